What follows belongs to an exercise in optimizing a design on an open flow for small area and a short achievable clock period; a production flow would make more cautious choices.
At most, simulation tests tie the RTL to the original design; equivalence was not proved.
The runs stand in the order in which they began. Some may have run side by side, so a run need not build on the results above it, and the first need not be the original design.
The series may have gaps, and a smaller design here may also do less where the tests do not look.
For run 1, only the layout was checked, not whether the RTL still works.
Power is estimated from default activity; no workload was simulated.

## design/flow/config.mk

```make
export PLATFORM = sky130hd
export DESIGN_NAME = PipeLineCPU
export DESIGN_NICKNAME = PipeLineCPU
export VERILOG_FILES = /design/flow/design.v
export SDC_FILE = /design/flow/constraint.sdc
export NUM_CORES = 4
export LEC_CHECK = 0
export CAP_MARGIN = 20
export CORE_MARGIN = 2
export CORE_UTILIZATION = 40
export GPL_ROUTABILITY_DRIVEN = 1
export PLACE_DENSITY = 0.5
export SLEW_MARGIN = 20
```

## design/flow/constraint.sdc

```tcl
create_clock -name core_clock -period 10.0 [get_ports {clk}]
set_input_delay 2.0000 -clock core_clock [delete_from_list [all_inputs] [get_ports {clk}]]
set_output_delay 2.0000 -clock core_clock [all_outputs]
set_load 0.01 [all_outputs]
```

## design/flow/design.v

```verilog
module IF(
    input	wire 		clk,
	input	wire		rst,
	input 	wire		Branch,
	input 	wire[31:0] 	Addr,
	input	wire 	    stall,
	output	reg [31:0] 	PC_out 
);
    always @ (posedge clk or posedge rst) begin
	if (rst)
		PC_out <= 32'h3000;
	else if (stall) begin
			PC_out <= PC_out;  
        end
	else if(Branch) PC_out <= Addr;
	else begin
		PC_out <= PC_out + 4'h4;
	end
    end
endmodule
module IF_ID(
    input   wire        clk,
	input   wire        rst,
	input   wire        LoadStall, 
    input   wire        BranchStall, 
	input   wire[31:0]	ifPC,
	input   wire[31:0]  ifInst,
	output  reg[31:0]   idPC,
	output  reg[31:0]   idInst
    );
always @ (posedge clk or posedge rst) begin
if (rst)
    idPC <= 32'h3000;
else if(LoadStall)
    idPC <= idPC;
else if (BranchStall)
    idPC <= 32'h3000;
else
    idPC <= ifPC;
end
always @ (posedge clk or posedge rst) begin
    if (rst)
        idInst <= 32'b0;
    else if (LoadStall)
        idInst <= idInst;
    else if (BranchStall)
        idInst <= 32'b0;
    else
        idInst <= ifInst;
end
endmodule
module Control(
    input  [6:0] Instruction,
    output reg jal,
    output reg branch,
    output reg [1:0] RegSrc,
    output reg [1:0] ALUop,
    output reg MemWrite,
    output reg ALUSrc,
    output reg RegWrite,
    output reg imm,
    output reg Load,
    output float 
);
always@ (*)
    begin
    case(Instruction)
    7'b1101111: 
    begin
        jal = 1;
        branch = 0;
        RegSrc = 2'h2; 
        ALUop = 2'b00;
        MemWrite = 0;
        ALUSrc = 1'h0;
        RegWrite = 1;
        Load = 0;
        imm = 1;
    end
    7'b1100011: 
    begin
        jal = 0;
        branch = 1;
        RegSrc = 2'h0; 
        ALUop = 2'b01;
        MemWrite = 0;
        ALUSrc = 1'h0;
        RegWrite = 0;
        Load = 0;
        imm = 0;
    end
    7'b0000011: 
    begin
        jal = 0;
        branch = 0;
        RegSrc = 2'h1; 
        ALUop = 2'b00;
        MemWrite = 0;
        ALUSrc = 1'h1;
        RegWrite = 1;
        Load = 1;
        imm = 1;
    end
    7'b0100011,7'b0100111: 
    begin
        jal = 0;
        branch = 0;
        RegSrc = 2'h0;
        ALUop = 2'b00;
        MemWrite = 1;
        ALUSrc = 1'h1;
        RegWrite = 0;    
        Load = 0;
        imm = 1;
    end
    7'b0010011: 
    begin
        jal = 0;
        branch = 0;
        RegSrc = 2'h0;
        ALUop = 2'b00;
        MemWrite = 0;
        ALUSrc = 1'h1; 
        RegWrite = 1;
        Load = 0;
        imm = 1;     
    end
    7'b0110011: 
    begin
        jal = 0;
        branch = 0;
        RegSrc = 2'h0;
        ALUop = 2'b10;
        MemWrite = 0;
        ALUSrc = 1'h0; 
        RegWrite = 1; 
        Load = 0;         
        imm = 0;
    end
    default:begin
            jal = 0;
            branch = 0;
            RegSrc = 2'h0;
            ALUop = 2'b00;
            MemWrite = 0;
            ALUSrc = 1'h0;
            RegWrite = 0;
            Load = 0;
            imm = 0;
            end
    endcase
    end
assign float = (Instruction == 7'b0100111 || Instruction == 7'b1010011);
endmodule
module HDU #(parameter SCALE=5)(
    input             exLoad, 
    input [SCALE-1:0] exRegDes,
    input [SCALE-1:0] RegSrc1, 
    input [SCALE-1:0] RegSrc2,
    input             Branch,
    input             idfloat,
    input             exfloat, 
    output LoadStall,
    output BranchStall 
); 
assign BranchStall = Branch;
assign LoadStall = ((exLoad | (idfloat & exfloat)) & 
((exRegDes == RegSrc1)||(exRegDes == RegSrc2)) & (exRegDes != 0));
endmodule
module BrhUnit(
    input wire branch, 
    input wire [4:0] Rs1,
    input wire [4:0] Rs2,
    input wire [4:0] id_ex_Rd,
    input wire [4:0] ex_mem_Rd,
    input wire [6:0] ex_mem_InsType,
    input wire [31:0] MEMResult,
    output wire LoadStall,
    output reg fw1,
    output reg fw2, 
    output reg [31:0] FWdata1,
    output reg [31:0] FWdata2
);
reg LS1,LS2;
assign LoadStall = LS1 | LS2;
always@(*)
begin
    if(branch)begin
        if((id_ex_Rd!=0)&(id_ex_Rd == Rs1))begin
            LS1 = 1; 
            fw1 = 0;
            FWdata1 = 32'b0; 
        end
        else if((ex_mem_Rd!=0)&(ex_mem_Rd == Rs1))begin
            if(ex_mem_InsType == 7'b0110011||ex_mem_InsType == 7'b0010011)begin
                LS1 = 0;
                fw1 = 1;
                FWdata1 = MEMResult;
            end
            else if(ex_mem_InsType == 7'b0000011)begin
                LS1 = 1;
                fw1 = 0; 
                FWdata1 = 32'b0;
            end
            else begin
                LS1 = 0;
                fw1 = 0;
                FWdata1 = 32'b0;
            end
        end
        else begin
            LS1 = 0;
            fw1 = 0;
            FWdata1 = 32'b0;
        end
    end
    else begin
        LS1 = 0;
        fw1 = 0;
        FWdata1 = 32'b0;
    end
end
always@(*)
begin
    if(branch)begin
        if((id_ex_Rd!=0)&(id_ex_Rd == Rs2))begin
            LS2 = 1; 
            fw2 = 0;
            FWdata2 = 32'b0; 
        end
        else if((ex_mem_Rd!=0)&(ex_mem_Rd == Rs2))begin
            if(ex_mem_InsType == 7'b0110011||ex_mem_InsType == 7'b0010011)begin
                LS2 = 0;
                fw2 = 1;
                FWdata2 = MEMResult;
            end
            else if(ex_mem_InsType == 7'b0000011)begin
                LS2 = 1;
                fw2 = 0; 
                FWdata2 = 32'b0;
            end
            else begin
                LS2 = 0;
                fw2 = 0;
                FWdata2 = 32'b0;
            end
        end
        else begin
            LS2 = 0;
            fw2 = 0;
            FWdata2 = 32'b0;
        end
    end
    else begin
        LS2 = 0;
        fw2 = 0;
        FWdata2 = 32'b0;
    end
end
endmodule
module Regfile #(parameter SCALE=3,WIDTH=32)
(
    input clk,
    input [SCALE-1:0] ra0,
    output reg [WIDTH-1:0] rd0,
    input [SCALE-1:0] ra1,
    output reg [WIDTH-1:0] rd1,
    input [SCALE-1:0] ra2,
    output reg  [WIDTH-1:0] rd2,
    input [SCALE-1:0] wa,
    input we,
    input [WIDTH-1:0] wd
);
    reg [WIDTH-1:0] regfile [0:2**SCALE - 1];
    always@(*)
    begin
        if(!ra0) rd0 = 0;
        else
        begin
            if(ra0==wa)
            rd0 = wd;
            else 
            rd0 = regfile[ra0];
        end
    end
    always@(*)
    begin
        if(!ra1) rd1 = 0;
        else
        begin
            if(ra1==wa)
            rd1 = wd;
            else 
            rd1 = regfile[ra1];
        end
    end
    always@(*)
    begin
        if(!ra2) rd2 = 0;
        else
        begin
            if(ra2==wa)
            rd2 = wd;
            else 
            rd2 = regfile[ra2];
        end
    end
always @(posedge clk)
    begin
        if(we)
        begin
            regfile[wa] <= wd;
        end
    end
endmodule
module IGU(
    input [31:0] Instruction,
    output reg [31:0] out
);
always@(*)
    begin
     case(Instruction[6:0])
          7'b1101111:begin 
                out = {{12{Instruction[31]}}, Instruction[19:12], Instruction[20], Instruction[30:21], 1'b0};
                end
          7'b1100011:begin 
                out = {{19{Instruction[31]}},
                Instruction[31],Instruction[7],Instruction[30:25],Instruction[11:8],1'b0};
                end
          7'b0010011:begin 
                out = {{20{Instruction[31]}},
                Instruction[31:20]};          
                end
            7'b0000011:begin 
                out = {{20{Instruction[31]}},
                Instruction[31:20]}; 
                end
          7'b0100011,7'b0100111:begin 
                out = {{20{Instruction[31]}},
                Instruction[31:25],Instruction[11:7]};    
                end
          default:begin
                out = 32'b0;
                end                                                                           
     endcase
    end
endmodule
module ID(
    input   wire        clk,
    input   wire        rst,
    input   wire[31:0]  pc_i,
    input   wire[31:0]  inst_i,  
    input   wire[4:0]   exRegDes, 
    input   wire[4:0]   memRegDes,
    input   wire[6:0]   memInsType,
    input   wire[31:0]  MEMResult,
    input   wire        wbRegWrite, 
    input   wire[4:0]   wbRegDes, 
    input   wire[32-1:0] wbRegData, 
    input wire exLoad,
    input exfloat,
    output  wire[1:0]   ALUop, 
    output  wire[2:0]   funct3,
    output  wire        funct7, 
    output  wire[31:0]  IMM,
    output  wire[31:0]  Operand1,
    output  wire[31:0]  Operand2, 
    output  wire[6:0]   InsType, 
    output  wire        Branch,        
    output  wire[31:0]  BranchAddr,    
    output  wire[31:0]  LinkAddr,  
    output  wire        MEMWrite, 
    output  wire        RegWrite, 
    output  wire[4:0]   RegDes, 
    output  wire[4:0]   RegSrc1,
    output  wire[4:0]   RegSrc2, 
    output  wire        LoadStall, 
    output  wire        BranchStall, 
    output  wire        imm,
    output  wire[1:0]   WBSrc, 
    output wire Load,
    output wire float_o,
    input [4:0]   m_rf_addr,
    output dbg_fw1,
    output dbg_fw2,
    output equal,
    output jal,
    output brh,
    output brhStall,
    output [32-1:0]    rf_data 
);
parameter SCALE = 5;
wire HazardStall;
wire [31:0] cmp1;
wire [31:0] cmp2;
wire [31:0] brhFW1;
wire [31:0] brhFW2;
wire fw1,fw2; 
wire [31:0] op1;
wire [31:0] op2; 
wire idfloat;
assign cmp1 = (fw1==1'b1)?brhFW1:op1;
assign cmp2 = (fw2==1'b1)?brhFW2:op2; 
assign dbg_fw1 = fw1;
assign dbg_fw2 = fw2;
assign equal = (cmp1 == cmp2);
assign Branch = jal | (brh & equal);
assign LoadStall = HazardStall | brhStall;
assign Operand1 = op1;
assign Operand2 = op2;
assign funct7 = inst_i[30];
assign funct3 = inst_i[14:12];
assign RegDes = inst_i[11:7];
assign InsType = inst_i[6:0];
Control CU(
    .Instruction(inst_i[6:0]),
    .jal(jal),
    .branch(brh),
    .ALUop(ALUop),
    .RegWrite(RegWrite),
    .Load(Load),
    .MemWrite(MEMWrite),
    .float(idfloat),
    .imm(imm),
    .RegSrc(WBSrc)
);
assign RegSrc1 = inst_i[19:15];
assign RegSrc2 = inst_i[24:20];
assign float_o = idfloat;
HDU #(.SCALE(SCALE)) Hazard(
    .exLoad(exLoad),
    .exRegDes(exRegDes),
    .RegSrc1(inst_i[19:15]),
    .RegSrc2(inst_i[24:20]),
    .idfloat(idfloat),
    .exfloat(exfloat),
    .Branch(Branch),
    .LoadStall(HazardStall),
    .BranchStall(BranchStall)
);
BrhUnit BRU(
    .branch(brh),
    .Rs1(RegSrc1),
    .Rs2(RegSrc2),
    .id_ex_Rd(exRegDes),
    .ex_mem_Rd(memRegDes),
    .ex_mem_InsType(memInsType),
    .MEMResult(MEMResult),
    .LoadStall(brhStall),
    .FWdata1(brhFW1),
    .FWdata2(brhFW2),
    .fw1(fw1),
    .fw2(fw2)
);
Regfile #(.SCALE(SCALE),.WIDTH(32)) Register(
    .clk(clk),
    .wa(wbRegDes),
    .we(wbRegWrite),
    .wd(wbRegData),
    .ra0(inst_i[19:15]),
    .rd0(op1),
    .ra1(inst_i[24:20]),
    .rd1(op2),
    .ra2(m_rf_addr),
    .rd2(rf_data)
);
IGU ImmUnit(
    .Instruction(inst_i),
    .out(IMM)
);
assign BranchAddr = pc_i + IMM;
assign LinkAddr = BranchAddr; 
endmodule
module ID_EX(
    input clk,
    input rst,
    input   wire        LoadStall, 
    input   wire[1:0]   idWBSrc,
    input   wire[1:0]   idALUop, 
    input   wire[2:0]   idfunct3,
    input   wire        idfunct7, 
    input   wire[31:0]  idIMM,
    input   wire        imm,
    input   wire[31:0]  idOperand1,
    input   wire[31:0]  idOperand2, 
    input   wire[6:0]   idInsType,
    input wire idLoad,
    input idfloat,
    output reg exfloat,
    input  wire [4:0]   idRegSrc1,
    input  wire [4:0]   idRegSrc2,
    input   wire        idMEMWrite,
    input   wire        idRegWrite,
    input   wire[4:0]   idRegDes,
    input   wire[31:0]  idLinkAddr,
    output  reg  [1:0]   exWBSrc,
    output  reg [4:0]   exRegSrc1,
    output  reg [4:0]   exRegSrc2,
    output  reg         exMEMWrite,
    output  reg [1:0]   exALUop,
    output  reg [2:0]   exfunct3,
    output  reg         exfunct7,
	output  reg [31:0]  exOperand1,
	output  reg [31:0]  exOperand2,
    output  reg [31:0]  exMEMWdata,
    output  reg [4:0]   exRegDes,
	output  reg         exRegWrite,
    output reg exLoad,
    output reg eximm,
    output  reg [31:0]  exLinkAddr,
    output  reg [6:0]   exInsType
);
always@(posedge clk)
begin
    if(rst|LoadStall)begin
        exMEMWrite <= 1'b0;
        exALUop <= 2'b0;
        exfunct3 <= 3'b0;
        exfunct7 <= 1'b0;
        exOperand1 <= 32'b0;
        exOperand2 <= 32'b0;
        exRegDes <= 5'b0;
        exRegWrite <= 1'b0; 
        exLinkAddr <= 32'b0;
        exRegSrc1 <= 5'b0;
        exRegSrc2 <= 5'b0;
        exInsType <= 7'b0;
        exWBSrc <= 0;
        exMEMWdata <= 0;
        eximm <= 0;
        exLoad <= 0;
        exfloat <= 0;
    end
    else begin
        exMEMWrite  <=  idMEMWrite;
        exALUop     <=  idALUop;
        exfunct3    <=  idfunct3;
        exfunct7    <=  idfunct7;
        exOperand1  <=  idOperand1;
        exOperand2  <=  (imm == 0)? idOperand2:idIMM;
        exRegDes    <=  idRegDes;
        exRegWrite  <=  idRegWrite; 
        exLinkAddr  <=  idLinkAddr;
        exRegSrc1   <=  idRegSrc1;
        exRegSrc2   <=  idRegSrc2;
        exInsType <= idInsType;
        exWBSrc <= idWBSrc;
        exLoad <= idLoad;
        eximm <= imm;
        exfloat <= idfloat;
        exMEMWdata <= idOperand2;
    end
end
endmodule
module ALUcontrol(
    input [1:0] ALUop,
    input funct7,
    input [2:0] funct3,
    output reg [2:0] Operation
);
always@(*)
begin
    case(ALUop)
    2'b00:
    begin
        Operation = 0; 
    end
    2'b01:
    begin
        Operation = 1; 
    end
    2'b10:
    begin
        if(funct7==1) Operation = 1;
        else Operation = 0;
    end
    default:
    begin
        Operation = 0;
    end
    endcase
end
endmodule
module ALU #(parameter WIDTH=32)
(
    input [WIDTH-1:0] a, b,	 
    input [2:0] f,			 
    output [WIDTH-1:0] y, 	 
    output z 
);
reg [WIDTH-1:0] tempY;
always@(*)
begin
    case(f)
    3'b000:tempY=a+b;
    3'b001:tempY=a-b;
    3'b010:tempY=a&b;
    3'b011:tempY=a|b;
    3'b100:tempY=a^b;
    default:tempY=0;
    endcase
end
assign z=~|tempY;
assign y=tempY;
endmodule
module EX(
	input	wire[1:0]   ALUop_i,
    input   wire[31:0]  Operand1_i,
    input   wire[31:0]  Operand2_i,
    input   wire        funct7,
    input   wire[2:0]   funct3,
    input   wire[6:0]   InsType_i,
    input save_float,
    input [31:0] float,
    input imm_i,
    output imm_o,
    input   wire        MEMWrite_i,
    input   wire[4:0]   RegDes_i,
	input 	wire		RegWrite_i,
	input	wire[31:0]  LinkAddr_i,
    input   wire[1:0]   ALUMUX1,
    input   wire[1:0]   ALUMUX2,
    input   wire[1:0]   memFW, 
    input   wire[31:0]  MEMFWdata,
    input   wire[31:0]  WBFWdata, 
    input wire [1:0] WBSrc_i,
    input wire [31:0]   MEMWdata_i,
    output wire [31:0] dbg_fwop1,
    output wire [31:0] dbg_fwop2, 
    output wire [1:0]   WBSrc_o,
    output  wire[6:0]   InsType_o,
    output  wire        MEMWrite_o,
	output	wire 		RegWrite_o,
	output	wire [4:0]	RegDes_o,
    output  wire[31:0]  LinkAddr_o,
    output  wire[31:0]  Result, 
    output  [31:0] MEMWdata_o
);
wire [2:0] ALUoperation;
wire zero;
reg [31:0] tempMEMWdata_o;
reg [31:0] ALUoperand1;
reg [31:0] ALUoperand2;
assign LinkAddr_o = LinkAddr_i;
assign RegWrite_o = RegWrite_i;
assign RegDes_o = RegDes_i;
assign MEMWrite_o = MEMWrite_i;
assign InsType_o = InsType_i;
assign WBSrc_o = WBSrc_i;
assign imm_o = imm_i;
always@(*)
begin
    if(ALUMUX1==2'b01) ALUoperand1 = WBFWdata;
    else if(ALUMUX1 == 2'b10) ALUoperand1 = MEMFWdata;
    else ALUoperand1 = Operand1_i;
end
always@(*)
begin
    if(ALUMUX2==2'b01) ALUoperand2 = WBFWdata;
    else if(ALUMUX2 == 2'b10) ALUoperand2 = MEMFWdata;
    else ALUoperand2 = Operand2_i;
end
always@(*)
begin
    if(memFW==2'b01) tempMEMWdata_o <= WBFWdata;
    else if(memFW == 2'b10) tempMEMWdata_o <= MEMFWdata;
    else tempMEMWdata_o <= MEMWdata_i;
end
assign MEMWdata_o = (save_float==0)?tempMEMWdata_o:float;
ALUcontrol ACU(
    .ALUop(ALUop_i),
    .funct7(funct7),
    .funct3(funct3),
    .Operation(ALUoperation)
);
ALU #(.WIDTH(32)) ALU(
    .a(ALUoperand1),
    .b(ALUoperand2),
    .f(ALUoperation),
    .y(Result),
    .z(zero)
);
assign dbg_fwop1 = ALUoperand1;
assign dbg_fwop2 = ALUoperand2;
endmodule
module Forward(
    input wire [4:0] Rs1,
    input wire [4:0] Rs2,
    input wire [4:0] MEMRd,
    input wire [4:0] WBRd,
    input wire       imm,
    input wire       memWrite, 
    input wire       MEMRegWrite,
    input wire       WBRegWrite, 
    output reg [1:0] memFW,
    output reg [1:0] ALUMUX1,
    output reg [1:0] ALUMUX2
);
always@(*)
begin
    if(MEMRegWrite & (MEMRd!=0) & (Rs1==MEMRd))
    begin
        ALUMUX1 = 2'b10;
    end
    else if(WBRegWrite & (WBRd!=0) & (Rs1 == WBRd))begin
        ALUMUX1 = 2'b01;
    end
    else 
    begin
        ALUMUX1 = 2'b00;
    end
end
always@(*)
begin
    if(MEMRegWrite & (MEMRd!=0) & (Rs2==MEMRd) & ~imm)
    begin
        ALUMUX2 = 2'b10;
    end
    else if(WBRegWrite & (WBRd!=0) & (Rs2 == WBRd) & ~imm)begin
        ALUMUX2 = 2'b01;
    end
    else 
    begin
        ALUMUX2 = 2'b00;
    end
end
always@(*)
begin
    if(MEMRegWrite & (MEMRd!=0) & (Rs2==MEMRd) & memWrite)
    begin
        memFW = 2'b10;
    end
    else if(WBRegWrite & (WBRd!=0) & (Rs2 == WBRd) & memWrite)begin
        memFW = 2'b01;
    end
    else 
    begin
        memFW = 2'b00;
    end
end
endmodule
module EX_MEM(
    input   clk,
    input   rst,
    input   wire[1:0]  exWBSrc,
    input   wire[6:0]   exInsType,
    input   wire        exMEMWrite,
	input   wire 		exRegWrite,
	input	wire[4:0]	exRegDes,
    input   wire[31:0]  exLinkAddr,
    input   wire[31:0]  exResult, 
    input   wire[31:0]  exMEMWdata,
    output  reg[6:0]   memInsType,
    output  reg        memMEMWrite,
	output	reg 		memRegWrite,
	output	reg [4:0]	memRegDes,
    output  reg[31:0]  memLinkAddr,
    output  reg[31:0]  memResult,
    output  reg[1:0]      memWBSrc,
    output  reg[31:0]   memMEMWdata
);
always@(posedge clk)begin
    if(rst)begin
    memInsType <= 0;
    memMEMWrite <= 0;
    memRegWrite <= 0;
    memRegDes <= 0;
    memLinkAddr <= 0;
    memResult <= 0;
    memWBSrc <= 0;
    memMEMWdata <= 0;
    end
    else begin
    memInsType <= exInsType;
    memMEMWrite <= exMEMWrite;
    memRegWrite <= exRegWrite;
    memRegDes <= exRegDes;
    memLinkAddr <= exLinkAddr;
    memResult <= exResult;
    memWBSrc <= exWBSrc;
    memMEMWdata <= exMEMWdata;
    end
end
endmodule
module MEM(
    input clk,
    input   wire[6:0]    InsType,
    input   wire         MEMWrite,
	input	wire 		 RegWrite_i,
	input   wire[4:0]	 RegDes_i,
    input   wire[31:0]   LinkAddr_i,
    input   wire[31:0]   Result_i, 
    input   wire[1:0]    WBSrc_i,
    input   wire[31:0]   MEMWdata,
    output wire RegWrite_o,
    output wire [4:0] RegDes_o,
    output wire [31:0] LinkAddr_o,
    output wire [31:0] Result_o, 
    output wire [31:0] MEMdata, 
    output wire [1:0]  WBSrc_o,
    output [7:0] dmem_addr,
    output [31:0] dmem_wdata,
    output dmem_we,
    input [31:0] dmem_rdata
);
assign RegWrite_o = RegWrite_i;
assign RegDes_o = RegDes_i;
assign LinkAddr_o = LinkAddr_i;
assign Result_o = Result_i;
assign WBSrc_o = WBSrc_i;
assign dmem_addr = Result_i[9:2];
assign dmem_wdata = MEMWdata;
assign dmem_we = MEMWrite & (~Result_i[10]);
assign MEMdata = dmem_rdata;
endmodule
module MEM_WB(
    input clk,
    input rst,
    input wire memRegWrite,
    input wire [4:0] memRegDes,
    input wire [31:0] LinkAddr,
    input wire [31:0] memResult, 
    input wire [31:0] MEMdata, 
    input wire [1:0]  WBSrc,
    input wire [31:0] io_din, 
    output reg wbRegWrite,
    output reg [4:0] wbRegDes,
    output reg [31:0] wbResult 
);
reg [31:0] tmpResult;
always@(*)
begin
    if(rst) tmpResult <= 0;
    else if(memResult[10])
    begin
        tmpResult <= io_din;
    end
    else
    begin
        tmpResult <= MEMdata;
    end
end
always@(posedge clk)
begin
    if(WBSrc == 2'h0) wbResult <= memResult;
    else if(WBSrc == 2'h1) wbResult <= tmpResult;
    else if(WBSrc == 2'h2) wbResult <= LinkAddr;
    else wbResult <= 32'b0;
end
always@(posedge clk)
begin
    if(rst)begin
        wbRegWrite <= 0;
        wbRegDes <= 0;
    end
    else begin
    wbRegWrite <= memRegWrite;
    wbRegDes <= memRegDes;
    end
end
endmodule
module SWAP(
    input [31:0] inst_i, 
    input [31:0] Float1,
    input [31:0] Float2, 
    output save, 
    output regWrite, 
    output [4:0] FALUop, 
    output [4:0] fRs1,
    output [4:0] fRs2, 
    output [4:0] fRd, 
    output [7:0] expDiff, 
    output [31:0] save_Float, 
    output sign, 
    output swap, 
    output hidemax,
    output hidemin, 
    output [31:0] FloatMAX,
    output [31:0] FloatMIN
);
wire MUX;
assign MUX = (Float1[30:23] >= Float2[30:23]); 
assign FloatMAX = (MUX==1)?Float1:Float2;
assign FloatMIN = (MUX==1)?Float2:Float1;
assign save_Float = Float2;
assign hidemax = |FloatMAX[30:23];
assign hidemin = |FloatMIN[30:23];
assign expDiff = FloatMAX[30:23] - FloatMIN[30:23];
assign fRs1 = inst_i[19:15];
assign fRs2 = inst_i[24:20];
assign fRd = ~(~inst_i[11:7]);
assign FALUop = inst_i[31:27];
assign save = (inst_i[6:0] == 7'b0100111);
assign regWrite = (inst_i[6:0] == 7'b1010011);
assign sign = Float1[31] ^ Float2[31];
assign swap = (Float1[30:23]<Float2[30:23]);
endmodule 
module Fregfile #(parameter SCALE=5,WIDTH=32)
(
    input clk,rst,
    input [SCALE-1:0] ra0,
    output reg [WIDTH-1:0] rd0,
    input [SCALE-1:0] ra1,
    output reg [WIDTH-1:0] rd1,
    input [SCALE-1:0] ra2,
    output reg  [WIDTH-1:0] rd2,
    input [SCALE-1:0] wa,
    input we,
    input [WIDTH-1:0] wd
);
    reg [WIDTH-1:0] regfile [0:2**SCALE - 1];
    always@(*)
    begin
        if(ra0==wa)
            rd0 = wd;
        else 
            rd0 = regfile[ra0];
    end
    always@(*)
    begin
        if(ra1==wa)
            rd1 = wd;
        else 
            rd1 = regfile[ra1];
    end
    always@(*)
    begin
        if(ra2==wa)
            rd2 = wd;
        else 
            rd2 = regfile[ra2];
    end
always @(posedge clk or posedge rst)
    begin
        if(rst)begin
            regfile[0] <= 32'h3F000000; 
            regfile[1] <= 32'h3E999999; 
            regfile[2] <= 32'h3E8F5C28; 
            regfile[3] <= 32'h3F68F5C2; 
        end
        else if(we)
        begin
            regfile[wa] <= wd;
        end
    end
endmodule
module PRE_EX(
    input clk,
    input rst,
    input PREsave,
    input PREfregWrite,
    input [4:0]     PREFALUop,
    input [4:0]     PREfRs1,
    input [4:0]     PREfRs2, 
    input [4:0]     PREfRd, 
    input [7:0]     PREexpDiff, 
    input           PREsign, 
    input           PREswap,
    input           PREhidemax,
    input           PREhidemin, 
    input [31:0]    PREFloatMAX,
    input [31:0]    PREFloatMIN,
    input [31:0]    PREsave_Float, 
    output reg          EXsave,
    output reg [31:0]   EXsave_Float,
    output reg          EXfregWrite,
    output reg [4:0]    EXFALUop,
    output reg [4:0]    EXfRs1,
    output reg [4:0]    EXfRs2,
    output reg [4:0]    EXfRd,
    output reg [7:0]    EXexpDiff,
    output reg          EXsign,
    output reg          EXhidemax,
    output reg          EXhidemin,
    output reg [31:0]   EXFloatMAX,
    output reg [31:0]   EXFloatMIN
);
reg [1:0] tempswap;
always@(posedge clk or posedge rst)begin
    if(rst)
    begin
        EXsave <= 1'b0;
        EXFALUop <= 5'b0;
        EXfRs1 <= 5'b0;
        EXfRs2 <= 5'b0;
        EXfRd <= 5'b0;
        EXexpDiff <= 8'b0;
        EXsign <= 1'b0;
        EXhidemax <= 1'b0;
        EXhidemin <= 1'b0;
        EXFloatMAX <= 32'b0;
        EXFloatMIN <= 32'b0;
        EXfregWrite <= 1'b0;
        EXsave_Float <= 32'b0;
    end
    else
    begin
        EXsave <= PREsave;
        EXsave_Float <= PREsave_Float;
        EXfregWrite <= PREfregWrite;
        EXFALUop <= PREFALUop;
        EXfRs1 <= PREfRs1;
        EXfRs2 <= PREfRs2;
        EXfRd <= PREfRd;
        EXexpDiff <= PREexpDiff;
        EXsign <= PREsign;
        EXhidemax <= PREhidemax;
        EXhidemin <= PREhidemin;
        EXFloatMAX <= PREFloatMAX;
        EXFloatMIN <= PREFloatMIN;
    end
end
endmodule
module Shift(
    input [31:0] FloatMAX,
    input [31:0] FloatMIN,
    input hidemax,
    input hidemin,
    input [7:0] expDiff,
    input [4:0] FALUop,
    output [23:0] FracMAX,
    output [23:0] FracMIN
);
wire [23:0] tempFrac;
assign tempFrac = {hidemin,FloatMIN[22:0]};
assign FracMAX = {hidemax,FloatMAX[22:0]};
assign FracMIN = (FALUop==5'b00010)?tempFrac:(tempFrac >> expDiff);
endmodule
module FALU(
    input [23:0] FracMAX,
    input [23:0] FracMIN, 
    input [4:0] FALUop,
    input signMAX,
    input signMIN, 
    input swap, 
    input [7:0] expMAX,
    input [7:0] expMIN,
    output [25:0] dbg_cplMAX,
    output [25:0] dbg_cplMIN,
    output [25:0] dbg_temp,
    output [7:0] expSUM,
    output reg [47:0] fracResult
);
reg [25:0] temp; 
reg [47:0] tempMUL;
wire [25:0] cplMAX,cplMIN; 
assign cplMAX = (signMAX==0)?{2'b0,FracMAX}:({1'b1,~{1'b0,FracMAX}+24'b1});
assign cplMIN = (signMIN==0)?{2'b0,FracMIN}:({1'b1,~{1'b0,FracMIN}+24'b1});
assign dbg_temp = temp;
assign dbg_cplMAX = cplMAX;
assign dbg_cplMIN = cplMIN;
always@(*)
begin
    case(FALUop)
    5'b00000:begin temp = cplMAX + cplMIN; tempMUL = 48'b0; end
    5'b00001:begin temp = (swap == 1'b0)?(cplMAX + (~cplMIN + 26'b1)):(cplMIN + (~cplMAX+26'b1)); tempMUL = 48'b0; end
    5'b00010:begin tempMUL = FracMAX * FracMIN; temp = 26'b0; end
    default:begin
        temp = 26'b0;
        tempMUL = 48'b0;
    end
    endcase
end
always@(*)
begin
    case(FALUop)
    5'b00000,5'b00001:begin
        fracResult = (temp[25]==0)?{22'b0,temp}:{1'b1,22'b0,~temp[24:0]+1'b1};
    end
    5'b00010:begin fracResult = tempMUL;end
    default:begin
        fracResult = 48'b0;
    end
    endcase
end
wire [7:0] realexpMIN;
assign realexpMIN = expMIN - 8'd127; 
assign expSUM = realexpMIN + expMAX; 
endmodule
module EX_NORMAL(
    input clk,
    input rst,
    input [47:0]    exfracALU,
    input           exswap,
    input           exsign,
    input [4:0]     exFALUop,
    input [7:0]     exexpSUM,
    input [7:0]     exexpMAX,
    input exfregWrite,
    input [4:0]     exfRd, 
    input           exsignMAX,
    output reg           norsignMAX,
    output reg           norfregWrite,
    output reg [4:0]     norfRd,
    output reg [47:0]    norfracALU,
    output reg           norswap,
    output reg           norsign,
    output reg [4:0]     norFALUop,
    output reg [7:0]     norexpSUM,
    output reg [7:0]     norexpMAX
);
always@(posedge clk or posedge rst)
begin
    if(rst)
    begin
        norsignMAX <= 1'b0;
        norfracALU <= 48'b0;
        norswap <= 1'b0;
        norsign <= 1'b0;
        norFALUop <= 5'b0;
        norexpSUM <= 8'b0;
        norexpMAX <= 8'b0;
        norfRd <= 5'b0;
        norfregWrite <= 1'b0;
    end
    else 
    begin
        norsignMAX <= exsignMAX;
        norfRd <= exfRd;
        norfregWrite <= exfregWrite;
        norfracALU  <= exfracALU;
        norswap     <= exswap;
        norsign     <= exsign;
        norFALUop   <= exFALUop;
        norexpSUM   <= exexpSUM;
        norexpMAX   <= exexpMAX;
    end
end
endmodule
module Normal(
    input [47:0] fracALU,
    input swap,
    input sign,
    input signMAX,
    input [4:0] FALUop,
    input [7:0] expMAX, 
    input [7:0] expSUM, 
    output [31:0] float 
);
reg signResult;
wire [7:0] expResult; 
wire [22:0] fracResult;
reg [7:0] expRevise;
reg [7:0] shift; 
wire [47:0] tempfrac;
always@(*)
begin
    if(FALUop == 5'b00010) signResult = sign; 
    else if(FALUop == 5'b00000 || FALUop== 5'b00001) begin
         signResult = fracALU[47]; 
    end
    else begin
        signResult = 0;
    end
end
always@(*)begin
    shift = 0; expRevise = 0;
    if(FALUop==5'b00010) begin
        if(fracALU[47] == 1'b1) begin shift = 0; expRevise = 8'b11111111;end 
        else if(fracALU[46] == 1'b1) begin shift = 8'b1;expRevise = 0;end
    end
    else if(FALUop == 5'b00000|| FALUop == 5'b00001) begin
        if( fracALU[24:23] == 2'b10 || fracALU[24:23] == 2'b11) begin shift = 8'b11111111;expRevise = 8'b11111111; end 
        else if( fracALU[24:23] == 2'b00 & fracALU[22] ) begin shift =  5'd1;expRevise = 8'd1; end
        else if( fracALU[24:23] == 2'b00 & fracALU[21] ) begin shift =  5'd2;expRevise = 8'd2; end
        else if( fracALU[24:23] == 2'b00 & fracALU[20] ) begin shift =  5'd3;expRevise = 8'd3; end
        else if( fracALU[24:23] == 2'b00 & fracALU[19] ) begin shift =  5'd4;expRevise = 8'd4; end
        else if( fracALU[24:23] == 2'b00 & fracALU[18] ) begin shift =  5'd5;expRevise = 8'd5; end
        else if( fracALU[24:23] == 2'b00 & fracALU[17] ) begin shift =  5'd6;expRevise = 8'd6; end
        else if( fracALU[24:23] == 2'b00 & fracALU[16] ) begin shift =  5'd7;expRevise = 8'd7; end
        else if( fracALU[24:23] == 2'b00 & fracALU[15] ) begin shift =  5'd8;expRevise = 8'd8; end
        else if( fracALU[24:23] == 2'b00 & fracALU[14] ) begin shift =  5'd9;expRevise = 8'd9; end 
        else if( fracALU[24:23] == 2'b00 & fracALU[13] ) begin shift =  5'd10;expRevise = 8'd10; end
        else if( fracALU[24:23] == 2'b00 & fracALU[12] ) begin shift =  5'd11;expRevise = 8'd11; end
        else if( fracALU[24:23] == 2'b00 & fracALU[11] ) begin shift =  5'd12;expRevise = 8'd12; end
        else if( fracALU[24:23] == 2'b00 & fracALU[10] ) begin shift =  5'd13;expRevise = 8'd13; end
        else if( fracALU[24:23] == 2'b00 & fracALU[9] ) begin shift =  5'd14;expRevise = 8'd14; end
        else if( fracALU[24:23] == 2'b00 & fracALU[8] ) begin shift =  5'd15;expRevise = 8'd15; end
        else if( fracALU[24:23] == 2'b00 & fracALU[7] ) begin shift =  5'd16;expRevise = 8'd16; end
        else if( fracALU[24:23] == 2'b00 & fracALU[6] ) begin shift =  5'd17;expRevise = 8'd17; end
        else if( fracALU[24:23] == 2'b00 & fracALU[5] ) begin shift =  5'd18;expRevise = 8'd18; end
        else if( fracALU[24:23] == 2'b00 & fracALU[4] ) begin shift =  5'd19;expRevise = 8'd19; end
        else if( fracALU[24:23] == 2'b00 & fracALU[3] ) begin shift =  5'd20;expRevise = 8'd20; end
        else if( fracALU[24:23] == 2'b00 & fracALU[2] ) begin shift =  5'd21;expRevise = 8'd21; end
        else if( fracALU[24:23] == 2'b00 & fracALU[1] ) begin shift =  5'd22;expRevise = 8'd22; end
        else if( fracALU[24:23] == 2'b00 & fracALU[0] ) begin shift =  5'd23;expRevise = 8'd23; end
        else begin
            shift = 0;expRevise = 0;
        end
    end
end
assign tempfrac = (shift==8'b11111111)?(fracALU >> 1):(fracALU << shift);
assign expResult = (FALUop == 5'b00010)?(expSUM - expRevise):(expMAX - expRevise);
assign fracResult = (FALUop == 5'b00010)?tempfrac[46:24]:tempfrac[22:0]; 
assign float = {signResult,expResult,fracResult}; 
endmodule
module FPU(
    input clk,
    input rst,
    input [31:0] inst_i,
    output [25:0] dbg_cplMAX,
    output [25:0] dbg_cplMIN,
    output [25:0] dbg_temp,
    output [4:0] dbg_FALUop,
    output [23:0]dbg_FracMAX,
    output [23:0]dbg_FracMIN,
    output dbg_hidemax,
    output dbg_hidemin,
    output dbg_PREswap,
    output [4:0] dbg_EXfRs1,
    output [4:0] dbg_PRERd,
    output [4:0] dbg_Rd,
    output dbg_swap,
    output dbg_save,
    output [47:0] dbg_fracResult,
    output [4:0] dbg_Rs1,
    output [4:0] dbg_Rs2,
    output [31:0] dbg_float,
    output fmemWrite, 
    output [31:0] memfloat
);
wire save;
wire regWrite;
wire [4:0] FALUop;
wire [4:0] fRs1;
wire [4:0] fRs2;
wire [4:0] fRd;
wire [7:0] expDiff;
wire sign;
wire swap;
wire hidemax;
wire hidemin;
wire [31:0] FloatMAX;
wire [31:0] FloatMIN;
wire [31:0] Float1;
wire [31:0] Float2;
wire [4:0] norfRd;
wire norfregWrite; 
wire [31:0] float;
wire [31:0] save_Float;
SWAP SWAP_u (
.inst_i(inst_i),
.Float1(Float1),
.Float2(Float2),
.save(save),
.regWrite(regWrite),
.FALUop(FALUop),
.fRs1(fRs1),
.fRs2(fRs2),
.fRd(fRd),
.expDiff(expDiff),
.save_Float(save_Float),
.sign(sign),
.swap(swap),
.hidemax(hidemax),
.hidemin(hidemin),
.FloatMAX(FloatMAX),
.FloatMIN(FloatMIN)
);
assign dbg_save = norfRd;
assign dbg_Rs1 = inst_i[19:15];
assign dbg_Rs2 = inst_i[24:20];
Fregfile #(.SCALE(5),.WIDTH(32))registers(
    .clk(clk),
    .rst(rst),
    .ra0(inst_i[19:15]),
    .rd0(Float1),
    .ra1(inst_i[24:20]),
    .rd1(Float2),
    .wa(norfRd),
    .we(norfregWrite),
    .wd(float)
);
wire [31:0] EXsave_Float;
wire EXfregWrite;
wire [4:0] EXFALUop;
wire [4:0] EXfRs1;
wire [4:0] EXfRs2;
reg [4:0] EXfRd;
wire [7:0] EXexpDiff;
wire [7:0] EXexpMAX;
wire EXsign;
reg EXswap;
wire EXhidemax;
wire EXhidemin;
wire [31:0] EXFloatMAX;
wire [31:0] EXFloatMIN;
PRE_EX PRE_EX_u (
.clk(clk),
.rst(rst),
.PREsave(save),
.PREfregWrite(regWrite),
.PREFALUop(FALUop),
.PREfRs1(fRs1),
.PREfRs2(fRs2),
.PREfRd(fRd),
.PREexpDiff(expDiff),
.PREsign(sign),
.PREswap(swap),
.PREhidemax(hidemax),
.PREhidemin(hidemin),
.PREFloatMAX(FloatMAX),
.PREFloatMIN(FloatMIN),
.PREsave_Float(save_Float),
.EXsave(fmemWrite),
.EXsave_Float(EXsave_Float),
.EXfregWrite(EXfregWrite),
.EXFALUop(EXFALUop),
.EXfRs1(EXfRs1),
.EXfRs2(EXfRs2),
.EXexpDiff(EXexpDiff),
.EXsign(EXsign),
.EXhidemax(EXhidemax),
.EXhidemin(EXhidemin),
.EXFloatMAX(EXFloatMAX),
.EXFloatMIN(EXFloatMIN)
);
always@(posedge clk)
begin
    EXswap <= swap;
    EXfRd <= fRd;
end
assign memfloat = EXsave_Float;
wire [23:0] FracMAX;
wire [23:0] FracMIN;
Shift Shift_u (
.FloatMAX(EXFloatMAX),
.FloatMIN(EXFloatMIN),
.FALUop(EXFALUop),
.hidemax(EXhidemax),
.hidemin(EXhidemin),
.expDiff(EXexpDiff),
.FracMAX(FracMAX),
.FracMIN(FracMIN)
);
wire [7:0] expSUM;
wire [47:0] fracResult;
FALU FALU_u (
.FracMAX(FracMAX),
.FracMIN(FracMIN),
.FALUop(EXFALUop),
.swap(EXswap),
.dbg_cplMAX(dbg_cplMAX),
.dbg_cplMIN(dbg_cplMIN),
.dbg_temp(dbg_temp),
.signMAX(EXFloatMAX[31]),
.signMIN(EXFloatMIN[31]),
.expMAX(EXFloatMAX[30:23]),
.expMIN(EXFloatMIN[30:23]),
.expSUM(expSUM),
.fracResult(fracResult)
);
wire [47:0] norfracALU;
wire norswap;
wire norsign;
wire [4:0] norFALUop;
wire [7:0] norexpSUM;
wire [7:0] norexpMAX;
wire norsignMAX;
EX_NORMAL EX_NORMAL_u (
.clk(clk),
.rst(rst),
.exfracALU(fracResult),
.exswap(EXswap),
.exsign(EXsign),
.exFALUop(EXFALUop),
.exexpSUM(expSUM),
.exexpMAX(EXFloatMAX[30:23]),
.exfregWrite(EXfregWrite),
.exfRd(EXfRd),
.exsignMAX(EXFloatMAX[31]),
.norsignMAX(norsignMAX),
.norfregWrite(norfregWrite),
.norfRd(norfRd),
.norfracALU(norfracALU),
.norswap(norswap),
.norsign(norsign),
.norFALUop(norFALUop),
.norexpSUM(norexpSUM),
.norexpMAX(norexpMAX)
);
Normal Normal_u (
.fracALU(norfracALU),
.swap(norswap),
.sign(norsign),
.signMAX(norsignMAX),
.FALUop(norFALUop),
.expMAX(norexpMAX),
.expSUM(norexpSUM),
.float(float)
);
assign dbg_float = float;
assign dbg_swap = EXswap;
assign dbg_Rd = EXfRd;
assign dbg_PRERd = fRd;
assign dbg_EXfRs1 = EXfRs1;
assign dbg_PREswap = swap;
assign dbg_fracResult = fracResult;
assign dbg_hidemax = FracMAX[23];
assign dbg_hidemin = FracMIN[23];
assign dbg_FracMAX = FracMAX;
assign dbg_FracMIN = FracMIN;
assign dbg_FALUop = EXFALUop;
endmodule
module PipeLineCPU(
    input clk,
    input rst,
    output wire [31:0] pc,
    input  wire [31:0] inst,
    output wire [7:0]  dmem_addr,
    output wire [31:0] dmem_wdata,
    output wire        dmem_we,
    input  wire [31:0] dmem_rdata,
    output wire [7:0]  io_addr,
    output wire [31:0] io_dout,
    output wire        io_we,
    input  wire [31:0] io_din
);
wire Branch;
wire [31:0] BranchAddr;
wire LoadStall;
wire BranchStall;
wire [31:0] idpc;
wire [31:0] idinst;
wire[4:0]   exRegDes; 
wire[4:0]   memRegDes;
wire[6:0]   memInsType;
wire        wbRegWrite; 
wire[4:0]   wbRegDes; 
wire[1:0]   ALUop; 
wire[2:0]   funct3;
wire        funct7; 
wire[31:0]  IMM;
wire[31:0]  Operand1;
wire[31:0]  Operand2; 
wire[6:0]   InsType; 
wire[31:0]  LinkAddr;  
wire        MEMWrite; 
wire        RegWrite; 
wire[4:0]   RegDes; 
wire[4:0]   RegSrc1;
wire[4:0]   RegSrc2; 
wire        imm;
wire[1:0]   WBSrc; 
wire [4:0] RegDes_o;
wire [31:0] memResult;
wire [31:0] wbResult;
wire [31:0] Result;
wire memRegWrite_o;
wire [4:0] memRegDes_o;
wire [31:0] memLinkAddr_o;
wire [31:0] memResult_o;
wire [31:0] memMEMdata;
wire [1:0] memWBSrc_o;
wire [1:0]   exWBSrc;
wire [4:0]   exRegSrc1;
wire [4:0]   exRegSrc2;
wire         exMEMWrite;
wire [1:0]   exALUop;
wire [2:0]   exfunct3;
wire         exfunct7;
wire [31:0]  exOperand1;
wire [31:0]  exOperand2;
wire [31:0]  exMEMWdata;
wire         exRegWrite;
wire [31:0]  exLinkAddr;
wire [6:0]   exInsType;
wire memRegWrite;
wire [1:0] ALUMUX1;
wire [1:0] ALUMUX2;
wire [1:0] memFW;
wire [1:0] WBSrc_o;
wire [6:0] InsType_o;
wire MEMWrite_o;
wire [31:0] LinkAddr_o;
wire [31:0] MEMWdata_o;
wire        RegWrite_o;
wire memMEMWrite;
wire [31:0] memLinkAddr;
wire [1:0] memWBSrc;
wire [31:0] memMEMWdata;
wire save_float;
wire [31:0] float;
assign io_dout = memMEMWdata;
assign io_addr = memResult[7:0];
assign io_we = memResult[10] & memMEMWrite;
IF IF(
    .clk(clk),
    .rst(rst),
    .Addr(BranchAddr),
    .Branch(Branch),
    .stall(LoadStall),
    .PC_out(pc)
);
IF_ID FD(
    .clk(clk),
    .rst(rst),
    .LoadStall(LoadStall),
    .BranchStall(BranchStall),
    .ifPC(pc),
    .ifInst(inst),
    .idPC(idpc),
    .idInst(idinst)
);
FPU FPU(
    .clk(clk),
    .rst(rst),
    .inst_i(idinst),
    .fmemWrite(save_float),
    .memfloat(float)
);
wire idLoad;
wire exLoad;
wire idfloat;
wire exfloat;
ID ID(
    .clk(clk),
    .rst(rst),
    .pc_i(idpc),
    .inst_i(idinst),
    .exLoad(exLoad),
    .exRegDes(exRegDes),
    .memRegDes(memRegDes),
    .memInsType(memInsType),
    .MEMResult(memResult),
    .wbRegDes(wbRegDes),
    .wbRegData(wbResult),
    .wbRegWrite(wbRegWrite),
    .ALUop(ALUop),
    .funct3(funct3),
    .funct7(funct7),
    .IMM(IMM),
    .Operand1(Operand1),
    .Operand2(Operand2),
    .InsType(InsType),
    .LinkAddr(LinkAddr),
    .MEMWrite(MEMWrite),
    .RegWrite(RegWrite),
    .RegDes(RegDes),
    .RegSrc1(RegSrc1),
    .RegSrc2(RegSrc2),
    .exfloat(exfloat),
    .float_o(idfloat),
    .Branch(Branch),
    .BranchAddr(BranchAddr),
    .LoadStall(LoadStall),
    .Load(idLoad),
    .BranchStall(BranchStall),
    .imm(imm),
    .WBSrc(WBSrc),
    .m_rf_addr(5'b0),
    .dbg_fw1(),
    .dbg_fw2(),
    .jal(),
    .brh(),
    .brhStall(),
    .equal(),
    .rf_data()
);
wire eximm;
wire imm_o;
ID_EX IE(
    .clk(clk),
    .rst(rst),
    .LoadStall(LoadStall),
    .idWBSrc(WBSrc),
    .idALUop(ALUop),
    .idfunct3(funct3),
    .idfunct7(funct7),
    .idIMM(IMM),
    .imm(imm),
    .idOperand1(Operand1),
    .idOperand2(Operand2),
    .idInsType(InsType),
    .idRegSrc1(RegSrc1),
    .idRegSrc2(RegSrc2),
    .idMEMWrite(MEMWrite),
    .idRegWrite(RegWrite),
    .idRegDes(RegDes),
    .idLinkAddr(LinkAddr),
    .idLoad(idLoad),
    .idfloat(idfloat),
    .exLoad(exLoad),
    .eximm(eximm),
    .exfloat(exfloat),
    .exWBSrc(exWBSrc),
    .exRegSrc1(exRegSrc1),
    .exRegSrc2(exRegSrc2),
    .exMEMWrite(exMEMWrite),
    .exALUop(exALUop),
    .exfunct3(exfunct3),
    .exfunct7(exfunct7),
    .exOperand1(exOperand1),
    .exOperand2(exOperand2),
    .exMEMWdata(exMEMWdata),
    .exRegDes(exRegDes),
    .exRegWrite(exRegWrite),
    .exLinkAddr(exLinkAddr),
    .exInsType(exInsType)
);
EX EX_u (
.ALUop_i(exALUop),
.Operand1_i(exOperand1),
.Operand2_i(exOperand2),
.funct7(exfunct7),
.funct3(exfunct3),
.InsType_i(exInsType),
.MEMWrite_i(exMEMWrite),
.RegDes_i(exRegDes),
.RegWrite_i(exRegWrite),
.RegDes_o(RegDes_o),
.LinkAddr_i(exLinkAddr),
.imm_i(eximm),
.imm_o(imm_o),
.ALUMUX1(ALUMUX1),
.ALUMUX2(ALUMUX2),
.memFW(memFW),
.MEMFWdata(memResult),
.WBFWdata(wbResult),
.save_float(save_float),
.float(float),
.WBSrc_i(exWBSrc),
.MEMWdata_i(exMEMWdata),
.WBSrc_o(WBSrc_o),
.InsType_o(InsType_o),
.MEMWrite_o(MEMWrite_o),
.RegWrite_o(RegWrite_o),
.LinkAddr_o(LinkAddr_o),
.Result(Result),
.dbg_fwop1(),
.dbg_fwop2(),
.MEMWdata_o(MEMWdata_o)
);
Forward Forward_u (
.Rs1(exRegSrc1),
.Rs2(exRegSrc2),
.MEMRd(memRegDes),
.imm(imm_o),
.WBRd(wbRegDes),
.memWrite(MEMWrite_o),
.MEMRegWrite(memRegWrite),
.WBRegWrite(wbRegWrite),
.ALUMUX1(ALUMUX1),
.ALUMUX2(ALUMUX2),
.memFW(memFW)
);
EX_MEM EX_MEM_u (
.clk(clk),
.rst(rst),
.exWBSrc(WBSrc_o),
.exInsType(InsType_o),
.exMEMWrite(MEMWrite_o),
.exRegWrite(RegWrite_o),
.exRegDes(RegDes_o),
.exLinkAddr(LinkAddr_o),
.exResult(Result),
.exMEMWdata(MEMWdata_o),
.memInsType(memInsType),
.memMEMWrite(memMEMWrite),
.memLinkAddr(memLinkAddr),
.memResult(memResult),
.memWBSrc(memWBSrc),
.memRegDes(memRegDes),
.memRegWrite(memRegWrite),
.memMEMWdata(memMEMWdata)
);
MEM MEM_u (
.clk(clk),
.InsType(memInsType),
.MEMWrite(memMEMWrite),
.RegDes_i(memRegDes),
.LinkAddr_i(memLinkAddr),
.RegWrite_i(memRegWrite),
.Result_i(memResult),
.WBSrc_i(memWBSrc),
.MEMWdata(memMEMWdata),
.RegWrite_o(memRegWrite_o),
.RegDes_o(memRegDes_o),
.LinkAddr_o(memLinkAddr_o),
.Result_o(memResult_o),
.MEMdata(memMEMdata),
.WBSrc_o(memWBSrc_o),
.dmem_addr(dmem_addr),
.dmem_wdata(dmem_wdata),
.dmem_we(dmem_we),
.dmem_rdata(dmem_rdata)
);
MEM_WB MEM_WB_u (
.clk(clk),
.rst(rst),
.memRegWrite(memRegWrite_o),
.memRegDes(memRegDes_o),
.LinkAddr(memLinkAddr_o),
.memResult(memResult_o),
.MEMdata(memMEMdata),
.WBSrc(memWBSrc_o),
.io_din(io_din),
.wbRegWrite(wbRegWrite),
.wbRegDes(wbRegDes),
.wbResult(wbResult)
);
endmodule
```

## design/flow/run.sh

```bash
#!/bin/bash
# synth_recipe.tcl (not shown) runs the flow's synth.tcl, then flattens the netlist and writes it again
# the make line also repeats each setting of config.mk as NAME=value (left out here)
make -C /OpenROAD-flow-scripts/flow DESIGN_CONFIG=/design/flow/config.mk WORK_HOME=/design/flow/orfs CLKGATE_MAP_FILE= SYNTH_SCRIPT=/design/flow/synth_recipe.tcl finish
```

==> summary.txt, run 1 <==
Outcome
  – Status: timing/DRC/antenna clean

Setup path
  – Worst path max stage delay: 0.58 ns
  – Worst Reg2Reg Path Length in Cells: 31
  – Req. time, crit path: 10.80 ns
  – CP Launch Type: register
  – Crit. End Element: register
  – FF-to-FF setup slack: 0.45 ns
  – Worst setup path endpoint: FPU.EX_NORMAL_u.norfracALU[47]$_DFF_PP0_
  – WP data arrival: 10.35 ns
  – Cell mode on critical path: fa_1
  – Crit Path Class: register to register
  – Worst-path fanout max: 26
  – Slowest CP cell: fa_1
  – Reg2reg start: FPU.PRE_EX_u.EXexpDiff[7]$_DFF_PP0_
  – Worst reg2reg endpoint: FPU.EX_NORMAL_u.norfracALU[47]$_DFF_PP0_
  – Crit. Startpoint: FPU.PRE_EX_u.EXexpDiff[7]$_DFF_PP0_

Route
  – Via count: 117,521
  – Remaining DRCs: 0
  – Wirelength, routed: 678,000 um
  – Vias per cell: 6.56
  – WL/cell: 37.9 um
  – DR pass1 iterations: 9
  – Initial DRC count: 18,117
  – Post-detailed-route count of antenna-violating nets: 0

Placement
  – Placer Congestion: 0.958
  – Hpwl dp: 428,000 um
  – IO Port Bufs: 211

Logic synthesis
  – Syn Inst Count: 12,570
  – Post-Syn Area: 150,000 um^2
  – FF+latch count, synth: 2,649
  – Async set-reset flop share out of synthesis: 15.6%
  – Syn. warnings: 20
  – Seq/Total Area, Yosys: 49.4%
  – Dominant synthesized flop cell: edfxtp_1
  – Unique masters post-synth: 111
  – Syn Area/Cell: 12.0 um^2
  – Syn_nets: 13,504
  – EDFF count, synth: 1,920

Timing
  – Fin crit share: 95.5%
  – Worst Max-Slew Pin Slew: 1.28 ns
  – Slew headroom: 13.9%
  – Clk_skew: 0.0820 ns
  – Final setup TNS: 0 ns
  – Final setup vio count: 0
  – Achievable frequency: 105 MHz
  – Final Hold Fails: 0
  – Hold WS: 0.328 ns
  – RSZ-0062 raised after global routing: false
  – Slew Limit Fails: 0
  – Period minus WS final: 9.55 ns

Global route
  – Met2 usage: 53.0%
  – Largest net degree at the start of global routing: 143
  – First-pass GRT wire length: 933,000 um
  – Busiest layer in global routing: met2
  – Grt ovf: 0
  – Grt met3 use: 7.78%
  – GRT met1 Usage: 45.7%
  – Initial antenna violation count: 39
  – Total GRT Usage: 34.8%
  – Number of global-route vias before repair: 116,041

Floorplan
  – IO Pins: 212
  – Row Count: 225
  – Initial core utilization: 40.1%
  – Die height: 617 um
  – Core area: 375,000 um^2
  – Die Span X: 617 um
  – Die area: 381,000 um^2

CTS
  – Sink Count: 2,649
  – CTS Buf Count: 310
  – Post-CTS Setup Inserts: 0
  – CTS root buf: clkbuf_16
  – Worst-path clk slew: 0.06 ns
  – H-tree Lvls: 5
  – CTS tree: done
  – Clock Latency Late Sink: 0.99 ns
  – CTS Buffer Depth: 4

Power
  – Internal: 0.0251 W
  – Net Sw Power: 0.0164 W
  – Sw frac: 39.5%
  – Worst IR Drop VDD: 190 uV
  – Lkg Pwr: 62.7 nW
  – Pwr Density: 244 nW/um^2
  – Reg power frac: 33.5%
  – Gate power share: 37.9%
  – Clock Power Share: 28.6%

Finish
  – Flip-flop and latch area: 74,400 um^2
  – Layout area overhead: 12.8%
  – Fill cells: 34,026
  – Multi-input gate area: 70,000 um^2
  – Biggest regs: FPU.registers.regfile (1024), ID.Register.regfile (1024), FPU.EX_NORMAL_u.norfracALU (48)
  – Final core utilization: 45.3%
  – Layout cell share with drive strength beyond 1: 15.4%
  – Nets@finish: 13,556

Worst hold path
  – HP Class: register to register

Job
  – Max_cap viols: 0
==> layer usage <==
layer	wire, um	share of wire [%]
met5	204	0.030
met4	49600	7.3
met3	73000	11
met2	296000	44
met1	259000	38
==> cells by family after synthesis <==
group / after synthesis / share of synthesized area (%)
AND/OR/NAND/NOR: 3292 / 10.3
adder cells (fa/ha/maj): 836 / 9.39
flip-flops: 2649 / 49.4
buffers and inverters: 1663 / 4.87
XOR/XNOR: 299 / 1.74
AO/OA/AOI/OAI: 2812 / 12.8
multiplexers: 1019 / 11.5
==> worst min-delay path by stage <==
stage,startpoint,end,slack [ns],depth (start not counted)
detailed placement,FPU.EXfRd[3]$_DFF_P_,FPU.EX_NORMAL_u.norfRd[3]$_DFF_PP0_,0.32,0
global route,FPU.EXfRd[3]$_DFF_P_,FPU.EX_NORMAL_u.norfRd[3]$_DFF_PP0_,0.33,0
finish,FPU.EXfRd[3]$_DFF_P_,FPU.EX_NORMAL_u.norfRd[3]$_DFF_PP0_,0.33,0
global placement,FPU.EXfRd[1]$_DFF_P_,FPU.EX_NORMAL_u.norfRd[1]$_DFF_PP0_,0.32,0
CTS,FPU.EXfRd[3]$_DFF_P_,FPU.EX_NORMAL_u.norfRd[3]$_DFF_PP0_,0.33,0
floorplan,FPU.EXfRd[0]$_DFF_P_,FPU.EX_NORMAL_u.norfRd[0]$_DFF_PP0_,0.32,0
==> critical path, delay by kind of cell, from the launching register on <==
kind                     cells  cell delay, ns
AO/OA/AOI/OAI               13            3.15
XOR/XNOR                     1            0.17
adder cells (fa/ha/maj)      8            3.91
buffers and inverters        4            0.37
flip-flops                   1            0.39
AND/OR/NAND/NOR              5            1.37
==> cell usage after synthesis, drive strengths merged, types with 28 or more instances <==
| cell | n | area share [%] |
|---|---|---|
| dfstp | 61 | 1.1 |
| or3 | 62 | 0.26 |
| o22ai | 81 | 0.34 |
| nor4 | 88 | 0.39 |
| o211ai | 72 | 0.37 |
| mux2 | 139 | 1.0 |
| clkbuf | 565 | 1.4 |
| ha | 347 | 2.9 |
| dfrtp | 353 | 5.9 |
| nand3 | 126 | 0.42 |
| dfxtp | 315 | 4.2 |
| nand4 | 135 | 0.56 |
| nand2b | 58 | 0.24 |
| nor2 | 635 | 1.6 |
| a211oi | 106 | 0.54 |
| and3 | 130 | 0.54 |
| fa | 489 | 6.5 |
| o31ai | 59 | 0.30 |
| a221oi | 43 | 0.25 |
| mux2i | 322 | 2.1 |
| nor3 | 197 | 0.66 |
| o21ai | 503 | 1.7 |
| xor2 | 118 | 0.69 |
| a2111oi | 34 | 0.20 |
| a22oi | 961 | 4.8 |
| xnor2 | 181 | 1.1 |
| and2 | 180 | 0.75 |
| a21oi | 447 | 1.5 |
| a21o | 84 | 0.42 |
| a31oi | 47 | 0.20 |
| inv | 726 | 1.8 |
| o21a | 41 | 0.20 |
| o21bai | 29 | 0.14 |
| or2 | 28 | 0.12 |
| buf | 368 | 1.6 |
| nand2 | 1374 | 3.4 |
| mux4 | 558 | 8.4 |
| a22o | 43 | 0.25 |
| edfxtp | 1920 | 38 |
| nand3b | 34 | 0.17 |
| nor2b | 160 | 0.67 |
==> layout make-up <==
| type | instances | area share, % |
|---|---|---|
| inverter | 730 | 1.62 |
| tap | 4994 | 3.68 |
| multi-input combinational | 8258 | 41.2 |
| timing repair buffer | 673 | 3.43 |
| sequential | 2649 | 43.8 |
| clock inverter | 163 | 1.14 |
| antenna | 23 | 0.0339 |
| clock buffer | 413 | 5.01 |
==> placed cells by master, fill, tap and decap left out, types with 210 or more instances in the layout <==
| cell | count |
|---|---|
| dfxtp_1 | 311 |
| edfxtp_1 | 1920 |
| nor2_1 | 529 |
| fa_1 | 489 |
| clkdlybuf4s50_1 | 210 |
| mux4_2 | 558 |
| dfrtp_1 | 337 |
| mux2i_1 | 320 |
| nand2_1 | 1365 |
| clkbuf_16 | 314 |
| a22oi_1 | 960 |
| o21ai_0 | 467 |
| a21oi_1 | 442 |
| buf_4 | 443 |
| ha_1 | 347 |
| inv_1 | 719 |
==> what timing repair did <==
action | CTS | global route
hold buffers | 0 | 0
endpoints found under the setup margin | 0 | 4
resized for setup | 0 | 6
==> power by group through the flow <==
| stage | clock network [W] | logic [W] | registers, W |
|---|---|---|---|
| 2_1_floorplan | 0 | 0.00959 | 0.0137 |
| 3_3_place_gp | 0 | 0.0153 | 0.0141 |
| 3_5_place_dp | 0 | 0.0154 | 0.0141 |
| 4_1_cts | 0.0119 | 0.0154 | 0.0139 |
| 5_1_grt | 0.0123 | 0.0170 | 0.0139 |
| 6_report | 0.0119 | 0.0157 | 0.0139 |
==> through the flow <==
step                      instances  worst slack, ns  area, um^2  power (W)
after floorplan               12570            0.369      150000     0.0233
after global placement        17296            0.376      159000     0.0294
after detailed placement      17300            0.438      159000     0.0295
after CTS                     17876            0.428      170000     0.0413
after global routing          17890           0.0175      170000     0.0433
final                         17903            0.449      170000     0.0415
==> run 2: changes to the inputs <==
==> design/flow/design.v (replaced) <==
module ksdual #(parameter W = 32) (
    input  [W-1:0] a,
    input  [W-1:0] b,
    output [W-1:0] s0,
    output [W-1:0] s1,
    output         c0,
    output         c1
);
localparam L = (W <= 2) ? 1 : (W <= 4) ? 2 : (W <= 8) ? 3 : (W <= 16) ? 4 : (W <= 32) ? 5 : 6;
wire [W-1:0] g [0:L];
wire [W-1:0] p [0:L];
assign g[0] = a & b;
assign p[0] = a ^ b;
genvar i, j;
generate
    for (j = 0; j < L; j = j + 1) begin : lvl
        for (i = 0; i < W; i = i + 1) begin : bit_
            if (i >= (1 << j)) begin : comb
                assign g[j+1][i] = g[j][i] | (p[j][i] & g[j][i - (1 << j)]);
                assign p[j+1][i] = p[j][i] & p[j][i - (1 << j)];
            end else begin : pass
                assign g[j+1][i] = g[j][i];
                assign p[j+1][i] = p[j][i];
            end
        end
    end
endgenerate
wire [W:0] cin0 = {g[L], 1'b0};
wire [W:0] cin1 = {g[L] | p[L], 1'b1};
assign s0 = p[0] ^ cin0[W-1:0];
assign s1 = p[0] ^ cin1[W-1:0];
assign c0 = cin0[W];
assign c1 = cin1[W];
endmodule
module ksadd #(parameter W = 32) (
    input  [W-1:0] a,
    input  [W-1:0] b,
    input          ci,
    output [W-1:0] s,
    output         co
);
wire [W:0] s0, s1;
wire c0, c1;
ksdual #(.W(W+1)) u (.a({a, ci}), .b({b, ci}), .s0(s0), .s1(s1), .c0(c0), .c1(c1));
assign s = s0[W:1];
assign co = c0;
endmodule
module fbooth(
    input  [23:0] b,
    output [12:0] one,
    output [12:0] two,
    output [12:0] neg
);
wire [25:0] bx = {2'b00, b};
assign one[0] = bx[0] ^ 1'b0;
assign two[0] = (bx[1] & ~bx[0] & ~1'b0) | (~bx[1] & bx[0] & 1'b0);
assign neg[0] = bx[1];
assign one[1] = bx[2] ^ bx[1];
assign two[1] = (bx[3] & ~bx[2] & ~bx[1]) | (~bx[3] & bx[2] & bx[1]);
assign neg[1] = bx[3];
assign one[2] = bx[4] ^ bx[3];
assign two[2] = (bx[5] & ~bx[4] & ~bx[3]) | (~bx[5] & bx[4] & bx[3]);
assign neg[2] = bx[5];
assign one[3] = bx[6] ^ bx[5];
assign two[3] = (bx[7] & ~bx[6] & ~bx[5]) | (~bx[7] & bx[6] & bx[5]);
assign neg[3] = bx[7];
assign one[4] = bx[8] ^ bx[7];
assign two[4] = (bx[9] & ~bx[8] & ~bx[7]) | (~bx[9] & bx[8] & bx[7]);
assign neg[4] = bx[9];
assign one[5] = bx[10] ^ bx[9];
assign two[5] = (bx[11] & ~bx[10] & ~bx[9]) | (~bx[11] & bx[10] & bx[9]);
assign neg[5] = bx[11];
assign one[6] = bx[12] ^ bx[11];
assign two[6] = (bx[13] & ~bx[12] & ~bx[11]) | (~bx[13] & bx[12] & bx[11]);
assign neg[6] = bx[13];
assign one[7] = bx[14] ^ bx[13];
assign two[7] = (bx[15] & ~bx[14] & ~bx[13]) | (~bx[15] & bx[14] & bx[13]);
assign neg[7] = bx[15];
assign one[8] = bx[16] ^ bx[15];
assign two[8] = (bx[17] & ~bx[16] & ~bx[15]) | (~bx[17] & bx[16] & bx[15]);
assign neg[8] = bx[17];
assign one[9] = bx[18] ^ bx[17];
assign two[9] = (bx[19] & ~bx[18] & ~bx[17]) | (~bx[19] & bx[18] & bx[17]);
assign neg[9] = bx[19];
assign one[10] = bx[20] ^ bx[19];
assign two[10] = (bx[21] & ~bx[20] & ~bx[19]) | (~bx[21] & bx[20] & bx[19]);
assign neg[10] = bx[21];
assign one[11] = bx[22] ^ bx[21];
assign two[11] = (bx[23] & ~bx[22] & ~bx[21]) | (~bx[23] & bx[22] & bx[21]);
assign neg[11] = bx[23];
assign one[12] = bx[24] ^ bx[23];
assign two[12] = (bx[25] & ~bx[24] & ~bx[23]) | (~bx[25] & bx[24] & bx[23]);
assign neg[12] = bx[25];
endmodule
module fmul_csa(
    input  [23:0] a,
    input  [12:0] one,
    input  [12:0] two,
    input  [12:0] neg,
    output [47:0] s,
    output [47:0] c
);
wire [24:0] a1 = {1'b0, a};
wire [24:0] a2 = {a, 1'b0};
wire g0_one = one[0];
wire g0_two = two[0];
wire g0_neg = neg[0];
wire [24:0] pp0 = ({25{g0_one}} & a1 | {25{g0_two}} & a2) ^ {25{g0_neg}};
wire g1_one = one[1];
wire g1_two = two[1];
wire g1_neg = neg[1];
wire [24:0] pp1 = ({25{g1_one}} & a1 | {25{g1_two}} & a2) ^ {25{g1_neg}};
wire g2_one = one[2];
wire g2_two = two[2];
wire g2_neg = neg[2];
wire [24:0] pp2 = ({25{g2_one}} & a1 | {25{g2_two}} & a2) ^ {25{g2_neg}};
wire g3_one = one[3];
wire g3_two = two[3];
wire g3_neg = neg[3];
wire [24:0] pp3 = ({25{g3_one}} & a1 | {25{g3_two}} & a2) ^ {25{g3_neg}};
wire g4_one = one[4];
wire g4_two = two[4];
wire g4_neg = neg[4];
wire [24:0] pp4 = ({25{g4_one}} & a1 | {25{g4_two}} & a2) ^ {25{g4_neg}};
wire g5_one = one[5];
wire g5_two = two[5];
wire g5_neg = neg[5];
wire [24:0] pp5 = ({25{g5_one}} & a1 | {25{g5_two}} & a2) ^ {25{g5_neg}};
wire g6_one = one[6];
wire g6_two = two[6];
wire g6_neg = neg[6];
wire [24:0] pp6 = ({25{g6_one}} & a1 | {25{g6_two}} & a2) ^ {25{g6_neg}};
wire g7_one = one[7];
wire g7_two = two[7];
wire g7_neg = neg[7];
wire [24:0] pp7 = ({25{g7_one}} & a1 | {25{g7_two}} & a2) ^ {25{g7_neg}};
wire g8_one = one[8];
wire g8_two = two[8];
wire g8_neg = neg[8];
wire [24:0] pp8 = ({25{g8_one}} & a1 | {25{g8_two}} & a2) ^ {25{g8_neg}};
wire g9_one = one[9];
wire g9_two = two[9];
wire g9_neg = neg[9];
wire [24:0] pp9 = ({25{g9_one}} & a1 | {25{g9_two}} & a2) ^ {25{g9_neg}};
wire g10_one = one[10];
wire g10_two = two[10];
wire g10_neg = neg[10];
wire [24:0] pp10 = ({25{g10_one}} & a1 | {25{g10_two}} & a2) ^ {25{g10_neg}};
wire g11_one = one[11];
wire g11_two = two[11];
wire g11_neg = neg[11];
wire [24:0] pp11 = ({25{g11_one}} & a1 | {25{g11_two}} & a2) ^ {25{g11_neg}};
wire g12_one = one[12];
wire g12_two = two[12];
wire g12_neg = neg[12];
wire [24:0] pp12 = ({25{g12_one}} & a1 | {25{g12_two}} & a2) ^ {25{g12_neg}};
wire t1 = pp0[24] ^ pp1[22];
wire t2 = pp0[24] & pp1[22];
wire t3 = g0_neg ^ pp1[23];
wire t4 = g0_neg & pp1[23];
wire t5 = ~g0_neg ^ pp1[24] ^ pp2[22];
wire t6 = (~g0_neg & pp1[24]) | (~g0_neg & pp2[22]) | (pp1[24] & pp2[22]);
wire t7 = g1_neg ^ pp2[23];
wire t8 = g1_neg & pp2[23];
wire t9 = pp0[16] ^ pp1[14];
wire t10 = pp0[16] & pp1[14];
wire t11 = pp0[17] ^ pp1[15];
wire t12 = pp0[17] & pp1[15];
wire t13 = pp0[18] ^ pp1[16] ^ pp2[14];
wire t14 = (pp0[18] & pp1[16]) | (pp0[18] & pp2[14]) | (pp1[16] & pp2[14]);
wire t15 = pp3[12] ^ pp4[10];
wire t16 = pp3[12] & pp4[10];
wire t17 = pp0[19] ^ pp1[17] ^ pp2[15];
wire t18 = (pp0[19] & pp1[17]) | (pp0[19] & pp2[15]) | (pp1[17] & pp2[15]);
wire t19 = pp3[13] ^ pp4[11];
wire t20 = pp3[13] & pp4[11];
wire t21 = pp0[20] ^ pp1[18] ^ pp2[16];
wire t22 = (pp0[20] & pp1[18]) | (pp0[20] & pp2[16]) | (pp1[18] & pp2[16]);
wire t23 = pp3[14] ^ pp4[12] ^ pp5[10];
wire t24 = (pp3[14] & pp4[12]) | (pp3[14] & pp5[10]) | (pp4[12] & pp5[10]);
wire t25 = pp6[8] ^ pp7[6];
wire t26 = pp6[8] & pp7[6];
wire t27 = pp0[21] ^ pp1[19] ^ pp2[17];
wire t28 = (pp0[21] & pp1[19]) | (pp0[21] & pp2[17]) | (pp1[19] & pp2[17]);
wire t29 = pp3[15] ^ pp4[13] ^ pp5[11];
wire t30 = (pp3[15] & pp4[13]) | (pp3[15] & pp5[11]) | (pp4[13] & pp5[11]);
wire t31 = pp6[9] ^ pp7[7];
wire t32 = pp6[9] & pp7[7];
wire t33 = pp0[22] ^ pp1[20] ^ pp2[18];
wire t34 = (pp0[22] & pp1[20]) | (pp0[22] & pp2[18]) | (pp1[20] & pp2[18]);
wire t35 = pp3[16] ^ pp4[14] ^ pp5[12];
wire t36 = (pp3[16] & pp4[14]) | (pp3[16] & pp5[12]) | (pp4[14] & pp5[12]);
wire t37 = pp6[10] ^ pp7[8] ^ pp8[6];
wire t38 = (pp6[10] & pp7[8]) | (pp6[10] & pp8[6]) | (pp7[8] & pp8[6]);
wire t39 = pp9[4] ^ pp10[2];
wire t40 = pp9[4] & pp10[2];
wire t41 = pp0[23] ^ pp1[21] ^ pp2[19];
wire t42 = (pp0[23] & pp1[21]) | (pp0[23] & pp2[19]) | (pp1[21] & pp2[19]);
wire t43 = pp3[17] ^ pp4[15] ^ pp5[13];
wire t44 = (pp3[17] & pp4[15]) | (pp3[17] & pp5[13]) | (pp4[15] & pp5[13]);
wire t45 = pp6[11] ^ pp7[9] ^ pp8[7];
wire t46 = (pp6[11] & pp7[9]) | (pp6[11] & pp8[7]) | (pp7[9] & pp8[7]);
wire t47 = pp9[5] ^ pp10[3];
wire t48 = pp9[5] & pp10[3];
wire t49 = pp2[20] ^ pp3[18] ^ pp4[16];
wire t50 = (pp2[20] & pp3[18]) | (pp2[20] & pp4[16]) | (pp3[18] & pp4[16]);
wire t51 = pp5[14] ^ pp6[12] ^ pp7[10];
wire t52 = (pp5[14] & pp6[12]) | (pp5[14] & pp7[10]) | (pp6[12] & pp7[10]);
wire t53 = pp8[8] ^ pp9[6] ^ pp10[4];
wire t54 = (pp8[8] & pp9[6]) | (pp8[8] & pp10[4]) | (pp9[6] & pp10[4]);
wire t55 = pp11[2] ^ pp12[0] ^ g12_neg;
wire t56 = (pp11[2] & pp12[0]) | (pp11[2] & g12_neg) | (pp12[0] & g12_neg);
wire t57 = pp2[21] ^ pp3[19] ^ pp4[17];
wire t58 = (pp2[21] & pp3[19]) | (pp2[21] & pp4[17]) | (pp3[19] & pp4[17]);
wire t59 = pp5[15] ^ pp6[13] ^ pp7[11];
wire t60 = (pp5[15] & pp6[13]) | (pp5[15] & pp7[11]) | (pp6[13] & pp7[11]);
wire t61 = pp8[9] ^ pp9[7] ^ pp10[5];
wire t62 = (pp8[9] & pp9[7]) | (pp8[9] & pp10[5]) | (pp9[7] & pp10[5]);
wire t63 = pp11[3] ^ pp12[1] ^ t3;
wire t64 = (pp11[3] & pp12[1]) | (pp11[3] & t3) | (pp12[1] & t3);
wire t65 = pp3[20] ^ pp4[18] ^ pp5[16];
wire t66 = (pp3[20] & pp4[18]) | (pp3[20] & pp5[16]) | (pp4[18] & pp5[16]);
wire t67 = pp6[14] ^ pp7[12] ^ pp8[10];
wire t68 = (pp6[14] & pp7[12]) | (pp6[14] & pp8[10]) | (pp7[12] & pp8[10]);
wire t69 = pp9[8] ^ pp10[6] ^ pp11[4];
wire t70 = (pp9[8] & pp10[6]) | (pp9[8] & pp11[4]) | (pp10[6] & pp11[4]);
wire t71 = pp12[2] ^ 1'b1 ^ t5;
wire t72 = (pp12[2] & 1'b1) | (pp12[2] & t5) | (1'b1 & t5);
wire t73 = pp3[21] ^ pp4[19] ^ pp5[17];
wire t74 = (pp3[21] & pp4[19]) | (pp3[21] & pp5[17]) | (pp4[19] & pp5[17]);
wire t75 = pp6[15] ^ pp7[13] ^ pp8[11];
wire t76 = (pp6[15] & pp7[13]) | (pp6[15] & pp8[11]) | (pp7[13] & pp8[11]);
wire t77 = pp9[9] ^ pp10[7] ^ pp11[5];
wire t78 = (pp9[9] & pp10[7]) | (pp9[9] & pp11[5]) | (pp10[7] & pp11[5]);
wire t79 = pp12[3] ^ 1'b1 ^ t7;
wire t80 = (pp12[3] & 1'b1) | (pp12[3] & t7) | (1'b1 & t7);
wire t81 = ~g1_neg ^ pp2[24] ^ pp3[22];
wire t82 = (~g1_neg & pp2[24]) | (~g1_neg & pp3[22]) | (pp2[24] & pp3[22]);
wire t83 = pp4[20] ^ pp5[18] ^ pp6[16];
wire t84 = (pp4[20] & pp5[18]) | (pp4[20] & pp6[16]) | (pp5[18] & pp6[16]);
wire t85 = pp7[14] ^ pp8[12] ^ pp9[10];
wire t86 = (pp7[14] & pp8[12]) | (pp7[14] & pp9[10]) | (pp8[12] & pp9[10]);
wire t87 = pp10[8] ^ pp11[6] ^ pp12[4];
wire t88 = (pp10[8] & pp11[6]) | (pp10[8] & pp12[4]) | (pp11[6] & pp12[4]);
wire t89 = g2_neg ^ pp3[23] ^ pp4[21];
wire t90 = (g2_neg & pp3[23]) | (g2_neg & pp4[21]) | (pp3[23] & pp4[21]);
wire t91 = pp5[19] ^ pp6[17] ^ pp7[15];
wire t92 = (pp5[19] & pp6[17]) | (pp5[19] & pp7[15]) | (pp6[17] & pp7[15]);
wire t93 = pp8[13] ^ pp9[11] ^ pp10[9];
wire t94 = (pp8[13] & pp9[11]) | (pp8[13] & pp10[9]) | (pp9[11] & pp10[9]);
wire t95 = pp11[7] ^ pp12[5];
wire t96 = pp11[7] & pp12[5];
wire t97 = ~g2_neg ^ pp3[24] ^ pp4[22];
wire t98 = (~g2_neg & pp3[24]) | (~g2_neg & pp4[22]) | (pp3[24] & pp4[22]);
wire t99 = pp5[20] ^ pp6[18] ^ pp7[16];
wire t100 = (pp5[20] & pp6[18]) | (pp5[20] & pp7[16]) | (pp6[18] & pp7[16]);
wire t101 = pp8[14] ^ pp9[12] ^ pp10[10];
wire t102 = (pp8[14] & pp9[12]) | (pp8[14] & pp10[10]) | (pp9[12] & pp10[10]);
wire t103 = g3_neg ^ pp4[23] ^ pp5[21];
wire t104 = (g3_neg & pp4[23]) | (g3_neg & pp5[21]) | (pp4[23] & pp5[21]);
wire t105 = pp6[19] ^ pp7[17] ^ pp8[15];
wire t106 = (pp6[19] & pp7[17]) | (pp6[19] & pp8[15]) | (pp7[17] & pp8[15]);
wire t107 = pp9[13] ^ pp10[11];
wire t108 = pp9[13] & pp10[11];
wire t109 = ~g3_neg ^ pp4[24] ^ pp5[22];
wire t110 = (~g3_neg & pp4[24]) | (~g3_neg & pp5[22]) | (pp4[24] & pp5[22]);
wire t111 = pp6[20] ^ pp7[18] ^ pp8[16];
wire t112 = (pp6[20] & pp7[18]) | (pp6[20] & pp8[16]) | (pp7[18] & pp8[16]);
wire t113 = g4_neg ^ pp5[23] ^ pp6[21];
wire t114 = (g4_neg & pp5[23]) | (g4_neg & pp6[21]) | (pp5[23] & pp6[21]);
wire t115 = pp7[19] ^ pp8[17];
wire t116 = pp7[19] & pp8[17];
wire t117 = ~g4_neg ^ pp5[24] ^ pp6[22];
wire t118 = (~g4_neg & pp5[24]) | (~g4_neg & pp6[22]) | (pp5[24] & pp6[22]);
wire t119 = g5_neg ^ pp6[23];
wire t120 = g5_neg & pp6[23];
wire t121 = pp0[10] ^ pp1[8];
wire t122 = pp0[10] & pp1[8];
wire t123 = pp0[11] ^ pp1[9];
wire t124 = pp0[11] & pp1[9];
wire t125 = pp0[12] ^ pp1[10] ^ pp2[8];
wire t126 = (pp0[12] & pp1[10]) | (pp0[12] & pp2[8]) | (pp1[10] & pp2[8]);
wire t127 = pp3[6] ^ pp4[4];
wire t128 = pp3[6] & pp4[4];
wire t129 = pp0[13] ^ pp1[11] ^ pp2[9];
wire t130 = (pp0[13] & pp1[11]) | (pp0[13] & pp2[9]) | (pp1[11] & pp2[9]);
wire t131 = pp3[7] ^ pp4[5];
wire t132 = pp3[7] & pp4[5];
wire t133 = pp0[14] ^ pp1[12] ^ pp2[10];
wire t134 = (pp0[14] & pp1[12]) | (pp0[14] & pp2[10]) | (pp1[12] & pp2[10]);
wire t135 = pp3[8] ^ pp4[6] ^ pp5[4];
wire t136 = (pp3[8] & pp4[6]) | (pp3[8] & pp5[4]) | (pp4[6] & pp5[4]);
wire t137 = pp6[2] ^ pp7[0];
wire t138 = pp6[2] & pp7[0];
wire t139 = pp0[15] ^ pp1[13] ^ pp2[11];
wire t140 = (pp0[15] & pp1[13]) | (pp0[15] & pp2[11]) | (pp1[13] & pp2[11]);
wire t141 = pp3[9] ^ pp4[7] ^ pp5[5];
wire t142 = (pp3[9] & pp4[7]) | (pp3[9] & pp5[5]) | (pp4[7] & pp5[5]);
wire t143 = pp6[3] ^ pp7[1];
wire t144 = pp6[3] & pp7[1];
wire t145 = pp2[12] ^ pp3[10] ^ pp4[8];
wire t146 = (pp2[12] & pp3[10]) | (pp2[12] & pp4[8]) | (pp3[10] & pp4[8]);
wire t147 = pp5[6] ^ pp6[4] ^ pp7[2];
wire t148 = (pp5[6] & pp6[4]) | (pp5[6] & pp7[2]) | (pp6[4] & pp7[2]);
wire t149 = pp8[0] ^ g8_neg ^ t9;
wire t150 = (pp8[0] & g8_neg) | (pp8[0] & t9) | (g8_neg & t9);
wire t151 = pp2[13] ^ pp3[11] ^ pp4[9];
wire t152 = (pp2[13] & pp3[11]) | (pp2[13] & pp4[9]) | (pp3[11] & pp4[9]);
wire t153 = pp5[7] ^ pp6[5] ^ pp7[3];
wire t154 = (pp5[7] & pp6[5]) | (pp5[7] & pp7[3]) | (pp6[5] & pp7[3]);
wire t155 = pp8[1] ^ t11 ^ t10;
wire t156 = (pp8[1] & t11) | (pp8[1] & t10) | (t11 & t10);
wire t157 = pp5[8] ^ pp6[6] ^ pp7[4];
wire t158 = (pp5[8] & pp6[6]) | (pp5[8] & pp7[4]) | (pp6[6] & pp7[4]);
wire t159 = pp8[2] ^ pp9[0] ^ g9_neg;
wire t160 = (pp8[2] & pp9[0]) | (pp8[2] & g9_neg) | (pp9[0] & g9_neg);
wire t161 = t13 ^ t15 ^ t12;
wire t162 = (t13 & t15) | (t13 & t12) | (t15 & t12);
wire t163 = pp5[9] ^ pp6[7] ^ pp7[5];
wire t164 = (pp5[9] & pp6[7]) | (pp5[9] & pp7[5]) | (pp6[7] & pp7[5]);
wire t165 = pp8[3] ^ pp9[1] ^ t17;
wire t166 = (pp8[3] & pp9[1]) | (pp8[3] & t17) | (pp9[1] & t17);
wire t167 = t19 ^ t14 ^ t16;
wire t168 = (t19 & t14) | (t19 & t16) | (t14 & t16);
wire t169 = pp8[4] ^ pp9[2] ^ pp10[0];
wire t170 = (pp8[4] & pp9[2]) | (pp8[4] & pp10[0]) | (pp9[2] & pp10[0]);
wire t171 = g10_neg ^ t21 ^ t23;
wire t172 = (g10_neg & t21) | (g10_neg & t23) | (t21 & t23);
wire t173 = t25 ^ t18 ^ t20;
wire t174 = (t25 & t18) | (t25 & t20) | (t18 & t20);
wire t175 = pp8[5] ^ pp9[3] ^ pp10[1];
wire t176 = (pp8[5] & pp9[3]) | (pp8[5] & pp10[1]) | (pp9[3] & pp10[1]);
wire t177 = t27 ^ t29 ^ t31;
wire t178 = (t27 & t29) | (t27 & t31) | (t29 & t31);
wire t179 = t22 ^ t24 ^ t26;
wire t180 = (t22 & t24) | (t22 & t26) | (t24 & t26);
wire t181 = pp11[0] ^ g11_neg ^ t33;
wire t182 = (pp11[0] & g11_neg) | (pp11[0] & t33) | (g11_neg & t33);
wire t183 = t35 ^ t37 ^ t39;
wire t184 = (t35 & t37) | (t35 & t39) | (t37 & t39);
wire t185 = t28 ^ t30 ^ t32;
wire t186 = (t28 & t30) | (t28 & t32) | (t30 & t32);
wire t187 = pp11[1] ^ t41 ^ t43;
wire t188 = (pp11[1] & t41) | (pp11[1] & t43) | (t41 & t43);
wire t189 = t45 ^ t47 ^ t34;
wire t190 = (t45 & t47) | (t45 & t34) | (t47 & t34);
wire t191 = t36 ^ t38 ^ t40;
wire t192 = (t36 & t38) | (t36 & t40) | (t38 & t40);
wire t193 = t1 ^ t49 ^ t51;
wire t194 = (t1 & t49) | (t1 & t51) | (t49 & t51);
wire t195 = t53 ^ t55 ^ t42;
wire t196 = (t53 & t55) | (t53 & t42) | (t55 & t42);
wire t197 = t44 ^ t46 ^ t48;
wire t198 = (t44 & t46) | (t44 & t48) | (t46 & t48);
wire t199 = t2 ^ t57 ^ t59;
wire t200 = (t2 & t57) | (t2 & t59) | (t57 & t59);
wire t201 = t61 ^ t63 ^ t50;
wire t202 = (t61 & t63) | (t61 & t50) | (t63 & t50);
wire t203 = t52 ^ t54 ^ t56;
wire t204 = (t52 & t54) | (t52 & t56) | (t54 & t56);
wire t205 = t4 ^ t65 ^ t67;
wire t206 = (t4 & t65) | (t4 & t67) | (t65 & t67);
wire t207 = t69 ^ t71 ^ t58;
wire t208 = (t69 & t71) | (t69 & t58) | (t71 & t58);
wire t209 = t60 ^ t62 ^ t64;
wire t210 = (t60 & t62) | (t60 & t64) | (t62 & t64);
wire t211 = t6 ^ t73 ^ t75;
wire t212 = (t6 & t73) | (t6 & t75) | (t73 & t75);
wire t213 = t77 ^ t79 ^ t66;
wire t214 = (t77 & t79) | (t77 & t66) | (t79 & t66);
wire t215 = t68 ^ t70 ^ t72;
wire t216 = (t68 & t70) | (t68 & t72) | (t70 & t72);
wire t217 = t8 ^ t81 ^ t83;
wire t218 = (t8 & t81) | (t8 & t83) | (t81 & t83);
wire t219 = t85 ^ t87 ^ t74;
wire t220 = (t85 & t87) | (t85 & t74) | (t87 & t74);
wire t221 = t76 ^ t78 ^ t80;
wire t222 = (t76 & t78) | (t76 & t80) | (t78 & t80);
wire t223 = 1'b1 ^ t89 ^ t91;
wire t224 = (1'b1 & t89) | (1'b1 & t91) | (t89 & t91);
wire t225 = t93 ^ t95 ^ t82;
wire t226 = (t93 & t95) | (t93 & t82) | (t95 & t82);
wire t227 = t84 ^ t86 ^ t88;
wire t228 = (t84 & t86) | (t84 & t88) | (t86 & t88);
wire t229 = pp11[8] ^ pp12[6] ^ t97;
wire t230 = (pp11[8] & pp12[6]) | (pp11[8] & t97) | (pp12[6] & t97);
wire t231 = t99 ^ t101 ^ t90;
wire t232 = (t99 & t101) | (t99 & t90) | (t101 & t90);
wire t233 = t92 ^ t94 ^ t96;
wire t234 = (t92 & t94) | (t92 & t96) | (t94 & t96);
wire t235 = pp11[9] ^ pp12[7] ^ 1'b1;
wire t236 = (pp11[9] & pp12[7]) | (pp11[9] & 1'b1) | (pp12[7] & 1'b1);
wire t237 = t103 ^ t105 ^ t107;
wire t238 = (t103 & t105) | (t103 & t107) | (t105 & t107);
wire t239 = t98 ^ t100 ^ t102;
wire t240 = (t98 & t100) | (t98 & t102) | (t100 & t102);
wire t241 = pp9[14] ^ pp10[12] ^ pp11[10];
wire t242 = (pp9[14] & pp10[12]) | (pp9[14] & pp11[10]) | (pp10[12] & pp11[10]);
wire t243 = pp12[8] ^ t109 ^ t111;
wire t244 = (pp12[8] & t109) | (pp12[8] & t111) | (t109 & t111);
wire t245 = t104 ^ t106 ^ t108;
wire t246 = (t104 & t106) | (t104 & t108) | (t106 & t108);
wire t247 = pp9[15] ^ pp10[13] ^ pp11[11];
wire t248 = (pp9[15] & pp10[13]) | (pp9[15] & pp11[11]) | (pp10[13] & pp11[11]);
wire t249 = pp12[9] ^ 1'b1 ^ t113;
wire t250 = (pp12[9] & 1'b1) | (pp12[9] & t113) | (1'b1 & t113);
wire t251 = t115 ^ t110 ^ t112;
wire t252 = (t115 & t110) | (t115 & t112) | (t110 & t112);
wire t253 = pp7[20] ^ pp8[18] ^ pp9[16];
wire t254 = (pp7[20] & pp8[18]) | (pp7[20] & pp9[16]) | (pp8[18] & pp9[16]);
wire t255 = pp10[14] ^ pp11[12] ^ pp12[10];
wire t256 = (pp10[14] & pp11[12]) | (pp10[14] & pp12[10]) | (pp11[12] & pp12[10]);
wire t257 = t117 ^ t114 ^ t116;
wire t258 = (t117 & t114) | (t117 & t116) | (t114 & t116);
wire t259 = pp7[21] ^ pp8[19] ^ pp9[17];
wire t260 = (pp7[21] & pp8[19]) | (pp7[21] & pp9[17]) | (pp8[19] & pp9[17]);
wire t261 = pp10[15] ^ pp11[13] ^ pp12[11];
wire t262 = (pp10[15] & pp11[13]) | (pp10[15] & pp12[11]) | (pp11[13] & pp12[11]);
wire t263 = 1'b1 ^ t119 ^ t118;
wire t264 = (1'b1 & t119) | (1'b1 & t118) | (t119 & t118);
wire t265 = ~g5_neg ^ pp6[24] ^ pp7[22];
wire t266 = (~g5_neg & pp6[24]) | (~g5_neg & pp7[22]) | (pp6[24] & pp7[22]);
wire t267 = pp8[20] ^ pp9[18] ^ pp10[16];
wire t268 = (pp8[20] & pp9[18]) | (pp8[20] & pp10[16]) | (pp9[18] & pp10[16]);
wire t269 = pp11[14] ^ pp12[12] ^ t120;
wire t270 = (pp11[14] & pp12[12]) | (pp11[14] & t120) | (pp12[12] & t120);
wire t271 = g6_neg ^ pp7[23] ^ pp8[21];
wire t272 = (g6_neg & pp7[23]) | (g6_neg & pp8[21]) | (pp7[23] & pp8[21]);
wire t273 = pp9[19] ^ pp10[17] ^ pp11[15];
wire t274 = (pp9[19] & pp10[17]) | (pp9[19] & pp11[15]) | (pp10[17] & pp11[15]);
wire t275 = pp12[13] ^ 1'b1;
wire t276 = pp12[13] & 1'b1;
wire t277 = ~g6_neg ^ pp7[24] ^ pp8[22];
wire t278 = (~g6_neg & pp7[24]) | (~g6_neg & pp8[22]) | (pp7[24] & pp8[22]);
wire t279 = pp9[20] ^ pp10[18] ^ pp11[16];
wire t280 = (pp9[20] & pp10[18]) | (pp9[20] & pp11[16]) | (pp10[18] & pp11[16]);
wire t281 = g7_neg ^ pp8[23] ^ pp9[21];
wire t282 = (g7_neg & pp8[23]) | (g7_neg & pp9[21]) | (pp8[23] & pp9[21]);
wire t283 = pp10[19] ^ pp11[17];
wire t284 = pp10[19] & pp11[17];
wire t285 = ~g7_neg ^ pp8[24] ^ pp9[22];
wire t286 = (~g7_neg & pp8[24]) | (~g7_neg & pp9[22]) | (pp8[24] & pp9[22]);
wire t287 = g8_neg ^ pp9[23];
wire t288 = g8_neg & pp9[23];
wire t289 = pp0[6] ^ pp1[4];
wire t290 = pp0[6] & pp1[4];
wire t291 = pp0[7] ^ pp1[5];
wire t292 = pp0[7] & pp1[5];
wire t293 = pp0[8] ^ pp1[6] ^ pp2[4];
wire t294 = (pp0[8] & pp1[6]) | (pp0[8] & pp2[4]) | (pp1[6] & pp2[4]);
wire t295 = pp3[2] ^ pp4[0];
wire t296 = pp3[2] & pp4[0];
wire t297 = pp0[9] ^ pp1[7] ^ pp2[5];
wire t298 = (pp0[9] & pp1[7]) | (pp0[9] & pp2[5]) | (pp1[7] & pp2[5]);
wire t299 = pp3[3] ^ pp4[1];
wire t300 = pp3[3] & pp4[1];
wire t301 = pp2[6] ^ pp3[4] ^ pp4[2];
wire t302 = (pp2[6] & pp3[4]) | (pp2[6] & pp4[2]) | (pp3[4] & pp4[2]);
wire t303 = pp5[0] ^ g5_neg ^ t121;
wire t304 = (pp5[0] & g5_neg) | (pp5[0] & t121) | (g5_neg & t121);
wire t305 = pp2[7] ^ pp3[5] ^ pp4[3];
wire t306 = (pp2[7] & pp3[5]) | (pp2[7] & pp4[3]) | (pp3[5] & pp4[3]);
wire t307 = pp5[1] ^ t123 ^ t122;
wire t308 = (pp5[1] & t123) | (pp5[1] & t122) | (t123 & t122);
wire t309 = pp5[2] ^ pp6[0] ^ g6_neg;
wire t310 = (pp5[2] & pp6[0]) | (pp5[2] & g6_neg) | (pp6[0] & g6_neg);
wire t311 = t125 ^ t127 ^ t124;
wire t312 = (t125 & t127) | (t125 & t124) | (t127 & t124);
wire t313 = pp5[3] ^ pp6[1] ^ t129;
wire t314 = (pp5[3] & pp6[1]) | (pp5[3] & t129) | (pp6[1] & t129);
wire t315 = t131 ^ t126 ^ t128;
wire t316 = (t131 & t126) | (t131 & t128) | (t126 & t128);
wire t317 = g7_neg ^ t133 ^ t135;
wire t318 = (g7_neg & t133) | (g7_neg & t135) | (t133 & t135);
wire t319 = t137 ^ t130 ^ t132;
wire t320 = (t137 & t130) | (t137 & t132) | (t130 & t132);
wire t321 = t139 ^ t141 ^ t143;
wire t322 = (t139 & t141) | (t139 & t143) | (t141 & t143);
wire t323 = t134 ^ t136 ^ t138;
wire t324 = (t134 & t136) | (t134 & t138) | (t136 & t138);
wire t325 = t145 ^ t147 ^ t149;
wire t326 = (t145 & t147) | (t145 & t149) | (t147 & t149);
wire t327 = t140 ^ t142 ^ t144;
wire t328 = (t140 & t142) | (t140 & t144) | (t142 & t144);
wire t329 = t151 ^ t153 ^ t155;
wire t330 = (t151 & t153) | (t151 & t155) | (t153 & t155);
wire t331 = t146 ^ t148 ^ t150;
wire t332 = (t146 & t148) | (t146 & t150) | (t148 & t150);
wire t333 = t157 ^ t159 ^ t161;
wire t334 = (t157 & t159) | (t157 & t161) | (t159 & t161);
wire t335 = t152 ^ t154 ^ t156;
wire t336 = (t152 & t154) | (t152 & t156) | (t154 & t156);
wire t337 = t163 ^ t165 ^ t167;
wire t338 = (t163 & t165) | (t163 & t167) | (t165 & t167);
wire t339 = t158 ^ t160 ^ t162;
wire t340 = (t158 & t160) | (t158 & t162) | (t160 & t162);
wire t341 = t169 ^ t171 ^ t173;
wire t342 = (t169 & t171) | (t169 & t173) | (t171 & t173);
wire t343 = t164 ^ t166 ^ t168;
wire t344 = (t164 & t166) | (t164 & t168) | (t166 & t168);
wire t345 = t175 ^ t177 ^ t179;
wire t346 = (t175 & t177) | (t175 & t179) | (t177 & t179);
wire t347 = t170 ^ t172 ^ t174;
wire t348 = (t170 & t172) | (t170 & t174) | (t172 & t174);
wire t349 = t181 ^ t183 ^ t185;
wire t350 = (t181 & t183) | (t181 & t185) | (t183 & t185);
wire t351 = t176 ^ t178 ^ t180;
wire t352 = (t176 & t178) | (t176 & t180) | (t178 & t180);
wire t353 = t187 ^ t189 ^ t191;
wire t354 = (t187 & t189) | (t187 & t191) | (t189 & t191);
wire t355 = t182 ^ t184 ^ t186;
wire t356 = (t182 & t184) | (t182 & t186) | (t184 & t186);
wire t357 = t193 ^ t195 ^ t197;
wire t358 = (t193 & t195) | (t193 & t197) | (t195 & t197);
wire t359 = t188 ^ t190 ^ t192;
wire t360 = (t188 & t190) | (t188 & t192) | (t190 & t192);
wire t361 = t199 ^ t201 ^ t203;
wire t362 = (t199 & t201) | (t199 & t203) | (t201 & t203);
wire t363 = t194 ^ t196 ^ t198;
wire t364 = (t194 & t196) | (t194 & t198) | (t196 & t198);
wire t365 = t205 ^ t207 ^ t209;
wire t366 = (t205 & t207) | (t205 & t209) | (t207 & t209);
wire t367 = t200 ^ t202 ^ t204;
wire t368 = (t200 & t202) | (t200 & t204) | (t202 & t204);
wire t369 = t211 ^ t213 ^ t215;
wire t370 = (t211 & t213) | (t211 & t215) | (t213 & t215);
wire t371 = t206 ^ t208 ^ t210;
wire t372 = (t206 & t208) | (t206 & t210) | (t208 & t210);
wire t373 = t217 ^ t219 ^ t221;
wire t374 = (t217 & t219) | (t217 & t221) | (t219 & t221);
wire t375 = t212 ^ t214 ^ t216;
wire t376 = (t212 & t214) | (t212 & t216) | (t214 & t216);
wire t377 = t223 ^ t225 ^ t227;
wire t378 = (t223 & t225) | (t223 & t227) | (t225 & t227);
wire t379 = t218 ^ t220 ^ t222;
wire t380 = (t218 & t220) | (t218 & t222) | (t220 & t222);
wire t381 = t229 ^ t231 ^ t233;
wire t382 = (t229 & t231) | (t229 & t233) | (t231 & t233);
wire t383 = t224 ^ t226 ^ t228;
wire t384 = (t224 & t226) | (t224 & t228) | (t226 & t228);
wire t385 = t235 ^ t237 ^ t239;
wire t386 = (t235 & t237) | (t235 & t239) | (t237 & t239);
wire t387 = t230 ^ t232 ^ t234;
wire t388 = (t230 & t232) | (t230 & t234) | (t232 & t234);
wire t389 = t241 ^ t243 ^ t245;
wire t390 = (t241 & t243) | (t241 & t245) | (t243 & t245);
wire t391 = t236 ^ t238 ^ t240;
wire t392 = (t236 & t238) | (t236 & t240) | (t238 & t240);
wire t393 = t247 ^ t249 ^ t251;
wire t394 = (t247 & t249) | (t247 & t251) | (t249 & t251);
wire t395 = t242 ^ t244 ^ t246;
wire t396 = (t242 & t244) | (t242 & t246) | (t244 & t246);
wire t397 = t253 ^ t255 ^ t257;
wire t398 = (t253 & t255) | (t253 & t257) | (t255 & t257);
wire t399 = t248 ^ t250 ^ t252;
wire t400 = (t248 & t250) | (t248 & t252) | (t250 & t252);
wire t401 = t259 ^ t261 ^ t263;
wire t402 = (t259 & t261) | (t259 & t263) | (t261 & t263);
wire t403 = t254 ^ t256 ^ t258;
wire t404 = (t254 & t256) | (t254 & t258) | (t256 & t258);
wire t405 = t265 ^ t267 ^ t269;
wire t406 = (t265 & t267) | (t265 & t269) | (t267 & t269);
wire t407 = t260 ^ t262 ^ t264;
wire t408 = (t260 & t262) | (t260 & t264) | (t262 & t264);
wire t409 = t271 ^ t273 ^ t275;
wire t410 = (t271 & t273) | (t271 & t275) | (t273 & t275);
wire t411 = t266 ^ t268 ^ t270;
wire t412 = (t266 & t268) | (t266 & t270) | (t268 & t270);
wire t413 = pp12[14] ^ t277 ^ t279;
wire t414 = (pp12[14] & t277) | (pp12[14] & t279) | (t277 & t279);
wire t415 = t272 ^ t274 ^ t276;
wire t416 = (t272 & t274) | (t272 & t276) | (t274 & t276);
wire t417 = pp12[15] ^ 1'b1 ^ t281;
wire t418 = (pp12[15] & 1'b1) | (pp12[15] & t281) | (1'b1 & t281);
wire t419 = t283 ^ t278 ^ t280;
wire t420 = (t283 & t278) | (t283 & t280) | (t278 & t280);
wire t421 = pp10[20] ^ pp11[18] ^ pp12[16];
wire t422 = (pp10[20] & pp11[18]) | (pp10[20] & pp12[16]) | (pp11[18] & pp12[16]);
wire t423 = t285 ^ t282 ^ t284;
wire t424 = (t285 & t282) | (t285 & t284) | (t282 & t284);
wire t425 = pp10[21] ^ pp11[19] ^ pp12[17];
wire t426 = (pp10[21] & pp11[19]) | (pp10[21] & pp12[17]) | (pp11[19] & pp12[17]);
wire t427 = 1'b1 ^ t287 ^ t286;
wire t428 = (1'b1 & t287) | (1'b1 & t286) | (t287 & t286);
wire t429 = ~g8_neg ^ pp9[24] ^ pp10[22];
wire t430 = (~g8_neg & pp9[24]) | (~g8_neg & pp10[22]) | (pp9[24] & pp10[22]);
wire t431 = pp11[20] ^ pp12[18] ^ t288;
wire t432 = (pp11[20] & pp12[18]) | (pp11[20] & t288) | (pp12[18] & t288);
wire t433 = g9_neg ^ pp10[23] ^ pp11[21];
wire t434 = (g9_neg & pp10[23]) | (g9_neg & pp11[21]) | (pp10[23] & pp11[21]);
wire t435 = pp12[19] ^ 1'b1;
wire t436 = pp12[19] & 1'b1;
wire t437 = ~g9_neg ^ pp10[24] ^ pp11[22];
wire t438 = (~g9_neg & pp10[24]) | (~g9_neg & pp11[22]) | (pp10[24] & pp11[22]);
wire t439 = g10_neg ^ pp11[23];
wire t440 = g10_neg & pp11[23];
wire t441 = pp0[4] ^ pp1[2];
wire t442 = pp0[4] & pp1[2];
wire t443 = pp0[5] ^ pp1[3];
wire t444 = pp0[5] & pp1[3];
wire t445 = pp2[2] ^ pp3[0] ^ g3_neg;
wire t446 = (pp2[2] & pp3[0]) | (pp2[2] & g3_neg) | (pp3[0] & g3_neg);
wire t447 = pp2[3] ^ pp3[1] ^ t291;
wire t448 = (pp2[3] & pp3[1]) | (pp2[3] & t291) | (pp3[1] & t291);
wire t449 = g4_neg ^ t293 ^ t295;
wire t450 = (g4_neg & t293) | (g4_neg & t295) | (t293 & t295);
wire t451 = t297 ^ t299 ^ t294;
wire t452 = (t297 & t299) | (t297 & t294) | (t299 & t294);
wire t453 = t301 ^ t303 ^ t298;
wire t454 = (t301 & t303) | (t301 & t298) | (t303 & t298);
wire t455 = t305 ^ t307 ^ t302;
wire t456 = (t305 & t307) | (t305 & t302) | (t307 & t302);
wire t457 = t309 ^ t311 ^ t306;
wire t458 = (t309 & t311) | (t309 & t306) | (t311 & t306);
wire t459 = t313 ^ t315 ^ t310;
wire t460 = (t313 & t315) | (t313 & t310) | (t315 & t310);
wire t461 = t317 ^ t319 ^ t314;
wire t462 = (t317 & t319) | (t317 & t314) | (t319 & t314);
wire t463 = t321 ^ t323 ^ t318;
wire t464 = (t321 & t323) | (t321 & t318) | (t323 & t318);
wire t465 = t325 ^ t327 ^ t322;
wire t466 = (t325 & t327) | (t325 & t322) | (t327 & t322);
wire t467 = t329 ^ t331 ^ t326;
wire t468 = (t329 & t331) | (t329 & t326) | (t331 & t326);
wire t469 = t333 ^ t335 ^ t330;
wire t470 = (t333 & t335) | (t333 & t330) | (t335 & t330);
wire t471 = t337 ^ t339 ^ t334;
wire t472 = (t337 & t339) | (t337 & t334) | (t339 & t334);
wire t473 = t341 ^ t343 ^ t338;
wire t474 = (t341 & t343) | (t341 & t338) | (t343 & t338);
wire t475 = t345 ^ t347 ^ t342;
wire t476 = (t345 & t347) | (t345 & t342) | (t347 & t342);
wire t477 = t349 ^ t351 ^ t346;
wire t478 = (t349 & t351) | (t349 & t346) | (t351 & t346);
wire t479 = t353 ^ t355 ^ t350;
wire t480 = (t353 & t355) | (t353 & t350) | (t355 & t350);
wire t481 = t357 ^ t359 ^ t354;
wire t482 = (t357 & t359) | (t357 & t354) | (t359 & t354);
wire t483 = t361 ^ t363 ^ t358;
wire t484 = (t361 & t363) | (t361 & t358) | (t363 & t358);
wire t485 = t365 ^ t367 ^ t362;
wire t486 = (t365 & t367) | (t365 & t362) | (t367 & t362);
wire t487 = t369 ^ t371 ^ t366;
wire t488 = (t369 & t371) | (t369 & t366) | (t371 & t366);
wire t489 = t373 ^ t375 ^ t370;
wire t490 = (t373 & t375) | (t373 & t370) | (t375 & t370);
wire t491 = t377 ^ t379 ^ t374;
wire t492 = (t377 & t379) | (t377 & t374) | (t379 & t374);
wire t493 = t381 ^ t383 ^ t378;
wire t494 = (t381 & t383) | (t381 & t378) | (t383 & t378);
wire t495 = t385 ^ t387 ^ t382;
wire t496 = (t385 & t387) | (t385 & t382) | (t387 & t382);
wire t497 = t389 ^ t391 ^ t386;
wire t498 = (t389 & t391) | (t389 & t386) | (t391 & t386);
wire t499 = t393 ^ t395 ^ t390;
wire t500 = (t393 & t395) | (t393 & t390) | (t395 & t390);
wire t501 = t397 ^ t399 ^ t394;
wire t502 = (t397 & t399) | (t397 & t394) | (t399 & t394);
wire t503 = t401 ^ t403 ^ t398;
wire t504 = (t401 & t403) | (t401 & t398) | (t403 & t398);
wire t505 = t405 ^ t407 ^ t402;
wire t506 = (t405 & t407) | (t405 & t402) | (t407 & t402);
wire t507 = t409 ^ t411 ^ t406;
wire t508 = (t409 & t411) | (t409 & t406) | (t411 & t406);
wire t509 = t413 ^ t415 ^ t410;
wire t510 = (t413 & t415) | (t413 & t410) | (t415 & t410);
wire t511 = t417 ^ t419 ^ t414;
wire t512 = (t417 & t419) | (t417 & t414) | (t419 & t414);
wire t513 = t421 ^ t423 ^ t418;
wire t514 = (t421 & t423) | (t421 & t418) | (t423 & t418);
wire t515 = t425 ^ t427 ^ t422;
wire t516 = (t425 & t427) | (t425 & t422) | (t427 & t422);
wire t517 = t429 ^ t431 ^ t426;
wire t518 = (t429 & t431) | (t429 & t426) | (t431 & t426);
wire t519 = t433 ^ t435 ^ t430;
wire t520 = (t433 & t435) | (t433 & t430) | (t435 & t430);
wire t521 = pp12[20] ^ t437 ^ t434;
wire t522 = (pp12[20] & t437) | (pp12[20] & t434) | (t437 & t434);
wire t523 = pp12[21] ^ 1'b1 ^ t439;
wire t524 = (pp12[21] & 1'b1) | (pp12[21] & t439) | (1'b1 & t439);
wire t525 = ~g10_neg ^ pp11[24] ^ pp12[22];
wire t526 = (~g10_neg & pp11[24]) | (~g10_neg & pp12[22]) | (pp11[24] & pp12[22]);
wire t527 = g11_neg ^ pp12[23];
wire t528 = g11_neg & pp12[23];
wire t529 = pp0[2] ^ pp1[0];
wire t530 = pp0[2] & pp1[0];
wire t531 = pp0[3] ^ pp1[1];
wire t532 = pp0[3] & pp1[1];
wire t533 = pp2[0] ^ g2_neg ^ t441;
wire t534 = (pp2[0] & g2_neg) | (pp2[0] & t441) | (g2_neg & t441);
wire t535 = pp2[1] ^ t443 ^ t442;
wire t536 = (pp2[1] & t443) | (pp2[1] & t442) | (t443 & t442);
wire t537 = t289 ^ t445 ^ t444;
wire t538 = (t289 & t445) | (t289 & t444) | (t445 & t444);
wire t539 = t290 ^ t447 ^ t446;
wire t540 = (t290 & t447) | (t290 & t446) | (t447 & t446);
wire t541 = t292 ^ t449 ^ t448;
wire t542 = (t292 & t449) | (t292 & t448) | (t449 & t448);
wire t543 = t296 ^ t451 ^ t450;
wire t544 = (t296 & t451) | (t296 & t450) | (t451 & t450);
wire t545 = t300 ^ t453 ^ t452;
wire t546 = (t300 & t453) | (t300 & t452) | (t453 & t452);
wire t547 = t304 ^ t455 ^ t454;
wire t548 = (t304 & t455) | (t304 & t454) | (t455 & t454);
wire t549 = t308 ^ t457 ^ t456;
wire t550 = (t308 & t457) | (t308 & t456) | (t457 & t456);
wire t551 = t312 ^ t459 ^ t458;
wire t552 = (t312 & t459) | (t312 & t458) | (t459 & t458);
wire t553 = t316 ^ t461 ^ t460;
wire t554 = (t316 & t461) | (t316 & t460) | (t461 & t460);
wire t555 = t320 ^ t463 ^ t462;
wire t556 = (t320 & t463) | (t320 & t462) | (t463 & t462);
wire t557 = t324 ^ t465 ^ t464;
wire t558 = (t324 & t465) | (t324 & t464) | (t465 & t464);
wire t559 = t328 ^ t467 ^ t466;
wire t560 = (t328 & t467) | (t328 & t466) | (t467 & t466);
wire t561 = t332 ^ t469 ^ t468;
wire t562 = (t332 & t469) | (t332 & t468) | (t469 & t468);
wire t563 = t336 ^ t471 ^ t470;
wire t564 = (t336 & t471) | (t336 & t470) | (t471 & t470);
wire t565 = t340 ^ t473 ^ t472;
wire t566 = (t340 & t473) | (t340 & t472) | (t473 & t472);
wire t567 = t344 ^ t475 ^ t474;
wire t568 = (t344 & t475) | (t344 & t474) | (t475 & t474);
wire t569 = t348 ^ t477 ^ t476;
wire t570 = (t348 & t477) | (t348 & t476) | (t477 & t476);
wire t571 = t352 ^ t479 ^ t478;
wire t572 = (t352 & t479) | (t352 & t478) | (t479 & t478);
wire t573 = t356 ^ t481 ^ t480;
wire t574 = (t356 & t481) | (t356 & t480) | (t481 & t480);
wire t575 = t360 ^ t483 ^ t482;
wire t576 = (t360 & t483) | (t360 & t482) | (t483 & t482);
wire t577 = t364 ^ t485 ^ t484;
wire t578 = (t364 & t485) | (t364 & t484) | (t485 & t484);
wire t579 = t368 ^ t487 ^ t486;
wire t580 = (t368 & t487) | (t368 & t486) | (t487 & t486);
wire t581 = t372 ^ t489 ^ t488;
wire t582 = (t372 & t489) | (t372 & t488) | (t489 & t488);
wire t583 = t376 ^ t491 ^ t490;
wire t584 = (t376 & t491) | (t376 & t490) | (t491 & t490);
wire t585 = t380 ^ t493 ^ t492;
wire t586 = (t380 & t493) | (t380 & t492) | (t493 & t492);
wire t587 = t384 ^ t495 ^ t494;
wire t588 = (t384 & t495) | (t384 & t494) | (t495 & t494);
wire t589 = t388 ^ t497 ^ t496;
wire t590 = (t388 & t497) | (t388 & t496) | (t497 & t496);
wire t591 = t392 ^ t499 ^ t498;
wire t592 = (t392 & t499) | (t392 & t498) | (t499 & t498);
wire t593 = t396 ^ t501 ^ t500;
wire t594 = (t396 & t501) | (t396 & t500) | (t501 & t500);
wire t595 = t400 ^ t503 ^ t502;
wire t596 = (t400 & t503) | (t400 & t502) | (t503 & t502);
wire t597 = t404 ^ t505 ^ t504;
wire t598 = (t404 & t505) | (t404 & t504) | (t505 & t504);
wire t599 = t408 ^ t507 ^ t506;
wire t600 = (t408 & t507) | (t408 & t506) | (t507 & t506);
wire t601 = t412 ^ t509 ^ t508;
wire t602 = (t412 & t509) | (t412 & t508) | (t509 & t508);
wire t603 = t416 ^ t511 ^ t510;
wire t604 = (t416 & t511) | (t416 & t510) | (t511 & t510);
wire t605 = t420 ^ t513 ^ t512;
wire t606 = (t420 & t513) | (t420 & t512) | (t513 & t512);
wire t607 = t424 ^ t515 ^ t514;
wire t608 = (t424 & t515) | (t424 & t514) | (t515 & t514);
wire t609 = t428 ^ t517 ^ t516;
wire t610 = (t428 & t517) | (t428 & t516) | (t517 & t516);
wire t611 = t432 ^ t519 ^ t518;
wire t612 = (t432 & t519) | (t432 & t518) | (t519 & t518);
wire t613 = t436 ^ t521 ^ t520;
wire t614 = (t436 & t521) | (t436 & t520) | (t521 & t520);
wire t615 = t438 ^ t523 ^ t522;
wire t616 = (t438 & t523) | (t438 & t522) | (t523 & t522);
wire t617 = t440 ^ t525 ^ t524;
wire t618 = (t440 & t525) | (t440 & t524) | (t525 & t524);
wire t619 = 1'b1 ^ t527 ^ t526;
wire t620 = (1'b1 & t527) | (1'b1 & t526) | (t527 & t526);
assign s = {t619, t617, t615, t613, t611, t609, t607, t605, t603, t601, t599, t597, t595, t593, t591, t589, t587, t585, t583, t581, t579, t577, t575, t573, t571, t569, t567, t565, t563, t561, t559, t557, t555, t553, t551, t549, t547, t545, t543, t541, t539, t537, t535, t533, t531, g1_neg, pp0[1], pp0[0]};
assign c = {t618, t616, t614, t612, t610, t608, t606, t604, t602, t600, t598, t596, t594, t592, t590, t588, t586, t584, t582, t580, t578, t576, t574, t572, t570, t568, t566, t564, t562, t560, t558, t556, t554, t552, t550, t548, t546, t544, t542, t540, t538, t536, t534, t532, t530, t529, 1'b0, g0_neg};
endmodule
module FPU(
    input clk,
    input rst,
    input [31:0] inst_i,
    input [31:0] oh1,
    input [31:0] oh2,
    input fF1,
    input fF2,
    output [4:0] xRd_o,
    output fmemWrite,
    output [31:0] memfloat
);
reg [31:0] freg [0:31];
reg [31:0] xF1, xF2;
reg        xGE;             
reg [12:0] xOne, xTwo, xNeg;  
reg [7:0]  xD12, xD21;      
reg        xEqE;            
reg        xH1, xH2;        
reg        xZ1, xZ2;        
reg        xAS, xSub, xMul;
reg [4:0]  xRd;
reg        xWrite, xSave;
reg        nAS, nMul;
reg        nSign;
reg [7:0]  nExp;
reg [24:0] nMag;
reg [23:0] nS, nC;
reg        nP23, nCy;
reg [4:0]  nRd;
reg        nWrite;
wire [31:0] float;
wire [4:0] ra1 = inst_i[19:15];
wire [4:0] ra2 = inst_i[24:20];
reg [31:0] row1, row2;
integer k;
always @(*) begin
    row1 = 32'b0;
    row2 = 32'b0;
    for (k = 0; k < 32; k = k + 1) begin
        row1 = row1 | ({32{oh1[k]}} & freg[k]);
        row2 = row2 | ({32{oh2[k]}} & freg[k]);
    end
end
wire [31:0] F1 = fF1 ? float : row1;
wire [31:0] F2 = fF2 ? float : row2;
wire [7:0] e1 = F1[30:23];
wire [7:0] e2 = F2[30:23];
wire ge;
ksdual #(.W(8)) EXPCMP(.a(e1), .b(~e2), .s0(), .s1(), .c0(), .c1(ge));
wire h2 = |e2;
wire [12:0] bOne, bTwo, bNeg;
fbooth BOOTH(.b({h2, F2[22:0]}), .one(bOne), .two(bTwo), .neg(bNeg));
wire [4:0] op = inst_i[31:27];
always @(posedge clk) begin
    xF1 <= F1;
    xF2 <= F2;
    xGE <= ge;
    xD12 <= e1 - e2;
    xD21 <= e2 - e1;
    xEqE <= (e1 == e2);
    xH1 <= |e1;
    xH2 <= h2;
    xOne <= bOne;
    xTwo <= bTwo;
    xNeg <= bNeg;
    xZ1 <= ~|F1[30:0];
    xZ2 <= ~|F2[30:0];
    xAS <= (op == 5'b00000) | (op == 5'b00001);
    xSub <= (op == 5'b00001);
    xMul <= (op == 5'b00010);
    xRd <= inst_i[11:7];
end
always @(posedge clk or posedge rst) begin
    if (rst) begin
        xWrite <= 1'b0;
        xSave <= 1'b0;
    end else begin
        xWrite <= (inst_i[6:0] == 7'b1010011);
        xSave <= (inst_i[6:0] == 7'b0100111);
    end
end
assign fmemWrite = xSave;
assign xRd_o = xRd;
assign memfloat = xF2;
wire [31:0] MAX = xGE ? xF1 : xF2;
wire [31:0] MIN = xGE ? xF2 : xF1;
wire swap = ~xGE;
wire sMAX = MAX[31];
wire sMIN = MIN[31];
wire [7:0] xDiff = xGE ? xD12 : xD21;
wire [23:0] X  = {xGE ? xH1 : xH2, MAX[22:0]};
wire [23:0] Ym = {xGE ? xH2 : xH1, MIN[22:0]};
wire [23:0] Y  = Ym >> xDiff;
wire X0 = xGE ? xZ1 : xZ2;
wire Y0 = (Y == 24'd0);
wire zx = sMAX & X0;
wire q  = zx ^ (sMIN & Y0);
wire eps1 = (xSub & swap) ^ sMAX;
wire eps2 = (xSub & ~swap) ^ sMIN;
wire [24:0] sumXY;
ksadd #(.W(24)) ADDXY(.a(X), .b(Y), .ci(1'b0), .s(sumXY[23:0]), .co(sumXY[24]));
wire [23:0] dm1XY, dXY;
ksdual #(.W(24)) SUBXY(.a(X), .b(~Y), .s0(dm1XY), .s1(dXY), .c0(), .c1());
wire [23:0] dYX = ~dm1XY;
wire xltY = xEqE & (X < Ym);
wire xeqY = xEqE & (X == Ym);
wire [24:0] negX = 25'd0 - {1'b0, X};
wire [24:0] negY = 25'd0 - {1'b0, Y};
wire same = (eps1 == eps2);
wire [24:0] absV = same ? sumXY : {1'b0, xltY ? dYX : dXY};
wire vNeg = same ? (eps1 & ~(X0 & Y0)) : (eps1 ? (~xltY & ~xeqY) : xltY);
wire asSign = q ^ vNeg;
wire [24:0] asMag = q ? (zx ? negY : negX) : absV;
wire [7:0] expSUM = xF1[30:23] + xF2[30:23] + 8'd129;
wire [47:0] ms, mc;
fmul_csa MUL(
    .a({xH1, xF1[22:0]}),
    .one(xOne),
    .two(xTwo),
    .neg(xNeg),
    .s(ms),
    .c(mc)
);
wire [23:0] mlo;
wire mlc;
ksadd #(.W(24)) MULLO(.a(ms[23:0]), .b(mc[23:0]), .ci(1'b0), .s(mlo), .co(mlc));
always @(posedge clk) begin
    nMag <= asMag;
    nS <= ms[47:24];
    nC <= mc[47:24];
    nP23 <= mlo[23];
    nCy <= mlc;
end
always @(posedge clk or posedge rst) begin
    if (rst) begin
        nAS <= 1'b0;
        nMul <= 1'b0;
        nSign <= 1'b0;
        nExp <= 8'b0;
        nRd <= 5'b0;
        nWrite <= 1'b0;
    end else begin
        nAS <= xAS;
        nMul <= xMul;
        nSign <= xMul ? (xF1[31] ^ xF2[31]) : (xAS & asSign);
        nExp <= xMul ? expSUM : MAX[30:23];
        nRd <= xRd;
        nWrite <= xWrite;
    end
end
wire [47:0] P;
ksadd #(.W(24)) MULHI(.a(nS), .b(nC), .ci(nCy), .s(P[47:24]), .co());
assign P[23] = nP23;
assign P[22:0] = 23'b0;
wire [22:0] mFrac = P[47] ? P[46:24] : (P[46] ? P[45:23] : P[46:24]);
wire [7:0]  mExp  = P[47] ? nExp + 8'd1 : nExp;
reg [4:0] lz;
integer i;
always @(*) begin
    lz = 5'd0;
    for (i = 0; i < 24; i = i + 1)
        if (nMag[i]) lz = 23 - i;
end
wire [23:0] shl = nMag[23:0] << lz;
wire [22:0] aFrac = nMag[24] ? nMag[23:1] : shl[22:0];
wire [7:0]  aExp  = nMag[24] ? nExp + 8'd1 : nExp - {3'b0, lz};
wire [22:0] frac = nMul ? mFrac : (nAS ? aFrac : 23'd0);
wire [7:0]  expo = nMul ? mExp : (nAS ? aExp : nExp);
assign float = {nSign, expo, frac};
always @(posedge clk or posedge rst) begin
    if (rst) begin
        freg[0] <= 32'h3F000000;
        freg[1] <= 32'h3E999999;
        freg[2] <= 32'h3E8F5C28;
        freg[3] <= 32'h3F68F5C2;
    end else if (nWrite) begin
        freg[nRd] <= float;
    end
end
endmodule
module PipeLineCPU(
    input clk,
    input rst,
    output wire [31:0] pc,
    input  wire [31:0] inst,
    output wire [7:0]  dmem_addr,
    output wire [31:0] dmem_wdata,
    output wire        dmem_we,
    input  wire [31:0] dmem_rdata,
    output wire [7:0]  io_addr,
    output wire [31:0] io_dout,
    output wire        io_we,
    input  wire [31:0] io_din
);
reg  [31:0] pc_r;
reg  [31:0] idPC;
reg  [31:0] idInst;
reg         exMEMWrite, exRegWrite, exLoad, exfloat, exSub;
reg  [1:0]  exWBSrc;
reg  [4:0]  exRegDes;
reg         exIsAddAddi, exIsLw;
reg  [31:0] exOperand1, exOperand2, exMEMWdata;
reg         exA_mem, exA_wb, exB_mem, exB_wb, exM_mem, exM_wb;
reg         memMEMWrite, memRegWrite;
reg  [1:0]  memWBSrc;
reg  [4:0]  memRegDes;
reg         memIsAddAddi, memIsLw;
reg  [31:0] memResult, memMEMWdata;
reg         wbRegWrite;
reg  [4:0]  wbRegDes;
reg  [31:0] wbResult;
reg  [31:0] xreg [1:31];
wire [6:0] opc = idInst[6:0];
wire isJal  = (opc == 7'b1101111);
wire isBeq  = (opc == 7'b1100011);
wire isLw   = (opc == 7'b0000011);
wire isSw   = (opc == 7'b0100011) | (opc == 7'b0100111);
wire isAddi = (opc == 7'b0010011);
wire isAdd  = (opc == 7'b0110011);
wire isFsw  = (opc == 7'b0100111);
wire isFop  = (opc == 7'b1010011);
wire idfloat = isFsw | isFop;
wire idRegWrite = isJal | isLw | isAddi | isAdd;
wire idImm = isJal | isLw | isSw | isAddi;
wire [1:0] idWBSrc = isJal ? 2'd2 : (isLw ? 2'd1 : 2'd0);
wire [4:0] rs1 = idInst[19:15];
wire [4:0] rs2 = idInst[24:20];
wire [4:0] rd  = idInst[11:7];
reg [31:0] IMM;
always @(*) begin
    case (opc)
    7'b1101111:        IMM = {{12{idInst[31]}}, idInst[19:12], idInst[20], idInst[30:21], 1'b0};
    7'b1100011:        IMM = {{20{idInst[31]}}, idInst[7], idInst[30:25], idInst[11:8], 1'b0};
    7'b0010011, 7'b0000011:  IMM = {{20{idInst[31]}}, idInst[31:20]};
    7'b0100011, 7'b0100111:   IMM = {{20{idInst[31]}}, idInst[31:25], idInst[11:7]};
    default:     IMM = 32'b0;
    endcase
end
reg [31:0] oh1, oh2;         
reg        fX1, fX2;         
reg        fF1, fF2;         
reg [31:0] row1, row2;
integer k;
always @(*) begin
    row1 = 32'b0;
    row2 = 32'b0;
    for (k = 1; k < 32; k = k + 1) begin
        row1 = row1 | ({32{oh1[k]}} & xreg[k]);
        row2 = row2 | ({32{oh2[k]}} & xreg[k]);
    end
end
wire [31:0] rf1 = fX1 ? wbResult : row1;
wire [31:0] rf2 = fX2 ? wbResult : row2;
reg exM1, exM2, memM1, memM2;
wire fw1 = isBeq & ~exM1 & memM1 & memIsAddAddi;
wire fw2 = isBeq & ~exM2 & memM2 & memIsAddAddi;
wire brhStall = isBeq & (exM1 | exM2 | (~exM1 & memM1 & memIsLw) | (~exM2 & memM2 & memIsLw));
wire [31:0] cmp1 = fw1 ? memResult : rf1;
wire [31:0] cmp2 = fw2 ? memResult : rf2;
wire equal = (cmp1 == cmp2);
wire Branch = isJal | (isBeq & equal);
wire hazStall = (exLoad | (idfloat & exfloat)) & (exM1 | exM2);
wire LoadStall = hazStall | brhStall;
wire [31:0] BranchAddr;
ksadd #(.W(32)) BRADD(.a(idPC), .b(IMM), .ci(1'b0), .s(BranchAddr), .co());
assign pc = pc_r;
always @(posedge clk or posedge rst) begin
    if (rst) pc_r <= 32'h3000;
    else if (LoadStall) pc_r <= pc_r;
    else if (Branch) pc_r <= BranchAddr;
    else pc_r <= pc_r + 32'h4;
end
always @(posedge clk or posedge rst) begin
    if (rst) idInst <= 32'b0;
    else if (LoadStall) idInst <= idInst;
    else if (Branch) idInst <= 32'b0;
    else idInst <= inst;
end
always @(posedge clk) begin
    if (!LoadStall) idPC <= pc_r;
end
wire [4:0] nrs1 = inst[19:15];
wire [4:0] nrs2 = inst[24:20];
wire [4:0] fxRd;             
always @(posedge clk or posedge rst) begin
    if (rst) begin
        oh1 <= 32'd1;
        oh2 <= 32'd1;
        fX1 <= 1'b0;
        fX2 <= 1'b0;
        exM1 <= 1'b0;
        exM2 <= 1'b0;
        memM1 <= 1'b0;
        memM2 <= 1'b0;
        fF1 <= 1'b1;
        fF2 <= 1'b1;
    end else if (LoadStall) begin
        exM1 <= 1'b0;
        exM2 <= 1'b0;
        memM1 <= exM1;
        memM2 <= exM2;
        fX1 <= (rs1 != 5'd0) & (rs1 == memRegDes);
        fX2 <= (rs2 != 5'd0) & (rs2 == memRegDes);
        fF1 <= (rs1 == fxRd);
        fF2 <= (rs2 == fxRd);
    end else if (Branch) begin
        oh1 <= 32'd1;
        oh2 <= 32'd1;
        fX1 <= 1'b0;
        fX2 <= 1'b0;
        exM1 <= 1'b0;
        exM2 <= 1'b0;
        memM1 <= 1'b0;
        memM2 <= 1'b0;
        fF1 <= (fxRd == 5'd0);
        fF2 <= (fxRd == 5'd0);
    end else begin
        oh1 <= 32'd1 << nrs1;
        oh2 <= 32'd1 << nrs2;
        exM1 <= (rd != 5'd0) & (rd == nrs1);
        exM2 <= (rd != 5'd0) & (rd == nrs2);
        memM1 <= (exRegDes != 5'd0) & (exRegDes == nrs1);
        memM2 <= (exRegDes != 5'd0) & (exRegDes == nrs2);
        fX1 <= (nrs1 != 5'd0) & (nrs1 == memRegDes);
        fX2 <= (nrs2 != 5'd0) & (nrs2 == memRegDes);
        fF1 <= (nrs1 == fxRd);
        fF2 <= (nrs2 == fxRd);
    end
end
wire nA_mem = exRegWrite & exM1;
wire nA_wb  = memRegWrite & memM1;
wire nB_mem = exRegWrite & exM2;
wire nB_wb  = memRegWrite & memM2;
always @(posedge clk) begin
    if (rst | LoadStall) begin
        exMEMWrite <= 1'b0;
        exRegWrite <= 1'b0;
        exLoad <= 1'b0;
        exfloat <= 1'b0;
        exSub <= 1'b0;
        exWBSrc <= 2'b0;
        exRegDes <= 5'b0;
        exIsAddAddi <= 1'b0;
        exIsLw <= 1'b0;
        exA_mem <= 1'b0; exA_wb <= 1'b0;
        exB_mem <= 1'b0; exB_wb <= 1'b0;
        exM_mem <= 1'b0; exM_wb <= 1'b0;
    end else begin
        exMEMWrite <= isSw;
        exRegWrite <= idRegWrite;
        exLoad <= isLw;
        exfloat <= idfloat;
        exSub <= isBeq | (isAdd & idInst[30]);
        exWBSrc <= idWBSrc;
        exRegDes <= rd;
        exIsAddAddi <= isAdd | isAddi;
        exIsLw <= isLw;
        exA_mem <= nA_mem;
        exA_wb  <= ~nA_mem & nA_wb;
        exB_mem <= nB_mem & ~idImm;
        exB_wb  <= ~nB_mem & nB_wb & ~idImm;
        exM_mem <= nB_mem & isSw;
        exM_wb  <= ~nB_mem & nB_wb & isSw;
    end
end
always @(posedge clk) begin
    exOperand1 <= rf1;
    exOperand2 <= idImm ? IMM : rf2;
    exMEMWdata <= rf2;
end
wire        fsave;           
wire [31:0] fsaveData;
wire [31:0] aluA = exA_mem ? memResult : (exA_wb ? wbResult : exOperand1);
wire [31:0] aluB = exB_mem ? memResult : (exB_wb ? wbResult : exOperand2);
wire [31:0] aluY;
ksadd #(.W(32)) ALUADD(.a(aluA), .b(aluB ^ {32{exSub}}), .ci(exSub), .s(aluY), .co());
wire [31:0] stData = fsave ? fsaveData :
                     (exM_mem ? memResult : (exM_wb ? wbResult : exMEMWdata));
always @(posedge clk) begin
    if (rst) begin
        memMEMWrite <= 1'b0;
        memRegWrite <= 1'b0;
        memWBSrc <= 2'b0;
        memRegDes <= 5'b0;
        memIsAddAddi <= 1'b0;
        memIsLw <= 1'b0;
    end else begin
        memMEMWrite <= exMEMWrite;
        memRegWrite <= exRegWrite;
        memWBSrc <= exWBSrc;
        memRegDes <= exRegDes;
        memIsAddAddi <= exIsAddAddi;
        memIsLw <= exIsLw;
    end
end
always @(posedge clk) begin
    memResult <= aluY;
    memMEMWdata <= stData;
end
assign dmem_addr = memResult[9:2];
assign dmem_wdata = memMEMWdata;
assign dmem_we = memMEMWrite & ~memResult[10];
assign io_addr = memResult[7:0];
assign io_dout = memMEMWdata;
assign io_we = memResult[10] & memMEMWrite;
wire [31:0] linkAddr = {pc_r[31:2] - 30'd1, pc_r[1:0]};
wire [31:0] loadData = rst ? 32'b0 : (memResult[10] ? io_din : dmem_rdata);
always @(posedge clk) begin
    case (memWBSrc)
    2'd0: wbResult <= memResult;
    2'd1: wbResult <= loadData;
    2'd2: wbResult <= linkAddr;
    default: wbResult <= 32'b0;
    endcase
end
always @(posedge clk) begin
    if (rst) begin
        wbRegWrite <= 1'b0;
        wbRegDes <= 5'b0;
    end else begin
        wbRegWrite <= memRegWrite;
        wbRegDes <= memRegDes;
    end
end
always @(posedge clk) begin
    for (k = 1; k < 32; k = k + 1)
        if (wbRegWrite && wbRegDes == k) xreg[k] <= wbResult;
end
FPU FPU(
    .clk(clk),
    .rst(rst),
    .inst_i(idInst),
    .oh1(oh1),
    .oh2(oh2),
    .fF1(fF1),
    .fF2(fF2),
    .xRd_o(fxRd),
    .fmemWrite(fsave),
    .memfloat(fsaveData)
);
endmodule
--- a/design/flow/config.mk
+++ b/design/flow/config.mk
@@ -12,2 +12,3 @@
 export PLACE_DENSITY = 0.5
+export SETUP_SLACK_MARGIN = 5
 export SLEW_MARGIN = 20
==> summary.txt, run 2 <==
Timing
  – Final setup TNS: 0 ns
  – Final worst slack: 4.84 ns
  – Slew Limit Fails: 0
  – Clk_skew: 0.0932 ns
  – Worst Max-Slew Pin Slew: 1.35 ns
  – Slew headroom: 9.25%
  – Fin crit share: 51.6%
  – RSZ-0062 raised after global routing: true
  – Hold WS: 0.357 ns
  – Period minus WS final: 5.16 ns
  – Final setup vio count: 0
  – Achievable frequency: 194 MHz
  – Final Hold Fails: 0

Logic synthesis
  – Dominant synthesized flop cell: edfxtp_1
  – Post-Syn Area: 135,000 um^2
  – Top-area cell type share of the netlist area: 42.6%
  – Seq/Total Area, Yosys: 54.1%
  – Dominant cells by area after synthesis: edfxtp_1, dfxtp_1, a22oi_1
  – Syn. warnings: 8
  – EDFF count, synth: 1,920
  – Syn Area/Cell: 11.8 um^2
  – FF+latch count, synth: 2,622
  – Post-synth top cells: edfxtp_1, a22oi_1, nand2_1, a221oi_1, a22o_1
  – Syn Inst Count: 11,480
  – Unique masters post-synth: 109
  – Async set-reset flop share out of synthesis: 10.8%
  – Syn_nets: 12,101
  – Most frequent cell after synthesis: edfxtp_1
  – Yosys top cell by area: edfxtp_1

Floorplan
  – Initial core utilization: 40.2%
  – Row Count: 213
  – Die Span X: 586 um
  – IO Pins: 212
  – Die area: 343,000 um^2
  – Die height: 586 um
  – Core area: 337,000 um^2

Setup path
  – WP data arrival: 5.99 ns
  – Req. time, crit path: 10.83 ns
  – Worst-path fanout max: 56
  – FF-to-FF setup slack: 4.84 ns
  – CP Launch Type: register
  – Crit Path Class: register to register
  – Crit. End Element: register
  – Worst reg2reg endpoint: pc_r[31]$_DFFE_PP0P_
  – Reg2reg start: oh1[31]$_DFFE_PP0P_
  – Crit. Startpoint: oh1[31]$_DFFE_PP0P_
  – Worst Reg2Reg Path Length in Cells: 15

Finish
  – Reg with most FFs: FPU.freg
  – Layout area overhead: 18.2%
  – Design Area, Final: 160,000 um^2
  – Nets@finish: 12,397
  – Commonest non-fill, non-tap cell in the layout: edfxtp_1
  – Most frequent cells in the layout: edfxtp_1, a22oi_1, nand2_1, a22o_1, a221oi_1
  – Layout cell share with drive strength beyond 1: 16.0%
  – Fin cells: 16,602
  – Biggest regs: FPU.freg (1024), xreg (992)
  – Max reg flops: 1,024

Worst hold path
  – Min-Delay Path Depth: 0
  – Worst Hold Path EP: FPU.nWrite$_DFF_PP0_
  – HP Class: register to register
  – HP Start: FPU.xWrite$_DFF_PP0_

CTS
  – CTS tree: done
  – Sink Count: 2,622
  – CTS root buf: clkbuf_16
  – CTS Buffer Depth: 4
  – H-tree Lvls: 5
  – CTS Buf Count: 300
  – Clock Latency Late Sink: 0.98 ns
  – Worst-path clk slew: 0.06 ns

Global route
  – Largest net degree at the start of global routing: 87
  – Initial antenna violation count: 60
  – First-pass GRT wire length: 988,000 um
  – Total GRT Usage: 42.0%
  – Number of global-route vias before repair: 113,543
  – Grt ovf: 0

Route
  – Vias per cell: 7.35
  – Initial DRC count: 25,334
  – WL/cell: 45.2 um
  – DR pass1 iterations: 15
  – Via count: 121,998
  – Wirelength, routed: 751,000 um
  – Post-detailed-route count of antenna-violating nets: 0
  – Remaining DRCs: 0

Placement
  – Cell total after placement: 15,631
  – Post-DP Area: 143,000 um^2
  – Placer Congestion: 0.970
  – Hpwl dp: 422,000 um
  – Dpl ws: 3.11 ns
  – IO Port Bufs: 211

Outcome
  – Status: timing/DRC/antenna clean

Power
  – Lkg Pwr: 56.9 nW
  – Worst IR Drop VDD: 979 uV
  – Pwr Density: 333 nW/um^2

Job
  – Max_cap viols: 0
[run 2: cell types whose count changed after synthesis, moves of 139 or more]
cell and delta:
nand3_1 +156, inv_1 -252, mux4_2 -530, a221oi_1 +599, nand2_1 -700, fa_1 -224
and2_1 -139, nand4_1 +154, a22o_1 +598, nor2_1 -250, xnor2_1 +181
[run 2: layer usage]
| layer | GRT usage [%] | vias up | share of wire [%] |
|---|---|---|---|
| li1 | - | 45567 | - |
| met3 | 19.3 | 3423 | 17 |
| met2 | 57.8 | 12235 | 39 |
| met4 | 23.6 | 70 | 7.5 |
| met1 | 53.9 | 60703 | 36 |
| met5 | 0.448 | - | 0.13 |
[run 2: through the flow]
step                utilization, %  total power, W
floorplan                        -          0.0293
global placement              42.5          0.0380
detailed placement            42.5          0.0378
CTS                           46.6          0.0515
global route                  47.5          0.0560
finish                        47.5          0.0532
[run 2: cell type report]
| cell class | count | area [um^2] |
|---|---|---|
| sequential | 2622 | 73600 |
| fill | 30087 | 177000 |
| multi-input combinational | 7410 | 58800 |
| tap | 4515 | 5650 |
| timing repair inverter | 9 | 45.0 |
| timing repair buffer | 948 | 9770 |
| clock buffer | 412 | 8420 |
| antenna | 59 | 148 |
| clock inverter | 142 | 1730 |
| inverter | 485 | 1910 |
[run 2: power breakdown]
part / total (W) / switching [W] / internal, W
combinational: 0.0270 / 0.0162 / 0.0108
sequential: 0.0145 / 0.00103 / 0.0135
clock: 0.0117 / 0.00489 / 0.00678
total: 0.0532 / 0.0221 / 0.0311
[run 2: worst max-delay path: stages, from the launching register on]
cell	delay (ns)
dfrtp_4	1.02
buf_6	0.57
a22o_1	0.24
a221oi_1	0.06
nand3_1	0.13
nor3_1	0.07
a21oi_1	0.73
a221oi_1	0.18
o21ai_0	0.33
o2111ai_1	0.22
nor4_4	0.26
buf_6	0.20
nor2_4	0.06
buf_8	0.22
or4_1	0.55
nand4_1	0.08
[run 2: kinds of logic after synthesis]
| logic type | after synthesis | share of synthesized area (%) |
|---|---|---|
| multiplexers | 349 | 2.92 |
| buffers and inverters | 1451 | 4.23 |
| XOR/XNOR | 601 | 3.89 |
| flip-flops | 2622 | 54.1 |
| adder cells (fa/ha/maj) | 523 | 6.30 |
| AND/OR/NAND/NOR | 2151 | 7.74 |
| AO/OA/AOI/OAI | 3783 | 20.8 |
[run 2: how the worst max path moves through the flow]
stage | end | slack, ns
finish | pc_r[31]$_DFFE_PP0P_ | 4.84
global route | FPU.nMag[16]$_DFF_P_ | 4.84
CTS | FPU.nMag[22]$_DFF_P_ | 4.96
detailed placement | FPU.nMag[22]$_DFF_P_ | 3.11
global placement | FPU.nMag[22]$_DFF_P_ | 2.94
floorplan | FPU.nMag[20]$_DFF_P_ | 5.01
[run 2: timing repair]
| action | CTS | global route |
|---|---|---|
| hold buffers | 0 | 0 |
| pin swaps | 41 | 110 |
| cloned | 27 | 14 |
| setup buffers | 149 | 167 |
| resized for setup | 426 | 284 |
| setup endpoints to repair | 392 | 123 |
==> run 3: changes to the inputs <==
--- a/design/flow/config.mk
+++ b/design/flow/config.mk
@@ -10,2 +10,5 @@
 export CORE_UTILIZATION = 40
+export CTS_BUF_LIST = sky130_fd_sc_hd__clkbuf_16
+export CTS_CLUSTER_DIAMETER = 60
+export CTS_CLUSTER_SIZE = 24
 export GPL_ROUTABILITY_DRIVEN = 1
==> summary.txt, run 3 <==
Outcome
  – Status: timing/DRC/antenna clean

Floorplan
  – Die area: 343,000 um^2
  – Row Count: 213
  – IO Pins: 212
  – Die Span X: 586 um
  – Initial core utilization: 40.2%
  – Die height: 586 um
  – Core area: 337,000 um^2

Logic synthesis
  – Syn Inst Count: 11,480
  – Yosys top cell by area: edfxtp_1
  – EDFF count, synth: 1,920
  – Syn_nets: 12,101
  – Post-Syn Area: 135,000 um^2
  – Post-synth top cells: edfxtp_1, a22oi_1, nand2_1, a221oi_1, a22o_1
  – Dominant synthesized flop cell: edfxtp_1
  – Seq/Total Area, Yosys: 54.1%
  – Async set-reset flop share out of synthesis: 10.8%
  – Syn Area/Cell: 11.8 um^2
  – Unique masters post-synth: 109
  – FF+latch count, synth: 2,622
  – Top-area cell type share of the netlist area: 42.6%
  – Dominant cells by area after synthesis: edfxtp_1, dfxtp_1, a22oi_1
  – Most frequent cell after synthesis: edfxtp_1
  – Syn. warnings: 8

Setup path
  – Slowest CP cell: dfrtp_4
  – Crit path buf inv count: 3
  – Worst path max stage delay: 0.91 ns
  – Critical path cell sequence: buf_6 -> a22o_1 -> a221oi_1 -> nand4_1 -> o32a_1 -> xor2_1 -> o22ai_1 -> a211oi_1 -> nor4_1 -> o2111ai_1 -> nor4_4 -> buf_6 -> nor2_4 -> buf_6 -> mux2_2 -> o22a_1
  – Req. time, crit path: 10.84 ns
  – CP delay by family, top: compound AO/OA/AOI/OAI gates
  – Cell mode on critical path: buf_6
  – WP data arrival: 5.90 ns
  – CP Launch Type: register
  – Crit Path Class: register to register
  – Crit. End Element: register
  – Worst-path fanout max: 56

Power
  – Lkg Pwr: 55.6 nW
  – Worst IR Drop VDD: 924 uV
  – Pwr Density: 325 nW/um^2

Global route
  – Largest net degree at the start of global routing: 87
  – Total GRT Usage: 42.1%
  – Grt ovf: 0
  – Initial antenna violation count: 61
  – First-pass GRT wire length: 990,000 um
  – Number of global-route vias before repair: 112,927

CTS
  – Worst-path clk slew: 0.07 ns
  – H-tree Lvls: 4
  – CTS tree: done
  – Clock Latency Late Sink: 1.04 ns
  – CTS Buffer Depth: 4
  – CTS Buf Count: 232
  – Sink Count: 2,622
  – CTS root buf: clkbuf_16

Timing
  – Slew Limit Fails: 0
  – Clk_skew: 0.138 ns
  – Fin crit share: 50.6%
  – Final setup TNS: 0 ns
  – RSZ-0062 raised after global routing: true
  – Achievable frequency: 197 MHz
  – Hold WS: 0.353 ns
  – Slew headroom: 12.6%
  – Final setup vio count: 0
  – Worst Max-Slew Pin Slew: 1.31 ns
  – Period minus WS final: 5.06 ns
  – Final Hold Fails: 0

Worst hold path
  – HP Class: register to register

Route
  – WL/cell: 45.7 um
  – DR pass1 iterations: 13
  – Via count: 121,649
  – Vias per cell: 7.41
  – Initial DRC count: 25,211
  – Remaining DRCs: 0
  – Wirelength, routed: 751,000 um
  – Post-detailed-route count of antenna-violating nets: 0

Finish
  – Nets@finish: 12,263
  – Multi-input gate area: 58,600 um^2
  – Fill cells: 30,233
  – Max reg flops: 1,024
  – Flip-flop and latch area: 73,600 um^2
  – Reg with most FFs: FPU.freg
  – Commonest non-fill, non-tap cell in the layout: edfxtp_1
  – Layout area overhead: 16.2%
  – Layout cell share with drive strength beyond 1: 15.1%
  – Biggest regs: FPU.freg (1024), xreg (992)
  – Most frequent cells in the layout: edfxtp_1, a22oi_1, nand2_1, a22o_1, a221oi_1

Placement
  – Placer Congestion: 0.970
  – IO Port Bufs: 211
  – Hpwl dp: 422,000 um

Job
  – Max_cap viols: 0
==> run 3: worst paths after layout <==
check	from	end	cells after the start	slack, ns
worst min register to register	FPU.xWrite$_DFF_PP0_	FPU.nWrite$_DFF_PP0_	0	0.35
worst max-delay path	oh2[28]$_DFFE_PP0P_	pc_r[18]$_DFFE_PP0P_	16	4.94
worst max register to register	oh2[28]$_DFFE_PP0P_	pc_r[18]$_DFFE_PP0P_	16	4.94
min in group asynchronous	rst	FPU.nRd[1]$_DFF_PP0_	2	1.08
max in group asynchronous	rst	FPU.nSign$_DFF_PP0_	4	6.54
worst min-delay path	FPU.xWrite$_DFF_PP0_	FPU.nWrite$_DFF_PP0_	0	0.35
==> run 3: worst reg2reg max path, cell delays in order (launching register included) <==
cell and delay [ns]:
dfrtp_4 0.91, buf_6 0.66, a22o_1 0.30, a221oi_1 0.06, nand4_1 0.16, o32a_1 0.36
xor2_1 0.19, o22ai_1 0.09, a211oi_1 0.42, nor4_1 0.12, o2111ai_1 0.18, nor4_4 0.08
buf_6 0.18, nor2_4 0.15, buf_6 0.43, mux2_2 0.47, o22a_1 0.19
==> run 3: metrics by stage <==
stage	area [um^2]	cells	utilization, %	worst slack (ns)	total power [W]
after floorplan	136000	11480	-	5.01	0.0293
after global placement	143000	15631	42.5	2.94	0.0380
after global routing	157000	16363	46.7	4.85	0.0539
after detailed placement	143000	15631	42.5	3.11	0.0378
after CTS	156000	16286	46.2	4.96	0.0499
final	157000	16406	46.7	4.94	0.0511
==> run 3: what timing repair did <==
item                                    in CTS  in global routing
gates resized for setup                    410                216
cloned                                      24                  8
endpoints found under the setup margin     361                105
pin swaps                                   43                 92
setup buffers                              195                 65
hold buffers                                 0                  0
==> run 3: logic make-up after synthesis <==
kind of cell | Yosys count | share of synthesized area (%)
compound gates | 3783 | 20.8
xor+xnor | 601 | 3.89
fa+ha+maj | 523 | 6.30
buf+inv | 1451 | 4.23
flops | 2622 | 54.1
mux | 349 | 2.92
simple gates | 2151 | 7.74
==> run 3: cell type report <==
class / instances / area share, %
antenna: 47 / 0.0748
clock buffer: 237 / 3.77
timing repair inverter: 9 / 0.0286
inverter: 485 / 1.21
tap: 4515 / 3.59
clock inverter: 199 / 1.54
sequential: 2622 / 46.8
multi-input combinational: 7410 / 37.3
timing repair buffer: 882 / 5.74
==> run 3: power by group <==
part	switching (W)	internal [W]	total, W
sequential	0.00100	0.0135	0.0145
combinational	0.0160	0.0105	0.0265
clock	0.00509	0.00501	0.0101
==> run 3: layer usage <==
metal | up-vias | global-route usage [%] | part of all wire [%]
met5 | - | 0.476 | 0.10
met4 | 52 | 24.1 | 7.4
met3 | 3294 | 19.6 | 17
met2 | 12051 | 57.8 | 39
met1 | 60954 | 54.2 | 36
li1 | 45298 | - | -
==> run 4: changes to the inputs <==
--- a/design/flow/config.mk
+++ b/design/flow/config.mk
@@ -11,4 +11,4 @@
 export CTS_BUF_LIST = sky130_fd_sc_hd__clkbuf_16
-export CTS_CLUSTER_DIAMETER = 60
-export CTS_CLUSTER_SIZE = 24
+export CTS_CLUSTER_DIAMETER = 72
+export CTS_CLUSTER_SIZE = 28
 export GPL_ROUTABILITY_DRIVEN = 1
==> summary.txt, run 4 <==
Logic synthesis
  – Seq/Total Area, Yosys: 54.1%
  – FF+latch count, synth: 2,622
  – Dominant synthesized flop cell: edfxtp_1
  – Top-area cell type share of the netlist area: 42.6%
  – Unique masters post-synth: 109
  – Post-synth top cells: edfxtp_1, a22oi_1, nand2_1, a221oi_1, a22o_1
  – Yosys top cell by area: edfxtp_1
  – EDFF count, synth: 1,920
  – Syn Inst Count: 11,480
  – Most frequent cell after synthesis: edfxtp_1
  – Dominant cells by area after synthesis: edfxtp_1, dfxtp_1, a22oi_1
  – Post-Syn Area: 135,000 um^2
  – Syn Area/Cell: 11.8 um^2
  – Syn. warnings: 8
  – Async set-reset flop share out of synthesis: 10.8%
  – Syn_nets: 12,101

Job
  – Max_cap viols: 0

Setup path
  – Cell mode on critical path: buf_6
  – Crit Path Class: register to register
  – Worst reg2reg endpoint: oh2[17]$_DFFE_PP0P_
  – Worst Reg2Reg Path Length in Cells: 16
  – Reg2reg start: oh2[21]$_DFFE_PP0P_
  – Crit. End Element: register
  – Req. time, crit path: 10.83 ns
  – Worst-path fanout max: 42
  – Slowest CP cell: dfrtp_4
  – Crit. Startpoint: oh2[21]$_DFFE_PP0P_
  – Critical path cell sequence: buf_4 -> buf_6 -> a221oi_1 -> nand4_1 -> nor3_1 -> a21oi_1 -> buf_4 -> a221oi_1 -> o21ai_0 -> o2111ai_1 -> nor4_4 -> buf_6 -> nor2_4 -> buf_6 -> and3_2 -> a32o_1
  – FF-to-FF setup slack: 4.89 ns
  – Worst path max stage delay: 0.83 ns
  – CP Launch Type: register
  – WP data arrival: 5.94 ns

Timing
  – Period minus WS final: 5.11 ns
  – Final Hold Fails: 0
  – Achievable frequency: 196 MHz
  – Slew headroom: 11.2%
  – Slew Limit Fails: 0
  – Worst Max-Slew Pin Slew: 1.32 ns
  – Final setup vio count: 0
  – Clk_skew: 0.150 ns
  – RSZ-0062 raised after global routing: true
  – Fin crit share: 51.1%
  – Final setup TNS: 0 ns

Floorplan
  – Die Span X: 586 um
  – Die height: 586 um
  – Row Count: 213
  – Initial core utilization: 40.2%
  – IO Pins: 212
  – Core area: 337,000 um^2
  – Die area: 343,000 um^2

CTS
  – Worst-path clk slew: 0.09 ns
  – CTS Buffer Depth: 4
  – CTS tree: done
  – Sink Count: 2,622
  – Clock Latency Late Sink: 0.98 ns
  – CTS Buf Count: 171
  – CTS root buf: clkbuf_16
  – H-tree Lvls: 4

Placement
  – Hpwl dp: 422,000 um
  – IO Port Bufs: 211
  – Cell total after placement: 15,631
  – Post-DP Area: 143,000 um^2
  – Placer Congestion: 0.970

Finish
  – Biggest regs: FPU.freg (1024), xreg (992)
  – Nets@finish: 12,214
  – Layout cell share with drive strength beyond 1: 14.5%
  – Max reg flops: 1,024
  – Fin cells: 16,288
  – Commonest non-fill, non-tap cell in the layout: edfxtp_1
  – Fill cells: 30,345
  – Most frequent cells in the layout: edfxtp_1, a22oi_1, nand2_1, a22o_1, a221oi_1
  – Design Area, Final: 155,000 um^2
  – Reg with most FFs: FPU.freg
  – Layout area overhead: 14.6%

Outcome
  – Status: timing/DRC/antenna clean

Route
  – Initial DRC count: 25,048
  – DR pass1 iterations: 12
  – Vias per cell: 7.44
  – Via count: 121,129
  – Remaining DRCs: 0
  – WL/cell: 45.9 um
  – Wirelength, routed: 748,000 um
  – Post-detailed-route count of antenna-violating nets: 0

Global route
  – Met2 usage: 57.4%
  – GRT met1 Usage: 54.4%
  – Grt met3 use: 19.2%
  – Number of global-route vias before repair: 112,131
  – Grt ovf: 0
  – Busiest layer in global routing: met2
  – Total GRT Usage: 42.1%
  – First-pass GRT wire length: 988,000 um
  – Initial antenna violation count: 67
  – Largest net degree at the start of global routing: 87

Power
  – Pwr Density: 318 nW/um^2
  – Worst IR Drop VDD: 960 uV
  – Lkg Pwr: 54.5 nW

Worst hold path
  – HP Start: FPU.xWrite$_DFF_PP0_
  – HP Class: register to register
  – Worst Hold Path EP: FPU.nWrite$_DFF_PP0_
  – Min-Delay Path Depth: 0
[run 4: cell types whose count changed in the layout (fill, tap and decap cells not counted), sizes merged, moves of 7 or more]
| cell | before | now |
|---|---|---|
| buf | 654 | 665 |
| bufinv | 15 | 7 |
| clkbuf | 244 | 183 |
| clkinv | 69 | 50 |
| diode | 47 | 40 |
| inv | 575 | 545 |
[run 4: worst max path at each step]
stage,endpoint,slack [ns]
floorplan,FPU.nMag[20]$_DFF_P_,5.01
global placement,FPU.nMag[22]$_DFF_P_,2.94
detailed placement,FPU.nMag[22]$_DFF_P_,3.11
CTS,FPU.nMag[22]$_DFF_P_,4.93
global route,FPU.nP23$_DFF_P_,4.86
finish,oh2[17]$_DFFE_PP0P_,4.89
[run 4: layer usage]
layer | up-vias | routed length (um)
met1 | 60535 | 273000
met5 | - | 876
met4 | 75 | 56800
met2 | 12093 | 293000
li1 | 45043 | -
met3 | 3383 | 124000
[run 4: power by group]
part	internal [W]	leakage [nW]	switching (W)
sequential	0.0135	24.5	0.00101
combinational	0.0105	27.1	0.0160
clock	0.00370	3.03	0.00465
total	0.0277	54.5	0.0216
[run 4: cells by family after synthesis]
kind of cell	Yosys count	share of synthesized area (%)
xor+xnor	601	3.89
mux	349	2.92
buf+inv	1451	4.23
compound gates	3783	20.8
fa+ha+maj	523	6.30
simple gates	2151	7.74
flops	2622	54.1
[run 4: worst max-delay path, delay by kind of cell, from the launching register on]
family / cells / cell delay, ns
compound gates: 6 / 1.28
buf+inv: 5 / 1.87
flops: 1 / 0.83
simple gates: 5 / 0.91
[run 4: cell type report]
class	count	area (um^2)	share of cell area (%)
multi-input combinational	7410	58700	37.8
clock inverter	137	1800	1.16
timing repair buffer	893	9010	5.81
antenna	40	100	0.0645
tap	4515	5650	3.64
timing repair inverter	10	50.0	0.0322
sequential	2622	73600	47.4
inverter	485	1910	1.23
clock buffer	176	4400	2.84
[run 4: per-stage QoR]
step / util (%) / setup slack (ns) / hold slack (ns) / power, W
floorplan: - / 5.01 / 0.331 / 0.0293
finish: 46.1 / 4.89 / 0.357 / 0.0493
global placement: 42.5 / 2.94 / 0.345 / 0.0380
CTS: 45.6 / 4.93 / 0.359 / 0.0483
detailed placement: 42.5 / 3.11 / 0.343 / 0.0378
global route: 46.0 / 4.86 / 0.374 / 0.0522
[run 4: repair_timing]
item / 4_1_cts / 5_1_grt
gates cloned: 25 / 6
setup buffers: 199 / 73
gates resized for setup: 433 / 215
endpoints found under the setup margin: 357 / 100
pin swaps: 49 / 82
hold buffers: 0 / 0
==> run 5: changes to the inputs <==
--- a/design/flow/config.mk
+++ b/design/flow/config.mk
@@ -9,3 +9,3 @@
 export CORE_MARGIN = 2
-export CORE_UTILIZATION = 40
+export CORE_UTILIZATION = 45
 export CTS_BUF_LIST = sky130_fd_sc_hd__clkbuf_16
@@ -14,3 +14,3 @@
 export GPL_ROUTABILITY_DRIVEN = 1
-export PLACE_DENSITY = 0.5
+export PLACE_DENSITY = 0.55
 export SETUP_SLACK_MARGIN = 5
==> summary.txt, run 5 <==
Outcome
  – Status: timing/DRC/antenna clean

Route
  – Initial DRC count: 27,108
  – Vias per cell: 7.81
  – Via count: 124,013
  – DR pass1 iterations: 13
  – Remaining DRCs: 0
  – WL/cell: 46.3 um
  – Wirelength, routed: 735,000 um
  – Post-detailed-route count of antenna-violating nets: 0

Timing
  – Slew headroom: 12.9%
  – Period minus WS final: 5.33 ns
  – Final Hold Fails: 0
  – Final worst slack: 4.67 ns
  – Final setup TNS: 0 ns
  – RSZ-0062 raised after global routing: true
  – Slew Limit Fails: 0
  – Worst Max-Slew Pin Slew: 1.31 ns
  – Fin crit share: 53.3%
  – Achievable frequency: 188 MHz
  – Final setup vio count: 0
  – Clk_skew: 0.113 ns

Logic synthesis
  – Syn. warnings: 8
  – Area share of fa/ha/maj cells after synthesis: 6.30%
  – Dominant cells by area after synthesis: edfxtp_1, dfxtp_1, a22oi_1
  – Syn Area/Cell: 11.8 um^2
  – Main combinational cell family by area after synthesis: compound AO/OA/AOI/OAI gates
  – Post-Synth Simple-Gate Area: 7.74%
  – Post-Synth XOR/XNOR Area: 3.89%
  – Syn Inst Count: 11,480
  – Async set-reset flop share out of synthesis: 10.8%
  – Seq/Total Area, Yosys: 54.1%
  – Synth Area in Compound Gates: 20.8%
  – Dominant synthesized flop cell: edfxtp_1
  – Unique masters post-synth: 109
  – Most frequent cell after synthesis: edfxtp_1
  – EDFF count, synth: 1,920
  – Yosys top cell by area: edfxtp_1
  – Mux share of post-synthesis cell area: 2.92%
  – Top-area cell type share of the netlist area: 42.6%
  – Post-Syn Area: 135,000 um^2
  – FF+latch count, synth: 2,622
  – Post-synth top cells: edfxtp_1, a22oi_1, nand2_1, a221oi_1, a22o_1
  – Syn_nets: 12,101

Floorplan
  – Die area: 305,000 um^2
  – Die Span X: 553 um
  – Initial core utilization: 45.2%
  – Row Count: 201
  – Die height: 553 um
  – Core area: 300,000 um^2
  – IO Pins: 212

Placement
  – Post-DP Area: 142,000 um^2
  – Cell total after placement: 15,058
  – Dpl ws: 3.03 ns
  – Placer Congestion: 1.01
  – Hpwl dp: 399,000 um
  – IO Port Bufs: 211

CTS
  – Sink Count: 2,622
  – CTS Buf Count: 160
  – H-tree Lvls: 4
  – CTS root buf: clkbuf_16
  – CTS Buffer Depth: 4
  – Worst-path clk slew: 0.11 ns
  – Clock Latency Late Sink: 0.97 ns
  – CTS tree: done

Setup path
  – CP Launch Type: register
  – Worst-path fanout max: 38
  – Crit. End Element: register
  – Crit Path Class: register to register
  – FF-to-FF setup slack: 4.67 ns
  – Req. time, crit path: 10.78 ns
  – WP data arrival: 6.11 ns

Finish
  – Layout area overhead: 15.5%
  – Layout cell share with drive strength beyond 1: 15.6%
  – Reg with most FFs: FPU.freg
  – Max reg flops: 1,024
  – Design Area, Final: 156,000 um^2
  – Most frequent cells in the layout: edfxtp_1, a22oi_1, nand2_1, a22o_1, a221oi_1
  – Fin cells: 15,884
  – Biggest regs: FPU.freg (1024), xreg (992)
  – Nets@finish: 12,329
  – Commonest non-fill, non-tap cell in the layout: edfxtp_1

Power
  – Total power: 0.0487 W
  – Pwr Density: 312 nW/um^2
  – Worst IR Drop VDD: 868 uV
  – Lkg Pwr: 55.3 nW

Global route
  – Largest net degree at the start of global routing: 144
  – Grt ovf: 0
  – Number of global-route vias before repair: 113,348
  – First-pass GRT wire length: 966,000 um
  – Total GRT Usage: 45.7%
  – Initial antenna violation count: 66

Job
  – Max_cap viols: 0

Worst hold path
  – HP Class: register to register
## run 5: cell counts after synthesis
No cell type changed its count.
## run 5: repair_timing
| action | CTS | global route |
|---|---|---|
| setup buffers | 232 | 162 |
| gates cloned | 26 | 25 |
| hold buffers | 0 | 0 |
| setup endpoints to repair | 348 | 111 |
| resized for setup | 435 | 355 |
| pin swaps | 50 | 108 |
## run 5: area by class of cell
cell class                 instances  area, um^2
timing repair buffer            1018       10900
fill                           25689      143000
timing repair inverter            10        50.0
tap                             3958        4950
inverter                         485        1920
clock buffer                     163        4080
clock inverter                   131        1620
multi-input combinational       7411       59000
sequential                      2622       73600
antenna                           86         215
## run 5: metrics by stage
stage	hold slack [ns]	utilization [%]
floorplan	0.331	-
CTS	0.362	51.0
finish	0.358	52.2
global placement	0.340	47.5
global route	0.371	52.1
detailed placement	0.347	47.5
## run 5: layer usage
metal	GRT usage [%]	share of wire (%)	vias up
li1	-	-	45358
met2	60.0	38	13890
met3	24.8	19	3821
met4	27.3	8.0	86
met1	58.1	35	60858
met5	4.55	0.43	-
## run 5: worst max-delay path, cell delays in order (launching register included)
cell       delay (ns)
dfrtp_1          0.37
buf_4            0.26
inv_1            0.47
nand2_1          0.37
nor2_1           0.80
nand2_1          0.76
o2111ai_4        0.54
inv_1            0.20
a21oi_1          1.06
or4b_1           0.26
nor4_2           0.05
## run 5: final timing paths
kind,start,endpoint,depth (start not counted)
setup / recovery,FPU.nMul$_DFF_PP0_,FPU.xZ1$_DFF_P_,10
hold / removal,FPU.xAS$_DFF_P_,FPU.nAS$_DFF_PP0_,0
setup reg to reg,FPU.nMul$_DFF_PP0_,FPU.xZ1$_DFF_P_,10
hold reg to reg,FPU.xAS$_DFF_P_,FPU.nAS$_DFF_PP0_,0
max in group asynchronous,rst,FPU.freg[2][1]$_DFFE_PP0P_,5
min in group asynchronous,rst,idInst[13]$_DFFE_PP0P_,3
## run 5: kinds of logic (layout without fill, tap and decap cells)
family | after synthesis | in the layout
buffers and inverters | 1451 | 1807
AND/OR/NAND/NOR | 2151 | 2153
flip-flops | 2622 | 2622
adder cells (fa/ha/maj) | 523 | 523
XOR/XNOR | 601 | 602
AO/OA/AOI/OAI | 3783 | 3784
other | 0 | 86
multiplexers | 349 | 349
## run 5: power by group
| group | switching, W | internal [W] | total, W |
|---|---|---|---|
| registers | 0.00103 | 0.0135 | 0.0145 |
| logic | 0.0158 | 0.0105 | 0.0263 |
| clock network | 0.00452 | 0.00336 | 0.00788 |
| total | 0.0214 | 0.0274 | 0.0487 |

## what the ideal ports hide
No port has a modelled driver above. Below, the same layouts with a new extraction and two added sets of constraints.
Step 1 sets driving cells, clkbuf_16 on the clock port and buf_2 on the other inputs (assumed; they add their load-dependent delay and slew).
Step 2 times the ports against the registers' clock, not the clock port: input delays grow and output delays shrink by t, the midpoint of the rising clock arrivals with the driver on.
a / b / c = ideal / step 1 / step 2; a / b = the first two.
| run | t (ns) | slack for setup (ns) | worst setup path at the end |
|---|---|---|---|
| run 1 | 1.067 | 0.449 / 0.449 / 0.449 | register to register |
| run 2 | 1.045 | 4.839 / 4.839 / 4.837 | input to register |
| run 3 | 1.079 | 4.935 / 4.935 / 4.875 | input to register |
| run 4 | 1.028 | 4.890 / 4.890 / 4.890 | register to register |
| run 5 | 1.034 | 4.667 / 4.667 / 4.667 | register to register |
After both steps setup and hold are still met in every run listed. For run 3, which loses most, drivers alone change the setup slack by 0.000 ns; drivers and shift together by -0.060 ns.
